From an optimization exercise on the open Yosys and OpenROAD flow, aimed at small area and a short achievable clock period; shortcuts taken in it are not production practice. Where RTL was checked, it was by simulation tests only, not by an equivalence proof against the original. Order is by start time. A run may have started before the one above it ended, and the first run may already hold edits. The series may have gaps, and a smaller design here may also do less where the tests do not look. Only the layout flow was run in runs 2, 4, 7 and 9; the RTL was not checked for function there. Power and IR drop assume default switching activity.

$ cat design/flow/run.sh
#!/bin/bash
# synth_recipe.tcl (not shown) runs the flow's synth.tcl, then flattens the netlist and writes it again
# the make line also repeats each setting of config.mk as NAME=value (left out here)
make -C /OpenROAD-flow-scripts/flow DESIGN_CONFIG=/design/flow/config.mk WORK_HOME=/design/flow/orfs CLKGATE_MAP_FILE= SYNTH_SCRIPT=/design/flow/synth_recipe.tcl finish
$ cat design/flow/config.mk
export PLATFORM = sky130hd
export DESIGN_NAME = cpu_riscv
export DESIGN_NICKNAME = cpu_riscv
export VERILOG_FILES = /design/flow/design.v
export SDC_FILE = /design/flow/constraint.sdc
export NUM_CORES = 8
export LEC_CHECK = 0
export CAP_MARGIN = 20
export CORE_MARGIN = 2
export CORE_UTILIZATION = 30
export SETUP_SLACK_MARGIN = 0.3
export SLEW_MARGIN = 20
$ cat design/flow/constraint.sdc
create_clock -name core_clock -period 13.0 [get_ports {clk}]
set_input_delay 2.6000 -clock core_clock [delete_from_list [all_inputs] [get_ports {clk}]]
set_output_delay 2.6000 -clock core_clock [all_outputs]
set_load 0.01 [all_outputs]
$ cat design/flow/design.v
`timescale 1ns / 1ps
module program_counter 
#(
    parameter INSTRUCTION_BITSIZE = 32
)
(
    input  wire clk,
    input  wire reset,
    input  wire [INSTRUCTION_BITSIZE-1:0] pc_next,
    output reg  [INSTRUCTION_BITSIZE-1:0] pc_current
);
always @(posedge clk or posedge reset) begin
    if (reset)
        pc_current <= {INSTRUCTION_BITSIZE{1'b0}};
    else
        pc_current <= pc_next;
end
endmodule
`timescale 1ns / 1ps
module alu 
(
    input  wire [31:0] a,
    input  wire [31:0] b,
    input  wire [3:0]  alu_control,
    output reg  [31:0] result,
    output wire        zero
);
always @(*) begin
    case (alu_control)
        4'b0000: result = a + b;                            
        4'b0001: result = a - b;                            
        4'b0010: result = a & b;                            
        4'b0011: result = a | b;                            
        4'b0100: result = a ^ b;                            
        4'b0101: result = ($signed(a) < $signed(b)) ? 1 : 0;  
        4'b0110: result = a << b[4:0];                      
        4'b0111: result = a >> b[4:0];                      
        4'b1000: result = $signed(a) >>> b[4:0];            
        4'b1001: result = (a < b) ? 1 : 0;                  
        default: result = 32'b0;
    endcase
end
assign zero = (result == 32'b0);
endmodule
`timescale 1ns / 1ps
module branch_unit 
#(parameter INSTRUCTION_BITSIZE = 32
)
(
    input  wire [2:0] funct3,
    input  wire [INSTRUCTION_BITSIZE-1:0] a,
    input  wire [INSTRUCTION_BITSIZE-1:0] b,
    output reg branch_taken
);
always @(*) begin
    case (funct3)
        3'b000: branch_taken = (a == b);                          
        3'b001: branch_taken = (a != b);                          
        3'b100: branch_taken = ($signed(a) < $signed(b));         
        3'b101: branch_taken = ($signed(a) >= $signed(b));        
        3'b110: branch_taken = (a < b);                           
        3'b111: branch_taken = (a >= b);                          
        default: branch_taken = 1'b0;
    endcase
end
endmodule
`timescale 1ns / 1ps
module immediate_generator
#(
    parameter INSTRUCTION_BITSIZE = 32,
    parameter OPCODE_SIZE = 7
)
(
    input  [INSTRUCTION_BITSIZE-1:0] instruction,
    output reg [INSTRUCTION_BITSIZE-1:0] immediate
);
    wire [OPCODE_SIZE-1:0] opcode;
    assign opcode = instruction[OPCODE_SIZE-1:0];
    always @(*) begin
        case (opcode)
            7'b0010011,
            7'b0000011,
            7'b1100111:
                immediate = {{20{instruction[31]}}, instruction[31:20]};
            7'b0100011:
                immediate = {{20{instruction[31]}},
                             instruction[31:25],
                             instruction[11:7]};
            7'b1100011:
                immediate = {{19{instruction[31]}},
                             instruction[31],
                             instruction[7],
                             instruction[30:25],
                             instruction[11:8],
                             1'b0};
            7'b0110111,
            7'b0010111:
                immediate = {instruction[31:12], 12'b0};
            7'b1101111:
                immediate = {{11{instruction[31]}},
                             instruction[31],
                             instruction[19:12],
                             instruction[20],
                             instruction[30:21],
                             1'b0};
            default:
                immediate = {INSTRUCTION_BITSIZE{1'b0}};
        endcase
    end
endmodule
`timescale 1ns / 1ps
module register_bank 
#(
    parameter INSTRUCTION_BITSIZE = 32,
    parameter REGISTER_ADDR_BITS = 5
)
(
    input wire clk,
    input wire reset,
    input wire register_enable_write,
    input wire [REGISTER_ADDR_BITS-1:0] register1_address,
    input wire [REGISTER_ADDR_BITS-1:0] register2_address,
    input wire [REGISTER_ADDR_BITS-1:0] register_address_to_write,
    input wire [INSTRUCTION_BITSIZE-1:0] register_data_to_write,
	input wire [REGISTER_ADDR_BITS-1:0] register_data_debug_address,
    output wire [INSTRUCTION_BITSIZE-1:0] register1_data,
    output wire [INSTRUCTION_BITSIZE-1:0] register2_data,
	output wire [INSTRUCTION_BITSIZE-1:0] register_data_debug
);
reg [INSTRUCTION_BITSIZE-1:0] registers [0:(1<<REGISTER_ADDR_BITS)-1];
integer i;
always @(posedge clk or posedge reset) begin
    if (reset) begin
        for (i = 0; i < (1<<REGISTER_ADDR_BITS); i = i + 1)
            registers[i] <= {INSTRUCTION_BITSIZE{1'b0}};
    end
    else if (register_enable_write && register_address_to_write != {REGISTER_ADDR_BITS{1'b0}})
        registers[register_address_to_write] <= register_data_to_write;
end
assign register1_data =  
	(register1_address == 0) ? 0 : registers[register1_address];
assign register2_data =   
	(register2_address == 0) ? 0 : registers[register2_address];
assign register_data_debug = 
	(register_data_debug_address == 0) ? 32'b0:
	registers[register_data_debug_address];
endmodule
`timescale 1ns / 1ps
module data_memory 
#(
    parameter DATA_WIDTH   = 32,
    parameter DATA_MEMORY_DEPTH = 256    
)
(
    input  wire                     clk,
    input  wire                     memory_enable_write,
    input  wire                     memory_enable_read,
    input  wire [1:0]               memory_size,       
    input  wire                     memory_sign_ext,   
    input  wire [DATA_WIDTH-1:0]    memory_address,
    input  wire [DATA_WIDTH-1:0]    memory_data_to_write,
    output reg  [DATA_WIDTH-1:0]    memory_data_read,
    output wire                     misaligned_exception
);
reg [DATA_WIDTH-1:0] memory [0:DATA_MEMORY_DEPTH-1];
wire [$clog2(DATA_MEMORY_DEPTH)-1:0] word_address;
wire [DATA_WIDTH-1:0] raw_word_address;
assign raw_word_address = memory_address >> 2;
assign word_address =
    (raw_word_address < DATA_MEMORY_DEPTH) ?
    raw_word_address[$clog2(DATA_MEMORY_DEPTH)-1:0] :
    {($clog2(DATA_MEMORY_DEPTH)){1'b0}};
wire misaligned_word = (memory_size == 2'b10) && (memory_address[1:0] != 2'b00);
wire misaligned_half = (memory_size == 2'b01) && (memory_address[0]   != 1'b0);
assign misaligned_exception = misaligned_word | misaligned_half;
always @(posedge clk) begin
    if (memory_enable_write && !misaligned_exception) begin
        case (memory_size)
            2'b00: begin
                case (memory_address[1:0])
                    2'b00: memory[word_address][7:0]   <= memory_data_to_write[7:0];
                    2'b01: memory[word_address][15:8]  <= memory_data_to_write[7:0];
                    2'b10: memory[word_address][23:16] <= memory_data_to_write[7:0];
                    2'b11: memory[word_address][31:24] <= memory_data_to_write[7:0];
                endcase
            end
            2'b01: begin
                if (memory_address[1] == 1'b0)
                    memory[word_address][15:0]  <= memory_data_to_write[15:0];
                else
                    memory[word_address][31:16] <= memory_data_to_write[15:0];
            end
            2'b10: begin
                memory[word_address] <= memory_data_to_write;
            end
        endcase
    end
end
reg [7:0]  read_byte;
reg [15:0] read_half;
reg [31:0] read_word;
always @(*) begin
    read_word        = 32'b0;
    read_byte        = 8'b0;
    read_half        = 16'b0;
    memory_data_read = 32'b0;
    if (memory_enable_read && !misaligned_exception) begin
        read_word = memory[word_address];
        case (memory_address[1:0])
            2'b00: read_byte = memory[word_address][7:0];
            2'b01: read_byte = memory[word_address][15:8];
            2'b10: read_byte = memory[word_address][23:16];
            2'b11: read_byte = memory[word_address][31:24];
        endcase
        if (memory_address[1] == 1'b0)
            read_half = memory[word_address][15:0];
        else
            read_half = memory[word_address][31:16];
        case (memory_size)
            2'b00:
                memory_data_read = memory_sign_ext ?
                    {{24{read_byte[7]}}, read_byte} :
                    {24'b0, read_byte};
            2'b01:
                memory_data_read = memory_sign_ext ?
                    {{16{read_half[15]}}, read_half} :
                    {16'b0, read_half};
            2'b10:
                memory_data_read = read_word;
        endcase
    end
end
endmodule
`timescale 1ns / 1ps
module control_unit 
(
    input  wire [6:0] opcode,
    input  wire [2:0] funct3,
    input  wire [6:0] funct7,
    output reg        register_enable_write,
    output reg        mem_enable_read,
    output reg        mem_enable_write,
    output reg        mem_to_reg,
    output reg        alu_src,
    output reg        branch,
    output reg        jump,
    output reg        alu_src_a_pc,
    output reg [1:0]  wb_select,
    output reg [1:0]  next_pc_select,
    output reg [1:0]  memory_size,
    output reg        memory_sign_ext,
    output reg [3:0]  alu_control
);
always @(*) begin
    register_enable_write = 0;
    mem_enable_read       = 0;
    mem_enable_write      = 0;
    mem_to_reg            = 0;
    alu_src               = 0;
    branch                = 0;
    jump                  = 0;
    alu_src_a_pc          = 0;
    wb_select             = 2'b00;
    next_pc_select        = 2'b00;
    memory_size           = 2'b10;
    memory_sign_ext       = 1'b1;
    alu_control           = 4'b0000;
    case (opcode)
    7'b0110011: begin
        register_enable_write = 1;
        wb_select = 2'b00;  
        case ({funct7, funct3})
            {7'b0000000,3'b000}: alu_control = 4'b0000;  
            {7'b0100000,3'b000}: alu_control = 4'b0001;  
            {7'b0000000,3'b001}: alu_control = 4'b0110;  
            {7'b0000000,3'b010}: alu_control = 4'b0101;  
            {7'b0000000,3'b011}: alu_control = 4'b1001;  
            {7'b0000000,3'b100}: alu_control = 4'b0100;  
            {7'b0000000,3'b101}: alu_control = 4'b0111;  
            {7'b0100000,3'b101}: alu_control = 4'b1000;  
            {7'b0000000,3'b110}: alu_control = 4'b0011;  
            {7'b0000000,3'b111}: alu_control = 4'b0010;  
        endcase
    end
    7'b0010011: begin
        register_enable_write = 1;
        alu_src = 1;
        wb_select = 2'b00;  
        case (funct3)
            3'b000: alu_control = 4'b0000;                        
            3'b001: alu_control = 4'b0110;                        
            3'b010: alu_control = 4'b0101;                        
            3'b011: alu_control = 4'b1001;                        
            3'b100: alu_control = 4'b0100;                        
            3'b101: alu_control = funct7[5] ? 4'b1000 : 4'b0111;  
            3'b110: alu_control = 4'b0011;                        
            3'b111: alu_control = 4'b0010;                        
        endcase
    end
    7'b0000011: begin
        register_enable_write = 1;
        mem_enable_read = 1;
        alu_src = 1;
        wb_select = 2'b01;  
        memory_size = funct3[1:0];
        memory_sign_ext = ~funct3[2];
    end
    7'b0100011: begin
        mem_enable_write = 1;
        alu_src = 1;
        memory_size = funct3[1:0];
    end
    7'b1100011: begin
        branch = 1;
        next_pc_select = 2'b01;  
    end
    7'b1101111: begin
        register_enable_write = 1;
        wb_select = 2'b10;        
        next_pc_select = 2'b10;   
    end
    7'b1100111: begin
        register_enable_write = 1;
        alu_src = 1;
        wb_select = 2'b10;        
        next_pc_select = 2'b11;   
    end
    7'b0110111: begin
        register_enable_write = 1;
        wb_select = 2'b11;  
    end
    7'b0010111: begin
        register_enable_write = 1;
        alu_src = 1;
        alu_src_a_pc = 1;
        wb_select = 2'b00;
        alu_control = 4'b0000;
    end
    endcase
end
endmodule
`timescale 1ns / 1ps
module cpu_riscv 
	#(
	parameter DATA_MEMORY_DEPTH = 32,
    parameter INSTRUCTION_BITSIZE = 32,
    parameter REGISTER_ADDR_BITS  = 5,
    parameter OPCODE_SIZE         = 7,
    parameter ENABLE_DEBUG        = 1)
	(
    input  wire clk,
    input  wire reset,
    output wire [31:0] instr_addr,
    input  wire [31:0] instr_data,
    input  wire [REGISTER_ADDR_BITS-1:0] register_data_debug_address,
    output wire [INSTRUCTION_BITSIZE-1:0] register_data_debug
);
wire [31:0] pc_current;
wire [31:0] pc_next;
program_counter pc (
    .clk(clk),
    .reset(reset),
    .pc_next(pc_next),
    .pc_current(pc_current)
);
wire [31:0] pc_plus_4 = pc_current + 32'd4;
wire [31:0] instruction;
assign instr_addr  = pc_current;
assign instruction = instr_data;
wire [4:0] rs1 = instruction[19:15];
wire [4:0] rs2 = instruction[24:20];
wire [4:0] rd  = instruction[11:7];
wire [6:0] opcode = instruction[6:0];
wire [2:0] funct3 = instruction[14:12];
wire [6:0] funct7 = instruction[31:25];
wire [31:0] register1_data;
wire [31:0] register2_data;
wire [31:0] register_data_to_write;
wire register_enable_write;
generate
if (ENABLE_DEBUG) begin
    register_bank regbank (
        .clk(clk),
        .reset(reset),
        .register_enable_write(register_enable_write),
        .register1_address(rs1),
        .register2_address(rs2),
        .register_address_to_write(rd),
        .register_data_to_write(register_data_to_write),
        .register1_data(register1_data),
        .register2_data(register2_data),
        .register_data_debug_address(register_data_debug_address),
        .register_data_debug(register_data_debug)
    );
end else begin
    register_bank regbank (
        .clk(clk),
        .reset(reset),
        .register_enable_write(register_enable_write),
        .register1_address(rs1),
        .register2_address(rs2),
        .register_address_to_write(rd),
        .register_data_to_write(register_data_to_write),
        .register1_data(register1_data),
        .register2_data(register2_data)
    );
    assign register_data_debug = 32'b0;
end
endgenerate
wire [31:0] immediate;
immediate_generator imm_gen (
    .instruction(instruction),
    .immediate(immediate)
);
wire mem_enable_read;
wire mem_enable_write;
wire mem_to_reg;
wire alu_src;
wire branch;
wire jump;
wire alu_src_a_pc;
wire [1:0] wb_select;
wire [1:0] next_pc_select;
wire [1:0] memory_size;
wire memory_sign_ext;
wire [3:0] alu_control;
control_unit control (
    .opcode(opcode),
    .funct3(funct3),
    .funct7(funct7),
    .register_enable_write(register_enable_write),
    .mem_enable_read(mem_enable_read),
    .mem_enable_write(mem_enable_write),
    .mem_to_reg(mem_to_reg),
    .alu_src(alu_src),
    .branch(branch),
    .jump(jump),
    .alu_src_a_pc(alu_src_a_pc),
    .wb_select(wb_select),
    .next_pc_select(next_pc_select),
    .memory_size(memory_size),
    .memory_sign_ext(memory_sign_ext),
    .alu_control(alu_control)
);
wire [31:0] alu_operand1;
wire [31:0] alu_operand2;
wire [31:0] alu_result;
wire zero_flag;
assign alu_operand1 =
    alu_src_a_pc ? pc_current :
                   register1_data;
assign alu_operand2 =
    alu_src ? immediate : register2_data;
alu alu_core (
    .a(alu_operand1),
    .b(alu_operand2),
    .alu_control(alu_control),
    .result(alu_result),
    .zero(zero_flag)
);
wire [31:0] memory_data_read;
wire misaligned_exception;
data_memory #(.DATA_MEMORY_DEPTH(DATA_MEMORY_DEPTH)) dataMem (
    .clk(clk),
    .memory_enable_write(mem_enable_write),
    .memory_enable_read(mem_enable_read),
    .memory_size(memory_size),
    .memory_sign_ext(memory_sign_ext),
    .memory_address(alu_result),
    .memory_data_to_write(register2_data),
    .memory_data_read(memory_data_read),
    .misaligned_exception(misaligned_exception)
);
wire branch_taken;
branch_unit brancher (
    .funct3(funct3),
    .a(register1_data),
    .b(register2_data),
    .branch_taken(branch_taken)
);
assign register_data_to_write =
    (wb_select == 2'b00) ? alu_result :
    (wb_select == 2'b01) ? memory_data_read :
    (wb_select == 2'b10) ? pc_plus_4 :
                           immediate;
wire [31:0] branch_target = pc_current + immediate;
wire [31:0] jal_target    = pc_current + immediate;
wire [31:0] jalr_target   = (register1_data + immediate) & 32'hFFFFFFFE;
assign pc_next =
    (next_pc_select == 2'b11) ? jalr_target :
    (next_pc_select == 2'b10) ? jal_target  :
    (next_pc_select == 2'b01 && branch_taken) ? branch_target :
                                                pc_plus_4;
endmodule
==> flow_summary.toml, run 1 <==
[clock_tree]
cts_made_buffers = 229
cts_hold_buf = 0
cts_buffer_depth = 4
cts-root-buf = "clkbuf_16"
clock_latency_ps = 1010
cts_htree_levels = 4
cts_tree = "yes"
cts_num_sinks = 2048
clk_pin_slew_ps = 60

[cells_and_area]
syn2layout_area_growth_pct = 19.70
drive_gt1_share_pct = 16.27
fin_cells = 17940
design_area_sq_mm = 0.1387
layout.nets = 12790

[power_and_ir_drop]
p_int_mw = 11.52
seqPwrFrac_pct = 42.8
power_frac_comb_pct = 16.5
p_clk_share_pct = 40.7
power_mw = 16.78
power_switching_mw = 5.256
leakagePower_nw = 54.91
powerDensity_mw_per_mm2 = 121.0
power_switching_share_pct = 31.33
vdd_ir_drop_max_mv = 0.1455

[logic_synthesis]
synth_top_cells_by_count = "nand2_1 (1,828), dfrtp_1 (1,024), edfxtp_1 (1,024)"
yosys_warnings = 8
yosys.area.top_type = "edfxtp_1"
ys.flop_type = "edfxtp_1"
postSynthAreaPerCell_sq_um = 9.531
synth.distinct_cells = 111
ys_top_cells_by_area = "edfxtp_1 (27%), dfrtp_1 (22%), nand2_1 (5.9%), a22oi_1 (4.3%), o21ai_0 (3.8%)"
ys_ff_latch = 2048
yosysMostFrequentCell = "nand2_1"
synth_top_area_share_pct = 26.54
synth-edff-count = 1024
syn_inst = 12160
async_flop_share_pct = 50.00
yosysSeqAreaShare_pct = 48.66
synthesis.area_sq_mm = 0.1158

[global_route]
antenna_found_initial = 98
gr-total-overflow = 0
grt_pass1_wl_microns = 984400
grt_pass1_vias = 109800
grt_max_degree = 158
track_usage_pct = 36.33

[worst_setup_path]
cp_num_buf_inv = 9
path_class = "primary input to flop"
crit_arrival_ps = 13440
r2r_start = "genblk1.regbank.registers[11][1]"
cp.required_ps = 13790
cp-startpoint = "instr_data[16]"
cp-end-kind = "flop"
path_depth = 37
r2r-end = "genblk1.regbank.registers[21][11]"
rr_worst_depth = 35
crit_top_cell = "buf_4"
timing.critical_path.to = "genblk1.regbank.registers[21][11]"
cp_max_fo = 32
start_kind = "primary input"
cp_slowest_stage_delay_ps = 750
crit_family = "compound AO/OA/AOI/OAI gates"
reg2reg_slack_ps = 2390
slowest_stage = "o21ai_0"

[place]
placed_cells = 17360
io_buffer_count = 102
dp_hpwl_microns = 490500
placed_area_sq_mm = 0.1304
place.gp.congestion = 1.094

[floorplan]
ioPinCount = 103
chipWidth_microns = 625.4
initial_core_util_pct = 30.08
rows = 228
core_sq_mm = 0.3851
die_area_sq_mm = 0.3912
die_h_microns = 625.4

[routing]
num_vias = 123000
drt_pass1_iterations = 14
final_antenna_net_count = 0
wire_per_inst_microns = 41.13
drt_wl_total_microns = 738100
via_per_inst = 6.856
drc = 0
drtIter0Drc = 24220

[run]
drv_cap = 0

[status]
status = "complete, no violations"

[sta]
skew_ps = 114.5
finalWorstPathRequiredPeriod_ps = 12650
timing.fmax_mhz = 79.07
rsz0062_at_grt = "no"
finalSetupViolations = 0
fin_crit_sh_pct = 97.28
worstMarginPinSlew_ps = 1424
maxSlewViolCount = 0
hold_viol_final = 0
fin_hold_ws_ps = 537.3
slew_headroom_pct = 4.993

[min_path]
min_from = "genblk1.regbank.registers[1][27]"
hold_class = "flop to flop"
min_path_cells = 2
-- per-stage QoR --
step           setup WS, ps  util [%]  setup TNS (ps)
2_1_floorplan         -3714         -        -3803070
3_3_place_gp         -662.8     33.83         -150560
3_5_place_dp         -332.9     33.85          -54060
4_1_cts               542.6     35.84               0
5_1_grt               326.1     35.93               0
6_report              353.2     36.01               0
-- worst min-delay path by stage --
stage                                              endpoint  slack [ps]
after floorplan             genblk1.regbank.registers[8][4]         480
after global placement    genblk1.regbank.registers[16][11]         510
after detailed placement   genblk1.regbank.registers[7][23]         520
after CTS                  genblk1.regbank.registers[7][23]         530
after global routing      genblk1.regbank.registers[19][27]         560
final                      genblk1.regbank.registers[1][27]         540
-- flip-flops by register name, summed over array words and instances, names as in the netlist --
signal,flops
genblk1.regbank.registers,992
dataMem.memory,1024
pc.pc_current,32
-- power groups by stage --
stage          registers [mW]  logic, mW  clock network, mW
2_1_floorplan            7.17       1.36                  0
3_3_place_gp             7.30       2.62                  0
3_5_place_dp             7.29       2.63                  0
4_1_cts                  7.16       2.64               6.83
5_1_grt                  7.17       2.83               7.08
6_report                 7.18       2.77               6.83
-- layout by cell type (no fill, tap or decap), drive strengths merged, types with 85 or more instances in the layout --
cell           instances
diode                128
buf                 1146
o31ai                 89
a31oi                158
a2111oi              137
clkbuf               297
ha                   193
a21oi                501
a22oi                671
a221oi               228
nor2                 667
nand3                482
o22ai                158
mux2i                184
mux2                 207
nand4                203
clkdlybuf4s50         91
dfrtp               1024
o211ai                85
inv                  203
and3                 437
nor3                 267
a22o                 245
o21ai                944
edfxtp              1024
clkinv                91
nand2               1829
-- tightest hold or removal path: stages (launching register included) --
cell and delay, ps:
dfrtp_1 380, nand2_1 60, o21ai_0 70
-- layer usage --
layer  wire (microns)  vias up  track usage [%]  part of all wire (%)
met5              447        -           0.1605                 0.061
met2           287700    12070            48.74                    39
met3           108200     3478            15.55                    15
met4            66910       48            26.04                   9.1
li1                 -    47220                -                     -
met1           274800    60210            46.17                    37
-- cell type report --
class                           instances  area, sq um
Antenna cell                          128        320.3
Clock buffer                          296         6285
Clock inverter                        136         1384
Fill cell                           38730       246500
Inverter                              198        747.0
Multi-Input combinational cell       8840        55910
Sequential cell                      2048        56370
Tap cell                             5060         6331
Timing Repair Buffer                 1238        11320
-- what timing repair did --
| item | in CTS | in global routing |
|---|---|---|
| endpoints found under the setup margin | 0 | 630 |
| setup buffers | 0 | 16 |
| gates resized for setup | 0 | 7 |
-- cells by family after synthesis --
logic type / after synthesis / share of synthesized area (%)
adder cells (fa/ha/maj): 197 / 2.154
AO/OA/AOI/OAI: 3831 / 22.81
AND/OR/NAND/NOR: 4329 / 17.47
buffers and inverters: 1268 / 4.578
multiplexers: 392 / 3.648
XOR/XNOR: 90 / 0.6804
flip-flops: 2048 / 48.66
==> run 2: changes to the inputs <==
==> design/flow/design.v (replaced) <==
`timescale 1ns / 1ps
module program_counter (
    input  wire        clk,
    input  wire        reset,
    input  wire [31:0] pc_next,
    output reg  [31:0] pc_current
);
always @(posedge clk or posedge reset) begin
    if (reset)
        pc_current <= 32'b0;
    else
        pc_current <= pc_next;
end
endmodule
`timescale 1ns / 1ps
module alu (
    input  wire [31:0] a,
    input  wire [31:0] rs2,
    input  wire [31:0] imm,
    input  wire        use_rs2,
    input  wire        sub,
    input  wire        shift_left,
    input  wire        shift_arith,
    output wire [31:0] sum,
    output wire [31:0] p,       
    output wire [31:0] g,       
    output wire [31:0] sh_r,    
    output wire        lt,
    output wire        ltu,
    output wire        cout,    
    output wire        eq       
);
wire [31:0] b_eff;
wire        b31;
wire [4:0]  shamt;
alu_operand operand (
    .rs2(rs2), .imm(imm), .use_rs2(use_rs2), .sub(sub),
    .b31(b31), .shamt(shamt), .b_eff(b_eff)
);
vec_xor pgen (.a(a), .b(b_eff), .y(p));
vec_and ggen (.a(a), .b(b_eff), .y(g));
wire [32:0] c;
prefix_carry carry (.g(g), .p(p), .cin(sub), .c(c));
vec_xor sgen (.a(p), .b(c[31:0]), .y(sum));
assign cout = c[32];
assign ltu = ~c[32];
assign lt  = (a[31] ^ b31) ? a[31] : ~c[32];
and_reduce32 eq_reduce (.a(p), .y(eq));
shifter sh (
    .a(a), .amount(shamt), .left(shift_left), .arith(shift_arith),
    .y(sh_r)
);
endmodule
module alu_operand (
    input  wire [31:0] rs2,
    input  wire [31:0] imm,
    input  wire        use_rs2,
    input  wire        sub,
    output wire        b31,
    output wire [4:0]  shamt,
    output wire [31:0] b_eff
);
wire [31:0] t;
alu_operand_t tgen (.imm(imm), .use_rs2(use_rs2), .sub(sub), .t(t));
and_xor32     mix  (.a(rs2), .en(use_rs2), .t(t), .y(b_eff));
assign b31   = use_rs2 ? rs2[31]  : imm[31];
assign shamt = use_rs2 ? rs2[4:0] : imm[4:0];
endmodule
module alu_operand_t (
    input  wire [31:0] imm,
    input  wire        use_rs2,
    input  wire        sub,
    output wire [31:0] t
);
wire [11:0] lo = use_rs2 ? {12{sub}} : (imm[11:0] ^ {12{sub}});
wire        hi = use_rs2 ? sub : (imm[11] ^ sub);
assign t = {{20{hi}}, lo};
endmodule
module and_xor32 (
    input  wire [31:0] a,
    input  wire        en,
    input  wire [31:0] t,
    output wire [31:0] y
);
assign y = (a & {32{en}}) ^ t;
endmodule
module vec_xor (
    input  wire [31:0] a,
    input  wire [31:0] b,
    output wire [31:0] y
);
assign y = a ^ b;
endmodule
module vec_and (
    input  wire [31:0] a,
    input  wire [31:0] b,
    output wire [31:0] y
);
assign y = a & b;
endmodule
module and_reduce32 (
    input  wire [31:0] a,
    output wire        y
);
assign y = &a;
endmodule
module prefix_carry (
    input  wire [31:0] g,
    input  wire [31:0] p,
    input  wire        cin,
    output wire [32:0] c
);
wire [31:0] gg [0:5];
wire [31:0] pp [0:5];
assign gg[0] = {g[31:1], g[0] | (p[0] & cin)};
assign pp[0] = p;
genvar l, i;
generate
    for (l = 1; l <= 5; l = l + 1) begin : lvl
        for (i = 0; i < 32; i = i + 1) begin : n
            if (i >= (1 << (l - 1))) begin
                assign gg[l][i] = gg[l-1][i] | (pp[l-1][i] & gg[l-1][i - (1 << (l - 1))]);
                assign pp[l][i] = pp[l-1][i] & pp[l-1][i - (1 << (l - 1))];
            end else begin
                assign gg[l][i] = gg[l-1][i];
                assign pp[l][i] = pp[l-1][i];
            end
        end
    end
endgenerate
assign c = {gg[5], cin};
endmodule
module shifter (
    input  wire [31:0] a,
    input  wire [4:0]  amount,
    input  wire        left,
    input  wire        arith,
    output wire [31:0] y
);
wire [31:0] a_rev;
genvar i;
generate
    for (i = 0; i < 32; i = i + 1) begin : rev
        assign a_rev[i] = a[31 - i];
    end
endgenerate
wire        fill = arith & a[31];
wire [31:0] s0 = left ? a_rev : a;
wire [31:0] s1 = amount[0] ? {fill,       s0[31:1]}  : s0;
wire [31:0] s2 = amount[1] ? {{2{fill}},  s1[31:2]}  : s1;
wire [31:0] s3 = amount[2] ? {{4{fill}},  s2[31:4]}  : s2;
wire [31:0] s4 = amount[3] ? {{8{fill}},  s3[31:8]}  : s3;
assign      y  = amount[4] ? {{16{fill}}, s4[31:16]} : s4;
endmodule
`timescale 1ns / 1ps
module branch_unit (
    input  wire [2:0]  funct3,
    input  wire        is_br,
    input  wire        is_jal,
    input  wire        eq,     
    input  wire        a31,    
    input  wire        b31,    
    output wire        taken1,
    output wire        taken0
);
wire sd = a31 ^ b31;
wire lt1 = sd & a31;
wire lt0 = ~sd | a31;
wire c_eq  = ~funct3[1] & (eq ^ funct3[0]);
wire c1 = funct3[2] ? ((funct3[1] ? 1'b0 : lt1) ^ funct3[0]) : c_eq;
wire c0 = funct3[2] ? ((funct3[1] ? 1'b1 : lt0) ^ funct3[0]) : c_eq;
assign taken1 = is_jal | (is_br & c1);
assign taken0 = is_jal | (is_br & c0);
endmodule
module pc_candidates (
    input  wire        taken1,
    input  wire        taken0,
    input  wire [31:0] pc_target,
    input  wire [31:0] pc_plus_4,
    output wire [31:0] next1,
    output wire [31:0] next0
);
assign next1 = taken1 ? pc_target : pc_plus_4;
assign next0 = taken0 ? pc_target : pc_plus_4;
endmodule
module pc_select (
    input  wire        is_jalr,
    input  wire        cout,
    input  wire [31:0] sum,
    input  wire [31:0] next1,
    input  wire [31:0] next0,
    output wire [31:0] pc_next
);
assign pc_next = is_jalr ? {sum[31:1], 1'b0} : (cout ? next1 : next0);
endmodule
`timescale 1ns / 1ps
module immediate_generator (
    input  wire [31:0] instr,
    input  wire        is_jal,
    input  wire        is_auipc,
    output wire [31:0] imm_pc
);
wire [31:0] imm_b = {{20{instr[31]}}, instr[7], instr[30:25], instr[11:8], 1'b0};
wire [31:0] imm_j = {{12{instr[31]}}, instr[19:12], instr[20], instr[30:21], 1'b0};
wire [31:0] imm_u = {instr[31:12], 12'b0};
assign imm_pc = is_jal ? imm_j : (is_auipc ? imm_u : imm_b);
endmodule
`timescale 1ns / 1ps
module register_bank (
    input  wire        clk,
    input  wire        reset,
    input  wire        write_enable,
    input  wire [4:0]  rs1,
    input  wire [4:0]  rs2,
    input  wire [4:0]  rd,
    input  wire [31:0] write_data,
    output wire [31:0] rs1_data,
    output wire [31:0] rs2_data,
    input  wire [4:0]  debug_address,
    output wire [31:0] debug_data
);
reg  [31:0] pend_data;
reg  [4:0]  pend_rd;
reg         pend_valid;
always @(posedge clk) begin
    pend_data <= write_data;
    pend_rd   <= rd;
end
always @(posedge clk or posedge reset)
    if (reset)
        pend_valid <= 1'b0;
    else
        pend_valid <= write_enable;
reg  [31:0] data  [1:31];
reg  [31:1] valid;
wire [31:1] wsel;      
wire [31:1] nsel;      
wire [32*31-1:0] flat;
genvar g;
generate
    for (g = 1; g < 32; g = g + 1) begin : w
        assign wsel[g] = pend_valid & (pend_rd == g);
        assign nsel[g] = write_enable & (rd == g);
        always @(posedge clk)
            if (wsel[g])
                data[g] <= pend_data;
        always @(posedge clk or posedge reset)
            if (reset)
                valid[g] <= 1'b0;
            else if (wsel[g] | nsel[g])
                valid[g] <= ~nsel[g];
        assign flat[32*(g-1) +: 32] = data[g];
    end
endgenerate
read_port port1  (.address(rs1),           .valid(valid), .data(flat),
                  .pend_valid(pend_valid), .pend_rd(pend_rd), .pend_data(pend_data), .q(rs1_data));
read_port port2  (.address(rs2),           .valid(valid), .data(flat),
                  .pend_valid(pend_valid), .pend_rd(pend_rd), .pend_data(pend_data), .q(rs2_data));
read_port port_d (.address(debug_address), .valid(valid), .data(flat),
                  .pend_valid(pend_valid), .pend_rd(pend_rd), .pend_data(pend_data), .q(debug_data));
endmodule
module read_port (
    input  wire [4:0]        address,
    input  wire [31:1]       valid,
    input  wire [32*31-1:0]  data,
    input  wire              pend_valid,
    input  wire [4:0]        pend_rd,
    input  wire [31:0]       pend_data,
    output wire [31:0]       q
);
wire        hit = pend_valid & (address == pend_rd);
wire [31:1] sel;
genvar g, b;
generate
    for (g = 1; g < 32; g = g + 1) begin : dec
        assign sel[g] = valid[g] & (address == g);
    end
    for (b = 0; b < 32; b = b + 1) begin : bits
        wire [30:0] column;
        for (g = 1; g < 32; g = g + 1) begin : col
            assign column[g-1] = data[32*(g-1) + b];
        end
        onehot_mux31 m (.sel(sel), .d(column), .sel_x(hit), .d_x(pend_data[b]), .q(q[b]));
    end
endgenerate
endmodule
module onehot_mux31 (
    input  wire [30:0] sel,
    input  wire [30:0] d,
    input  wire        sel_x,     
    input  wire        d_x,
    output wire        q
);
wire [3:0] grp;
wire [1:0] n;
wire       nx;
onehot_or8 g0 (.sel(sel[7:0]),   .d(d[7:0]),   .q(grp[0]));
onehot_or8 g1 (.sel(sel[15:8]),  .d(d[15:8]),  .q(grp[1]));
onehot_or8 g2 (.sel(sel[23:16]), .d(d[23:16]), .q(grp[2]));
onehot_or7 g3 (.sel(sel[30:24]), .d(d[30:24]), .q(grp[3]));
nor2_cell  n0 (.a(grp[0]), .b(grp[1]), .y(n[0]));
nor2_cell  n1 (.a(grp[2]), .b(grp[3]), .y(n[1]));
nand2_cell x0 (.a(sel_x), .b(d_x), .y(nx));
nand3_cell n2 (.a(n[0]), .b(n[1]), .c(nx), .y(q));
endmodule
module onehot_or8 (
    input  wire [7:0] sel,
    input  wire [7:0] d,
    output wire       q
);
assign q = |(sel & d);
endmodule
module onehot_or7 (
    input  wire [6:0] sel,
    input  wire [6:0] d,
    output wire       q
);
assign q = |(sel & d);
endmodule
module nor2_cell (input wire a, b, output wire y);
assign y = ~(a | b);
endmodule
module nand2_cell (input wire a, b, output wire y);
assign y = ~(a & b);
endmodule
module nand3_cell (input wire a, b, c, output wire y);
assign y = ~(a & b & c);
endmodule
`timescale 1ns / 1ps
module data_memory (
    input  wire        clk,
    input  wire        store,
    input  wire [2:0]  funct3,
    input  wire [31:0] base,
    input  wire [11:0] offset,
    input  wire [31:0] store_data,
    output wire [31:0] word,        
    output wire [1:0]  addr_lo,     
    output wire        aligned      
);
wire [31:0] off = {{20{offset[11]}}, offset};
assign addr_lo = base[1:0] + off[1:0];
wire [1:0] size = funct3[1:0];
assign aligned = (size == 2'b00) |
               ((size == 2'b01) & ~addr_lo[0]) |
               ((size == 2'b10) & (addr_lo == 2'b00));
wire [31:0] hit;
wire        in_range;
wire [31:0] word_sel;
genvar g;
dmem_decode decode (
    .base(base),
    .off(off),
    .hit(hit),
    .in_range(in_range),
    .word_sel(word_sel)
);
wire [6:0] addr = {5'b0, addr_lo};
wire [3:0] lane_en;
assign lane_en[0] = (size == 2'b10) | ((size == 2'b01) & ~addr[1]) | ((size == 2'b00) & (addr[1:0] == 2'd0));
assign lane_en[1] = (size == 2'b10) | ((size == 2'b01) & ~addr[1]) | ((size == 2'b00) & (addr[1:0] == 2'd1));
assign lane_en[2] = (size == 2'b10) | ((size == 2'b01) &  addr[1]) | ((size == 2'b00) & (addr[1:0] == 2'd2));
assign lane_en[3] = (size == 2'b10) | ((size == 2'b01) &  addr[1]) | ((size == 2'b00) & (addr[1:0] == 2'd3));
wire [31:0] wdata;
assign wdata[7:0]   = store_data[7:0];
assign wdata[15:8]  = (size == 2'b00) ? store_data[7:0] : store_data[15:8];
assign wdata[23:16] = size[1] ? store_data[23:16] : store_data[7:0];
assign wdata[31:24] = size[1] ? store_data[31:24] : (size[0] ? store_data[15:8] : store_data[7:0]);
wire do_store = store & aligned;
reg [31:0] mem [0:31];
generate
    for (g = 0; g < 32; g = g + 1) begin : wr
        genvar l;
        for (l = 0; l < 4; l = l + 1) begin : lane
            always @(posedge clk)
                if (do_store & word_sel[g] & lane_en[l])
                    mem[g][8*l +: 8] <= wdata[8*l +: 8];
        end
    end
endgenerate
generate
    for (g = 0; g < 32; g = g + 1) begin : rd
        wire [31:0] column;
        genvar k;
        for (k = 0; k < 32; k = k + 1) begin : col
            assign column[k] = mem[k][g];
        end
        dmem_mux32 m (.sel(hit), .d(column), .in_range(in_range), .q(word[g]));
    end
endgenerate
endmodule
module dmem_decode (
    input  wire [31:0] base,
    input  wire [31:0] off,
    output wire [31:0] hit,
    output wire        in_range,
    output wire [31:0] word_sel
);
wire [31:0] p;
wire [6:0]  g;
wire [30:0] o;
vec_xor          pgen (.a(base), .b(off), .y(p));
vec_and7         ggen (.a(base[6:0]), .b(off[6:0]), .y(g));
vec_or31         ogen (.a(base[30:0]), .b(off[30:0]), .y(o));
dmem_match       match (.p(p), .g(g), .o(o), .hit(hit), .in_range(in_range), .word_sel(word_sel));
endmodule
module vec_and7 (
    input  wire [6:0] a,
    input  wire [6:0] b,
    output wire [6:0] y
);
assign y = a & b;
endmodule
module vec_or31 (
    input  wire [30:0] a,
    input  wire [30:0] b,
    output wire [30:0] y
);
assign y = a | b;
endmodule
module dmem_match (
    input  wire [31:0] p,
    input  wire [6:0]  g,
    input  wire [30:0] o,
    output wire [31:0] hit,
    output wire        in_range,
    output wire [31:0] word_sel
);
wire c2 = g[1] | (p[1] & g[0]);
wire c3 = g[2] | (p[2] & c2);
wire c4 = g[3] | (p[3] & c3);
wire c5 = g[4] | (p[4] & c4);
wire c6 = g[5] | (p[5] & c5);
wire c7 = g[6] | (p[6] & c6);
wire [31:7] z;
assign z[7] = ~(p[7] ^ c7);
genvar i;
generate
    for (i = 8; i < 32; i = i + 1) begin : hz
        assign z[i] = ~(p[i] ^ o[i-1]);
    end
endgenerate
assign in_range = &z;
wire [1:0] m2;
assign m2[1] = p[2] ^ c2;
assign m2[0] = ~m2[1];
wire [3:0] m3, m4, m5, m6;
assign m3[0] = ~(p[3] ^ o[2]);  assign m3[1] = ~(p[3] ^ g[2]);
assign m3[2] =  (p[3] ^ o[2]);  assign m3[3] =  (p[3] ^ g[2]);
assign m4[0] = ~(p[4] ^ o[3]);  assign m4[1] = ~(p[4] ^ g[3]);
assign m4[2] =  (p[4] ^ o[3]);  assign m4[3] =  (p[4] ^ g[3]);
assign m5[0] = ~(p[5] ^ o[4]);  assign m5[1] = ~(p[5] ^ g[4]);
assign m5[2] =  (p[5] ^ o[4]);  assign m5[3] =  (p[5] ^ g[4]);
assign m6[0] = ~(p[6] ^ o[5]);  assign m6[1] = ~(p[6] ^ g[5]);
assign m6[2] =  (p[6] ^ o[5]);  assign m6[3] =  (p[6] ^ g[5]);
genvar w;
generate
    for (w = 0; w < 32; w = w + 1) begin : sel
        assign hit[w] = m2[w & 1] & m3[(w >> 0) & 3] & m4[(w >> 1) & 3] &
                        m5[(w >> 2) & 3] & m6[(w >> 3) & 3];
        if (w == 0)
            assign word_sel[w] = hit[w] | ~in_range;
        else
            assign word_sel[w] = hit[w] & in_range;
    end
endgenerate
endmodule
module dmem_mux32 (
    input  wire [31:0] sel,
    input  wire [31:0] d,
    input  wire        in_range,
    output wire        q
);
wire [3:0] grp;
wire [1:0] n;
wire       x;
onehot_or8 g0 (.sel(sel[7:0]),   .d(d[7:0]),   .q(grp[0]));
onehot_or8 g1 (.sel(sel[15:8]),  .d(d[15:8]),  .q(grp[1]));
onehot_or8 g2 (.sel(sel[23:16]), .d(d[23:16]), .q(grp[2]));
onehot_or8 g3 (.sel(sel[31:24]), .d(d[31:24]), .q(grp[3]));
oai21_cell n0 (.a1(grp[0]), .a2(grp[1]), .b(in_range), .y(n[0]));
oai21_cell n1 (.a1(grp[2]), .a2(grp[3]), .b(in_range), .y(n[1]));
nand2b_cell x0 (.a_n(in_range), .b(d[0]), .y(x));
nand3_cell n2 (.a(n[0]), .b(n[1]), .c(x), .y(q));
endmodule
module oai21_cell (input wire a1, a2, b, output wire y);
assign y = ~((a1 | a2) & b);
endmodule
module nand2b_cell (input wire a_n, b, output wire y);
assign y = ~(~a_n & b);
endmodule
`timescale 1ns / 1ps
module control_unit (
    input  wire [31:0] instr,
    output wire is_op,
    output wire is_opi,
    output wire is_load,
    output wire is_store,
    output wire is_br,
    output wire is_jal,
    output wire is_jalr,
    output wire is_lui,
    output wire is_auipc,
    output wire sel_sum,
    output wire sel_p,       
    output wire sel_g,       
    output wire sel_shr,     
    output wire sel_shl,     
    output wire sel_slt,
    output wire sel_sltu,
    output wire alu_sub,
    output wire use_rs2,
    output wire shift_left,
    output wire shift_arith,
    output wire reg_write
);
wire [6:0] opcode = instr[6:0];
wire [2:0] f3     = instr[14:12];
wire [6:0] f7     = instr[31:25];
assign is_op    = opcode == 7'b0110011;
assign is_opi   = opcode == 7'b0010011;
assign is_load  = opcode == 7'b0000011;
assign is_store = opcode == 7'b0100011;
assign is_br    = opcode == 7'b1100011;
assign is_jal   = opcode == 7'b1101111;
assign is_jalr  = opcode == 7'b1100111;
assign is_lui   = opcode == 7'b0110111;
assign is_auipc = opcode == 7'b0010111;
wire f7z = f7 == 7'b0000000;
wire f7s = f7 == 7'b0100000;
wire rz  = is_op & f7z;    
wire ri  = rz | is_opi;
wire op_sll  = ri & (f3 == 3'b001);
wire op_slt  = ri & (f3 == 3'b010);
wire op_sltu = ri & (f3 == 3'b011);
wire op_xor  = ri & (f3 == 3'b100);
wire op_srl  = (rz | (is_opi & ~instr[30])) & (f3 == 3'b101);
wire op_sra  = ((is_op & f7s) | (is_opi & instr[30])) & (f3 == 3'b101);
wire op_or   = ri & (f3 == 3'b110);
wire op_and  = ri & (f3 == 3'b111);
wire op_sub  = is_op & f7s & (f3 == 3'b000);
assign sel_sum  = (is_op | is_opi) &
                  ~(op_sll | op_slt | op_sltu | op_xor | op_srl | op_sra | op_or | op_and);
assign sel_p    = op_xor | op_or;
assign sel_g    = op_and | op_or;
assign sel_shr  = op_srl | op_sra;
assign sel_shl  = op_sll;
assign sel_slt  = op_slt;
assign sel_sltu = op_sltu;
assign alu_sub     = op_sub | op_slt | op_sltu | is_br;
assign use_rs2     = is_op | is_br;
assign shift_left  = op_sll;
assign shift_arith = op_sra;
assign reg_write = (is_op | is_opi | is_load | is_jal | is_jalr | is_lui | is_auipc)
                   & (instr[11:7] != 5'd0);
endmodule
`timescale 1ns / 1ps
module cpu_riscv (
    input  wire        clk,
    input  wire        reset,
    output wire [31:0] instr_addr,
    input  wire [31:0] instr_data,
    input  wire [4:0]  register_data_debug_address,
    output wire [31:0] register_data_debug
);
wire [31:0] instr = instr_data;
wire [31:0] pc;
wire [31:0] pc_next;
program_counter pc_reg (
    .clk(clk),
    .reset(reset),
    .pc_next(pc_next),
    .pc_current(pc)
);
assign instr_addr = pc;
wire is_op, is_opi, is_load, is_store, is_br, is_jal, is_jalr, is_lui, is_auipc;
wire sel_sum, sel_p, sel_g, sel_shr, sel_shl, sel_slt, sel_sltu;
wire alu_sub, use_rs2, shift_left, shift_arith;
wire reg_write;
control_unit ctrl (
    .instr(instr),
    .is_op(is_op), .is_opi(is_opi), .is_load(is_load), .is_store(is_store),
    .is_br(is_br), .is_jal(is_jal), .is_jalr(is_jalr), .is_lui(is_lui), .is_auipc(is_auipc),
    .sel_sum(sel_sum), .sel_p(sel_p), .sel_g(sel_g), .sel_shr(sel_shr), .sel_shl(sel_shl),
    .sel_slt(sel_slt), .sel_sltu(sel_sltu),
    .alu_sub(alu_sub), .use_rs2(use_rs2), .shift_left(shift_left), .shift_arith(shift_arith),
    .reg_write(reg_write)
);
wire [31:0] imm_i = {{20{instr[31]}}, instr[31:20]};
wire [31:0] imm_s = {{20{instr[31]}}, instr[31:25], instr[11:7]};
wire [31:0] imm_u = {instr[31:12], 12'b0};
wire [31:0] pc_imm;
immediate_generator imm_gen (
    .instr(instr),
    .is_jal(is_jal),
    .is_auipc(is_auipc),
    .imm_pc(pc_imm)
);
wire [31:0] rs1_data, rs2_data, wb_data;
register_bank regs (
    .clk(clk),
    .reset(reset),
    .write_enable(reg_write),
    .rs1(instr[19:15]),
    .rs2(instr[24:20]),
    .rd(instr[11:7]),
    .write_data(wb_data),
    .rs1_data(rs1_data),
    .rs2_data(rs2_data),
    .debug_address(register_data_debug_address),
    .debug_data(register_data_debug)
);
wire [31:0] alu_sum, alu_p, alu_g, alu_sh;
wire        alu_lt, alu_ltu, alu_cout, alu_eq;
alu alu_core (
    .a(rs1_data), .rs2(rs2_data), .imm(imm_i), .use_rs2(use_rs2), .sub(alu_sub),
    .shift_left(shift_left), .shift_arith(shift_arith),
    .sum(alu_sum), .p(alu_p), .g(alu_g), .sh_r(alu_sh),
    .lt(alu_lt), .ltu(alu_ltu), .cout(alu_cout), .eq(alu_eq)
);
wire taken1, taken0;
branch_unit brancher (
    .funct3(instr[14:12]),
    .is_br(is_br),
    .is_jal(is_jal),
    .eq(alu_eq),
    .a31(rs1_data[31]),
    .b31(rs2_data[31]),
    .taken1(taken1),
    .taken0(taken0)
);
wire [31:0] mem_word;
wire [1:0]  mem_addr_lo;
wire        mem_aligned;
data_memory dmem (
    .clk(clk),
    .store(is_store),
    .funct3(instr[14:12]),
    .base(rs1_data),
    .offset(is_store ? imm_s[11:0] : imm_i[11:0]),
    .store_data(rs2_data),
    .word(mem_word),
    .addr_lo(mem_addr_lo),
    .aligned(mem_aligned)
);
wire [31:0] pc_plus_4 = {pc[31:2] + 30'd1, pc[1:0]};
wire [31:0] pc_target = pc + pc_imm;
wire [31:0] next1, next0;
pc_candidates pc_cand (
    .taken1(taken1), .taken0(taken0),
    .pc_target(pc_target), .pc_plus_4(pc_plus_4),
    .next1(next1), .next0(next0)
);
pc_select pc_sel (
    .is_jalr(is_jalr), .cout(alu_cout), .sum(alu_sum),
    .next1(next1), .next0(next0),
    .pc_next(pc_next)
);
wire l0, l1, l2, l3, h0, h1, w0, s7, s15, s23, s31, e8, e16;
load_select lsel (
    .is_load(is_load), .funct3(instr[14:12]), .addr_lo(mem_addr_lo), .aligned(mem_aligned),
    .l0(l0), .l1(l1), .l2(l2), .l3(l3), .h0(h0), .h1(h1), .w0(w0),
    .s7(s7), .s15(s15), .s23(s23), .s31(s31), .e8(e8), .e16(e16)
);
write_back wb (
    .sel_sum(sel_sum), .sel_p(sel_p), .sel_g(sel_g), .sel_shr(sel_shr), .sel_shl(sel_shl),
    .sel_slt(sel_slt), .sel_sltu(sel_sltu),
    .is_link(is_jal | is_jalr),
    .is_lui(is_lui),
    .is_auipc(is_auipc),
    .l0(l0), .l1(l1), .l2(l2), .l3(l3), .h0(h0), .h1(h1), .w0(w0),
    .s7(s7), .s15(s15), .s23(s23), .s31(s31), .e8(e8), .e16(e16),
    .word(mem_word),
    .sum(alu_sum), .p(alu_p), .g(alu_g), .sh(alu_sh), .lt(alu_lt), .ltu(alu_ltu),
    .pc_plus_4(pc_plus_4),
    .imm_u(imm_u),
    .pc_target(pc_target),
    .wb_data(wb_data)
);
endmodule
module load_select (
    input  wire        is_load,
    input  wire [2:0]  funct3,
    input  wire [1:0]  addr_lo,
    input  wire        aligned,
    output wire        l0, l1, l2, l3,       
    output wire        h0, h1,               
    output wire        w0,                   
    output wire        s7, s15, s23, s31,    
    output wire        e8, e16               
);
wire ld   = is_load & aligned;     
wire sb   = funct3[1:0] == 2'b00;
wire sh16 = funct3[1:0] == 2'b01;
wire sw   = funct3[1:0] == 2'b10;
wire sx   = ~funct3[2];
assign l0 = ld & (addr_lo == 2'd0);
assign l1 = ld & (addr_lo == 2'd1);
assign l2 = ld & (addr_lo == 2'd2);
assign l3 = ld & (addr_lo == 2'd3);
assign h0 = ld & (sw | (sh16 & ~addr_lo[1]));
assign h1 = ld & sh16 & addr_lo[1];
assign w0 = ld & sw;
assign s7  = sb & (addr_lo == 2'd0);
assign s15 = (sb & (addr_lo == 2'd1)) | (sh16 & ~addr_lo[1]);
assign s23 = sb & (addr_lo == 2'd2);
assign s31 = (sb & (addr_lo == 2'd3)) | (sh16 & addr_lo[1]);
assign e8  = ld & sb & sx;
assign e16 = ld & (sb | sh16) & sx;
endmodule
module write_back (
    input  wire        sel_sum,
    input  wire        sel_p,
    input  wire        sel_g,
    input  wire        sel_shr,
    input  wire        sel_shl,
    input  wire        sel_slt,
    input  wire        sel_sltu,
    input  wire        is_link,
    input  wire        is_lui,
    input  wire        is_auipc,
    input  wire        l0, l1, l2, l3, h0, h1, w0,
    input  wire        s7, s15, s23, s31, e8, e16,
    input  wire [31:0] word,
    input  wire [31:0] sum,
    input  wire [31:0] p,
    input  wire [31:0] g,
    input  wire [31:0] sh,
    input  wire        lt,
    input  wire        ltu,
    input  wire [31:0] pc_plus_4,
    input  wire [31:0] imm_u,
    input  wire [31:0] pc_target,
    output wire [31:0] wb_data
);
wire [31:0] sh_rev;
genvar i;
generate
    for (i = 0; i < 32; i = i + 1) begin : rev
        assign sh_rev[i] = sh[31 - i];
    end
endgenerate
wire [31:0] other =
    ({32{sel_sum}}  & sum)       |
    ({32{sel_p}}    & p)         |
    ({32{sel_g}}    & g)         |
    ({32{sel_shr}}  & sh)        |
    ({32{sel_shl}}  & sh_rev)    |
    {31'b0, (sel_slt & lt) | (sel_sltu & ltu)} |
    ({32{is_link}}  & pc_plus_4) |
    ({32{is_lui}}   & imm_u)     |
    ({32{is_auipc}} & pc_target);
wire sign = (s7 & word[7]) | (s15 & word[15]) | (s23 & word[23]) | (s31 & word[31]);
assign wb_data[7:0]   = other[7:0] |
                        ({8{l0}} & word[7:0])   | ({8{l1}} & word[15:8]) |
                        ({8{l2}} & word[23:16]) | ({8{l3}} & word[31:24]);
assign wb_data[15:8]  = other[15:8] |
                        ({8{h0}} & word[15:8]) | ({8{h1}} & word[31:24]) | {8{e8 & sign}};
assign wb_data[31:16] = other[31:16] |
                        ({16{w0}} & word[31:16]) | {16{e16 & sign}};
endmodule
==> design/flow/flow/run.sh (new file) <==
#!/bin/bash
set -euo pipefail
cd "$(dirname "$0")/.."
MARGIN=6
bash standard.sh SETUP_SLACK_MARGIN=$MARGIN finish > flow_make.log 2>&1
==> design/flow/standard.sh (new file) <==
#!/bin/bash
# synth_recipe.tcl (not shown) runs the flow's synth.tcl, then flattens the netlist and writes it again
# the make line also repeats each setting of config.mk as NAME=value (left out here)
make -C /OpenROAD-flow-scripts/flow DESIGN_CONFIG=/design/flow/config.mk WORK_HOME=/design/flow/orfs CLKGATE_MAP_FILE= SYNTH_SCRIPT=/design/flow/synth_recipe.tcl "${@:-finish}"
--- a/design/flow/config.mk
+++ b/design/flow/config.mk
@@ -9,4 +9,9 @@
 export CORE_MARGIN = 2
-export CORE_UTILIZATION = 30
-export SETUP_SLACK_MARGIN = 0.3
+export CORE_UTILIZATION = 35
+export CTS_BUF_LIST = sky130_fd_sc_hd__clkbuf_16
+export CTS_CLUSTER_DIAMETER = 100
+export CTS_CLUSTER_SIZE = 20
+export PLACE_DENSITY = 0.5
+export SETUP_SLACK_MARGIN = 5
 export SLEW_MARGIN = 20
+export SYNTH_HIERARCHICAL = 1
removed: design/flow/run.sh
==> flow_summary.toml, run 2 <==
[floorplan]
die_h_microns = 542.9
ioPinCount = 103
rows = 197
chipWidth_microns = 542.9
initial_core_util_pct = 35.24
die_area_sq_mm = 0.2947
core_sq_mm = 0.2884

[min_path]
hold_class = "flop to flop"

[run]
drv_cap = 0

[routing]
final_antenna_net_count = 0
drc = 0
drtIter0Drc = 15770
drt_pass1_iterations = 13
drt_wl_total_microns = 511800
via_per_inst = 6.969
num_vias = 86290
wire_per_inst_microns = 41.33

[sta]
worstMarginPinSlew_ps = 1328
hold_viol_final = 0
finalSetupViolations = 0
finalWorstPathRequiredPeriod_ps = 7528
maxSlewViolCount = 0
rsz0062_at_grt = "yes"
slew_headroom_pct = 10.53
totalNegativeSetupSlack_ps = 0
timing.fmax_mhz = 132.8
setup_slack_ps = 5472
fin_crit_sh_pct = 57.91
skew_ps = 64.65

[power_and_ir_drop]
vdd_ir_drop_max_mv = 0.1099
leakagePower_nw = 44.19
powerDensity_mw_per_mm2 = 115.1

[global_route]
track_usage_pct = 33.10
antenna_found_initial = 25
gr-total-overflow = 0
grt_max_degree = 65
grt_pass1_wl_microns = 678200
grt_pass1_vias = 80540

[clock_tree]
cts_htree_levels = 4
cts_tree = "yes"
clk_pin_slew_ps = 90
cts_hold_buf = 0
clock_latency_ps = 910
cts_buffer_depth = 4
cts-root-buf = "clkbuf_16"
cts_num_sinks = 2117
cts_made_buffers = 136

[place]
dp_hpwl_microns = 297900
placed_cells = 11400
place.gp.congestion = 0.9940
placed_area_sq_mm = 0.1089
io_buffer_count = 102
place_ws_ps = 2242

[cells_and_area]
fin_cells = 12380
design_area_sq_mm = 0.1285
final_common_cell = "edfxtp_1"
n_fill_cell = 25740
syn2layout_area_growth_pct = 26.41
largest_reg_flops = 1024
layout.nets = 8601
top_register = "dmem.mem"
mostFrequentLayoutCells = "edfxtp_1 (2,016), a22oi_1 (1,740), buf_4 (648)"
reg_top3 = "dmem.mem x1024, regs.data x992"
drive_gt1_share_pct = 29.58

[worst_setup_path]
reg2reg_slack_ps = 7280
cp-end-kind = "output port"
start_kind = "primary input"
crit_arrival_ps = 4930
cp_max_fo = 7
cp.required_ps = 10400
path_class = "primary input to output port"

[logic_synthesis]
syn_inst = 7406
postSynthAreaPerCell_sq_um = 13.72
synthesis.area_sq_mm = 0.1016
yosys_warnings = 12

[status]
status = "complete, no violations"
==> run 2: cell types whose count changed in the layout (fill, tap and decap cells not counted), sizes merged, moves of 272 or more <==
cell	previous run	this run
a21oi	501	65
a22oi	671	1889
and3	437	165
dfrtp	1024	64
edfxtp	1024	2016
nand2	1829	297
nor2	667	316
o21ai	944	152
==> run 2: what timing repair did <==
| item | 4_1_cts | 5_1_grt |
|---|---|---|
| cloned | 87 | 14 |
| pin swaps | 393 | 357 |
| buffers inserted | 474 | 198 |
| endpoints found under the setup margin | 1134 | 1100 |
| resized for setup | 1410 | 390 |
==> run 2: critical path, cell delays in order <==
cell,delay (ps)
buf_12,110
nor2b_4,140
and2b_4,200
and3_4,260
buf_12,150
buf_16,140
buf_6,110
a22oi_2,130
nand4_1,420
nor2_4,370
nand3_2,150
buf_6,140
==> run 2: final cells by class <==
| class | instances | area [sq um] | share of cell area [%] |
|---|---|---|---|
| inverters | 66 | 311.5 | 0.2425 |
| repair buffers | 1094 | 12370 | 9.629 |
| flip-flops and latches | 2117 | 62880 | 48.94 |
| clock inverters | 54 | 410.4 | 0.3194 |
| diodes | 18 | 45.04 | 0.03506 |
| well taps | 3781 | 4731 | 3.682 |
| clock buffers | 141 | 3528 | 2.746 |
| multi-input cells | 5112 | 44200 | 34.40 |
==> run 2: metal layers <==
layer  global-route usage [%]  routed length [microns]  part of all wire, %
met4                    22.60                    45370                  8.9
met2                    50.52                   222300                   43
met1                    39.81                   181100                   35
met3                    10.50                    62960                   12
met5                   0.2795                      128                0.025
==> run 2: final timing paths <==
kind                            cells past startpoint                            from                       to
worst min-delay path                                1                  regs.valid[27]           regs.valid[27]
worst max-delay path                               12  register_data_debug_address[0]  register_data_debug[31]
min in group asynchronous                           3                           reset           regs.valid[26]
max in group asynchronous                           3                           reset    pc_reg.pc_current[15]
worst min register to register                      1                  regs.valid[27]           regs.valid[27]
worst max register to register                     22                 regs.pend_rd[1]        regs.pend_data[2]
==> run 2: through the flow <==
stage,util [%],hold slack (ps),power [mW]
2_1_floorplan,-,479.2,9.037
3_3_place_gp,37.77,545.5,9.991
3_5_place_dp,37.77,552.0,9.990
4_1_cts,43.15,595.2,14.62
5_1_grt,44.54,617.7,15.11
6_report,44.55,628.4,14.78
==> run 2: power by group <==
| group | switching (mW) | internal [mW] |
|---|---|---|
| Clock | 2.44 | 2.01 |
| Sequential | 0.146 | 7.51 |
| Combinational | 1.69 | 0.982 |
==> run 3: changes to the inputs <==
--- a/design/flow/design.v
+++ b/design/flow/design.v
@@ -29,3 +29,2 @@
     output wire        ltu,
-    output wire        cout,    
     output wire        eq       
@@ -44,3 +43,2 @@
 vec_xor sgen (.a(p), .b(c[31:0]), .y(sum));
-assign cout = c[32];
 assign ltu = ~c[32];
@@ -74,5 +72,3 @@
 );
-wire [11:0] lo = use_rs2 ? {12{sub}} : (imm[11:0] ^ {12{sub}});
-wire        hi = use_rs2 ? sub : (imm[11] ^ sub);
-assign t = {{20{hi}}, lo};
+assign t = use_rs2 ? {32{sub}} : (imm ^ {32{sub}});
 endmodule
@@ -146,9 +142,6 @@
 endgenerate
-wire        fill = arith & a[31];
-wire [31:0] s0 = left ? a_rev : a;
-wire [31:0] s1 = amount[0] ? {fill,       s0[31:1]}  : s0;
-wire [31:0] s2 = amount[1] ? {{2{fill}},  s1[31:2]}  : s1;
-wire [31:0] s3 = amount[2] ? {{4{fill}},  s2[31:4]}  : s2;
-wire [31:0] s4 = amount[3] ? {{8{fill}},  s3[31:8]}  : s3;
-assign      y  = amount[4] ? {{16{fill}}, s4[31:16]} : s4;
+wire [31:0] sh_in   = left ? a_rev : a;
+wire        sh_fill = arith & a[31];
+wire [63:0] sh_wide = {{32{sh_fill}}, sh_in} >> amount;
+assign y = sh_wide[31:0];
 endmodule
@@ -157,39 +150,9 @@
     input  wire [2:0]  funct3,
-    input  wire        is_br,
-    input  wire        is_jal,
     input  wire        eq,     
-    input  wire        a31,    
-    input  wire        b31,    
-    output wire        taken1,
-    output wire        taken0
-);
-wire sd = a31 ^ b31;
-wire lt1 = sd & a31;
-wire lt0 = ~sd | a31;
-wire c_eq  = ~funct3[1] & (eq ^ funct3[0]);
-wire c1 = funct3[2] ? ((funct3[1] ? 1'b0 : lt1) ^ funct3[0]) : c_eq;
-wire c0 = funct3[2] ? ((funct3[1] ? 1'b1 : lt0) ^ funct3[0]) : c_eq;
-assign taken1 = is_jal | (is_br & c1);
-assign taken0 = is_jal | (is_br & c0);
-endmodule
-module pc_candidates (
-    input  wire        taken1,
-    input  wire        taken0,
-    input  wire [31:0] pc_target,
-    input  wire [31:0] pc_plus_4,
-    output wire [31:0] next1,
-    output wire [31:0] next0
-);
-assign next1 = taken1 ? pc_target : pc_plus_4;
-assign next0 = taken0 ? pc_target : pc_plus_4;
-endmodule
-module pc_select (
-    input  wire        is_jalr,
-    input  wire        cout,
-    input  wire [31:0] sum,
-    input  wire [31:0] next1,
-    input  wire [31:0] next0,
-    output wire [31:0] pc_next
+    input  wire        lt,     
+    input  wire        ltu,    
+    output wire        branch_taken
 );
-assign pc_next = is_jalr ? {sum[31:1], 1'b0} : (cout ? next1 : next0);
+assign branch_taken = funct3[2] ? ((funct3[1] ? ltu : lt) ^ funct3[0])
+                                : (~funct3[1] & (eq ^ funct3[0]));
 endmodule
@@ -286,2 +249,17 @@
 endmodule
+module onehot_mux32 (
+    input  wire [31:0] sel,
+    input  wire [31:0] d,
+    output wire        q
+);
+wire [3:0] grp;
+wire [1:0] n;
+onehot_or8 g0 (.sel(sel[7:0]),   .d(d[7:0]),   .q(grp[0]));
+onehot_or8 g1 (.sel(sel[15:8]),  .d(d[15:8]),  .q(grp[1]));
+onehot_or8 g2 (.sel(sel[23:16]), .d(d[23:16]), .q(grp[2]));
+onehot_or8 g3 (.sel(sel[31:24]), .d(d[31:24]), .q(grp[3]));
+nor2_cell  n0 (.a(grp[0]), .b(grp[1]), .y(n[0]));
+nor2_cell  n1 (.a(grp[2]), .b(grp[3]), .y(n[1]));
+nand2_cell n2 (.a(n[0]), .b(n[1]), .y(q));
+endmodule
 module onehot_mux31 (
@@ -346,4 +324,2 @@
                ((size == 2'b10) & (addr_lo == 2'b00));
-wire [31:0] hit;
-wire        in_range;
 wire [31:0] word_sel;
@@ -353,4 +329,2 @@
     .off(off),
-    .hit(hit),
-    .in_range(in_range),
     .word_sel(word_sel)
@@ -387,3 +361,3 @@
         end
-        dmem_mux32 m (.sel(hit), .d(column), .in_range(in_range), .q(word[g]));
+        onehot_mux32 m (.sel(word_sel), .d(column), .q(word[g]));
     end
@@ -394,4 +368,2 @@
     input  wire [31:0] off,
-    output wire [31:0] hit,
-    output wire        in_range,
     output wire [31:0] word_sel
@@ -404,3 +376,3 @@
 vec_or31         ogen (.a(base[30:0]), .b(off[30:0]), .y(o));
-dmem_match       match (.p(p), .g(g), .o(o), .hit(hit), .in_range(in_range), .word_sel(word_sel));
+dmem_match       match (.p(p), .g(g), .o(o), .word_sel(word_sel));
 endmodule
@@ -424,4 +396,2 @@
     input  wire [30:0] o,
-    output wire [31:0] hit,
-    output wire        in_range,
     output wire [31:0] word_sel
@@ -442,3 +412,3 @@
 endgenerate
-assign in_range = &z;
+wire in_range = &z;
 wire [1:0] m2;
@@ -458,8 +428,8 @@
     for (w = 0; w < 32; w = w + 1) begin : sel
-        assign hit[w] = m2[w & 1] & m3[(w >> 0) & 3] & m4[(w >> 1) & 3] &
-                        m5[(w >> 2) & 3] & m6[(w >> 3) & 3];
+        wire hit = m2[w & 1] & m3[(w >> 0) & 3] & m4[(w >> 1) & 3] &
+                   m5[(w >> 2) & 3] & m6[(w >> 3) & 3];
         if (w == 0)
-            assign word_sel[w] = hit[w] | ~in_range;
+            assign word_sel[w] = hit | ~in_range;
         else
-            assign word_sel[w] = hit[w] & in_range;
+            assign word_sel[w] = hit & in_range;
     end
@@ -467,26 +437,2 @@
 endmodule
-module dmem_mux32 (
-    input  wire [31:0] sel,
-    input  wire [31:0] d,
-    input  wire        in_range,
-    output wire        q
-);
-wire [3:0] grp;
-wire [1:0] n;
-wire       x;
-onehot_or8 g0 (.sel(sel[7:0]),   .d(d[7:0]),   .q(grp[0]));
-onehot_or8 g1 (.sel(sel[15:8]),  .d(d[15:8]),  .q(grp[1]));
-onehot_or8 g2 (.sel(sel[23:16]), .d(d[23:16]), .q(grp[2]));
-onehot_or8 g3 (.sel(sel[31:24]), .d(d[31:24]), .q(grp[3]));
-oai21_cell n0 (.a1(grp[0]), .a2(grp[1]), .b(in_range), .y(n[0]));
-oai21_cell n1 (.a1(grp[2]), .a2(grp[3]), .b(in_range), .y(n[1]));
-nand2b_cell x0 (.a_n(in_range), .b(d[0]), .y(x));
-nand3_cell n2 (.a(n[0]), .b(n[1]), .c(x), .y(q));
-endmodule
-module oai21_cell (input wire a1, a2, b, output wire y);
-assign y = ~((a1 | a2) & b);
-endmodule
-module nand2b_cell (input wire a_n, b, output wire y);
-assign y = ~(~a_n & b);
-endmodule
 `timescale 1ns / 1ps
@@ -613,3 +559,3 @@
 wire [31:0] alu_sum, alu_p, alu_g, alu_sh;
-wire        alu_lt, alu_ltu, alu_cout, alu_eq;
+wire        alu_lt, alu_ltu, alu_eq;
 alu alu_core (
@@ -618,14 +564,11 @@
     .sum(alu_sum), .p(alu_p), .g(alu_g), .sh_r(alu_sh),
-    .lt(alu_lt), .ltu(alu_ltu), .cout(alu_cout), .eq(alu_eq)
+    .lt(alu_lt), .ltu(alu_ltu), .eq(alu_eq)
 );
-wire taken1, taken0;
+wire branch_taken;
 branch_unit brancher (
     .funct3(instr[14:12]),
-    .is_br(is_br),
-    .is_jal(is_jal),
     .eq(alu_eq),
-    .a31(rs1_data[31]),
-    .b31(rs2_data[31]),
-    .taken1(taken1),
-    .taken0(taken0)
+    .lt(alu_lt),
+    .ltu(alu_ltu),
+    .branch_taken(branch_taken)
 );
@@ -647,13 +590,6 @@
 wire [31:0] pc_target = pc + pc_imm;
-wire [31:0] next1, next0;
-pc_candidates pc_cand (
-    .taken1(taken1), .taken0(taken0),
-    .pc_target(pc_target), .pc_plus_4(pc_plus_4),
-    .next1(next1), .next0(next0)
-);
-pc_select pc_sel (
-    .is_jalr(is_jalr), .cout(alu_cout), .sum(alu_sum),
-    .next1(next1), .next0(next0),
-    .pc_next(pc_next)
-);
+assign pc_next =
+    is_jalr                          ? {alu_sum[31:1], 1'b0} :
+    (is_jal | (is_br & branch_taken)) ? pc_target :
+                                       pc_plus_4;
 wire l0, l1, l2, l3, h0, h1, w0, s7, s15, s23, s31, e8, e16;
==> design/flow/run.sh (new file) <==
#!/bin/bash
# synth_recipe.tcl (not shown) runs the flow's synth.tcl, then flattens the netlist and writes it again
# the make line also repeats each setting of config.mk as NAME=value (left out here)
make -C /OpenROAD-flow-scripts/flow DESIGN_CONFIG=/design/flow/config.mk WORK_HOME=/design/flow/orfs CLKGATE_MAP_FILE= SYNTH_SCRIPT=/design/flow/synth_recipe.tcl finish
removed: design/flow/flow/run.sh
removed: design/flow/standard.sh
==> flow_summary.toml, run 3 <==
[clock_tree]
cts_buffer_depth = 4
clock_latency_ps = 880
cts_tree = "yes"
cts_made_buffers = 138
cts_htree_levels = 4
cts_num_sinks = 2117
cts-root-buf = "clkbuf_16"
clk_pin_slew_ps = 90

[power_and_ir_drop]
powerDensity_mw_per_mm2 = 118.6
power_mw = 13.75
leakagePower_nw = 37.80
power_switching_mw = 3.675
vdd_ir_drop_max_mv = 0.08882
p_int_mw = 10.08
p_clk_share_pct = 31.9
power_switching_share_pct = 26.72
seqPwrFrac_pct = 55.4
power_frac_comb_pct = 12.7

[worst_setup_path]
cp-end-kind = "flop"
crit_family = "simple AND/OR/NAND/NOR gates"
cp_num_buf_inv = 7
cp_max_fo = 36
cp.required_ps = 13670
slowest_stage = "and3_2"
start_kind = "primary input"
cp_slowest_stage_delay_ps = 460
timing.critical_path.to = "regs.pend_data[1]"
r2r-end = "regs.pend_data[1]"
crit_top_cell = "buf_4"
path_depth = 26
r2r_start = "regs.valid[16]"
cp-startpoint = "instr_data[19]"
reg2reg_slack_ps = 6600
path_class = "primary input to flop"
rr_worst_depth = 23
crit_arrival_ps = 8820

[run]
drv_cap = 0

[cells_and_area]
final_common_cell = "edfxtp_1"
largest_reg_flops = 1024
design_area_sq_mm = 0.1159
syn2layout_area_growth_pct = 15.79
fin_util_pct = 40.69
mostFrequentLayoutCells = "edfxtp_1 (2,016), a22oi_1 (1,886), nand4_1 (474)"
fin_cells = 11670
drive_gt1_share_pct = 18.87
layout.nets = 7915
top_register = "dmem.mem"
reg_top3 = "dmem.mem x1024, regs.data x992"

[sta]
setup_slack_ps = 4851
slew_headroom_pct = 20.25
maxSlewViolCount = 0
skew_ps = 71.09
fin_hold_ws_ps = 596.3
timing.fmax_mhz = 122.7
totalNegativeSetupSlack_ps = 0
finalWorstPathRequiredPeriod_ps = 8149
worstMarginPinSlew_ps = 1180
hold_viol_final = 0
finalSetupViolations = 0
rsz0062_at_grt = "yes"
fin_crit_sh_pct = 62.68

[global_route]
gr-total-overflow = 0
antenna_found_initial = 27
grt_pass1_wl_microns = 620500
track_usage_pct = 30.12
grt_pass1_vias = 75090
grt_max_degree = 88

[routing]
drtIter0Drc = 13510
wire_per_inst_microns = 39.20
num_vias = 79900
drt_wl_total_microns = 457300
drc = 0
via_per_inst = 6.849
drt_pass1_iterations = 10
final_antenna_net_count = 0

[floorplan]
rows = 196
die_h_microns = 538.9
die_area_sq_mm = 0.2904
ioPinCount = 103
core_sq_mm = 0.2850
initial_core_util_pct = 35.14
chipWidth_microns = 538.9

[min_path]
hold_class = "flop to flop"

[place]
dp_hpwl_microns = 293000
placed_area_sq_mm = 0.1082
placed_cells = 11310
io_buffer_count = 102
place.gp.congestion = 1.014
place_ws_ps = 1634

[logic_synthesis]
syn_inst = 7255
synthesis.area_sq_mm = 0.1001
yosys_warnings = 12
postSynthAreaPerCell_sq_um = 13.80

[status]
status = "complete, no violations"
[run 3: cell count changes in the layout (fill, tap and decap cells not counted), sizes merged, moves of 16 or more]
cell,previous run,this run
buf,1018,477
nor2,316,370
xnor2,101,131
o21ai,152,94
dlymetal6s2s,1,17
clkdlybuf4s50,46,65
and3,165,131
mux2,136,67
inv,90,65
nand3,267,241
[run 3: timing repair]
item | 4_1_cts | 5_1_grt
resized for setup | 492 | 183
buffers inserted | 78 | 49
hold endpoints to repair | 0 | 0
hold buffers | 0 | 0
pin swaps | 75 | 118
setup endpoints to repair | 1120 | 630
cloned | 19 | 9
[run 3: how the worst min path moves through the flow]
| stage | from | to | cells past startpoint |
|---|---|---|---|
| 2_1_floorplan | regs.valid[22] | regs.valid[22] | 1 |
| 3_3_place_gp | regs.valid[15] | regs.valid[15] | 1 |
| 3_5_place_dp | regs.valid[15] | regs.valid[15] | 1 |
| 4_1_cts | regs.valid[27] | regs.valid[27] | 1 |
| 5_1_grt | regs.valid[31] | regs.valid[31] | 1 |
| 6_report | regs.valid[27] | regs.valid[27] | 1 |
[run 3: final cells by class]
class	instances	area [sq um]
Clock buffer	140	3503
Inverter	31	116.4
Sequential cell	2117	62890
Clock inverter	48	387.9
Antenna cell	15	37.54
Fill cell	26330	169000
Multi-Input combinational cell	4984	39340
Tap cell	3762	4707
Timing Repair Buffer	569	4962
[run 3: power groups by stage]
stage	registers [mW]	clock network [mW]	logic, mW
after floorplan	7.75	0	0.883
after global placement	7.77	0	1.60
after detailed placement	7.77	0	1.61
after CTS	7.62	4.45	1.67
after global routing	7.63	4.66	1.80
final	7.62	4.39	1.74
[run 3: layer usage]
| layer | share of wire, % | GRT usage, % | up-vias |
|---|---|---|---|
| li1 | - | - | 32100 |
| met1 | 37 | 37.54 | 40460 |
| met2 | 44 | 46.06 | 5917 |
| met3 | 11 | 8.579 | 1402 |
| met4 | 7.8 | 18.84 | 21 |
| met5 | 0.066 | 0.03288 | - |
==> run 4: changes to the inputs <==
--- a/design/flow/design.v
+++ b/design/flow/design.v
@@ -29,2 +29,3 @@
     output wire        ltu,
+    output wire        cout,    
     output wire        eq       
@@ -43,2 +44,3 @@
 vec_xor sgen (.a(p), .b(c[31:0]), .y(sum));
+assign cout = c[32];
 assign ltu = ~c[32];
@@ -72,3 +74,5 @@
 );
-assign t = use_rs2 ? {32{sub}} : (imm ^ {32{sub}});
+wire [11:0] lo = use_rs2 ? {12{sub}} : (imm[11:0] ^ {12{sub}});
+wire        hi = use_rs2 ? sub : (imm[11] ^ sub);
+assign t = {{20{hi}}, lo};
 endmodule
@@ -142,6 +146,9 @@
 endgenerate
-wire [31:0] sh_in   = left ? a_rev : a;
-wire        sh_fill = arith & a[31];
-wire [63:0] sh_wide = {{32{sh_fill}}, sh_in} >> amount;
-assign y = sh_wide[31:0];
+wire        fill = arith & a[31];
+wire [31:0] s0 = left ? a_rev : a;
+wire [31:0] s1 = amount[0] ? {fill,       s0[31:1]}  : s0;
+wire [31:0] s2 = amount[1] ? {{2{fill}},  s1[31:2]}  : s1;
+wire [31:0] s3 = amount[2] ? {{4{fill}},  s2[31:4]}  : s2;
+wire [31:0] s4 = amount[3] ? {{8{fill}},  s3[31:8]}  : s3;
+assign      y  = amount[4] ? {{16{fill}}, s4[31:16]} : s4;
 endmodule
@@ -150,9 +157,39 @@
     input  wire [2:0]  funct3,
+    input  wire        is_br,
+    input  wire        is_jal,
     input  wire        eq,     
-    input  wire        lt,     
-    input  wire        ltu,    
-    output wire        branch_taken
+    input  wire        a31,    
+    input  wire        b31,    
+    output wire        taken1,
+    output wire        taken0
+);
+wire sd = a31 ^ b31;
+wire lt1 = sd & a31;
+wire lt0 = ~sd | a31;
+wire c_eq  = ~funct3[1] & (eq ^ funct3[0]);
+wire c1 = funct3[2] ? ((funct3[1] ? 1'b0 : lt1) ^ funct3[0]) : c_eq;
+wire c0 = funct3[2] ? ((funct3[1] ? 1'b1 : lt0) ^ funct3[0]) : c_eq;
+assign taken1 = is_jal | (is_br & c1);
+assign taken0 = is_jal | (is_br & c0);
+endmodule
+module pc_candidates (
+    input  wire        taken1,
+    input  wire        taken0,
+    input  wire [31:0] pc_target,
+    input  wire [31:0] pc_plus_4,
+    output wire [31:0] next1,
+    output wire [31:0] next0
+);
+assign next1 = taken1 ? pc_target : pc_plus_4;
+assign next0 = taken0 ? pc_target : pc_plus_4;
+endmodule
+module pc_select (
+    input  wire        is_jalr,
+    input  wire        cout,
+    input  wire [31:0] sum,
+    input  wire [31:0] next1,
+    input  wire [31:0] next0,
+    output wire [31:0] pc_next
 );
-assign branch_taken = funct3[2] ? ((funct3[1] ? ltu : lt) ^ funct3[0])
-                                : (~funct3[1] & (eq ^ funct3[0]));
+assign pc_next = is_jalr ? {sum[31:1], 1'b0} : (cout ? next1 : next0);
 endmodule
@@ -249,17 +286,2 @@
 endmodule
-module onehot_mux32 (
-    input  wire [31:0] sel,
-    input  wire [31:0] d,
-    output wire        q
-);
-wire [3:0] grp;
-wire [1:0] n;
-onehot_or8 g0 (.sel(sel[7:0]),   .d(d[7:0]),   .q(grp[0]));
-onehot_or8 g1 (.sel(sel[15:8]),  .d(d[15:8]),  .q(grp[1]));
-onehot_or8 g2 (.sel(sel[23:16]), .d(d[23:16]), .q(grp[2]));
-onehot_or8 g3 (.sel(sel[31:24]), .d(d[31:24]), .q(grp[3]));
-nor2_cell  n0 (.a(grp[0]), .b(grp[1]), .y(n[0]));
-nor2_cell  n1 (.a(grp[2]), .b(grp[3]), .y(n[1]));
-nand2_cell n2 (.a(n[0]), .b(n[1]), .y(q));
-endmodule
 module onehot_mux31 (
@@ -324,2 +346,4 @@
                ((size == 2'b10) & (addr_lo == 2'b00));
+wire [31:0] hit;
+wire        in_range;
 wire [31:0] word_sel;
@@ -329,2 +353,4 @@
     .off(off),
+    .hit(hit),
+    .in_range(in_range),
     .word_sel(word_sel)
@@ -361,3 +387,3 @@
         end
-        onehot_mux32 m (.sel(word_sel), .d(column), .q(word[g]));
+        dmem_mux32 m (.sel(hit), .d(column), .in_range(in_range), .q(word[g]));
     end
@@ -368,2 +394,4 @@
     input  wire [31:0] off,
+    output wire [31:0] hit,
+    output wire        in_range,
     output wire [31:0] word_sel
@@ -376,3 +404,3 @@
 vec_or31         ogen (.a(base[30:0]), .b(off[30:0]), .y(o));
-dmem_match       match (.p(p), .g(g), .o(o), .word_sel(word_sel));
+dmem_match       match (.p(p), .g(g), .o(o), .hit(hit), .in_range(in_range), .word_sel(word_sel));
 endmodule
@@ -396,10 +424,12 @@
     input  wire [30:0] o,
+    output wire [31:0] hit,
+    output wire        in_range,
     output wire [31:0] word_sel
 );
-wire c2 = g[1] | (p[1] & g[0]);
-wire c3 = g[2] | (p[2] & c2);
-wire c4 = g[3] | (p[3] & c3);
-wire c5 = g[4] | (p[4] & c4);
-wire c6 = g[5] | (p[5] & c5);
-wire c7 = g[6] | (p[6] & c6);
+wire c2 = g[1] | (o[1] & g[0]);
+wire c3 = g[2] | (o[2] & c2);
+wire c4 = g[3] | (o[3] & c3);
+wire c5 = g[4] | (o[4] & c4);
+wire c6 = g[5] | (o[5] & c5);
+wire c7 = g[6] | (o[6] & c6);
 wire [31:7] z;
@@ -412,3 +442,3 @@
 endgenerate
-wire in_range = &z;
+assign in_range = &z;
 wire [1:0] m2;
@@ -428,8 +458,8 @@
     for (w = 0; w < 32; w = w + 1) begin : sel
-        wire hit = m2[w & 1] & m3[(w >> 0) & 3] & m4[(w >> 1) & 3] &
-                   m5[(w >> 2) & 3] & m6[(w >> 3) & 3];
+        assign hit[w] = m2[w & 1] & m3[(w >> 0) & 3] & m4[(w >> 1) & 3] &
+                        m5[(w >> 2) & 3] & m6[(w >> 3) & 3];
         if (w == 0)
-            assign word_sel[w] = hit | ~in_range;
+            assign word_sel[w] = hit[w] | ~in_range;
         else
-            assign word_sel[w] = hit & in_range;
+            assign word_sel[w] = hit[w] & in_range;
     end
@@ -437,2 +467,26 @@
 endmodule
+module dmem_mux32 (
+    input  wire [31:0] sel,
+    input  wire [31:0] d,
+    input  wire        in_range,
+    output wire        q
+);
+wire [3:0] grp;
+wire [1:0] n;
+wire       x;
+onehot_or8 g0 (.sel(sel[7:0]),   .d(d[7:0]),   .q(grp[0]));
+onehot_or8 g1 (.sel(sel[15:8]),  .d(d[15:8]),  .q(grp[1]));
+onehot_or8 g2 (.sel(sel[23:16]), .d(d[23:16]), .q(grp[2]));
+onehot_or8 g3 (.sel(sel[31:24]), .d(d[31:24]), .q(grp[3]));
+oai21_cell n0 (.a1(grp[0]), .a2(grp[1]), .b(in_range), .y(n[0]));
+oai21_cell n1 (.a1(grp[2]), .a2(grp[3]), .b(in_range), .y(n[1]));
+nand2b_cell x0 (.a_n(in_range), .b(d[0]), .y(x));
+nand3_cell n2 (.a(n[0]), .b(n[1]), .c(x), .y(q));
+endmodule
+module oai21_cell (input wire a1, a2, b, output wire y);
+assign y = ~((a1 | a2) & b);
+endmodule
+module nand2b_cell (input wire a_n, b, output wire y);
+assign y = ~(~a_n & b);
+endmodule
 `timescale 1ns / 1ps
@@ -559,3 +613,3 @@
 wire [31:0] alu_sum, alu_p, alu_g, alu_sh;
-wire        alu_lt, alu_ltu, alu_eq;
+wire        alu_lt, alu_ltu, alu_cout, alu_eq;
 alu alu_core (
@@ -564,11 +618,14 @@
     .sum(alu_sum), .p(alu_p), .g(alu_g), .sh_r(alu_sh),
-    .lt(alu_lt), .ltu(alu_ltu), .eq(alu_eq)
+    .lt(alu_lt), .ltu(alu_ltu), .cout(alu_cout), .eq(alu_eq)
 );
-wire branch_taken;
+wire taken1, taken0;
 branch_unit brancher (
     .funct3(instr[14:12]),
+    .is_br(is_br),
+    .is_jal(is_jal),
     .eq(alu_eq),
-    .lt(alu_lt),
-    .ltu(alu_ltu),
-    .branch_taken(branch_taken)
+    .a31(rs1_data[31]),
+    .b31(rs2_data[31]),
+    .taken1(taken1),
+    .taken0(taken0)
 );
@@ -590,6 +647,13 @@
 wire [31:0] pc_target = pc + pc_imm;
-assign pc_next =
-    is_jalr                          ? {alu_sum[31:1], 1'b0} :
-    (is_jal | (is_br & branch_taken)) ? pc_target :
-                                       pc_plus_4;
+wire [31:0] next1, next0;
+pc_candidates pc_cand (
+    .taken1(taken1), .taken0(taken0),
+    .pc_target(pc_target), .pc_plus_4(pc_plus_4),
+    .next1(next1), .next0(next0)
+);
+pc_select pc_sel (
+    .is_jalr(is_jalr), .cout(alu_cout), .sum(alu_sum),
+    .next1(next1), .next0(next0),
+    .pc_next(pc_next)
+);
 wire l0, l1, l2, l3, h0, h1, w0, s7, s15, s23, s31, e8, e16;
--- a/design/flow/config.mk
+++ b/design/flow/config.mk
@@ -13,3 +13,3 @@
 export CTS_CLUSTER_SIZE = 20
-export PLACE_DENSITY = 0.5
+export PLACE_DENSITY = 0.62
 export SETUP_SLACK_MARGIN = 5
==> flow_summary.toml, run 4 <==
[sta]
fin_crit_sh_pct = 62.55
finalWorstPathRequiredPeriod_ps = 8132
skew_ps = 73.67
hold_viol_final = 0
slew_headroom_pct = 11.45
worstMarginPinSlew_ps = 1317
fin_hold_ws_ps = 552.6
finalSetupViolations = 0
maxSlewViolCount = 0
totalNegativeSetupSlack_ps = 0
rsz0062_at_grt = "yes"
timing.fmax_mhz = 123.0

[clock_tree]
clock_latency_ps = 850
cts_tree = "yes"
cts_hold_buf = 0
cts_buffer_depth = 3
cts_htree_levels = 3
cts-root-buf = "clkbuf_16"
clk_pin_slew_ps = 90
cts_num_sinks = 2117
cts_made_buffers = 120

[worst_setup_path]
r2r_start = "regs.valid[19]"
cp_slowest_stage_delay_ps = 460
start_kind = "primary input"
path_class = "primary input to output port"
cp-startpoint = "register_data_debug_address[0]"
cp-end-kind = "output port"
cp_max_fo = 32
timing.critical_path.to = "register_data_debug[24]"
crit_arrival_ps = 5530
rr_worst_depth = 19
cp.required_ps = 10400
cp_cell_sequence = "clkdlybuf4s15_2 -> and2_4 -> and2b_1 -> and3_1 -> buf_6 -> a22oi_1 -> nand4_1 -> nor2_4 -> nand3_1 -> dlygate4sd2_1"
slowest_stage = "nand4_1"
r2r-end = "pc_reg.pc_current[31]"
reg2reg_slack_ps = 7130

[run]
drv_cap = 0

[cells_and_area]
n_fill_cell = 26440
layout.nets = 7890
largest_reg_flops = 1024
mostFrequentLayoutCells = "edfxtp_1 (2,016), a22oi_1 (1,878), nand4_1 (476)"
top_register = "dmem.mem"
final_common_cell = "edfxtp_1"
reg_top3 = "dmem.mem x1024, regs.data x992"
syn2layout_area_growth_pct = 14.03
drive_gt1_share_pct = 16.70

[routing]
drt_wl_total_microns = 434600
final_antenna_net_count = 0
num_vias = 81610
via_per_inst = 6.993
wire_per_inst_microns = 37.24
drtIter0Drc = 16410
drt_pass1_iterations = 16
drc = 0

[floorplan]
ioPinCount = 103
die_h_microns = 541.8
chipWidth_microns = 541.8
die_area_sq_mm = 0.2935
core_sq_mm = 0.2879
rows = 197
initial_core_util_pct = 35.16

[global_route]
grt_max_degree = 127
grt_pass1_vias = 75250
gr-total-overflow = 0
track_usage_pct = 28.26
grt_pass1_wl_microns = 594600
antenna_found_initial = 16

[power_and_ir_drop]
leakagePower_nw = 37.65
vdd_ir_drop_max_mv = 0.1317
powerDensity_mw_per_mm2 = 120.7

[place]
dp_hpwl_microns = 277200
io_buffer_count = 102
place.gp.congestion = 1.009

[min_path]
hold_class = "flop to flop"

[logic_synthesis]
synthesis.area_sq_mm = 0.1012
syn_inst = 7363
yosys_warnings = 12
postSynthAreaPerCell_sq_um = 13.75

[status]
status = "complete, no violations"
## run 4: final cells by class
cell class	instances	area, sq um	share of cell area (%)
clock buffers	121	3028	2.623
well taps	3781	4731	4.099
flip-flops and latches	2117	62880	54.48
multi-input cells	5059	39880	34.55
repair inverters	1	5.005	0.004336
clock inverters	68	439.2	0.3805
repair buffers	482	4309	3.733
diodes	6	15.01	0.01301
inverters	36	138.9	0.1203
## run 4: worst min-delay path by stage
| stage | from | end | slack [ps] | cells after the start |
|---|---|---|---|---|
| after detailed placement | regs.valid[20] | regs.valid[20] | 520 | 1 |
| final | regs.valid[20] | regs.valid[20] | 550 | 1 |
| after global placement | regs.valid[12] | regs.valid[12] | 520 | 1 |
| after global routing | regs.valid[20] | regs.valid[20] | 570 | 1 |
| after CTS | regs.valid[20] | regs.valid[20] | 540 | 1 |
| after floorplan | regs.valid[22] | regs.valid[22] | 480 | 1 |
## run 4: where the power goes
| group | internal, mW | switching (mW) | leakage (nW) | total [mW] |
|---|---|---|---|---|
| clock | 1.70 | 2.30 | 1.87 | 4.00 |
| combinational | 0.810 | 1.49 | 15.9 | 2.30 |
| sequential | 7.51 | 0.122 | 19.9 | 7.63 |
| total | 10.0 | 3.91 | 37.6 | 13.9 |
## run 4: through the flow
| stage | area, sq um | utilization, % | cells | power [mW] | setup slack, ps |
|---|---|---|---|---|---|
| 2_1_floorplan | 101300 | - | 7374 | 9.026 | 5186 |
| 3_3_place_gp | 108500 | 37.68 | 11400 | 9.903 | 1999 |
| 3_5_place_dp | 108600 | 37.71 | 11400 | 9.911 | 1909 |
| 4_1_cts | 113800 | 39.54 | 11620 | 13.84 | 4965 |
| 5_1_grt | 115400 | 40.09 | 11670 | 14.26 | 4964 |
| 6_report | 115400 | 40.09 | 11670 | 13.93 | 4868 |
## run 4: critical path, delay by kind of cell
| kind | cells | cell delay (ps) |
|---|---|---|
| simple gates | 6 | 1710 |
| compound gates | 1 | 270 |
| buf+inv | 3 | 880 |
## run 4: what timing repair did
item / CTS / global route
cloned: 7 / 1
endpoints found under the setup margin: 1120 / 1068
pin swaps: 36 / 92
hold endpoints to repair: 0 / 0
buffers inserted: 19 / 49
gates resized for setup: 390 / 262
## run 4: routing by layer
| layer | GRT usage (%) | part of all wire (%) |
|---|---|---|
| met2 | 42.65 | 43 |
| met5 | 0 | 0.023 |
| met1 | 35.69 | 35 |
| met3 | 9.412 | 14 |
| met4 | 15.41 | 7.1 |
==> run 5: changes to the inputs <==
--- a/design/flow/design.v
+++ b/design/flow/design.v
@@ -148,7 +148,25 @@
 wire [31:0] s0 = left ? a_rev : a;
-wire [31:0] s1 = amount[0] ? {fill,       s0[31:1]}  : s0;
-wire [31:0] s2 = amount[1] ? {{2{fill}},  s1[31:2]}  : s1;
-wire [31:0] s3 = amount[2] ? {{4{fill}},  s2[31:4]}  : s2;
-wire [31:0] s4 = amount[3] ? {{8{fill}},  s3[31:8]}  : s3;
-assign      y  = amount[4] ? {{16{fill}}, s4[31:16]} : s4;
+wire [34:0] e0 = {{3{fill}}, s0};
+reg  [31:0] s1, s2;
+integer k;
+always @(*) begin
+    for (k = 0; k < 32; k = k + 1)
+        case (amount[1:0])
+            2'd0:    s1[k] = e0[k];
+            2'd1:    s1[k] = e0[k+1];
+            2'd2:    s1[k] = e0[k+2];
+            default: s1[k] = e0[k+3];
+        endcase
+end
+wire [43:0] e1 = {{12{fill}}, s1};
+always @(*) begin
+    for (k = 0; k < 32; k = k + 1)
+        case (amount[3:2])
+            2'd0:    s2[k] = e1[k];
+            2'd1:    s2[k] = e1[k+4];
+            2'd2:    s2[k] = e1[k+8];
+            default: s2[k] = e1[k+12];
+        endcase
+end
+assign y = amount[4] ? {{16{fill}}, s2[31:16]} : s2;
 endmodule
@@ -174,12 +192,16 @@
 endmodule
-module pc_candidates (
-    input  wire        taken1,
-    input  wire        taken0,
-    input  wire [31:0] pc_target,
-    input  wire [31:0] pc_plus_4,
-    output wire [31:0] next1,
-    output wire [31:0] next0
-);
-assign next1 = taken1 ? pc_target : pc_plus_4;
-assign next0 = taken0 ? pc_target : pc_plus_4;
+module pc_choice (
+    input  wire is_jalr,
+    input  wire cout,
+    input  wire taken1,
+    input  wire taken0,
+    output wire take,
+    output wire step
+);
+wire t1 = ~is_jalr & taken1;
+wire t0 = ~is_jalr & taken0;
+wire s1 = ~is_jalr & ~taken1;
+wire s0 = ~is_jalr & ~taken0;
+assign take = cout ? t1 : t0;
+assign step = cout ? s1 : s0;
 endmodule
@@ -187,9 +209,12 @@
     input  wire        is_jalr,
-    input  wire        cout,
+    input  wire        take,
+    input  wire        step,
     input  wire [31:0] sum,
-    input  wire [31:0] next1,
-    input  wire [31:0] next0,
+    input  wire [31:0] pc_target,
+    input  wire [31:0] pc_plus_4,
     output wire [31:0] pc_next
 );
-assign pc_next = is_jalr ? {sum[31:1], 1'b0} : (cout ? next1 : next0);
+assign pc_next = ({32{is_jalr}} & {sum[31:1], 1'b0}) |
+                 ({32{take}}    & pc_target)         |
+                 ({32{step}}    & pc_plus_4);
 endmodule
@@ -647,11 +672,10 @@
 wire [31:0] pc_target = pc + pc_imm;
-wire [31:0] next1, next0;
-pc_candidates pc_cand (
-    .taken1(taken1), .taken0(taken0),
-    .pc_target(pc_target), .pc_plus_4(pc_plus_4),
-    .next1(next1), .next0(next0)
+wire pc_take, pc_step;
+pc_choice pc_ch (
+    .is_jalr(is_jalr), .cout(alu_cout), .taken1(taken1), .taken0(taken0),
+    .take(pc_take), .step(pc_step)
 );
 pc_select pc_sel (
-    .is_jalr(is_jalr), .cout(alu_cout), .sum(alu_sum),
-    .next1(next1), .next0(next0),
+    .is_jalr(is_jalr), .take(pc_take), .step(pc_step), .sum(alu_sum),
+    .pc_target(pc_target), .pc_plus_4(pc_plus_4),
     .pc_next(pc_next)
--- a/design/flow/config.mk
+++ b/design/flow/config.mk
@@ -12,3 +12,3 @@
 export CTS_CLUSTER_DIAMETER = 100
-export CTS_CLUSTER_SIZE = 20
+export CTS_CLUSTER_SIZE = 25
 export PLACE_DENSITY = 0.62
==> flow_summary.toml, run 5 <==
[status]
status = "complete, no violations"

[sta]
hold_viol_final = 0
finalSetupViolations = 0
maxSlewViolCount = 0
totalNegativeSetupSlack_ps = 0
fin_crit_sh_pct = 62.57
worstMarginPinSlew_ps = 1224
skew_ps = 80.11
timing.fmax_mhz = 122.9
slew_headroom_pct = 17.14
rsz0062_at_grt = "yes"
setup_slack_ps = 4866
finalWorstPathRequiredPeriod_ps = 8134

[clock_tree]
cts_buffer_depth = 3
cts_num_sinks = 2117
clock_latency_ps = 840
cts_made_buffers = 100
cts-root-buf = "clkbuf_16"
cts_tree = "yes"
cts_hold_buf = 0
cts_htree_levels = 3
clk_pin_slew_ps = 90

[place]
dp_hpwl_microns = 279300
placed_area_sq_mm = 0.1071
io_buffer_count = 102
place.gp.congestion = 1.011
place_ws_ps = 2002

[cells_and_area]
top_register = "dmem.mem"
largest_reg_flops = 1024
n_fill_cell = 26060
drive_gt1_share_pct = 16.42
syn2layout_area_growth_pct = 14.08
final_common_cell = "edfxtp_1"
layout.nets = 7747
mostFrequentLayoutCells = "edfxtp_1 (2,016), a22oi_1 (1,885), nand4_1 (469)"
design_area_sq_mm = 0.1135
reg_top3 = "dmem.mem x1024, regs.data x992"

[routing]
wire_per_inst_microns = 37.43
final_antenna_net_count = 0
drt_pass1_iterations = 17
drt_wl_total_microns = 429200
drtIter0Drc = 15160
via_per_inst = 6.898
num_vias = 79090
drc = 0

[power_and_ir_drop]
powerDensity_mw_per_mm2 = 117.4
leakagePower_nw = 36.90
vdd_ir_drop_max_mv = 0.1280

[worst_setup_path]
cp_num_buf_inv = 4
path_class = "primary input to flop"
cp-end-kind = "flop"
slowest_stage = "o21ai_1"
start_kind = "primary input"
crit_arrival_ps = 8790
cp_cell_sequence = "clkdlybuf4s50_1 -> buf_6 -> nor2b_4 -> and2_1 -> and3_1 -> buf_4 -> a22oi_1 -> nand4_1 -> nor2_2 -> nand3_4 -> xor2_1 -> xor2_4 -> and2b_1 -> nand2_4 -> nor2_2 -> buf_4 -> a22oi_1 -> nand4_1 -> o21ai_1 -> nand3_1 -> a221oi_1 -> nand4_1"
cp_max_fo = 32
cp_slowest_stage_delay_ps = 540
cp.required_ps = 13660
reg2reg_slack_ps = 6920
crit_top_cell = "nand4_1"
crit_family = "simple AND/OR/NAND/NOR gates"

[run]
drv_cap = 0

[floorplan]
rows = 195
initial_core_util_pct = 35.20
core_sq_mm = 0.2825
chipWidth_microns = 537.1
die_area_sq_mm = 0.2885
die_h_microns = 537.1
ioPinCount = 103

[logic_synthesis]
syn_inst = 7215
postSynthAreaPerCell_sq_um = 13.79
yosys_warnings = 13
synthesis.area_sq_mm = 0.09946

[global_route]
gr-total-overflow = 0
grt_pass1_vias = 73140
grt_max_degree = 58
track_usage_pct = 28.46
grt_pass1_wl_microns = 584800
antenna_found_initial = 17

[min_path]
hold_class = "flop to flop"
==> run 5: cell count changes in the layout (fill, tap and decap cells not counted), moves of 27 or more <==
cell	change
mux2_4	-61
o21ai_1	-30
nand2_1	-28
nor2_2	+39
a222oi_1	+30
o21ai_0	+27
mux2i_1	-27
==> run 5: layer usage <==
layer | share of wire [%] | vias up | global-route usage (%)
li1 | - | 31620 | -
met1 | 36 | 39780 | 36.74
met2 | 43 | 6394 | 42.90
met3 | 13 | 1279 | 7.930
met4 | 7.4 | 12 | 16.35
met5 | 0.017 | - | 0
==> run 5: final cells by class <==
| cell class | count | area (sq um) | share of cell area [%] |
|---|---|---|---|
| Clock inverter | 45 | 519.2 | 0.4576 |
| Clock buffer | 100 | 2502 | 2.205 |
| Tap cell | 3743 | 4683 | 4.127 |
| Timing Repair Buffer | 497 | 4441 | 3.914 |
| Multi-Input combinational cell | 4892 | 38180 | 33.65 |
| Antenna cell | 6 | 15.01 | 0.01323 |
| Inverter | 66 | 247.7 | 0.2183 |
| Sequential cell | 2117 | 62880 | 55.42 |
==> run 5: worst register-to-register path: stages, from the launching register on <==
cell	delay, ps
dfxtp_1	810
xor2_1	150
nor4_1	240
and3_1	600
buf_4	420
nand2_1	100
nand3_1	260
nand2_1	110
xnor2_1	300
xor2_2	240
a21oi_2	250
nor2_1	120
or2_2	330
a221oi_2	310
nor2_1	90
a211oi_1	410
o21ai_2	200
mux2i_2	260
nor2_2	60
buf_4	200
a222oi_1	370
inv_1	70
==> run 5: metrics by stage <==
step / total power, mW / instances / utilization (%) / hold WS (ps)
after detailed placement: 9.564 / 11250 / 37.89 / 549.4
after global placement: 9.560 / 11240 / 37.86 / 545.0
final: 13.32 / 11470 / 40.16 / 578.2
after floorplan: 8.728 / 7226 / - / 479.7
after CTS: 13.23 / 11400 / 39.64 / 569.7
after global routing: 13.63 / 11460 / 40.16 / 589.1
==> run 5: power by group <==
group / internal, mW / switching (mW)
clock: 1.52 / 2.22
sequential: 7.50 / 0.122
combinational: 0.616 / 1.35
==> run 5: worst paths after layout <==
path                                  from               endpoint  cells past startpoint
setup / recovery            instr_data[19]      regs.pend_data[9]                     22
hold / removal              regs.valid[25]         regs.valid[25]                      1
setup reg to reg           regs.pend_rd[4]  pc_reg.pc_current[27]                     21
hold reg to reg             regs.valid[25]         regs.valid[25]                      1
max in group asynchronous            reset  pc_reg.pc_current[26]                      3
min in group asynchronous            reset         regs.valid[17]                      3
==> run 5: timing repair <==
item	CTS	global route
gates resized for setup	451	224
setup buffers	9	57
gates cloned	1	2
pin swaps	31	94
endpoints found under the setup margin	1120	1062
==> run 6: changes to the inputs <==
--- a/design/flow/design.v
+++ b/design/flow/design.v
@@ -321,6 +321,6 @@
 wire       nx;
-onehot_or8 g0 (.sel(sel[7:0]),   .d(d[7:0]),   .q(grp[0]));
-onehot_or8 g1 (.sel(sel[15:8]),  .d(d[15:8]),  .q(grp[1]));
-onehot_or8 g2 (.sel(sel[23:16]), .d(d[23:16]), .q(grp[2]));
-onehot_or7 g3 (.sel(sel[30:24]), .d(d[30:24]), .q(grp[3]));
+onehot_or9 g0 (.sel(sel[8:0]),   .d(d[8:0]),   .q(grp[0]));
+onehot_or9 g1 (.sel(sel[17:9]),  .d(d[17:9]),  .q(grp[1]));
+onehot_or9 g2 (.sel(sel[26:18]), .d(d[26:18]), .q(grp[2]));
+onehot_or4 g3 (.sel(sel[30:27]), .d(d[30:27]), .q(grp[3]));
 nor2_cell  n0 (.a(grp[0]), .b(grp[1]), .y(n[0]));
@@ -330,5 +330,16 @@
 endmodule
-module onehot_or8 (
-    input  wire [7:0] sel,
-    input  wire [7:0] d,
+module onehot_or9 (
+    input  wire [8:0] sel,
+    input  wire [8:0] d,
+    output wire       q
+);
+wire [2:0] n;
+aoi222_cell a0 (.a1(sel[0]), .a2(d[0]), .b1(sel[1]), .b2(d[1]), .c1(sel[2]), .c2(d[2]), .y(n[0]));
+aoi222_cell a1 (.a1(sel[3]), .a2(d[3]), .b1(sel[4]), .b2(d[4]), .c1(sel[5]), .c2(d[5]), .y(n[1]));
+aoi222_cell a2 (.a1(sel[6]), .a2(d[6]), .b1(sel[7]), .b2(d[7]), .c1(sel[8]), .c2(d[8]), .y(n[2]));
+nand3_cell  r  (.a(n[0]), .b(n[1]), .c(n[2]), .y(q));
+endmodule
+module onehot_or4 (
+    input  wire [3:0] sel,
+    input  wire [3:0] d,
     output wire       q
@@ -337,5 +348,5 @@
 endmodule
-module onehot_or7 (
-    input  wire [6:0] sel,
-    input  wire [6:0] d,
+module onehot_or5 (
+    input  wire [4:0] sel,
+    input  wire [4:0] d,
     output wire       q
@@ -344,2 +355,5 @@
 endmodule
+module aoi222_cell (input wire a1, a2, b1, b2, c1, c2, output wire y);
+assign y = ~((a1 & a2) | (b1 & b2) | (c1 & c2));
+endmodule
 module nor2_cell (input wire a, b, output wire y);
@@ -501,6 +515,6 @@
 wire       x;
-onehot_or8 g0 (.sel(sel[7:0]),   .d(d[7:0]),   .q(grp[0]));
-onehot_or8 g1 (.sel(sel[15:8]),  .d(d[15:8]),  .q(grp[1]));
-onehot_or8 g2 (.sel(sel[23:16]), .d(d[23:16]), .q(grp[2]));
-onehot_or8 g3 (.sel(sel[31:24]), .d(d[31:24]), .q(grp[3]));
+onehot_or9 g0 (.sel(sel[8:0]),   .d(d[8:0]),   .q(grp[0]));
+onehot_or9 g1 (.sel(sel[17:9]),  .d(d[17:9]),  .q(grp[1]));
+onehot_or9 g2 (.sel(sel[26:18]), .d(d[26:18]), .q(grp[2]));
+onehot_or5 g3 (.sel(sel[31:27]), .d(d[31:27]), .q(grp[3]));
 oai21_cell n0 (.a1(grp[0]), .a2(grp[1]), .b(in_range), .y(n[0]));
==> flow_summary.toml, run 6 <==
[clock_tree]
cts_htree_levels = 3
clock_latency_ps = 850
clk_pin_slew_ps = 100
cts_tree = "yes"
cts_buffer_depth = 3
cts_hold_buf = 0
cts_made_buffers = 101
cts-root-buf = "clkbuf_16"
cts_num_sinks = 2117

[place]
place_ws_ps = 1739
placed_area_sq_mm = 0.1049
place.gp.congestion = 1.017
io_buffer_count = 102
dp_hpwl_microns = 278800

[cells_and_area]
design_area_sq_mm = 0.1120
layout.nets = 7227
top_register = "dmem.mem"
largest_reg_flops = 1024
fin_util_pct = 40.47
reg_top3 = "dmem.mem x1024, regs.data x992"
drive_gt1_share_pct = 18.50
mostFrequentLayoutCells = "edfxtp_1 (2,016), a222oi_1 (1,231), nand3_1 (427)"
final_common_cell = "edfxtp_1"
syn2layout_area_growth_pct = 14.97

[floorplan]
core_sq_mm = 0.2767
die_area_sq_mm = 0.2826
die_h_microns = 531.6
chipWidth_microns = 531.6
initial_core_util_pct = 35.20
ioPinCount = 103
rows = 193

[worst_setup_path]
cp-end-kind = "flop"
slowest_stage = "a222oi_1"
cp_slowest_stage_delay_ps = 900
path_class = "primary input to flop"
crit_top_cell = "nand3_1"
cp_max_fo = 32
cp_cell_sequence = "clkbuf_4 -> and2_4 -> and2b_1 -> and3_1 -> buf_6 -> a222oi_1 -> nand3_1 -> nor2_4 -> nand3_1 -> buf_4 -> and2_1 -> a21oi_4 -> xor2_4 -> and2b_2 -> nand2_4 -> nor2_2 -> buf_12 -> a222oi_1 -> nand3_1 -> o21ai_4 -> nand3_4 -> a22o_1 -> a221oi_1 -> nand3_1"
start_kind = "primary input"
crit_arrival_ps = 8820
cp.required_ps = 13670

[routing]
drc = 0
final_antenna_net_count = 0
drt_pass1_iterations = 15
wire_per_inst_microns = 40.24
drtIter0Drc = 21010
drt_wl_total_microns = 439600
num_vias = 78780
via_per_inst = 7.211

[sta]
worstMarginPinSlew_ps = 1237
maxSlewViolCount = 0
finalSetupViolations = 0
skew_ps = 62.86
totalNegativeSetupSlack_ps = 0
fin_hold_ws_ps = 552.7
slew_headroom_pct = 17.42
rsz0062_at_grt = "yes"
setup_slack_ps = 4847
hold_viol_final = 0
fin_crit_sh_pct = 62.72
finalWorstPathRequiredPeriod_ps = 8153
timing.fmax_mhz = 122.6

[status]
status = "complete, no violations"

[global_route]
gr-total-overflow = 0
grt_pass1_wl_microns = 587800
antenna_found_initial = 27
track_usage_pct = 29.22
grt_max_degree = 58
grt_pass1_vias = 71560

[power_and_ir_drop]
vdd_ir_drop_max_mv = 0.1233
leakagePower_nw = 38.65
powerDensity_mw_per_mm2 = 119.9

[logic_synthesis]
postSynthAreaPerCell_sq_um = 14.60
synthesis.area_sq_mm = 0.09742
yosys_warnings = 13
syn_inst = 6671

[run]
drv_cap = 0

[min_path]
hold_class = "flop to flop"
## run 6: per-stage QoR
step	total power, mW	std cells
floorplan	8.733	6682
global placement	9.596	10650
detailed placement	9.601	10650
CTS	13.32	10860
global route	13.70	10910
finish	13.43	10930
## run 6: where the power goes
| part | leakage (nW) | internal (mW) | switching (mW) |
|---|---|---|---|
| logic | 16.9 | 0.631 | 1.40 |
| clock network | 1.60 | 1.49 | 2.29 |
| registers | 20.1 | 7.50 | 0.121 |
| total | 38.6 | 9.62 | 3.81 |
## run 6: area by class of cell
class	count	area, sq um
clock inverter	53	564.3
sequential	2117	62880
multi-input combinational	4352	36310
inverter	66	255.2
timing repair buffer	516	4796
fill	25390	164700
tap	3705	4636
clock buffer	101	2527
antenna	15	37.54
## run 6: final timing paths
path	startpoint	to	slack [ps]	cells past startpoint
min in group asynchronous	reset	regs.valid[10]	2520	3
setup / recovery	instr_data[17]	regs.pend_data[5]	4850	24
hold / removal	regs.valid[27]	regs.valid[27]	550	1
setup reg to reg	regs.valid[8]	regs.pend_data[5]	6790	21
max in group asynchronous	reset	pc_reg.pc_current[3]	9960	3
hold reg to reg	regs.valid[27]	regs.valid[27]	550	1
## run 6: timing repair
action                                  in CTS  in global routing
buffers inserted                            51                 45
resized for setup                          538                215
pin swaps                                  102                128
gates cloned                                 5                  6
endpoints found under the setup margin    1120               1077
## run 6: worst max-delay path, delay by kind of cell
family | cells | cell delay [ps]
AND/OR/NAND/NOR | 13 | 2780
AO/OA/AOI/OAI | 6 | 2380
buffers and inverters | 4 | 840
XOR/XNOR | 1 | 150
## run 6: routing by layer
| layer | track usage (%) | part of all wire, % | vias up |
|---|---|---|---|
| met4 | 17.77 | 8.0 | 10 |
| met5 | 0 | 0.049 | - |
| met1 | 37.61 | 35 | 39570 |
| li1 | - | - | 30610 |
| met3 | 8.894 | 15 | 1297 |
| met2 | 43.11 | 42 | 7292 |
==> run 7: changes to the inputs <==
--- a/design/flow/design.v
+++ b/design/flow/design.v
@@ -348,9 +348,2 @@
 endmodule
-module onehot_or5 (
-    input  wire [4:0] sel,
-    input  wire [4:0] d,
-    output wire       q
-);
-assign q = |(sel & d);
-endmodule
 module aoi222_cell (input wire a1, a2, b1, b2, c1, c2, output wire y);
@@ -376,2 +369,4 @@
     output wire [31:0] word,        
+    output wire [31:0] word0,       
+    output wire        in_range,    
     output wire [1:0]  addr_lo,     
@@ -386,4 +381,2 @@
 wire [31:0] hit;
-wire        in_range;
-wire [31:0] word_sel;
 genvar g;
@@ -393,4 +386,3 @@
     .hit(hit),
-    .in_range(in_range),
-    .word_sel(word_sel)
+    .in_range(in_range)
 );
@@ -408,2 +400,4 @@
 wire do_store = store & aligned;
+wire [3:0] st_in  = {4{do_store &  in_range}} & lane_en;
+wire [3:0] st_out = {4{do_store & ~in_range}} & lane_en;
 reg [31:0] mem [0:31];
@@ -413,4 +407,9 @@
         for (l = 0; l < 4; l = l + 1) begin : lane
+            wire we;
+            if (g == 0)
+                assign we = (hit[g] & st_in[l]) | st_out[l];
+            else
+                assign we = hit[g] & st_in[l];
             always @(posedge clk)
-                if (do_store & word_sel[g] & lane_en[l])
+                if (we)
                     mem[g][8*l +: 8] <= wdata[8*l +: 8];
@@ -419,2 +418,3 @@
 endgenerate
+assign word0 = mem[0];
 generate
@@ -426,3 +426,3 @@
         end
-        dmem_mux32 m (.sel(hit), .d(column), .in_range(in_range), .q(word[g]));
+        onehot_mux32 m (.sel(hit), .d(column), .q(word[g]));
     end
@@ -434,4 +434,3 @@
     output wire [31:0] hit,
-    output wire        in_range,
-    output wire [31:0] word_sel
+    output wire        in_range
 );
@@ -443,3 +442,3 @@
 vec_or31         ogen (.a(base[30:0]), .b(off[30:0]), .y(o));
-dmem_match       match (.p(p), .g(g), .o(o), .hit(hit), .in_range(in_range), .word_sel(word_sel));
+dmem_match       match (.p(p), .g(g), .o(o), .hit(hit), .in_range(in_range));
 endmodule
@@ -464,4 +463,3 @@
     output wire [31:0] hit,
-    output wire        in_range,
-    output wire [31:0] word_sel
+    output wire        in_range
 );
@@ -499,6 +497,2 @@
                         m5[(w >> 2) & 3] & m6[(w >> 3) & 3];
-        if (w == 0)
-            assign word_sel[w] = hit[w] | ~in_range;
-        else
-            assign word_sel[w] = hit[w] & in_range;
     end
@@ -506,6 +500,5 @@
 endmodule
-module dmem_mux32 (
+module onehot_mux32 (
     input  wire [31:0] sel,
     input  wire [31:0] d,
-    input  wire        in_range,
     output wire        q
@@ -514,17 +507,16 @@
 wire [1:0] n;
-wire       x;
-onehot_or9 g0 (.sel(sel[8:0]),   .d(d[8:0]),   .q(grp[0]));
-onehot_or9 g1 (.sel(sel[17:9]),  .d(d[17:9]),  .q(grp[1]));
-onehot_or9 g2 (.sel(sel[26:18]), .d(d[26:18]), .q(grp[2]));
-onehot_or5 g3 (.sel(sel[31:27]), .d(d[31:27]), .q(grp[3]));
-oai21_cell n0 (.a1(grp[0]), .a2(grp[1]), .b(in_range), .y(n[0]));
-oai21_cell n1 (.a1(grp[2]), .a2(grp[3]), .b(in_range), .y(n[1]));
-nand2b_cell x0 (.a_n(in_range), .b(d[0]), .y(x));
-nand3_cell n2 (.a(n[0]), .b(n[1]), .c(x), .y(q));
-endmodule
-module oai21_cell (input wire a1, a2, b, output wire y);
-assign y = ~((a1 | a2) & b);
-endmodule
-module nand2b_cell (input wire a_n, b, output wire y);
-assign y = ~(~a_n & b);
+onehot_or8 g0 (.sel(sel[7:0]),   .d(d[7:0]),   .q(grp[0]));
+onehot_or8 g1 (.sel(sel[15:8]),  .d(d[15:8]),  .q(grp[1]));
+onehot_or8 g2 (.sel(sel[23:16]), .d(d[23:16]), .q(grp[2]));
+onehot_or8 g3 (.sel(sel[31:24]), .d(d[31:24]), .q(grp[3]));
+nor2_cell  n0 (.a(grp[0]), .b(grp[1]), .y(n[0]));
+nor2_cell  n1 (.a(grp[2]), .b(grp[3]), .y(n[1]));
+nand2_cell n2 (.a(n[0]), .b(n[1]), .y(q));
+endmodule
+module onehot_or8 (
+    input  wire [7:0] sel,
+    input  wire [7:0] d,
+    output wire       q
+);
+assign q = |(sel & d);
 endmodule
@@ -670,3 +662,4 @@
 );
-wire [31:0] mem_word;
+wire [31:0] mem_word, mem_word0;
+wire        mem_in_range;
 wire [1:0]  mem_addr_lo;
@@ -681,2 +674,4 @@
     .word(mem_word),
+    .word0(mem_word0),
+    .in_range(mem_in_range),
     .addr_lo(mem_addr_lo),
@@ -696,7 +691,8 @@
 );
-wire l0, l1, l2, l3, h0, h1, w0, s7, s15, s23, s31, e8, e16;
+wire [10:0] lsel_in, lsel_out;
+wire        e8, e16;
 load_select lsel (
     .is_load(is_load), .funct3(instr[14:12]), .addr_lo(mem_addr_lo), .aligned(mem_aligned),
-    .l0(l0), .l1(l1), .l2(l2), .l3(l3), .h0(h0), .h1(h1), .w0(w0),
-    .s7(s7), .s15(s15), .s23(s23), .s31(s31), .e8(e8), .e16(e16)
+    .in_range(mem_in_range),
+    .sel_in(lsel_in), .sel_out(lsel_out), .e8(e8), .e16(e16)
 );
@@ -708,5 +704,4 @@
     .is_auipc(is_auipc),
-    .l0(l0), .l1(l1), .l2(l2), .l3(l3), .h0(h0), .h1(h1), .w0(w0),
-    .s7(s7), .s15(s15), .s23(s23), .s31(s31), .e8(e8), .e16(e16),
-    .word(mem_word),
+    .lsel_in(lsel_in), .lsel_out(lsel_out), .e8(e8), .e16(e16),
+    .word(mem_word), .word0(mem_word0),
     .sum(alu_sum), .p(alu_p), .g(alu_g), .sh(alu_sh), .lt(alu_lt), .ltu(alu_ltu),
@@ -723,7 +718,7 @@
     input  wire        aligned,
-    output wire        l0, l1, l2, l3,       
-    output wire        h0, h1,               
-    output wire        w0,                   
-    output wire        s7, s15, s23, s31,    
-    output wire        e8, e16               
+    input  wire        in_range,
+    output wire [10:0] sel_in,
+    output wire [10:0] sel_out,
+    output wire        e8,                   
+    output wire        e16                   
 );
@@ -734,13 +729,16 @@
 wire sx   = ~funct3[2];
-assign l0 = ld & (addr_lo == 2'd0);
-assign l1 = ld & (addr_lo == 2'd1);
-assign l2 = ld & (addr_lo == 2'd2);
-assign l3 = ld & (addr_lo == 2'd3);
-assign h0 = ld & (sw | (sh16 & ~addr_lo[1]));
-assign h1 = ld & sh16 & addr_lo[1];
-assign w0 = ld & sw;
-assign s7  = sb & (addr_lo == 2'd0);
-assign s15 = (sb & (addr_lo == 2'd1)) | (sh16 & ~addr_lo[1]);
-assign s23 = sb & (addr_lo == 2'd2);
-assign s31 = (sb & (addr_lo == 2'd3)) | (sh16 & addr_lo[1]);
+wire [10:0] s;
+assign s[0]  = ld & (addr_lo == 2'd0);
+assign s[1]  = ld & (addr_lo == 2'd1);
+assign s[2]  = ld & (addr_lo == 2'd2);
+assign s[3]  = ld & (addr_lo == 2'd3);
+assign s[4]  = ld & (sw | (sh16 & ~addr_lo[1]));
+assign s[5]  = ld & sh16 & addr_lo[1];
+assign s[6]  = ld & sw;
+assign s[7]  = sb & (addr_lo == 2'd0);
+assign s[8]  = (sb & (addr_lo == 2'd1)) | (sh16 & ~addr_lo[1]);
+assign s[9]  = sb & (addr_lo == 2'd2);
+assign s[10] = (sb & (addr_lo == 2'd3)) | (sh16 & addr_lo[1]);
+assign sel_in  = s & {11{ in_range}};
+assign sel_out = s & {11{~in_range}};
 assign e8  = ld & sb & sx;
@@ -759,5 +757,8 @@
     input  wire        is_auipc,
-    input  wire        l0, l1, l2, l3, h0, h1, w0,
-    input  wire        s7, s15, s23, s31, e8, e16,
+    input  wire [10:0] lsel_in,
+    input  wire [10:0] lsel_out,
+    input  wire        e8,
+    input  wire        e16,
     input  wire [31:0] word,
+    input  wire [31:0] word0,
     input  wire [31:0] sum,
@@ -790,10 +791,18 @@
     ({32{is_auipc}} & pc_target);
-wire sign = (s7 & word[7]) | (s15 & word[15]) | (s23 & word[23]) | (s31 & word[31]);
+wire [31:0] w = word;
+wire [31:0] z = word0;
+wire [10:0] a = lsel_in[10:0];
+wire [10:0] b = lsel_out[10:0];
+wire sign = (a[7] & w[7])  | (a[8] & w[15])  | (a[9] & w[23])  | (a[10] & w[31]) |
+            (b[7] & z[7])  | (b[8] & z[15])  | (b[9] & z[23])  | (b[10] & z[31]);
 assign wb_data[7:0]   = other[7:0] |
-                        ({8{l0}} & word[7:0])   | ({8{l1}} & word[15:8]) |
-                        ({8{l2}} & word[23:16]) | ({8{l3}} & word[31:24]);
+                        ({8{a[0]}} & w[7:0])   | ({8{a[1]}} & w[15:8]) |
+                        ({8{a[2]}} & w[23:16]) | ({8{a[3]}} & w[31:24]) |
+                        ({8{b[0]}} & z[7:0])   | ({8{b[1]}} & z[15:8]) |
+                        ({8{b[2]}} & z[23:16]) | ({8{b[3]}} & z[31:24]);
 assign wb_data[15:8]  = other[15:8] |
-                        ({8{h0}} & word[15:8]) | ({8{h1}} & word[31:24]) | {8{e8 & sign}};
+                        ({8{a[4]}} & w[15:8]) | ({8{a[5]}} & w[31:24]) |
+                        ({8{b[4]}} & z[15:8]) | ({8{b[5]}} & z[31:24]) | {8{e8 & sign}};
 assign wb_data[31:16] = other[31:16] |
-                        ({16{w0}} & word[31:16]) | {16{e16 & sign}};
+                        ({16{a[6]}} & w[31:16]) | ({16{b[6]}} & z[31:16]) | {16{e16 & sign}};
 endmodule
==> flow_summary.toml, run 7 <==
[logic_synthesis]
postSynthAreaPerCell_sq_um = 14.26
yosys_warnings = 13
synthesis.area_sq_mm = 0.09741
syn_inst = 6830

[routing]
via_per_inst = 7.080
drc = 0
wire_per_inst_microns = 39.20
drt_pass1_iterations = 17
num_vias = 78990
drt_wl_total_microns = 437300
drtIter0Drc = 20600
final_antenna_net_count = 0

[worst_setup_path]
cp_cell_sequence = "clkdlybuf4s50_1 -> buf_6 -> nor2b_4 -> and2b_1 -> and3_1 -> buf_4 -> a222oi_1 -> nand3_2 -> nor2_4 -> nand3_1 -> buf_4 -> or2_1 -> a21oi_4 -> xor2_1 -> and2_1 -> nand2_2 -> nor2_2 -> buf_4 -> a22oi_1 -> nand4_1 -> nor2_1 -> nand2_1 -> a221oi_2 -> nand4_1"
crit_family = "simple AND/OR/NAND/NOR gates"
slowest_stage = "a222oi_1"
cp_num_buf_inv = 5
cp_max_fo = 36
crit_arrival_ps = 9010
crit_top_cell = "buf_4"
r2r_start = "regs.pend_rd[1]"
cp.required_ps = 13740
cp_slowest_stage_delay_ps = 490
cp-end-kind = "flop"
cp-startpoint = "instr_data[17]"
path_class = "primary input to flop"
start_kind = "primary input"

[floorplan]
initial_core_util_pct = 35.20
core_sq_mm = 0.2767
ioPinCount = 103
die_h_microns = 531.6
rows = 193
die_area_sq_mm = 0.2826
chipWidth_microns = 531.6

[run]
drv_cap = 0

[clock_tree]
cts_tree = "yes"
cts_buffer_depth = 3
cts_num_sinks = 2117
clk_pin_slew_ps = 110
cts_hold_buf = 0
cts-root-buf = "clkbuf_16"
cts_htree_levels = 3
cts_made_buffers = 101
clock_latency_ps = 880

[global_route]
gr-total-overflow = 0
antenna_found_initial = 38
grt_pass1_vias = 72700
grt_max_degree = 129
grt_pass1_wl_microns = 591000
track_usage_pct = 29.28

[cells_and_area]
fin_util_pct = 40.48
regArea_sq_mm = 0.06288
drive_gt1_share_pct = 17.77
syn2layout_area_growth_pct = 15.00
largest_reg_flops = 1024
n_fill_cell = 25590
multi_input_area_sq_mm = 0.03602
reg_top3 = "dmem.mem x1024, regs.data x992"
layout.nets = 7455
mostFrequentLayoutCells = "edfxtp_1 (2,016), a222oi_1 (895), a22oi_1 (763)"
final_common_cell = "edfxtp_1"
top_register = "dmem.mem"

[sta]
maxSlewViolCount = 0
worstMarginPinSlew_ps = 1166
skew_ps = 80.59
finalSetupViolations = 0
hold_viol_final = 0
setup_slack_ps = 4730
slew_headroom_pct = 21.48
rsz0062_at_grt = "yes"
finalWorstPathRequiredPeriod_ps = 8270
fin_crit_sh_pct = 63.62
totalNegativeSetupSlack_ps = 0
timing.fmax_mhz = 120.9

[status]
status = "complete, no violations"

[place]
io_buffer_count = 102
dp_hpwl_microns = 281900
place_ws_ps = 2200
place.gp.congestion = 1.046

[min_path]
hold_class = "flop to flop"
min_from = "regs.valid[25]"

[power_and_ir_drop]
vdd_ir_drop_max_mv = 0.1192
leakagePower_nw = 38.53
powerDensity_mw_per_mm2 = 120.2
## run 7: changes by cell type in the layout (fill, tap and decap cells not counted), moves of 39 or more
cell	delta
nand3_1	-118
buf_4	+135
a22oi_1	+505
o21ai_1	-50
nor2_1	+39
nor4b_1	+95
nor3b_2	-90
a222oi_1	-336
nand4_1	+140
## run 7: layer usage
layer  up-vias  wire length, microns  track usage, %
li1      31060                     -               -
met1     39690                156300           37.34
met2      6813                189000           43.88
met3      1423                 58140           8.513
met4         6                 33790           17.82
met5         -                   120         0.06748
## run 7: area by class of cell
type	count	area share [%]
flip-flops and latches	2117	56.13
multi-input cells	4493	32.15
repair buffers	605	4.555
well taps	3705	4.138
clock buffers	101	2.256
clock inverters	53	0.5026
inverters	63	0.2178
diodes	19	0.04244
repair inverters	1	0.004468
## run 7: worst paths after layout
check / end / slack [ps] / cells after the start
worst max-delay path: regs.pend_data[4] / 4730 / 24
worst min-delay path: regs.valid[25] / 620 / 1
worst max register to register: regs.pend_data[31] / 6880 / 19
worst min register to register: regs.valid[25] / 620 / 1
max in group asynchronous: pc_reg.pc_current[30] / 10070 / 3
min in group asynchronous: regs.valid[14] / 2530 / 3
## run 7: timing repair
item / in CTS / in global routing
resized for setup: 417 / 223
setup buffers: 32 / 43
endpoints found under the setup margin: 1120 / 1115
cloned: 7 / 3
pin swaps: 70 / 118
## run 7: report_power, final
group | total [mW] | switching (mW) | leakage [nW] | internal (mW)
Clock | 3.75 | 2.27 | 1.59 | 1.48
Sequential | 7.63 | 0.130 | 20.3 | 7.50
Combinational | 2.10 | 1.47 | 16.6 | 0.633
Total | 13.5 | 3.86 | 38.5 | 9.61
## run 7: stage by stage
stage | area, sq um | hold WS [ps] | total power, mW | instances
after floorplan | 97450 | 479.7 | 8.752 | 6841
after global placement | 105600 | 574.9 | 9.676 | 10900
after detailed placement | 105600 | 566.3 | 9.684 | 10900
after CTS | 110700 | 587.2 | 13.37 | 11090
after global routing | 112000 | 609.2 | 13.79 | 11140
final | 112000 | 617.9 | 13.47 | 11160
==> run 8: changes to the inputs <==
==> design/flow/design.v: back to that of run 6 <==
==> design/flow/flow/run.sh (new file) <==
#!/bin/bash
# Own layout flow: the standard flow (standard.sh: unchanged synthesis
# and steps). Placement and clock tree synthesis run with config.mk's
# settings; global routing's timing repair then aims at a slightly larger
# setup margin, to make up for what detailed routing later loses. The clock
# period and constraints are the design's. Each step's full log is in
# orfs/logs/; make's own output is in flow_make_*.log here.
set -euo pipefail
cd "$(dirname "$0")/.."
bash standard.sh cts > flow_make_cts.log 2>&1
bash standard.sh SETUP_SLACK_MARGIN=5.35 finish > flow_make_finish.log 2>&1
==> design/flow/standard.sh (new file) <==
#!/bin/bash
# synth_recipe.tcl (not shown) runs the flow's synth.tcl, then flattens the netlist and writes it again
# the make line also repeats each setting of config.mk as NAME=value (left out here)
make -C /OpenROAD-flow-scripts/flow DESIGN_CONFIG=/design/flow/config.mk WORK_HOME=/design/flow/orfs CLKGATE_MAP_FILE= SYNTH_SCRIPT=/design/flow/synth_recipe.tcl "${@:-finish}"
removed: design/flow/run.sh
==> flow_summary.toml, run 8 <==
[sta]
fin_crit_sh_pct = 61.89
skew_ps = 66.79
slew_headroom_pct = 19.22
finalWorstPathRequiredPeriod_ps = 8046
timing.fmax_mhz = 124.3
rsz0062_at_grt = "yes"
hold_viol_final = 0
maxSlewViolCount = 0
finalSetupViolations = 0
worstMarginPinSlew_ps = 1210
fin_hold_ws_ps = 547.0
totalNegativeSetupSlack_ps = 0

[clock_tree]
clk_pin_slew_ps = 110
cts_made_buffers = 101
clock_latency_ps = 860
cts_num_sinks = 2117
cts_htree_levels = 3
cts_tree = "yes"
cts-root-buf = "clkbuf_16"
cts_buffer_depth = 3

[min_path]
min_path_cells = 1
hold_class = "flop to flop"

[cells_and_area]
syn2layout_area_growth_pct = 16.68
reg_top3 = "dmem.mem x1024, regs.data x992"
fin_util_pct = 41.08
fin_cells = 10980
final_common_cell = "edfxtp_1"
largest_reg_flops = 1024
top_register = "dmem.mem"
layout.nets = 7275
n_fill_cell = 25220
mostFrequentLayoutCells = "edfxtp_1 (2,016), a222oi_1 (1,231), nand3_1 (386)"
drive_gt1_share_pct = 20.41

[global_route]
grt_max_degree = 58
grt_pass1_vias = 71560
track_usage_pct = 29.22
gr-total-overflow = 0
grt_pass1_wl_microns = 587800
antenna_found_initial = 23

[logic_synthesis]
postSynthAreaPerCell_sq_um = 14.60
syn_inst = 6671
synthesis.area_sq_mm = 0.09742
yosys_warnings = 13

[routing]
drt_pass1_iterations = 17
num_vias = 78930
drtIter0Drc = 20710
via_per_inst = 7.192
final_antenna_net_count = 0
wire_per_inst_microns = 40.25
drt_wl_total_microns = 441700
drc = 0

[place]
io_buffer_count = 102
place.gp.congestion = 1.017
placed_cells = 10650
dp_hpwl_microns = 278800

[power_and_ir_drop]
vdd_ir_drop_max_mv = 0.1231
powerDensity_mw_per_mm2 = 118.5
power_mw = 13.47
leakagePower_nw = 39.96

[worst_setup_path]
cp_max_fo = 17
path_class = "primary input to flop"
crit_arrival_ps = 8710
cp-end-kind = "flop"
start_kind = "primary input"
rr_worst_depth = 22
cp.required_ps = 13670

[floorplan]
rows = 193
die_h_microns = 531.6
die_area_sq_mm = 0.2826
chipWidth_microns = 531.6
ioPinCount = 103
initial_core_util_pct = 35.20
core_sq_mm = 0.2767

[run]
drv_cap = 0

[status]
status = "complete, no violations"
## run 8: final timing paths
| path | start | endpoint | slack [ps] |
|---|---|---|---|
| worst max-delay path | instr_data[16] | regs.pend_data[18] | 4950 |
| worst min register to register | regs.valid[31] | regs.valid[31] | 550 |
| min in group asynchronous | reset | regs.valid[10] | 2520 |
| worst min-delay path | regs.valid[31] | regs.valid[31] | 550 |
| worst max register to register | regs.valid[8] | regs.pend_data[18] | 6830 |
| max in group asynchronous | reset | pc_reg.pc_current[3] | 9940 |
## run 8: what timing repair did
item | in CTS | in global routing
gates cloned | 5 | 10
gates resized for setup | 538 | 495
setup buffers | 51 | 89
endpoints found under the setup margin | 1120 | 1120
pin swaps | 102 | 294
hold buffers | 0 | 0
## run 8: layout make-up
class	instances	area, sq um	area share (%)
Antenna cell	17	42.54	0.03742
Clock buffer	101	2527	2.223
Clock inverter	53	564.3	0.4964
Inverter	66	255.2	0.2245
Multi-Input combinational cell	4352	37240	32.76
Sequential cell	2117	62880	55.32
Tap cell	3705	4636	4.078
Timing Repair Buffer	563	5522	4.857
Timing Repair inverter	1	5.005	0.004403
## run 8: critical path, cell delays in order
cell and delay [ps]:
buf_2 320, and2b_2 320, and3_4 200, buf_4 170, clkbuf_16 220, a222oi_1 420
nand3_1 370, nor2_4 350, nand3_4 270, and2_1 310, xnor2_1 210, nand2_2 360
nor2_2 280, buf_6 250, a222oi_1 400, nand3_1 270, o21ai_2 270, nand3_4 160
a22o_4 290, o21ai_4 300, clkbuf_16 220, nand4_1 90
## run 8: per-stage QoR
step | setup WS, ps | cell area (sq um)
4_1_cts | 5001 | 110600
3_3_place_gp | 1563 | 104800
3_5_place_dp | 1739 | 104900
6_report | 4954 | 113700
2_1_floorplan | 5190 | 97460
5_1_grt | 5104 | 113600
## run 8: routing by layer
layer / part of all wire [%] / global-route usage (%)
met1: 35 / 37.61
met5: 0.062 / 0
met4: 8.2 / 17.77
met3: 15 / 8.894
met2: 42 / 43.11
## run 8: power breakdown
| group | switching (mW) | internal [mW] |
|---|---|---|
| logic | 1.42 | 0.655 |
| registers | 0.121 | 7.50 |
| clock network | 2.29 | 1.49 |
| total | 3.83 | 9.64 |
==> run 9: changes to the inputs <==
--- a/design/flow/design.v
+++ b/design/flow/design.v
@@ -17,5 +17,3 @@
     input  wire [31:0] a,
-    input  wire [31:0] rs2,
-    input  wire [31:0] imm,
-    input  wire        use_rs2,
+    input  wire [31:0] b,       
     input  wire        sub,
@@ -33,8 +31,3 @@
 wire [31:0] b_eff;
-wire        b31;
-wire [4:0]  shamt;
-alu_operand operand (
-    .rs2(rs2), .imm(imm), .use_rs2(use_rs2), .sub(sub),
-    .b31(b31), .shamt(shamt), .b_eff(b_eff)
-);
+vec_xor_bit binv (.a(b), .b(sub), .y(b_eff));
 vec_xor pgen (.a(a), .b(b_eff), .y(p));
@@ -46,6 +39,6 @@
 assign ltu = ~c[32];
-assign lt  = (a[31] ^ b31) ? a[31] : ~c[32];
+assign lt  = (a[31] ^ b[31]) ? a[31] : ~c[32];
 and_reduce32 eq_reduce (.a(p), .y(eq));
 shifter sh (
-    .a(a), .amount(shamt), .left(shift_left), .arith(shift_arith),
+    .a(a), .amount(b[4:0]), .left(shift_left), .arith(shift_arith),
     .y(sh_r)
@@ -53,34 +46,8 @@
 endmodule
-module alu_operand (
-    input  wire [31:0] rs2,
-    input  wire [31:0] imm,
-    input  wire        use_rs2,
-    input  wire        sub,
-    output wire        b31,
-    output wire [4:0]  shamt,
-    output wire [31:0] b_eff
-);
-wire [31:0] t;
-alu_operand_t tgen (.imm(imm), .use_rs2(use_rs2), .sub(sub), .t(t));
-and_xor32     mix  (.a(rs2), .en(use_rs2), .t(t), .y(b_eff));
-assign b31   = use_rs2 ? rs2[31]  : imm[31];
-assign shamt = use_rs2 ? rs2[4:0] : imm[4:0];
-endmodule
-module alu_operand_t (
-    input  wire [31:0] imm,
-    input  wire        use_rs2,
-    input  wire        sub,
-    output wire [31:0] t
-);
-wire [11:0] lo = use_rs2 ? {12{sub}} : (imm[11:0] ^ {12{sub}});
-wire        hi = use_rs2 ? sub : (imm[11] ^ sub);
-assign t = {{20{hi}}, lo};
-endmodule
-module and_xor32 (
+module vec_xor_bit (
     input  wire [31:0] a,
-    input  wire        en,
-    input  wire [31:0] t,
+    input  wire        b,
     output wire [31:0] y
 );
-assign y = (a & {32{en}}) ^ t;
+assign y = a ^ {32{b}};
 endmodule
@@ -242,3 +209,5 @@
     output wire [31:0] rs1_data,
-    output wire [31:0] rs2_data,
+    output wire [31:0] rs2_data,       
+    input  wire        rs2_enable,
+    input  wire [31:0] alt_data,
     input  wire [4:0]  debug_address,
@@ -281,4 +250,5 @@
                   .pend_valid(pend_valid), .pend_rd(pend_rd), .pend_data(pend_data), .q(rs1_data));
-read_port port2  (.address(rs2),           .valid(valid), .data(flat),
-                  .pend_valid(pend_valid), .pend_rd(pend_rd), .pend_data(pend_data), .q(rs2_data));
+read_port_alt port2 (.address(rs2),        .valid(valid), .data(flat),
+                  .pend_valid(pend_valid), .pend_rd(pend_rd), .pend_data(pend_data),
+                  .enable(rs2_enable), .alt_data(alt_data), .q(rs2_data));
 read_port port_d (.address(debug_address), .valid(valid), .data(flat),
@@ -311,2 +281,31 @@
 endmodule
+module read_port_alt (
+    input  wire [4:0]        address,
+    input  wire [31:1]       valid,
+    input  wire [32*31-1:0]  data,
+    input  wire              pend_valid,
+    input  wire [4:0]        pend_rd,
+    input  wire [31:0]       pend_data,
+    input  wire              enable,
+    input  wire [31:0]       alt_data,
+    output wire [31:0]       q
+);
+wire        hit = enable & pend_valid & (address == pend_rd);
+wire        alt = ~enable;
+wire [31:1] sel;
+genvar g, b;
+generate
+    for (g = 1; g < 32; g = g + 1) begin : dec
+        assign sel[g] = valid[g] & (address == g);
+    end
+    for (b = 0; b < 32; b = b + 1) begin : bits
+        wire [30:0] column;
+        for (g = 1; g < 32; g = g + 1) begin : col
+            assign column[g-1] = data[32*(g-1) + b];
+        end
+        onehot_mux31_alt m (.sel(sel), .d(column), .enable(enable), .sel_x(hit), .d_x(pend_data[b]),
+                            .sel_y(alt), .d_y(alt_data[b]), .q(q[b]));
+    end
+endgenerate
+endmodule
 module onehot_mux31 (
@@ -330,2 +329,25 @@
 endmodule
+module onehot_mux31_alt (
+    input  wire [30:0] sel,
+    input  wire [30:0] d,
+    input  wire        enable,    
+    input  wire        sel_x,     
+    input  wire        d_x,
+    input  wire        sel_y,
+    input  wire        d_y,
+    output wire        q
+);
+wire [3:0] grp;
+wire [1:0] n;
+wire       nx, ny;
+onehot_or9 g0 (.sel(sel[8:0]),   .d(d[8:0]),   .q(grp[0]));
+onehot_or9 g1 (.sel(sel[17:9]),  .d(d[17:9]),  .q(grp[1]));
+onehot_or9 g2 (.sel(sel[26:18]), .d(d[26:18]), .q(grp[2]));
+onehot_or4 g3 (.sel(sel[30:27]), .d(d[30:27]), .q(grp[3]));
+oai21_cell n0 (.a1(grp[0]), .a2(grp[1]), .b(enable), .y(n[0]));
+oai21_cell n1 (.a1(grp[2]), .a2(grp[3]), .b(enable), .y(n[1]));
+nand2_cell x0 (.a(sel_x), .b(d_x), .y(nx));
+nand2_cell y0 (.a(sel_y), .b(d_y), .y(ny));
+nand4_cell n2 (.a(n[0]), .b(n[1]), .c(nx), .d(ny), .y(q));
+endmodule
 module onehot_or9 (
@@ -348,9 +370,2 @@
 endmodule
-module onehot_or5 (
-    input  wire [4:0] sel,
-    input  wire [4:0] d,
-    output wire       q
-);
-assign q = |(sel & d);
-endmodule
 module aoi222_cell (input wire a1, a2, b1, b2, c1, c2, output wire y);
@@ -367,2 +382,8 @@
 endmodule
+module nand4_cell (input wire a, b, c, d, output wire y);
+assign y = ~(a & b & c & d);
+endmodule
+module oai21_cell (input wire a1, a2, b, output wire y);
+assign y = ~((a1 | a2) & b);
+endmodule
 `timescale 1ns / 1ps
@@ -376,2 +397,4 @@
     output wire [31:0] word,        
+    output wire [31:0] word0,       
+    output wire        in_range,    
     output wire [1:0]  addr_lo,     
@@ -386,4 +409,2 @@
 wire [31:0] hit;
-wire        in_range;
-wire [31:0] word_sel;
 genvar g;
@@ -393,4 +414,3 @@
     .hit(hit),
-    .in_range(in_range),
-    .word_sel(word_sel)
+    .in_range(in_range)
 );
@@ -408,2 +428,4 @@
 wire do_store = store & aligned;
+wire [3:0] st_in  = {4{do_store &  in_range}} & lane_en;
+wire [3:0] st_out = {4{do_store & ~in_range}} & lane_en;
 reg [31:0] mem [0:31];
@@ -413,4 +435,9 @@
         for (l = 0; l < 4; l = l + 1) begin : lane
+            wire we;
+            if (g == 0)
+                assign we = (hit[g] & st_in[l]) | st_out[l];
+            else
+                assign we = hit[g] & st_in[l];
             always @(posedge clk)
-                if (do_store & word_sel[g] & lane_en[l])
+                if (we)
                     mem[g][8*l +: 8] <= wdata[8*l +: 8];
@@ -419,2 +446,3 @@
 endgenerate
+assign word0 = mem[0];
 generate
@@ -426,3 +454,3 @@
         end
-        dmem_mux32 m (.sel(hit), .d(column), .in_range(in_range), .q(word[g]));
+        onehot_mux32 m (.sel(hit), .d(column), .q(word[g]));
     end
@@ -434,4 +462,3 @@
     output wire [31:0] hit,
-    output wire        in_range,
-    output wire [31:0] word_sel
+    output wire        in_range
 );
@@ -443,3 +470,3 @@
 vec_or31         ogen (.a(base[30:0]), .b(off[30:0]), .y(o));
-dmem_match       match (.p(p), .g(g), .o(o), .hit(hit), .in_range(in_range), .word_sel(word_sel));
+dmem_match       match (.p(p), .g(g), .o(o), .hit(hit), .in_range(in_range));
 endmodule
@@ -464,4 +491,3 @@
     output wire [31:0] hit,
-    output wire        in_range,
-    output wire [31:0] word_sel
+    output wire        in_range
 );
@@ -499,6 +525,2 @@
                         m5[(w >> 2) & 3] & m6[(w >> 3) & 3];
-        if (w == 0)
-            assign word_sel[w] = hit[w] | ~in_range;
-        else
-            assign word_sel[w] = hit[w] & in_range;
     end
@@ -506,6 +528,5 @@
 endmodule
-module dmem_mux32 (
+module onehot_mux32 (
     input  wire [31:0] sel,
     input  wire [31:0] d,
-    input  wire        in_range,
     output wire        q
@@ -514,17 +535,16 @@
 wire [1:0] n;
-wire       x;
-onehot_or9 g0 (.sel(sel[8:0]),   .d(d[8:0]),   .q(grp[0]));
-onehot_or9 g1 (.sel(sel[17:9]),  .d(d[17:9]),  .q(grp[1]));
-onehot_or9 g2 (.sel(sel[26:18]), .d(d[26:18]), .q(grp[2]));
-onehot_or5 g3 (.sel(sel[31:27]), .d(d[31:27]), .q(grp[3]));
-oai21_cell n0 (.a1(grp[0]), .a2(grp[1]), .b(in_range), .y(n[0]));
-oai21_cell n1 (.a1(grp[2]), .a2(grp[3]), .b(in_range), .y(n[1]));
-nand2b_cell x0 (.a_n(in_range), .b(d[0]), .y(x));
-nand3_cell n2 (.a(n[0]), .b(n[1]), .c(x), .y(q));
-endmodule
-module oai21_cell (input wire a1, a2, b, output wire y);
-assign y = ~((a1 | a2) & b);
+onehot_or8 g0 (.sel(sel[7:0]),   .d(d[7:0]),   .q(grp[0]));
+onehot_or8 g1 (.sel(sel[15:8]),  .d(d[15:8]),  .q(grp[1]));
+onehot_or8 g2 (.sel(sel[23:16]), .d(d[23:16]), .q(grp[2]));
+onehot_or8 g3 (.sel(sel[31:24]), .d(d[31:24]), .q(grp[3]));
+nor2_cell  n0 (.a(grp[0]), .b(grp[1]), .y(n[0]));
+nor2_cell  n1 (.a(grp[2]), .b(grp[3]), .y(n[1]));
+nand2_cell n2 (.a(n[0]), .b(n[1]), .y(q));
 endmodule
-module nand2b_cell (input wire a_n, b, output wire y);
-assign y = ~(~a_n & b);
+module onehot_or8 (
+    input  wire [7:0] sel,
+    input  wire [7:0] d,
+    output wire       q
+);
+assign q = |(sel & d);
 endmodule
@@ -589,3 +609,3 @@
 assign alu_sub     = op_sub | op_slt | op_sltu | is_br;
-assign use_rs2     = is_op | is_br;
+assign use_rs2     = is_op | is_br | is_store;
 assign shift_left  = op_sll;
@@ -648,2 +668,4 @@
     .rs2_data(rs2_data),
+    .rs2_enable(use_rs2),
+    .alt_data(imm_i),
     .debug_address(register_data_debug_address),
@@ -654,3 +676,3 @@
 alu alu_core (
-    .a(rs1_data), .rs2(rs2_data), .imm(imm_i), .use_rs2(use_rs2), .sub(alu_sub),
+    .a(rs1_data), .b(rs2_data), .sub(alu_sub),
     .shift_left(shift_left), .shift_arith(shift_arith),
@@ -670,3 +692,4 @@
 );
-wire [31:0] mem_word;
+wire [31:0] mem_word, mem_word0;
+wire        mem_in_range;
 wire [1:0]  mem_addr_lo;
@@ -681,2 +704,4 @@
     .word(mem_word),
+    .word0(mem_word0),
+    .in_range(mem_in_range),
     .addr_lo(mem_addr_lo),
@@ -696,7 +721,8 @@
 );
-wire l0, l1, l2, l3, h0, h1, w0, s7, s15, s23, s31, e8, e16;
+wire [10:0] lsel_in, lsel_out;
+wire        e8, e16;
 load_select lsel (
     .is_load(is_load), .funct3(instr[14:12]), .addr_lo(mem_addr_lo), .aligned(mem_aligned),
-    .l0(l0), .l1(l1), .l2(l2), .l3(l3), .h0(h0), .h1(h1), .w0(w0),
-    .s7(s7), .s15(s15), .s23(s23), .s31(s31), .e8(e8), .e16(e16)
+    .in_range(mem_in_range),
+    .sel_in(lsel_in), .sel_out(lsel_out), .e8(e8), .e16(e16)
 );
@@ -708,5 +734,4 @@
     .is_auipc(is_auipc),
-    .l0(l0), .l1(l1), .l2(l2), .l3(l3), .h0(h0), .h1(h1), .w0(w0),
-    .s7(s7), .s15(s15), .s23(s23), .s31(s31), .e8(e8), .e16(e16),
-    .word(mem_word),
+    .lsel_in(lsel_in), .lsel_out(lsel_out), .e8(e8), .e16(e16),
+    .word(mem_word), .word0(mem_word0),
     .sum(alu_sum), .p(alu_p), .g(alu_g), .sh(alu_sh), .lt(alu_lt), .ltu(alu_ltu),
@@ -723,7 +748,7 @@
     input  wire        aligned,
-    output wire        l0, l1, l2, l3,       
-    output wire        h0, h1,               
-    output wire        w0,                   
-    output wire        s7, s15, s23, s31,    
-    output wire        e8, e16               
+    input  wire        in_range,
+    output wire [10:0] sel_in,
+    output wire [10:0] sel_out,
+    output wire        e8,                   
+    output wire        e16                   
 );
@@ -734,13 +759,16 @@
 wire sx   = ~funct3[2];
-assign l0 = ld & (addr_lo == 2'd0);
-assign l1 = ld & (addr_lo == 2'd1);
-assign l2 = ld & (addr_lo == 2'd2);
-assign l3 = ld & (addr_lo == 2'd3);
-assign h0 = ld & (sw | (sh16 & ~addr_lo[1]));
-assign h1 = ld & sh16 & addr_lo[1];
-assign w0 = ld & sw;
-assign s7  = sb & (addr_lo == 2'd0);
-assign s15 = (sb & (addr_lo == 2'd1)) | (sh16 & ~addr_lo[1]);
-assign s23 = sb & (addr_lo == 2'd2);
-assign s31 = (sb & (addr_lo == 2'd3)) | (sh16 & addr_lo[1]);
+wire [10:0] s;
+assign s[0]  = ld & (addr_lo == 2'd0);
+assign s[1]  = ld & (addr_lo == 2'd1);
+assign s[2]  = ld & (addr_lo == 2'd2);
+assign s[3]  = ld & (addr_lo == 2'd3);
+assign s[4]  = ld & (sw | (sh16 & ~addr_lo[1]));
+assign s[5]  = ld & sh16 & addr_lo[1];
+assign s[6]  = ld & sw;
+assign s[7]  = sb & (addr_lo == 2'd0);
+assign s[8]  = (sb & (addr_lo == 2'd1)) | (sh16 & ~addr_lo[1]);
+assign s[9]  = sb & (addr_lo == 2'd2);
+assign s[10] = (sb & (addr_lo == 2'd3)) | (sh16 & addr_lo[1]);
+assign sel_in  = s & {11{ in_range}};
+assign sel_out = s & {11{~in_range}};
 assign e8  = ld & sb & sx;
@@ -759,5 +787,8 @@
     input  wire        is_auipc,
-    input  wire        l0, l1, l2, l3, h0, h1, w0,
-    input  wire        s7, s15, s23, s31, e8, e16,
+    input  wire [10:0] lsel_in,
+    input  wire [10:0] lsel_out,
+    input  wire        e8,
+    input  wire        e16,
     input  wire [31:0] word,
+    input  wire [31:0] word0,
     input  wire [31:0] sum,
@@ -790,10 +821,18 @@
     ({32{is_auipc}} & pc_target);
-wire sign = (s7 & word[7]) | (s15 & word[15]) | (s23 & word[23]) | (s31 & word[31]);
+wire [31:0] w = word;
+wire [31:0] z = word0;
+wire [10:0] a = lsel_in[10:0];
+wire [10:0] b = lsel_out[10:0];
+wire sign = (a[7] & w[7])  | (a[8] & w[15])  | (a[9] & w[23])  | (a[10] & w[31]) |
+            (b[7] & z[7])  | (b[8] & z[15])  | (b[9] & z[23])  | (b[10] & z[31]);
 assign wb_data[7:0]   = other[7:0] |
-                        ({8{l0}} & word[7:0])   | ({8{l1}} & word[15:8]) |
-                        ({8{l2}} & word[23:16]) | ({8{l3}} & word[31:24]);
+                        ({8{a[0]}} & w[7:0])   | ({8{a[1]}} & w[15:8]) |
+                        ({8{a[2]}} & w[23:16]) | ({8{a[3]}} & w[31:24]) |
+                        ({8{b[0]}} & z[7:0])   | ({8{b[1]}} & z[15:8]) |
+                        ({8{b[2]}} & z[23:16]) | ({8{b[3]}} & z[31:24]);
 assign wb_data[15:8]  = other[15:8] |
-                        ({8{h0}} & word[15:8]) | ({8{h1}} & word[31:24]) | {8{e8 & sign}};
+                        ({8{a[4]}} & w[15:8]) | ({8{a[5]}} & w[31:24]) |
+                        ({8{b[4]}} & z[15:8]) | ({8{b[5]}} & z[31:24]) | {8{e8 & sign}};
 assign wb_data[31:16] = other[31:16] |
-                        ({16{w0}} & word[31:16]) | {16{e16 & sign}};
+                        ({16{a[6]}} & w[31:16]) | ({16{b[6]}} & z[31:16]) | {16{e16 & sign}};
 endmodule
==> design/flow/run.sh (new file) <==
#!/bin/bash
# synth_recipe.tcl (not shown) runs the flow's synth.tcl, then flattens the netlist and writes it again
# the make line also repeats each setting of config.mk as NAME=value (left out here)
make -C /OpenROAD-flow-scripts/flow DESIGN_CONFIG=/design/flow/config.mk WORK_HOME=/design/flow/orfs CLKGATE_MAP_FILE= SYNTH_SCRIPT=/design/flow/synth_recipe.tcl finish
removed: design/flow/flow/run.sh
removed: design/flow/standard.sh
==> flow_summary.toml, run 9 <==
[status]
status = "complete, no violations"

[sta]
skew_ps = 89.68
maxSlewViolCount = 0
timing.fmax_mhz = 120.4
finalWorstPathRequiredPeriod_ps = 8308
fin_crit_sh_pct = 63.91
totalNegativeSetupSlack_ps = 0
slew_headroom_pct = 3.662
rsz0062_at_grt = "yes"
hold_viol_final = 0
worstMarginPinSlew_ps = 1432
finalSetupViolations = 0

[power_and_ir_drop]
powerDensity_mw_per_mm2 = 120.3
p_int_mw = 9.615
seqPwrFrac_pct = 56.8
power_switching_share_pct = 28.74
leakagePower_nw = 37.66
power_frac_comb_pct = 16.0
power_switching_mw = 3.878
vdd_ir_drop_max_mv = 0.1097
p_clk_share_pct = 27.2

[global_route]
track_usage_pct = 28.79
grt_pass1_wl_microns = 578000
grt_pass1_vias = 72240
grt_max_degree = 129
gr-total-overflow = 0
antenna_found_initial = 21

[worst_setup_path]
crit_top_cell = "buf_4"
cp-end-kind = "flop"
slowest_stage = "nor2_1"
path_class = "primary input to flop"
cp_max_fo = 32
crit_family = "simple AND/OR/NAND/NOR gates"
reg2reg_slack_ps = 6880
r2r-end = "regs.pend_data[0]"
start_kind = "primary input"
cp.required_ps = 13700
cp_slowest_stage_delay_ps = 540
cp_num_buf_inv = 5
cp_cell_sequence = "clkdlybuf4s50_1 -> buf_8 -> nor2b_4 -> and2b_1 -> and3_1 -> buf_4 -> a222oi_1 -> nand3_1 -> nor2_1 -> nand3_2 -> or2_1 -> xor2_1 -> nor4_1 -> nand4_1 -> nor4_4 -> buf_4 -> buf_4 -> nand2b_1 -> nor2_1 -> a22o_1 -> a221oi_2 -> and3_1 -> nand4_1"
r2r_start = "regs.pend_rd[1]"
crit_arrival_ps = 9010
rr_worst_depth = 20

[min_path]
whs_endpoint = "regs.valid[27]"
min_path_cells = 1
hold_class = "flop to flop"
min_from = "regs.valid[27]"

[clock_tree]
clk_pin_slew_ps = 100
clock_latency_ps = 860
cts_made_buffers = 99
cts_hold_buf = 0
cts_tree = "yes"
cts-root-buf = "clkbuf_16"
cts_num_sinks = 2117
cts_buffer_depth = 3
cts_htree_levels = 3

[routing]
via_per_inst = 7.119
drc = 0
wire_per_inst_microns = 38.23
final_antenna_net_count = 0
drt_wl_total_microns = 426100
num_vias = 79360
drtIter0Drc = 21340
drt_pass1_iterations = 23

[cells_and_area]
reg_top3 = "dmem.mem x1024, regs.data x992"
final_common_cell = "edfxtp_1"
syn2layout_area_growth_pct = 15.63
design_area_sq_mm = 0.1122
drive_gt1_share_pct = 17.90
largest_reg_flops = 1024
top_register = "dmem.mem"
layout.nets = 7453
mostFrequentLayoutCells = "edfxtp_1 (2,016), a222oi_1 (895), a22oi_1 (760)"

[floorplan]
die_area_sq_mm = 0.2815
die_h_microns = 530.6
chipWidth_microns = 530.6
core_sq_mm = 0.2763
ioPinCount = 103
initial_core_util_pct = 35.13
rows = 193

[logic_synthesis]
syn_inst = 6782
postSynthAreaPerCell_sq_um = 14.31
synthesis.area_sq_mm = 0.09704
yosys_warnings = 13

[place]
dp_hpwl_microns = 266800
place.gp.congestion = 1.052
placed_area_sq_mm = 0.1053
io_buffer_count = 102

[run]
drv_cap = 0
-- run 9: changes by cell type in the layout (fill, tap and decap cells not counted), sizes merged, moves of 37 or more --
cell	previous run	this run
nand4	54	225
buf	464	533
nand3	568	395
a22oi	259	780
nor3b	140	11
nor4b	5	126
xnor2	109	62
nand2b	61	18
a222oi	1231	895
xor2	141	178
-- run 9: cell type report --
| type | count | area, sq um |
|---|---|---|
| diodes | 13 | 32.53 |
| clock buffers | 99 | 2477 |
| clock inverters | 52 | 466.7 |
| fillers | 25480 | 164100 |
| inverters | 68 | 271.5 |
| multi-input cells | 4456 | 36030 |
| flip-flops and latches | 2117 | 62880 |
| well taps | 3705 | 4636 |
| repair buffers | 635 | 5388 |
| repair inverters | 3 | 20.02 |
-- run 9: through the flow --
step | hold slack (ps) | setup WS [ps] | total power, mW | utilization, % | cells
after CTS | 543.2 | 4961 | 13.37 | 40.01 | 11080
after global routing | 559.1 | 4857 | 13.82 | 40.60 | 11140
after floorplan | 479.7 | 4667 | 8.794 | - | 6793
after detailed placement | 522.6 | 2547 | 9.764 | 38.13 | 10870
final | 561.4 | 4692 | 13.49 | 40.62 | 11150
after global placement | 513.3 | 2540 | 9.756 | 38.13 | 10870
-- run 9: worst register-to-register path, cell delays in order, from the launching register on --
cell and delay [ps]:
dfxtp_1 620, xor2_1 120, nor4_1 260, and3_1 1070, buf_4 400, nand2_1 90, nand3_1 110, buf_4 220
xor2_1 220, xor2_1 110, nor4_2 290, nand4_1 390, nor4_4 360, buf_4 210, buf_4 230, nand2b_1 170
nor2_1 200, a22o_1 300, a221oi_2 280, and3_1 230, nand4_1 80
-- run 9: how the worst max path moves through the flow --
stage | slack (ps) | startpoint | endpoint | depth (start not counted)
finish | 4690 | instr_data[15] | regs.pend_data[0] | 23
detailed placement | 2550 | instr_data[20] | pc_reg.pc_current[30] | 20
CTS | 4960 | instr_data[17] | dmem.mem[0][16] | 21
global placement | 2540 | instr_data[20] | pc_reg.pc_current[30] | 20
floorplan | 4670 | instr_data[5] | pc_reg.pc_current[21] | 22
global route | 4860 | instr_data[15] | regs.pend_data[0] | 23
-- run 9: power groups by stage --
stage | clock network [mW] | registers, mW | logic (mW)
after floorplan | 0 | 7.78 | 1.01
after global placement | 0 | 7.81 | 1.95
after detailed placement | 0 | 7.81 | 1.96
after CTS | 3.68 | 7.65 | 2.04
after global routing | 3.92 | 7.66 | 2.23
final | 3.67 | 7.66 | 2.17
-- run 9: repair_timing --
action,4_1_cts,5_1_grt
gates resized for setup,411,250
setup buffers,53,51
gates cloned,9,4
pin swaps,63,135
setup endpoints to repair,1120,1118
-- run 9: metal layers --
metal,share of wire (%),GRT usage [%],vias up
met5,0.018,0.08547,-
met3,15,9.426,1430
li1,-,-,31090
met1,35,37.22,39530
met2,42,42.16,7294
met4,7.7,16.66,12
==> run 10: changes to the inputs <==
==> design/flow/design.v: back to that of run 6 <==
--- a/design/flow/config.mk
+++ b/design/flow/config.mk
@@ -13,3 +13,3 @@
 export CTS_CLUSTER_SIZE = 25
-export PLACE_DENSITY = 0.62
+export PLACE_DENSITY = 0.55
 export SETUP_SLACK_MARGIN = 5
==> flow_summary.toml, run 10 <==
[cells_and_area]
drive_gt1_share_pct = 18.81
multi_input_area_sq_mm = 0.03645
n_fill_cell = 25600
reg_top3 = "dmem.mem x1024, regs.data x992"
regArea_sq_mm = 0.06288
final_common_cell = "edfxtp_1"
largest_reg_flops = 1024
mostFrequentLayoutCells = "edfxtp_1 (2,016), a222oi_1 (1,231), nand3_1 (445)"
design_area_sq_mm = 0.1122
layout.nets = 7262
syn2layout_area_growth_pct = 15.20
fin_util_pct = 40.55
top_register = "dmem.mem"

[sta]
totalNegativeSetupSlack_ps = 0
finalSetupViolations = 0
skew_ps = 86.66
worstMarginPinSlew_ps = 1380
maxSlewViolCount = 0
fin_hold_ws_ps = 604.8
fin_crit_sh_pct = 62.26
slew_headroom_pct = 7.046
hold_viol_final = 0
finalWorstPathRequiredPeriod_ps = 8094
rsz0062_at_grt = "yes"
timing.fmax_mhz = 123.5

[power_and_ir_drop]
vdd_ir_drop_max_mv = 0.1402
leakagePower_nw = 38.71
powerDensity_mw_per_mm2 = 119.8

[global_route]
grt_pass1_vias = 71810
track_usage_pct = 29.35
antenna_found_initial = 18
grt_pass1_wl_microns = 590300
gr-total-overflow = 0
grt_max_degree = 129

[min_path]
min_from = "regs.pend_data[15]"
hold_class = "flop to flop"
whs_endpoint = "regs.data[24][15]"
min_path_cells = 0

[routing]
drtIter0Drc = 21300
final_antenna_net_count = 0
drt_pass1_iterations = 23
wire_per_inst_microns = 40.23
num_vias = 78330
via_per_inst = 7.156
drc = 0
drt_wl_total_microns = 440400

[logic_synthesis]
yosys_warnings = 13
postSynthAreaPerCell_sq_um = 14.60
syn_inst = 6671
synthesis.area_sq_mm = 0.09742

[clock_tree]
clock_latency_ps = 850
cts_tree = "yes"
cts_hold_buf = 0
cts-root-buf = "clkbuf_16"
clk_pin_slew_ps = 110
cts_num_sinks = 2117
cts_made_buffers = 101
cts_buffer_depth = 3
cts_htree_levels = 3

[floorplan]
die_area_sq_mm = 0.2826
ioPinCount = 103
initial_core_util_pct = 35.20
rows = 193
chipWidth_microns = 531.6
core_sq_mm = 0.2767
die_h_microns = 531.6

[status]
status = "complete, no violations"

[worst_setup_path]
crit_arrival_ps = 5490
reg2reg_slack_ps = 6830
rr_worst_depth = 23
cp.required_ps = 10400
start_kind = "primary input"
r2r-end = "regs.pend_data[20]"
cp-end-kind = "output port"
path_class = "primary input to output port"
cp_max_fo = 27
r2r_start = "regs.valid[24]"

[run]
drv_cap = 0

[place]
placed_area_sq_mm = 0.1052
dp_hpwl_microns = 284900
io_buffer_count = 102
place.gp.congestion = 1.031
## run 10: metrics by stage
| step | total power, mW | setup slack [ps] | std cells |
|---|---|---|---|
| after floorplan | 8.733 | 5190 | 6682 |
| after global placement | 9.626 | 1335 | 10680 |
| after detailed placement | 9.623 | 2055 | 10690 |
| after CTS | 13.35 | 4982 | 10880 |
| after global routing | 13.75 | 4964 | 10940 |
| final | 13.44 | 4906 | 10950 |
## run 10: critical path, cell delays in order
cell	delay [ps]
buf_2	270
nor2b_4	300
and3_1	570
buf_6	430
a22oi_1	150
nand2_1	210
nor2_4	110
nand3_1	210
clkdlybuf4s50_1	600
## run 10: metal layers
metal  track usage [%]  share of wire [%]  vias up
met3             9.311                 15     1204
li1                  -                  -    30660
met1             38.91                 36    39630
met5            0.1687              0.032        -
met2             42.77                 42     6825
met4             15.49                6.9       16
## run 10: what timing repair did
action                                  in CTS  in global routing
endpoints found under the setup margin    1120               1101
gates cloned                                 1                  7
setup buffers                               42                 53
pin swaps                                   62                148
resized for setup                          481                227
## run 10: worst max path at each step
stage                                               from                      end  cells past startpoint
after floorplan                           instr_data[17]       regs.pend_data[21]                     20
after global placement                    instr_data[18]         dmem.mem[31][11]                     17
after CTS                                 instr_data[17]       regs.pend_data[13]                     24
final                     register_data_debug_address[2]  register_data_debug[30]                      9
after detailed placement                  instr_data[19]         dmem.mem[30][28]                     17
after global routing      register_data_debug_address[4]  register_data_debug[10]                     10
## run 10: cell type report
type	instances	area share (%)
Antenna cell	11	0.02453
Sequential cell	2117	56.03
Clock buffer	102	2.274
Clock inverter	43	0.4571
Timing Repair Buffer	553	4.381
Tap cell	3705	4.131
Inverter	66	0.2241
Multi-Input combinational cell	4350	32.48
## run 10: report_power, final
part           internal [mW]  switching [mW]  total, mW
Sequential              7.50           0.127       7.62
Combinational          0.637            1.41       2.04
Clock                   1.49            2.28       3.78
==> run 11: changes to the inputs <==
--- a/design/flow/config.mk
+++ b/design/flow/config.mk
@@ -9,3 +9,3 @@
 export CORE_MARGIN = 2
-export CORE_UTILIZATION = 35
+export CORE_UTILIZATION = 30
 export CTS_BUF_LIST = sky130_fd_sc_hd__clkbuf_16
@@ -13,3 +13,3 @@
 export CTS_CLUSTER_SIZE = 25
-export PLACE_DENSITY = 0.55
+export PLACE_DENSITY = 0.62
 export SETUP_SLACK_MARGIN = 5
==> flow_summary.toml, run 11 <==
[sta]
timing.fmax_mhz = 123.0
skew_ps = 66.86
fin_crit_sh_pct = 62.52
hold_viol_final = 0
rsz0062_at_grt = "yes"
maxSlewViolCount = 0
finalWorstPathRequiredPeriod_ps = 8128
totalNegativeSetupSlack_ps = 0
slew_headroom_pct = 16.23
finalSetupViolations = 0
worstMarginPinSlew_ps = 1243

[power_and_ir_drop]
seqPwrFrac_pct = 57.1
powerDensity_mw_per_mm2 = 119.0
leakagePower_nw = 38.42
p_clk_share_pct = 28.4
power_switching_share_pct = 27.86
power_switching_mw = 3.718
power_mw = 13.34
p_int_mw = 9.625
power_frac_comb_pct = 14.6
vdd_ir_drop_max_mv = 0.1209

[logic_synthesis]
synthesis.area_sq_mm = 0.09742
yosys_warnings = 13
syn_inst = 6671
postSynthAreaPerCell_sq_um = 14.60

[worst_setup_path]
crit_arrival_ps = 8790
path_class = "primary input to flop"
cp_slowest_stage_delay_ps = 530
crit_family = "simple AND/OR/NAND/NOR gates"
cp-end-kind = "flop"
slowest_stage = "a222oi_1"
start_kind = "primary input"
cp_max_fo = 32
cp_num_buf_inv = 5
cp.required_ps = 13660

[cells_and_area]
mostFrequentLayoutCells = "edfxtp_1 (2,016), a222oi_1 (1,231), nand3_1 (427)"
n_fill_cell = 30990
top_register = "dmem.mem"
design_area_sq_mm = 0.1122
final_common_cell = "edfxtp_1"
reg_top3 = "dmem.mem x1024, regs.data x992"
layout.nets = 7150
drive_gt1_share_pct = 17.66
syn2layout_area_growth_pct = 15.12
fin_util_pct = 34.64
largest_reg_flops = 1024

[global_route]
grt_pass1_vias = 71500
gr-total-overflow = 0
grt_max_degree = 57
antenna_found_initial = 35
grt_pass1_wl_microns = 578200
track_usage_pct = 24.48

[clock_tree]
cts_made_buffers = 102
cts_hold_buf = 0
cts_num_sinks = 2117
clk_pin_slew_ps = 110
cts-root-buf = "clkbuf_16"
cts_tree = "yes"
clock_latency_ps = 820
cts_htree_levels = 3
cts_buffer_depth = 3

[place]
io_buffer_count = 102
placed_area_sq_mm = 0.1055
place.gp.congestion = 1.014
dp_hpwl_microns = 271900

[run]
drv_cap = 0

[routing]
drt_pass1_iterations = 15
num_vias = 77880
drt_wl_total_microns = 427600
drc = 0
drtIter0Drc = 20880
wire_per_inst_microns = 37.29
via_per_inst = 6.792
final_antenna_net_count = 0

[floorplan]
die_area_sq_mm = 0.3293
ioPinCount = 103
rows = 209
core_sq_mm = 0.3237
chipWidth_microns = 573.9
die_h_microns = 573.9
initial_core_util_pct = 30.09

[status]
status = "complete, no violations"

[min_path]
hold_class = "flop to flop"
## run 11: changes by cell type in the layout (fill, tap and decap cells not counted), moves of 8 or more
| cell | previous run | this run |
|---|---|---|
| nand3_1 | 445 | 427 |
| nor2_1 | 162 | 151 |
| nor2_4 | 119 | 131 |
| nand3_2 | 99 | 112 |
| nor4_4 | 15 | 29 |
| buf_4 | 372 | 284 |
| dlygate4sd2_1 | 0 | 16 |
| buf_12 | 20 | 6 |
| nor3b_1 | 16 | 8 |
| nor4_2 | 22 | 6 |
| o21ai_4 | 11 | 3 |
| clkdlybuf4s50_1 | 81 | 66 |
| a221oi_1 | 39 | 48 |
## run 11: layout make-up
| class | instances | area [sq um] | area share (%) |
|---|---|---|---|
| Multi-Input combinational cell | 4349 | 36660 | 32.69 |
| Timing Repair inverter | 1 | 5.005 | 0.004463 |
| Antenna cell | 17 | 42.54 | 0.03793 |
| Clock buffer | 105 | 2628 | 2.343 |
| Tap cell | 4325 | 5411 | 4.825 |
| Timing Repair Buffer | 440 | 3784 | 3.374 |
| Inverter | 66 | 255.2 | 0.2276 |
| Clock inverter | 47 | 481.7 | 0.4295 |
| Sequential cell | 2117 | 62880 | 56.07 |
## run 11: worst paths after layout
| path | from | to | slack, ps | depth (start not counted) |
|---|---|---|---|---|
| max in group asynchronous | reset | pc_reg.pc_current[5] | 10060 | 3 |
| worst min register to register | regs.valid[22] | regs.valid[22] | 630 | 1 |
| worst max-delay path | instr_data[17] | regs.pend_data[22] | 4870 | 25 |
| min in group asynchronous | reset | pc_reg.pc_current[29] | 2290 | 2 |
| worst min-delay path | regs.valid[22] | regs.valid[22] | 630 | 1 |
| worst max register to register | regs.valid[16] | regs.pend_data[22] | 6800 | 22 |
## run 11: stage by stage
step                setup WS [ps]  std cells  hold slack (ps)
floorplan                    5190       6682            479.7
global placement             1837      11250            579.9
detailed placement           1880      11250            581.4
CTS                          4885      11430            602.0
global route                 4949      11460            628.6
finish                       4872      11470            625.3
## run 11: power groups by stage
stage	Sequential, mW	Clock [mW]	Combinational (mW)
6_report	7.62	3.78	1.94
5_1_grt	7.62	4.02	2.02
4_1_cts	7.61	3.80	1.85
3_5_place_dp	7.77	0	1.78
3_3_place_gp	7.77	0	1.77
2_1_floorplan	7.76	0	0.976
## run 11: per-layer routing
metal	share of wire [%]	track usage [%]
met2	42	36.71
met5	0.074	0
met3	15	8.075
met4	7.2	13.28
met1	36	31.20
## run 11: timing repair
action / CTS / global route
pin swaps: 103 / 89
cloned: 2 / 0
endpoints found under the hold margin: 0 / 0
gates resized for setup: 532 / 213
setup endpoints to repair: 1120 / 1103
buffers inserted: 34 / 17
==> run 12: changes to the inputs <==
--- a/design/flow/config.mk
+++ b/design/flow/config.mk
@@ -13,3 +13,3 @@
 export CTS_CLUSTER_SIZE = 25
-export PLACE_DENSITY = 0.62
+export PLACE_DENSITY = 0.55
 export SETUP_SLACK_MARGIN = 5
==> flow_summary.toml, run 12 <==
[worst_setup_path]
cp_slowest_stage_delay_ps = 540
rr_worst_depth = 20
cp_max_fo = 19
cp.required_ps = 13680
cp-end-kind = "flop"
crit_arrival_ps = 8800
path_class = "primary input to flop"
r2r-end = "regs.pend_data[6]"
cp_cell_sequence = "buf_2 -> nor2_1 -> and2_1 -> and3_1 -> buf_4 -> buf_4 -> a222oi_1 -> nand3_1 -> nor2_4 -> nand3_1 -> buf_4 -> or2_1 -> xnor2_2 -> and2b_1 -> nand2_4 -> nor2_4 -> buf_4 -> a222oi_1 -> nand3_1 -> o21ai_1 -> nand3_1 -> a221oi_2 -> nand3_1"
r2r_start = "regs.valid[6]"
crit_top_cell = "nand3_1"
slowest_stage = "a222oi_1"
reg2reg_slack_ps = 6810
start_kind = "primary input"

[sta]
finalWorstPathRequiredPeriod_ps = 8122
fin_crit_sh_pct = 62.48
rsz0062_at_grt = "yes"
maxSlewViolCount = 0
setup_slack_ps = 4878
hold_viol_final = 0
finalSetupViolations = 0
totalNegativeSetupSlack_ps = 0
worstMarginPinSlew_ps = 1148
timing.fmax_mhz = 123.1
skew_ps = 70.20
slew_headroom_pct = 22.28

[status]
status = "complete, no violations"

[place]
io_buffer_count = 102
place.gp.congestion = 1.004
place_ws_ps = 2112
dp_hpwl_microns = 292400

[cells_and_area]
drive_gt1_share_pct = 19.49
layout.nets = 7213
largest_reg_flops = 1024
final_common_cell = "edfxtp_1"
syn2layout_area_growth_pct = 15.48
top_register = "dmem.mem"
mostFrequentLayoutCells = "edfxtp_1 (2,016), a222oi_1 (1,231), nand3_1 (393)"
reg_top3 = "dmem.mem x1024, regs.data x992"

[min_path]
whs_endpoint = "regs.data[23][12]"
hold_class = "flop to flop"
min_from = "regs.pend_data[12]"
min_path_cells = 0

[clock_tree]
cts_buffer_depth = 3
cts-root-buf = "clkbuf_16"
cts_made_buffers = 100
cts_htree_levels = 3
clock_latency_ps = 840
cts_tree = "yes"
clk_pin_slew_ps = 110
cts_num_sinks = 2117

[routing]
num_vias = 77380
drc = 0
drt_wl_total_microns = 445700
final_antenna_net_count = 0
via_per_inst = 6.714
drtIter0Drc = 18640
drt_pass1_iterations = 20
wire_per_inst_microns = 38.68

[global_route]
grt_max_degree = 129
track_usage_pct = 25.68
antenna_found_initial = 32
grt_pass1_wl_microns = 599800
gr-total-overflow = 0
grt_pass1_vias = 71760

[floorplan]
rows = 209
die_h_microns = 573.9
ioPinCount = 103
initial_core_util_pct = 30.09
core_sq_mm = 0.3237
die_area_sq_mm = 0.3293
chipWidth_microns = 573.9

[power_and_ir_drop]
leakagePower_nw = 38.29
powerDensity_mw_per_mm2 = 118.4
vdd_ir_drop_max_mv = 0.1309

[logic_synthesis]
postSynthAreaPerCell_sq_um = 14.60
syn_inst = 6671
yosys_warnings = 13
synthesis.area_sq_mm = 0.09742

[run]
drv_cap = 0
[run 12: per-layer routing]
metal	global-route usage, %	part of all wire (%)	routed length [microns]	vias up
met4	14.94	7.6	33960	10
met5	0.3443	0.066	294	-
met1	32.57	36	158700	39290
li1	-	-	-	30560
met3	7.238	13	59000	1181
met2	39.14	43	193800	6345
[run 12: worst max-delay path, delay by kind of cell]
| family | cells | cell delay [ps] |
|---|---|---|
| and+or+nand+nor | 13 | 2890 |
| buffers and inverters | 5 | 1270 |
| AOI/OAI and AO/OA | 4 | 1740 |
| xor gates and xnor gates | 1 | 260 |
[run 12: cell type report]
type / count / area (sq um)
clock inverters: 44 / 496.7
inverters: 66 / 251.5
fillers: 31220 / 211200
diodes: 18 / 45.04
clock buffers: 100 / 2502
repair buffers: 506 / 4299
well taps: 4325 / 5411
flip-flops and latches: 2117 / 62890
multi-input cells: 4349 / 36600
[run 12: how the worst max path moves through the flow]
| stage | slack [ps] | startpoint | depth (start not counted) | end |
|---|---|---|---|---|
| after floorplan | 5190 | instr_data[17] | 20 | regs.pend_data[21] |
| after global placement | 1030 | instr_data[18] | 17 | dmem.mem[4][3] |
| after detailed placement | 2110 | instr_data[16] | 21 | regs.pend_data[18] |
| after CTS | 4810 | register_data_debug_address[4] | 11 | register_data_debug[3] |
| after global routing | 4890 | register_data_debug_address[4] | 11 | register_data_debug[9] |
| final | 4880 | instr_data[19] | 23 | regs.pend_data[6] |
[run 12: per-stage QoR]
stage | util, % | instance area [sq um] | instances | hold slack (ps) | power (mW)
final | 34.75 | 112500 | 11530 | 589.7 | 13.32
after global routing | 34.74 | 112500 | 11510 | 592.0 | 13.66
after CTS | 34.32 | 111100 | 11450 | 585.1 | 13.25
after detailed placement | 32.70 | 105900 | 11290 | 560.7 | 9.590
after global placement | 32.64 | 105700 | 11280 | 557.2 | 9.591
after floorplan | - | 97460 | 6682 | 479.7 | 8.733
[run 12: repair_timing]
item	4_1_cts	5_1_grt
pin swaps	158	186
cloned	3	5
resized for setup	579	248
hold buffers	0	0
endpoints found under the setup margin	1120	1101
setup buffers	10	52
[run 12: report_power, final]
part | leakage (nW) | internal [mW] | switching [mW]
clock network | 1.52 | 1.47 | 2.27
registers | 20.2 | 7.50 | 0.126
logic | 16.6 | 0.618 | 1.34

-- re-timing with driven ports --
How much do the figures lean on ideal ports? The routed layouts below were timed once more, with nothing changed but the port constraints. Step 1 assumes that a clkbuf_16 drives the clock port and a buf_2 every other input. Step 2 moves the port delays by t, midway between the first and last clock arrival at a register: inputs arrive t later, outputs are due t later. That takes back most of the time a late clock gives input paths. Slacks: ideal ports / drivers / drivers and shift; pairs: ideal ports / drivers.
| run | shift t [ns] | setup slack, ns | hold slack, ns | clock arrival spread, ns | worst data-port slew with drivers (ns) |
|---|---|---|---|---|---|
| run 1 | 1.056 | 0.353 / 0.346 / -0.711 | 0.537 / 0.537 / 0.537 | 0.115 / 0.115 | 0.24 |
| run 2 | 0.986 | 5.472 / 5.344 / 4.781 | 0.628 / 0.628 / 0.628 | 0.065 / 0.064 | 0.16 |
| run 3 | 0.951 | 4.851 / 4.844 / 3.983 | 0.596 / 0.596 / 0.596 | 0.071 / 0.071 | 0.05 |
| run 4 | 0.912 | 4.868 / 4.821 / 4.063 | 0.553 / 0.553 / 0.553 | 0.074 / 0.074 | 0.13 |
| run 5 | 0.879 | 4.866 / 4.836 / 4.046 | 0.578 / 0.578 / 0.578 | 0.080 / 0.080 | 0.13 |
| run 6 | 0.909 | 4.847 / 4.840 / 4.007 | 0.553 / 0.553 / 0.553 | 0.067 / 0.067 | 0.10 |
| run 7 | 0.925 | 4.730 / 4.765 / 3.869 | 0.618 / 0.618 / 0.618 | 0.082 / 0.082 | 0.29 |
| run 8 | 0.914 | 4.954 / 5.004 / 4.090 | 0.547 / 0.547 / 0.547 | 0.073 / 0.073 | 0.10 |
| run 9 | 0.915 | 4.692 / 4.769 / 3.853 | 0.561 / 0.561 / 0.561 | 0.090 / 0.089 | 0.14 |
| run 10 | 0.907 | 4.906 / 4.881 / 4.094 | 0.605 / 0.605 / 0.605 | 0.086 / 0.086 | 0.04 |
| run 11 | 0.883 | 4.872 / 4.715 / 4.057 | 0.625 / 0.625 / 0.625 | 0.067 / 0.067 | 0.34 |
| run 12 | 0.909 | 4.878 / 4.892 / 4.049 | 0.590 / 0.590 / 0.590 | 0.070 / 0.071 | 0.28 |
With both steps, setup timing fails in run 1, where it was met with ideal ports. For run 1, which loses most, drivers alone change the setup slack by -0.007 ns; drivers and shift together by -1.064 ns.
